This is an optimization exercise on Yosys and OpenROAD, whose aim is small area, a short achievable clock period and few clock cycles, not a production implementation.
In this exercise RTL edits were held to simulation tests only and were not proved equivalent to the original.
Runs are listed by start time; runs that overlapped did not see each other's results, and the first one shown may already differ from the original design.
Some runs may be left out. An edit can pass the tests and still lose a function that they never use.

### flow/run.sh
#!/bin/bash
# synth_recipe.tcl (not shown) runs the flow's synth.tcl, then flattens the netlist and writes it again
# the make line also repeats each setting of config.mk as NAME=value (left out here)
make -C /OpenROAD-flow-scripts/flow DESIGN_CONFIG=/design/flow/config.mk WORK_HOME=/design/flow/orfs CLKGATE_MAP_FILE= SYNTH_SCRIPT=/design/flow/synth_recipe.tcl finish
### flow/config.mk
export PLATFORM = sky130hd
export DESIGN_NAME = top
export DESIGN_NICKNAME = top
export VERILOG_FILES = /design/flow/design.v
export SDC_FILE = /design/flow/constraint.sdc
export NUM_CORES = 4
export LEC_CHECK = 0
export CAP_MARGIN = 20
export CORE_MARGIN = 2
export CORE_UTILIZATION = 45
export PLACE_DENSITY = 0.6
export SLEW_MARGIN = 20
### flow/constraint.sdc
create_clock -name core_clock -period 35.0 [get_ports {clk}]
set_input_delay 7.0000 -clock core_clock [delete_from_list [all_inputs] [get_ports {clk}]]
set_output_delay 7.0000 -clock core_clock [all_outputs]
set_load 0.01 [all_outputs]
### flow/design.v
module multiplier #(parameter n=32, 
                    parameter intbits=12,
                    parameter fracbits=20)
                    (input [n-1:0] a,b,
                    output [n-1:0] result,
                    output reg ovf);
        reg [2*n-1:0] inter_result;
        reg [n-1:0] o_result;
        assign result=o_result;
        always @(a,b) begin
            inter_result=a[n-2:0]*b[n-2:0];
            o_result={a[n-1]^b[n-1],inter_result[n+fracbits-2:fracbits]};
            ovf=(inter_result[2*n-1:n+fracbits-1]>0);
        end
endmodule
`timescale 1ns/1ns
module adder_tree #(parameter m=8,
                    parameter n=32,
                    parameter intbits=12,
                    parameter fracbits=20 )
                    (
                    input [n*m-1:0] operand,
                    output reg [n-1:0] result
                    );
    reg [n-1:0] o_result;
    reg sign;
    integer i;
    always @(operand) begin
        for(i=0;i<=m;i=i+1) begin
            if(i==0)begin
                o_result=0;
            end
            else begin
                o_result=sum(o_result,operand[n*i-1 -: n]);
            end
        end
        if(o_result[n-1])
            o_result = 0;
        else
            o_result = o_result;
        result<=o_result[n-1:0];
    end
function [n-1:0] sum;
    input[n-1:0] a,b;
    reg [n-1:0] res;
begin
    if(a[n-1] == b[n-1]) begin				
		res[n-2:0] = a[n-2:0] + b[n-2:0];	 	
		res[n-1] = a[n-1];				
	end												
	else if(a[n-1] == 0 && b[n-1] == 1) begin		
		if( a[n-2:0] > b[n-2:0] ) begin					
			res[n-2:0] = a[n-2:0] - b[n-2:0];			
			res[n-1] = 0;										
			end
		else begin												
			res[n-2:0] = b[n-2:0] - a[n-2:0];			
			if (res[n-2:0] == 0)
				res[n-1] = 0;										
			else
				res[n-1] = 1;										
			end
		end
	else begin												
		if( a[n-2:0] > b[n-2:0] ) begin					
			res[n-2:0] = a[n-2:0] - b[n-2:0];			
			if (res[n-2:0] == 0)
				res[n-1] = 0;										
			else
				res[n-1] = 1;										
			end
		else begin												
			res[n-2:0] = b[n-2:0] - a[n-2:0];			
			res[n-1] = 0;										
			end
		end
sum=res;
end
endfunction
endmodule
module s1neuron #(parameter M=8,           
                  parameter n=32,           
                  parameter intbits=12,
                  parameter fracbits=20)(
    input [M*n-1:0] X,
    input [M*n-1:0] W,
    output [n-1:0] H
);
    wire [M*n-1:0] WX;
    wire [M-1:0] ovf;
    genvar i;
    generate
        for (i=1;i<=M;i=i+1) begin:gen
            multiplier #(n,intbits,fracbits)mul(.a(X[n*i-1 -:n]),
                           .b(W[n*i-1 -:n]),
                           .result(WX[n*i-1 -:n]),
                           .ovf(ovf[i-1])
                            );
        end
    endgenerate
    adder_tree #(M,n,intbits,fracbits) adder(WX,H);
endmodule
module rmac#(parameter S=8,
            parameter  n=32,
            parameter intbits=12,
            parameter fracbits=20)
            (input [n-1:0] W,X,
            input clk,
            input reset,
            output reg [n-1:0] sum);
    wire [n-1:0] WX;
    wire ovf;
    reg [n-1:0] psum;
    integer cnt;
    multiplier #(n,intbits,fracbits) mult(W,X,WX,ovf);
    always @(posedge clk) begin
        if(reset)begin
            cnt<=0;
        end
        else begin
            if(cnt==0||cnt==1)begin
                psum<=0;
                cnt<=cnt+1;
            end
            else if(cnt<S+2) begin
                psum <= sum_of(WX,psum);
                cnt <= cnt+1;
            end
            else begin
                if(psum[n-1])
                    sum <= 'b0;
                else
                sum <= psum;
            end
        end
    end
    function [n-1:0] sum_of;
    input[n-1:0] a,b;
    reg [n-1:0] res;
    begin
    if(a[n-1] == b[n-1]) begin				
		res[n-2:0] = a[n-2:0] + b[n-2:0];	 	
		res[n-1] = a[n-1];				
	end												
	else if(a[n-1] == 0 && b[n-1] == 1) begin		
		if( a[n-2:0] > b[n-2:0] ) begin					
			res[n-2:0] = a[n-2:0] - b[n-2:0];			
			res[n-1] = 0;										
			end
		else begin												
			res[n-2:0] = b[n-2:0] - a[n-2:0];			
			if (res[n-2:0] == 0)
				res[n-1] = 0;										
			else
				res[n-1] = 1;										
			end
		end
	else begin												
		if( a[n-2:0] > b[n-2:0] ) begin					
			res[n-2:0] = a[n-2:0] - b[n-2:0];			
			if (res[n-2:0] == 0)
				res[n-1] = 0;										
			else
				res[n-1] = 1;										
			end
		else begin												
			res[n-2:0] = b[n-2:0] - a[n-2:0];			
			res[n-1] = 0;										
			end
		end
    sum_of=res;
    end
endfunction
endmodule
module s2neuron #(parameter N=8,
                parameter S=8,
                parameter n=32,
                parameter intbits=12,
                parameter fracbits=32)
                (
                input [n-1 : 0] H,
                input [N*n-1 : 0] W,
                input clk,
                input reset,
                output [N*n-1 : 0] Y
                );
    genvar i;
    generate
        for(i=1;i<=N;i=i+1) begin:gen
            rmac #(S,n,intbits,fracbits) mac (.W(W[n*i-1 -:n]),
                                              .X(H),
                                              .clk(clk),
                                              .reset(reset),
                                              .sum(Y[n*i-1 -:n]));
        end
    endgenerate
endmodule
module ctrl #(parameter S=8,
                parameter addrwidth=3)(
    input clk,
    input reset,
    output reg finished,
    output reg [addrwidth:0] addr_r,addr_c
);
    integer state;
    always @(posedge clk) begin
        if(reset) begin
            state<=0;
            finished <= 0;
        end
        else
            if(state <= S+2)begin
                state <= state + 1;
                if(state==S+2)
                    finished <= 1;
            end
    end
    always @(state) begin
        if(state==0)begin
            addr_r<=8;
            addr_c<=8;
        end
        else if(state==1)begin
            addr_r<=state-1;
            addr_c<=8;
        end
        else if(state<=S)begin
            addr_r<=state-1;
            addr_c<=state-2;
        end
        else if(state==S+1) begin
            addr_r <=8;
            addr_c <=state-2;
        end
        else begin
            addr_r<=8;
            addr_c<=8;
        end
    end
endmodule
module top(input clk,reset,
            input start,
            input [127 : 0] IN,
            output [3:0] addr_r,addr_c,
            input [127 : 0] Wr,
            input [127 : 0] Wc,
            output done,
            output [127: 0] Y);
    wire finished;
    wire restart;
    wire [15 : 0] H;
    reg [15 : 0] H1;
    always@(posedge clk)begin
        H1<=H;
    end
    assign restart = reset | start;
    assign done = finished;
    ctrl #(8,3) ctrl_path(clk,restart,finished,addr_r,addr_c);
    s1neuron #(8,16,6,10) s1n(IN,Wr,H);
    s2neuron #(8,8,16,6,10) s2n(H1,Wc,clk,restart,Y);
endmodule
==> run_results.csv, run 1 <==
group,metric,value,unit
floorplan,initial_utilization,45.1,%
global_route,grt_usage,25.1,%
yosys,synth_area,0.157,mm^2
placed_design,place.gp.congestion,0.959,
clocking,cts.sinks,552,
setup_path,critical_path_buf_inv_count,19,
timing,worst_pin_slew,1.17,ns
routing,drt_iter0_drc,7742,
clocking,root_buffer,"clkbuf_16",
routing,num_vias,123353,
timing,min_period,33.16,ns
routing,drt_wl_total,440000,um
yosys,ys_async_sr_fraction,0,%
placed_design,io_buffers,515,
clocking,cts_tree,"yes",
floorplan,rows,217,
setup_path,cp-start-kind,"input port",
clocking,clk_pin_slew,0.06,ns
yosys,syn_inst,18518,
setup_path,end_kind,"flop",
timing,hold_viol,0,
floorplan,die_height,595,um
setup_path,path_class,"input port to flop",
placed_design,place_area,0.167,mm^2
yosys,avgSynthCellArea,8.50,um^2
global_route,grt_pass1_vias,127298,
finish,drive_gt1_share,2.73,%
routing,ant_nets,0,
clocking,htree_levels,3,
clocking,clockBufferDepth,3,
clocking,clk_latency,0.71,ns
timing,relSlewSlack,21.1,%
finish,multi_input_area,0.129,mm^2
outcome,status,"finished clean",
finish,layout_commonest_cell,"inv_1",
finish,fin_nets,23113,
finish,fill_cells,33947,
finish,syn2layout_area_growth,7.53,%
finish,design_area,0.169,mm^2
setup_path,worst-path-max-fanout,25,
timing,setup_viol,0,
run,maxCapViolations,0,
finish,seq_area,0.0136,mm^2
global_route,grt_first_pass_wirelength,715000,um
clocking,cts_buffers,72,
floorplan,ios,524,
yosys,synth_seq_area_share,8.60,%
yosys,ys.flop_type,"dfxtp_1",
clocking,postCtsHoldBufs,0,
setup_path,crit_family,"compound AO/OA/AOI/OAI gates",
finish,final_cell_mix,"inv_1, fa_1, nand2_1, ha_1, and2_1",
routing,drcViolationCount,0,
routing,wire_per_inst,19.0,um
setup_path,crit_path_max_incr_delay,0.62,ns
global_route,grt_max_degree,73,
timing,fin_skew,0.0326,ns
floorplan,core_area,0.349,mm^2
timing,drv_slew,0,
placed_design,hpwl,351000,um
yosys,yosysWarnings,5,
setup_path,cp.arrival,33.77,ns
yosys,synth_edf_count,248,
floorplan,dieArea,0.355,mm^2
routing,vias_per_cell,5.34,
global_route,grt.overflow.total,0,
floorplan,die_w,595,um
timing,fin_crit_sh,94.8,%
global_route,antenna_found_initial,87,
setup_path,critPathSlowestCell,"clkdlybuf4s50_1",
routing,first_pass_iters,6,
setup_path,cp.required,35.60,ns
min_path,hold_path.class,"flop to flop",
yosys,ys_seq_elements,552,
yosys,synth.distinct_cells,98,
setup_path,cp_common_cell,"a21oi_1",
timing,fmax,30.2,MHz
## worst reg2reg max path, delay by kind of cell, from the launching register on
kind | cells | cell delay (ns)
fa+ha+maj | 8 | 3.72
compound gates | 9 | 3.37
buf+inv | 7 | 2.15
simple gates | 4 | 0.91
flops | 1 | 0.54
xor+xnor | 1 | 0.39
## sequential cells by signal (all words and copies together) (netlist names)
register,flops
H1,15
ctrl_path.finished,1
ctrl_path.state,32
s2n.gen.mac.cnt,256
s2n.gen.mac.psum,128
s2n.gen.mac.sum,120
## layer usage
metal	part of all wire (%)	vias to the layer above	track usage, %
met4	2.5	30	6.25
met2	48	2917	42.2
met3	4.8	493	2.70
met5	0.039	-	0
li1	-	57886	-
met1	45	62027	34.5
## timing repair
| item | 4_1_cts | 5_1_grt |
|---|---|---|
| setup buffers | 0 | 1 |
| endpoints found under the hold margin | 0 | 0 |
| setup endpoints to repair | 0 | 15 |
| resized for setup | 0 | 41 |
## cells by family after synthesis
family,count (synthesis),synth area share (%)
adder cells (fa/ha/maj),4313,46.5
AND/OR/NAND/NOR,6205,19.1
XOR/XNOR,1097,6.10
flip-flops,552,8.60
other,1,0.00238
buffers and inverters,4032,9.65
multiplexers,152,0.997
AO/OA/AOI/OAI,2166,9.00
## layout make-up
class / count / share of cell area, %
multi-input combinational: 13941 / 76.2
sequential: 552 / 8.03
inverter: 3147 / 6.98
timing repair buffer: 699 / 3.89
tap: 4599 / 3.40
clock buffer: 90 / 1.20
clock inverter: 43 / 0.279
antenna: 40 / 0.0591
## per-stage QoR
stage	setup WS, ns	std cells	TNS, ns	utilization (%)	hold slack, ns
finish	1.84	23111	0	48.5	0.459
global placement	0.956	22936	0	47.7	0.451
global route	-0.0514	23102	-0.196	48.5	0.501
CTS	1.33	23070	0	48.4	0.461
detailed placement	0.664	22937	0	47.7	0.453
floorplan	2.28	18525	0	-	0.425
## path summary, 6_finish.rpt
check	depth (start not counted)	slack (ns)	startpoint	to
setup / recovery	111	1.84	IN[10]	H1[8]
hold / removal	2	0.46	s2n.gen[5].mac.cnt[31]	s2n.gen[5].mac.cnt[31]
setup reg to reg	29	23.75	H1[3]	s2n.gen[7].mac.psum[3]
hold reg to reg	2	0.46	s2n.gen[5].mac.cnt[31]	s2n.gen[5].mac.cnt[31]
## Yosys cell counts, types with 45 or more instances
library cell	n	area share (%)
nand2b_1	78	0.31
o21bai_1	186	0.89
o31ai_1	55	0.26
dfxtp_1	304	3.9
xor2_1	427	2.4
a21o_1	174	0.83
or3_1	89	0.35
inv_1	3128	7.5
mux2i_1	116	0.74
and2_1	1521	6.0
a31oi_1	71	0.28
nor2b_1	131	0.52
nand3_1	214	0.68
xnor2_1	670	3.7
or2_2	50	0.20
o21a_1	51	0.24
clkbuf_1	827	2.0
ha_1	1740	14
and3_1	115	0.46
nor3_1	229	0.73
nor4_1	124	0.49
a21oi_1	700	2.2
fa_1	2573	33
nand4_1	113	0.45
a211oi_1	86	0.41
nand2_1	2377	5.7
o211ai_1	45	0.21
edfxtp_1	248	4.7
o21ai_0	375	1.2
nor2_1	1015	2.4
Testbench counts, summed over its fixed seeds: cycles 6,144.
Power of run 1 is left out: the tool's default activity adds up to more than one toggle a clock period on the data nets, which glitch-free logic cannot reach.
==> inputs of run 2 (changes only) <==
==> flow/design.v (replaced) <==
module multiplier (
    input  [15:0] a,
    input  [15:0] b,
    output [15:0] p
);
    wire [24:0] full = a[14:0] * b[14:0];
    assign p = {a[15] ^ b[15], full[24:10]};
endmodule
module smacc (
    input  [15:0] acc,
    input  [15:0] p,
    output [15:0] res
);
    wire        az = ~(|acc[14:0]);
    wire        as = acc[15] & ~az;           
    wire        s  = p[15];
    wire [16:0] t  = {as, as, acc[14:0]} + {s, s, p[14:0] ^ {15{s}}} + {16'd0, s};
    assign res = {t[16], t[14:0]};
endmodule
module s1neuron #(parameter G = 2, parameter CW = 5) (
    input              clk,
    input  [CW-1:0]    cnt,
    input              busy,
    input  [127:0]     IN,
    input  [127:0]     Wr,
    output [3:0]       addr_r,
    output reg [15:0]  h
);
    localparam Q = 8 / G;
    localparam LG = (G <= 2) ? 1 : (G <= 4) ? 2 : 3;
    wire [CW-1:0] u = cnt;
    wire [LG-1:0] g = (G == 1) ? 0 : u[LG-1:0];
    assign addr_r = (u < 8*G) ? {1'b0, u[LG+2:LG]} : 4'd0;
    reg  [16*Q-1:0] opx, opw;
    reg  [16*Q-1:0] prod;
    wire [16*Q-1:0] pw;
    reg  [15:0] acc;
    genvar i;
    generate
        for (i = 0; i < Q; i = i + 1) begin : lane
            always @(posedge clk) begin
                opx[16*i +: 16] <= IN[16*(g*Q+i) +: 16];
                opw[16*i +: 16] <= Wr[16*(g*Q+i) +: 16];
            end
            multiplier mul (.a(opx[16*i +: 16]), .b(opw[16*i +: 16]), .p(pw[16*i +: 16]));
        end
    endgenerate
    always @(posedge clk) prod <= pw;
    wire [CW-1:0] u2 = cnt - 2;
    wire          act = (cnt >= 2) && (cnt < 8*G+2);
    wire          first = (G == 1) ? 1'b1 : (u2[LG-1:0] == 0);
    wire          last  = (G == 1) ? 1'b1 : (u2[LG-1:0] == G-1);
    wire [16*(Q+1)-1:0] chain;
    assign chain[15:0] = first ? 16'd0 : acc;
    generate
        for (i = 0; i < Q; i = i + 1) begin : fold
            smacc add (.acc(chain[16*i +: 16]), .p(prod[16*i +: 16]), .res(chain[16*(i+1) +: 16]));
        end
    endgenerate
    wire [15:0] s = chain[16*Q +: 16];
    always @(posedge clk) begin
        if (act) acc <= s;
        if (act && last) h <= s[15] ? 16'd0 : s;
    end
endmodule
module rmac #(parameter G = 2) (
    input              clk,
    input              act,
    input  [G-1:0]     sel,
    input              first,
    input  [15:0]      w,
    input  [15:0]      h,
    output reg [16*G-1:0] y
);
    wire [15:0] p, s;
    reg  [15:0] cur;
    integer k;
    always @* begin
        cur = 16'd0;
        for (k = 0; k < G; k = k + 1)
            if (sel[k]) cur = y[16*k +: 16];
    end
    multiplier mul (.a(w), .b(h), .p(p));
    smacc add (.acc(first ? 16'd0 : cur), .p(p), .res(s));
    always @(posedge clk)
        for (k = 0; k < G; k = k + 1)
            if (act && sel[k]) y[16*k +: 16] <= s;
endmodule
module s2neuron #(parameter G = 2, parameter CW = 5) (
    input              clk,
    input  [CW-1:0]    cnt,
    input  [127:0]     Wc,
    input  [15:0]      h,
    output [3:0]       addr_c,
    output [127:0]     Y
);
    localparam Q = 8 / G;
    localparam LG = (G <= 2) ? 1 : (G <= 4) ? 2 : 3;
    wire [CW-1:0] v = cnt - (G + 1);
    wire [LG-1:0] g = (G == 1) ? 0 : v[LG-1:0];
    assign addr_c = {1'b0, v[LG+2:LG]};
    wire [CW-1:0] v2 = cnt - (G + 2);
    wire          act = (cnt >= G+2) && (cnt < 9*G+2);
    wire [LG-1:0] g2 = (G == 1) ? 0 : v2[LG-1:0];
    wire          first = (v2 < G);
    wire [G-1:0]  sel = 1 << g2;
    reg  [16*Q-1:0] opw;
    wire [16*8-1:0] y;
    genvar i, k;
    generate
        for (i = 0; i < Q; i = i + 1) begin : lane
            wire [16*G-1:0] ly;
            always @(posedge clk) opw[16*i +: 16] <= Wc[16*(g*Q+i) +: 16];
            rmac #(G) mac (.clk(clk), .act(act), .sel(sel), .first(first),
                           .w(opw[16*i +: 16]), .h(h), .y(ly));
            for (k = 0; k < G; k = k + 1) begin : out
                assign y[16*(k*Q+i) +: 16] = ly[16*k +: 16];
            end
        end
        for (i = 0; i < 8; i = i + 1) begin : relu
            assign Y[16*i +: 16] = y[16*i+15] ? 16'd0 : y[16*i +: 16];
        end
    endgenerate
endmodule
module ctrl #(parameter G = 2, parameter CW = 5) (
    input               clk,
    input               reset,
    input               start,
    output reg          done,
    output reg [CW-1:0] cnt,
    output reg          busy
);
    localparam LAST = 9*G+1;
    always @(posedge clk) begin
        if (reset) begin
            busy <= 1'b0;
            cnt  <= 0;
            done <= 1'b0;
        end else if (start) begin
            busy <= 1'b1;
            cnt  <= busy ? 0 : 1;
            done <= 1'b0;
        end else if (busy) begin
            if (cnt == LAST) begin
                busy <= 1'b0;
                cnt  <= 0;
                done <= 1'b1;
            end else
                cnt <= cnt + 1'b1;
        end
    end
endmodule
module top (
    input          clk,
    input          reset,
    input          start,
    input  [127:0] IN,
    output [3:0]   addr_r,
    output [3:0]   addr_c,
    input  [127:0] Wr,
    input  [127:0] Wc,
    output         done,
    output [127:0] Y
);
    localparam G  = 2;
    localparam CW = 5;
    wire [CW-1:0] cnt;
    wire          busy;
    wire [15:0]   h;
    ctrl #(G, CW) ctrl_path (.clk(clk), .reset(reset), .start(start),
                             .done(done), .cnt(cnt), .busy(busy));
    s1neuron #(G, CW) s1n (.clk(clk), .cnt(cnt), .busy(busy), .IN(IN), .Wr(Wr),
                           .addr_r(addr_r), .h(h));
    s2neuron #(G, CW) s2n (.clk(clk), .cnt(cnt), .Wc(Wc), .h(h),
                           .addr_c(addr_c), .Y(Y));
endmodule
==> run 2 against run 1 <==
Net effect:
- non-clock buffer count shrank 146
- final area shrank 53%
- clock-buffer cell count shrank 18
- hold slack gained 0.018 ns
- global-route usage shrank 1.9 points
- final cell count shrank 57%
- maximum frequency grew to 3.3 times the previous value
- sequential share of layout area grew 4.5 points
- die area shrank 54%
- utilization grew 2.2 points
- flip-flop and latch count shrank 130
- highest routed layer unchanged
==> run_results.csv, run 2 <==
group,metric,value,unit
setup_path,cp.arrival,3.11,ns
finish,layout_commonest_cell,"inv_1",
clocking,clk_pin_slew,0.06,ns
placed_design,io_buffers,513,
global_route,grt_usage,23.2,%
global_route,use_met1,31.1,%
global_route,gr-max-usage-layer,"met2",
floorplan,initial_utilization,45.2,%
yosys,synth_area,0.0713,mm^2
global_route,grt_first_pass_wirelength,300000,um
timing,grt_setup_unrepaired,"false",
timing,relSlewSlack,29.3,%
yosys,yosysMostFrequentCell,"inv_1",
min_path,hold_path.class,"flop to flop",
yosys,synth_common_cells,"inv_1, fa_1, nand2_1",
placed_design,dp_cells,9819,
outcome,status,"finished clean",
setup_path,reg2regPathDepth,29,
yosys,synth_edf_count,159,
global_route,grt_max_degree,104,
setup_path,path_class,"flop to output port",
timing,drv_slew,0,
clocking,root_buffer,"clkbuf_16",
timing,setup_tns,0,ns
floorplan,die_height,402,um
clocking,clk_latency,0.72,ns
yosys,synth.distinct_cells,79,
timing,worst_pin_slew,1.06,ns
clocking,cts_setup_buffers,0,
routing,vias_per_cell,5.11,
routing,num_vias,50686,
clocking,cts.sinks,422,
floorplan,rows,146,
clocking,htree_levels,2,
yosys,synth_seq_area_share,14.1,%
floorplan,core_area,0.158,mm^2
yosys,ys_async_sr_fraction,0,%
global_route,grt.overflow.total,0,
timing,hold_viol,0,
yosys,ys_seq_elements,422,
routing,wire_per_inst,18.3,um
clocking,cts_tree,"yes",
finish,fin_nets,10109,
setup_path,worst-path-max-fanout,62,
setup_path,cp-start-kind,"flop",
finish,regMostFlops,"s2n.lane.mac.y",
yosys,yosysWarnings,4,
timing,fin_crit_sh,28.9,%
yosys,avgSynthCellArea,9.46,um^2
timing,fin_skew,0.0413,ns
finish,syn2layout_area_growth,12.2,%
clocking,ctsResizeCount,0,
timing,min_period,10.11,ns
global_route,antenna_found_initial,4,
finish,final_cell_mix,"inv_1, fa_1, nand2_1, and2_1, ha_1",
finish,drive_gt1_share,4.56,%
finish,layout.cells.non_filler,9925,
placed_design,hpwl,141000,um
timing,setup_viol,0,
run,maxCapViolations,0,
routing,ant_nets,0,
routing,drt_wl_total,182000,um
clocking,postCtsHoldBufs,0,
setup_path,cp.required,28.00,ns
placed_design,place.gp.congestion,0.847,
global_route,met3_usage,2.94,%
min_path,whs_path_depth,1,
timing,fmax,98.9,MHz
global_route,grt_pass1_vias,55846,
finish,largest_register_ffs,128,
timing,holdWs,0.477,ns
yosys,synth_top_cell_by_area,"fa_1",
yosys,yosys.area.top_type_share,35.7,%
routing,drcViolationCount,0,
yosys,ys.flop_type,"dfxtp_1",
yosys,synth_area_leaders,"fa_1, ha_1, dfxtp_1",
setup_path,end_kind,"output port",
clocking,cts_buffers,56,
routing,drt_iter0_drc,2491,
clocking,clockBufferDepth,3,
yosys,syn_inst,7536,
floorplan,dieArea,0.162,mm^2
routing,first_pass_iters,5,
global_route,use_met2,39.9,%
floorplan,die_w,402,um
floorplan,ios,524,
run 2: cell types whose count changed after synthesis, sizes merged, moves of 279 or more:
cell	previous run	this run
inv	3129	1375
nand2	2377	1000
fa	2573	1272
ha	1740	645
nor2	1015	187
and2	1521	768
a21oi	711	141
clkbuf	827	318
xnor2	670	265
o21ai	384	63
xor2	427	148
run 2: path summary, 6_finish.rpt:
kind / end / slack, ns / start
worst max register to register: s2n.lane[2].mac.y[14] / 25.94 / s1n.h[5]
worst min-delay path: s1n.prod[15] / 0.48 / s1n.opx[15]
worst max-delay path: addr_c[2] / 24.89 / ctrl_path.cnt[0]
worst min register to register: s1n.prod[15] / 0.48 / s1n.opx[15]
run 2: area by class of cell:
class                           count  area, um^2
Tap cell                         2072        2590
Fill cell                       14678       77800
Inverter                         1375        5160
Clock inverter                     33         424
Multi-Input combinational cell   5397       54800
Antenna cell                        1        2.50
Timing Repair Buffer              553        5450
Clock buffer                       72        1540
Sequential cell                   422       10000
run 2: critical path: stages, from the launching register on:
cell and delay, ns:
dfxtp_4 0.94, a21oi_1 0.17, xnor2_1 0.57, clkdlybuf4s50_1 0.72
run 2: per-layer routing:
metal	vias to the layer above	wire (um)
li1	23480	-
met1	25815	79300
met2	1183	88600
met3	204	9540
met4	4	4150
met5	-	29
run 2: cell families (layout without fill, tap and decap cells):
| logic type | Yosys count | in the layout | synth area share [%] |
|---|---|---|---|
| mux | 262 | 262 | 4.02 |
| other cells | 1 | 11 | 0.00526 |
| simple gates | 2350 | 2350 | 16.4 |
| buf+inv | 1726 | 2033 | 9.14 |
| fa+ha+maj | 1917 | 1917 | 47.0 |
| xor+xnor | 416 | 416 | 5.17 |
| flops | 422 | 422 | 14.1 |
| compound gates | 442 | 442 | 4.16 |
run 2: per-stage QoR:
step / setup WS (ns) / cell area, um^2 / util [%]
2_1_floorplan: 25.25 / 71400 / -
5_1_grt: 24.66 / 80000 / 50.7
3_5_place_dp: 25.57 / 78100 / 49.5
4_1_cts: 24.76 / 80000 / 50.7
3_3_place_gp: 25.57 / 78100 / 49.5
6_report: 24.89 / 80000 / 50.7
Testbench counts for the RTL of run 2, summed over its fixed seeds: cycles 10,240.
Power of run 2 is left out for the same reason.
==> inputs of run 3 (changes only) <==
--- a/flow/design.v
+++ b/flow/design.v
@@ -23,14 +23,12 @@
     input              busy,
     input  [127:0]     IN,
     input  [127:0]     Wr,
-    output [3:0]       addr_r,
     output reg [15:0]  h
 );
     localparam Q = 8 / G;
     localparam LG = (G <= 2) ? 1 : (G <= 4) ? 2 : 3;
     wire [CW-1:0] u = cnt;
     wire [LG-1:0] g = (G == 1) ? 0 : u[LG-1:0];
-    assign addr_r = (u < 8*G) ? {1'b0, u[LG+2:LG]} : 4'd0;
     reg  [16*Q-1:0] opx, opw;
     reg  [16*Q-1:0] prod;
     wire [16*Q-1:0] pw;
@@ -91,14 +89,12 @@
     input  [CW-1:0]    cnt,
     input  [127:0]     Wc,
     input  [15:0]      h,
-    output [3:0]       addr_c,
     output [127:0]     Y
 );
     localparam Q = 8 / G;
     localparam LG = (G <= 2) ? 1 : (G <= 4) ? 2 : 3;
     wire [CW-1:0] v = cnt - (G + 1);
     wire [LG-1:0] g = (G == 1) ? 0 : v[LG-1:0];
-    assign addr_c = {1'b0, v[LG+2:LG]};
     wire [CW-1:0] v2 = cnt - (G + 2);
     wire          act = (cnt >= G+2) && (cnt < 9*G+2);
     wire [LG-1:0] g2 = (G == 1) ? 0 : v2[LG-1:0];
@@ -128,25 +124,37 @@
     input               start,
     output reg          done,
     output reg [CW-1:0] cnt,
-    output reg          busy
+    output reg          busy,
+    output reg [3:0]    addr_r,
+    output reg [3:0]    addr_c
 );
     localparam LAST = 9*G+1;
+    localparam LG = (G <= 2) ? 1 : (G <= 4) ? 2 : 3;
+    reg [CW-1:0] nxt;
+    reg [CW-1:0] vn;
+    always @* begin
+        nxt = cnt;
+        if (reset)
+            nxt = 0;
+        else if (start)
+            nxt = busy ? 0 : 1;
+        else if (busy)
+            nxt = (cnt == LAST) ? 0 : cnt + 1'b1;
+        vn = nxt - (G + 1);
+    end
     always @(posedge clk) begin
+        cnt    <= nxt;
+        addr_r <= (nxt < 8*G) ? {1'b0, nxt[LG+2:LG]} : 4'd0;
+        addr_c <= {1'b0, vn[LG+2:LG]};
         if (reset) begin
             busy <= 1'b0;
-            cnt  <= 0;
             done <= 1'b0;
         end else if (start) begin
             busy <= 1'b1;
-            cnt  <= busy ? 0 : 1;
             done <= 1'b0;
-        end else if (busy) begin
-            if (cnt == LAST) begin
-                busy <= 1'b0;
-                cnt  <= 0;
-                done <= 1'b1;
-            end else
-                cnt <= cnt + 1'b1;
+        end else if (busy && cnt == LAST) begin
+            busy <= 1'b0;
+            done <= 1'b1;
         end
     end
 endmodule
@@ -168,9 +176,10 @@
     wire          busy;
     wire [15:0]   h;
     ctrl #(G, CW) ctrl_path (.clk(clk), .reset(reset), .start(start),
-                             .done(done), .cnt(cnt), .busy(busy));
+                             .done(done), .cnt(cnt), .busy(busy),
+                             .addr_r(addr_r), .addr_c(addr_c));
     s1neuron #(G, CW) s1n (.clk(clk), .cnt(cnt), .busy(busy), .IN(IN), .Wr(Wr),
-                           .addr_r(addr_r), .h(h));
+                           .h(h));
     s2neuron #(G, CW) s2n (.clk(clk), .cnt(cnt), .Wc(Wc), .h(h),
-                           .addr_c(addr_c), .Y(Y));
+                           .Y(Y));
 endmodule
==> run 3 against run 2 <==
Net effect:
- still clean on timing, DRC and antenna
- wire length is 1.7% higher
- critical path depth decreased by 1
- die area up 0.74%
- synthesized cell count rose by 1.0%
- hold slack better by 0.011 ns
- flip-flop and latch count grew 6
- register-to-register slack gained 0.26 ns
- area after synthesis increased by 0.75%
- sequential share of layout area increased by 0.091 points
- global-route usage is 0.16 points higher
- setup slack improved by 0.80 ns
- highest routed layer is now met4
==> run_results.csv, run 3 <==
group,metric,value,unit
floorplan,die_w,404,um
timing,relSlewSlack,23.8,%
yosys,synth_area_leaders,"fa_1, ha_1, dfxtp_1",
finish,largest_register_ffs,128,
timing,setup_tns,0,ns
yosys,synth_top_cell_by_area,"fa_1",
yosys,ys_async_sr_fraction,0,%
floorplan,ios,524,
run,maxCapViolations,0,
clocking,cts_setup_buffers,0,
global_route,grt_pass1_vias,56104,
setup_path,cp.arrival,2.31,ns
timing,drv_slew,0,
finish,fin_nets,10185,
yosys,synth.distinct_cells,82,
clocking,ctsResizeCount,0,
yosys,synth_common_cells,"inv_1, fa_1, nand2_1",
yosys,synth_area,0.0719,mm^2
global_route,antenna_found_initial,3,
finish,drive_gt1_share,4.60,%
yosys,synth_seq_area_share,14.1,%
floorplan,rows,146,
global_route,grt_usage,23.4,%
yosys,avgSynthCellArea,9.44,um^2
yosys,syn_inst,7615,
routing,num_vias,51354,
routing,drt_wl_total,185000,um
placed_design,io_buffers,513,
setup_path,cp-start-kind,"flop",
clocking,root_buffer,"clkbuf_16",
finish,layout_commonest_cell,"inv_1",
min_path,hold_path.class,"flop to flop",
clocking,cts.sinks,428,
routing,drt_iter0_drc,2705,
clocking,clk_latency,0.68,ns
placed_design,place.gp.congestion,0.865,
yosys,yosysWarnings,4,
yosys,ys.flop_type,"dfxtp_1",
timing,fmax,107,MHz
global_route,grt_max_degree,61,
timing,grt_setup_unrepaired,"false",
finish,syn2layout_area_growth,11.9,%
clocking,postCtsHoldBufs,0,
finish,fill_cells,14797,
timing,fin_crit_sh,26.6,%
timing,hold_viol,0,
clocking,clk_pin_slew,0.06,ns
floorplan,die_height,404,um
setup_path,worst-path-max-fanout,16,
timing,setup_viol,0,
setup_path,cp.required,28.00,ns
routing,drcViolationCount,0,
floorplan,initial_utilization,45.3,%
clocking,cts_tree,"yes",
setup_path,end_kind,"output port",
yosys,ys_seq_elements,428,
timing,worst_pin_slew,1.14,ns
clocking,htree_levels,2,
floorplan,dieArea,0.163,mm^2
finish,regMostFlops,"s2n.lane.mac.y",
timing,min_period,9.31,ns
global_route,grt_first_pass_wirelength,303000,um
placed_design,hpwl,147000,um
routing,ant_nets,0,
global_route,grt.overflow.total,0,
outcome,status,"finished clean",
clocking,cts_buffers,55,
finish,final_cell_mix,"inv_1, fa_1, nand2_1, and2_1, ha_1",
yosys,yosysMostFrequentCell,"inv_1",
floorplan,core_area,0.159,mm^2
yosys,synth_edf_count,159,
routing,vias_per_cell,5.13,
clocking,clockBufferDepth,3,
timing,fin_skew,0.0381,ns
setup_path,path_class,"flop to output port",
yosys,yosys.area.top_type_share,35.4,%
routing,wire_per_inst,18.5,um
routing,first_pass_iters,5,
run 3: routing by layer:
layer  GRT usage, %  vias to the layer above  wire, um
met4           6.26                        0      5040
met5              0                        -         0
met1           30.9                    26110     79600
met3           2.66                      219      9310
met2           40.7                     1300     90900
li1               -                    23725         -
run 3: logic make-up after synthesis:
logic type                 after synthesis  share of synthesized area [%]
and+or+nand+nor                       2357                           16.5
buffers and inverters                 1775                           9.34
AOI/OAI and AO/OA                      465                           4.28
xor gates and xnor gates               410                           5.08
other                                    1                        0.00522
muxes                                  262                           3.99
adders and majority gates             1917                           46.7
DFF                                    428                           14.1
run 3: through the flow:
stage                     cell area [um^2]  cells  utilization (%)  hold slack (ns)  setup WS (ns)
final                                80400  10002             50.7            0.488          25.69
after global placement               78600   9896             49.5            0.470          26.35
after detailed placement             78600   9896             49.5            0.492          26.21
after CTS                            80400  10000             50.7            0.504          25.58
after floorplan                      71900   7624                -            0.406          27.10
after global routing                 80400  10000             50.7            0.504          25.58
run 3: final cells by class:
| cell class | count | area, um^2 | share of cell area (%) |
|---|---|---|---|
| inverter | 1424 | 5350 | 6.65 |
| clock buffer | 75 | 1570 | 1.96 |
| timing repair buffer | 551 | 5420 | 6.74 |
| sequential | 428 | 10200 | 12.6 |
| multi-input combinational | 5421 | 55000 | 68.5 |
| antenna | 2 | 5.00 | 0.00622 |
| clock inverter | 29 | 267 | 0.331 |
| tap | 2072 | 2590 | 3.22 |
run 3: worst max-delay path, cell delays in order, from the launching register on:
cell and delay, ns:
edfxtp_1 0.97, nor2b_1 0.13, clkdlybuf4s50_1 0.53
run 3: final timing paths:
kind	end	slack [ns]	cells after the start	startpoint
worst max register to register	s2n.lane[0].mac.y[30]	26.20	29	s1n.h[3]
worst min-delay path	ctrl_path.done	0.49	1	ctrl_path.done
worst min register to register	ctrl_path.done	0.49	1	ctrl_path.done
worst max-delay path	Y[99]	25.69	2	s2n.lane[2].mac.y[31]
Testbench counts for the RTL of run 3, summed over its fixed seeds: cycles 10,240.
Power of run 3 is left out for the same reason.
==> inputs of run 4 (changes only) <==
==> flow/flow/run.sh (new file) <==
#!/bin/bash
set -euo pipefail
bash standard.sh SETUP_SLACK_MARGIN=26.5 finish > standard_flow.log 2>&1
==> flow/standard.sh (new file) <==
#!/bin/bash
# synth_recipe.tcl (not shown) runs the flow's synth.tcl, then flattens the netlist and writes it again
# the make line also repeats each setting of config.mk as NAME=value (left out here)
make -C /OpenROAD-flow-scripts/flow DESIGN_CONFIG=/design/flow/config.mk WORK_HOME=/design/flow/orfs CLKGATE_MAP_FILE= SYNTH_SCRIPT=/design/flow/synth_recipe.tcl "${@:-finish}"
removed: flow/run.sh
==> run 4 against run 3 <==
Net effect:
- clock-buffer cell count unchanged
- wire length increased by 0.41%
- final area rose by 0.33%
- maximum frequency rose by 7.6%
- critical path depth increased by 2
- via count up 0.23%
- critical endpoint is now Y[107]
- critical path type unchanged
- non-clock buffer count is 24 higher
==> run_results.csv, run 4 <==
group,metric,value,unit
outcome,status,"finished clean",
yosys,yosys.area_share.adder,46.7,%
timing,drv_slew,0,
min_path,hold_path.class,"flop to flop",
yosys,synth_edf_count,159,
floorplan,die_height,404,um
yosys,synth_top_cell_by_area,"fa_1",
setup_path,reg2regPathDepth,30,
global_route,grt_first_pass_wirelength,304000,um
clocking,clk_pin_slew,0.06,ns
routing,wire_per_inst,18.5,um
global_route,grt_pass1_vias,56199,
placed_design,place.gp.congestion,0.865,
routing,vias_per_cell,5.13,
timing,hold_viol,0,
placed_design,place_ws,26.21,ns
yosys,ys_async_sr_fraction,0,%
routing,drt_wl_total,186000,um
floorplan,die_w,404,um
yosys,synth.distinct_cells,82,
yosys,avgSynthCellArea,9.44,um^2
finish,regMostFlops,"s2n.lane.mac.y",
finish,drive_gt1_share,6.99,%
yosys,synthSimpleGateAreaFrac,16.5,%
timing,setup_tns,0,ns
timing,worst_pin_slew,1.16,ns
timing,setup_viol,0,
floorplan,rows,146,
clocking,htree_levels,2,
clocking,clockBufferDepth,3,
timing,setup_ws,26.35,ns
yosys,synth_compound_area_share,4.28,%
global_route,antenna_found_initial,3,
clocking,postCtsHoldBufs,0,
placed_design,io_buffers,513,
yosys,synth_top_family_by_area,"adder cells",
routing,first_pass_iters,5,
setup_path,crit_family,"buffers and inverters",
setup_path,worst-path-max-fanout,6,
yosys,yosys.area.top_type_share,35.4,%
yosys,ys.flop_type,"dfxtp_1",
run,maxCapViolations,0,
floorplan,initial_utilization,45.3,%
yosys,ys_seq_elements,428,
global_route,grt.overflow.total,0,
timing,relSlewSlack,22.7,%
timing,grt_setup_unrepaired,"true",
timing,fmax,116,MHz
placed_design,hpwl,147000,um
clocking,cts_tree,"yes",
yosys,yosysMostFrequentCell,"inv_1",
finish,syn2layout_area_growth,12.3,%
yosys,synthXorXnorAreaFrac,5.08,%
setup_path,cp-start-kind,"flop",
routing,drt_iter0_drc,2719,
floorplan,dieArea,0.163,mm^2
setup_path,crit_path_max_incr_delay,0.38,ns
setup_path,path_cells,"buf_6 > buf_12 > nor2b_1 > buf_2",
clocking,clk_latency,0.68,ns
routing,drcViolationCount,0,
yosys,syn_inst,7615,
setup_path,cp.arrival,1.65,ns
timing,min_period,8.65,ns
setup_path,critPathSlowestCell,"edfxtp_1",
clocking,cts_buffers,55,
floorplan,core_area,0.159,mm^2
routing,ant_nets,0,
yosys,yosysWarnings,4,
floorplan,ios,524,
finish,design_area,0.0807,mm^2
finish,layout_commonest_cell,"inv_1",
setup_path,critPathCapture,"Y[107]",
setup_path,cp.depth,4,
clocking,root_buffer,"clkbuf_16",
setup_path,end_kind,"output port",
setup_path,r2r_slack,26.79,ns
setup_path,critical_path_buf_inv_count,3,
timing,fin_skew,0.0393,ns
finish,largest_register_ffs,128,
setup_path,r2r-end,"s2n.lane[2].mac.y[14]",
yosys,synth_seq_area_share,14.1,%
timing,fin_crit_sh,24.7,%
yosys,synth_common_cells,"inv_1, fa_1, nand2_1",
yosys,muxShareOfSynthArea,3.99,%
setup_path,r2r-start,"s1n.h[2]",
setup_path,path_class,"flop to output port",
setup_path,cp.required,28.00,ns
yosys,synth_area_leaders,"fa_1, ha_1, dfxtp_1",
global_route,grt_max_degree,61,
global_route,grt_usage,23.5,%
setup_path,startpoint,"s2n.lane[2].mac.y[31]",
routing,num_vias,51473,
yosys,synth_area,0.0719,mm^2
clocking,cts.sinks,428,
placed_design,place_area,0.0786,mm^2
finish,final_cell_mix,"inv_1, fa_1, nand2_1, and2_1, ha_1",
finish,fin_nets,10209,
## run 4: cell counts after synthesis
Identical to the previous run, type by type.
## run 4: worst reg2reg max path: cells and delay by family, from the launching register on
family                     cells  cell delay, ns
AOI/OAI and AO/OA             11            2.17
buffers and inverters          6            0.58
DFF                            1            0.37
and+or+nand+nor                4            0.79
adders and majority gates      8            3.67
muxes                          1            0.37
## run 4: repair_timing
item / 4_1_cts / 5_1_grt
cloned: 3 / 2
setup endpoints to repair: 135 / 145
pin swaps: 0 / 1
gates resized for setup: 484 / 103
buffers inserted: 17 / 2
## run 4: per-layer routing
metal  vias to the layer above  part of all wire, %  global-route usage, %
met5                         -                    0                      0
met3                       223                  5.3                   2.76
li1                      23769                    -                      -
met2                      1322                   49                   40.7
met1                     26159                   43                   31.0
met4                         0                  2.8                   6.38
## run 4: kinds of logic after synthesis
| logic type | count (synthesis) |
|---|---|
| flops | 428 |
| buf+inv | 1775 |
| simple gates | 2357 |
| fa+ha+maj | 1917 |
| other cells | 1 |
| xor+xnor | 410 |
| mux | 262 |
| compound gates | 465 |
## run 4: how the worst min path moves through the flow
stage,to,depth (start not counted),start,slack (ns)
6_report,ctrl_path.done,1,ctrl_path.done,0.49
5_1_grt,ctrl_path.done,1,ctrl_path.done,0.50
4_1_cts,ctrl_path.done,1,ctrl_path.done,0.50
3_5_place_dp,ctrl_path.done,1,ctrl_path.done,0.49
3_3_place_gp,ctrl_path.done,1,ctrl_path.done,0.47
2_1_floorplan,s1n.prod[15],1,s1n.opx[15],0.41
## run 4: cell type report
cell class | count | area [um^2]
fill | 14794 | 77900
antenna | 1 | 2.50
clock inverter | 29 | 267
tap | 2072 | 2590
timing repair buffer | 575 | 5440
multi-input combinational | 5421 | 55300
sequential | 428 | 10200
inverter | 1424 | 5350
clock buffer | 75 | 1570
## run 4: per-stage QoR
stage / util (%) / std cells / hold slack [ns]
after detailed placement: 49.5 / 9896 / 0.492
after CTS: 50.7 / 10020 / 0.502
after floorplan: - / 7624 / 0.406
after global placement: 49.5 / 9896 / 0.470
final: 50.9 / 10025 / 0.487
after global routing: 50.9 / 10024 / 0.503
Power of run 4 is left out for the same reason.
==> inputs of run 5 (changes only) <==
--- a/flow/design.v
+++ b/flow/design.v
@@ -66,9 +66,11 @@
     input              act,
     input  [G-1:0]     sel,
     input              first,
+    input              last,
     input  [15:0]      w,
     input  [15:0]      h,
-    output reg [16*G-1:0] y
+    output reg [16*G-1:0] y,
+    output reg [G-1:0] neg
 );
     wire [15:0] p, s;
     reg  [15:0] cur;
@@ -82,7 +84,10 @@
     smacc add (.acc(first ? 16'd0 : cur), .p(p), .res(s));
     always @(posedge clk)
         for (k = 0; k < G; k = k + 1)
-            if (act && sel[k]) y[16*k +: 16] <= s;
+            if (act && sel[k]) begin
+                y[16*k +: 16] <= s;
+                neg[k] <= last & s[15];
+            end
 endmodule
 module s2neuron #(parameter G = 2, parameter CW = 5) (
     input              clk,
@@ -99,22 +104,26 @@
     wire          act = (cnt >= G+2) && (cnt < 9*G+2);
     wire [LG-1:0] g2 = (G == 1) ? 0 : v2[LG-1:0];
     wire          first = (v2 < G);
+    wire          last  = (v2 >= 7*G);
     wire [G-1:0]  sel = 1 << g2;
     reg  [16*Q-1:0] opw;
     wire [16*8-1:0] y;
+    wire [7:0]      neg;
     genvar i, k;
     generate
         for (i = 0; i < Q; i = i + 1) begin : lane
             wire [16*G-1:0] ly;
+            wire [G-1:0]    lneg;
             always @(posedge clk) opw[16*i +: 16] <= Wc[16*(g*Q+i) +: 16];
-            rmac #(G) mac (.clk(clk), .act(act), .sel(sel), .first(first),
-                           .w(opw[16*i +: 16]), .h(h), .y(ly));
+            rmac #(G) mac (.clk(clk), .act(act), .sel(sel), .first(first), .last(last),
+                           .w(opw[16*i +: 16]), .h(h), .y(ly), .neg(lneg));
             for (k = 0; k < G; k = k + 1) begin : out
                 assign y[16*(k*Q+i) +: 16] = ly[16*k +: 16];
+                assign neg[k*Q+i] = lneg[k];
             end
         end
         for (i = 0; i < 8; i = i + 1) begin : relu
-            assign Y[16*i +: 16] = y[16*i+15] ? 16'd0 : y[16*i +: 16];
+            assign Y[16*i +: 16] = neg[i] ? 16'd0 : y[16*i +: 16];
         end
     endgenerate
 endmodule
==> flow/flow/run.sh (replaced) <==
#!/bin/bash
set -euo pipefail
bash standard.sh SETUP_SLACK_MARGIN=26.8 finish > standard_flow.log 2>&1
==> run 5 against run 4 <==
Net effect:
- via count is 0.33% higher
- sequential share of layout area is 0.10 points higher
- wire length is 3.9% higher
- area after synthesis is 0.26% lower
- critical path depth stayed put
- clock skew is 0.0042 ns lower
- global-route usage is 0.34 points higher
- first-iteration DRC count is 4.0% higher
- critical path type unchanged
- final area is 1.7% higher
==> run_results.csv, run 5 <==
group,metric,value,unit
outcome,status,"finished clean",
setup_path,r2r_slack,26.86,ns
placed_design,io_buffers,521,
yosys,synth_edf_count,167,
clocking,clockBufferDepth,3,
floorplan,dieArea,0.162,mm^2
global_route,met3_usage,4.16,%
global_route,grt_first_pass_wirelength,306000,um
setup_path,critPathSlowestCell,"edfxtp_1",
finish,multi_input_area,0.0556,mm^2
timing,setup_viol,0,
placed_design,place_area,0.0786,mm^2
setup_path,end_kind,"output port",
setup_path,worst-path-max-fanout,9,
routing,wire_per_inst,19.3,um
finish,num_antenna_cells,0,
yosys,synth_seq_area_share,14.5,%
routing,vias_per_cell,5.16,
timing,grt_setup_unrepaired,"true",
timing,worst_pin_slew,1.14,ns
finish,final_cell_mix,"inv_1, fa_1, nand2_1, and2_1, ha_1",
clocking,htree_levels,2,
yosys,avgSynthCellArea,9.55,um^2
global_route,gr-max-usage-layer,"met2",
global_route,use_met1,32.2,%
finish,syn2layout_area_growth,14.4,%
yosys,yosysMostFrequentCell,"inv_1",
timing,setup_tns,0,ns
floorplan,core_area,0.158,mm^2
yosys,syn_inst,7507,
routing,ant_nets,0,
yosys,synth_top_cell_by_area,"fa_1",
yosys,ys_async_sr_fraction,0,%
yosys,yosysWarnings,4,
clocking,clk_pin_slew,0.06,ns
routing,drt_iter0_drc,2827,
run,maxCapViolations,0,
global_route,antenna_found_initial,4,
finish,drive_gt1_share,9.21,%
floorplan,die_height,403,um
placed_design,place_ws,26.12,ns
placed_design,hpwl,147000,um
clocking,clk_latency,0.69,ns
timing,relSlewSlack,24.3,%
finish,seq_area,0.0104,mm^2
routing,num_vias,51643,
finish,layout_commonest_cell,"inv_1",
timing,drv_slew,0,
finish,regMostFlops,"s2n.lane.mac.y",
min_path,hold_path.class,"flop to flop",
yosys,synth_common_cells,"inv_1, fa_1, nand2_1",
yosys,synth.distinct_cells,81,
floorplan,die_w,403,um
finish,largest_register_ffs,128,
global_route,grt_max_degree,87,
global_route,grt.overflow.total,0,
setup_path,cp.required,28.00,ns
routing,drcViolationCount,0,
setup_path,cp.arrival,1.68,ns
yosys,yosys.area.top_type_share,35.5,%
setup_path,crit_path_max_incr_delay,0.43,ns
timing,hold_viol,0,
placed_design,place.gp.congestion,0.870,
setup_path,cp-start-kind,"flop",
finish,fill_cells,14551,
floorplan,ios,524,
floorplan,rows,146,
yosys,ys_seq_elements,436,
global_route,grt_usage,23.8,%
timing,fmax,115,MHz
yosys,ys.flop_type,"dfxtp_1",
finish,fin_nets,10188,
timing,fin_crit_sh,24.8,%
timing,min_period,8.68,ns
clocking,cts.sinks,436,
global_route,grt_pass1_vias,56104,
yosys,synth_area,0.0717,mm^2
routing,drt_wl_total,193000,um
global_route,use_met2,40.1,%
floorplan,initial_utilization,45.3,%
yosys,synth_area_leaders,"fa_1, ha_1, dfxtp_1",
clocking,root_buffer,"clkbuf_16",
routing,first_pass_iters,7,
finish,design_area,0.0820,mm^2
clocking,cts_tree,"yes",
setup_path,path_class,"flop to output port",
timing,setup_ws,26.32,ns
timing,fin_skew,0.0351,ns
setup_path,path_cells,"buf_6 > buf_12 > nor2b_1 > buf_2",
clocking,cts_buffers,55,
## run 5: cell types whose count changed after synthesis, sizes merged, moves of 10 or more
cell	before	now
xnor2	254	271
o21ai	83	60
nand2	982	967
inv	1424	1347
clkbuf	317	306
or3	17	7
or4	9	19
a21o	47	63
## run 5: final timing paths
path	start	to	cells past startpoint
max	s2n.lane[0].mac.neg[0]	Y[14]	4
min	s1n.opx[31]	s1n.prod[31]	1
max reg2reg	s1n.h[1]	s2n.lane[1].mac.y[30]	33
min reg2reg	s1n.opx[31]	s1n.prod[31]	1
## run 5: area by class of cell
type | instances | area share, %
Multi-Input combinational cell | 5384 | 67.8
Sequential cell | 436 | 12.7
Tap cell | 2072 | 3.16
Timing Repair Buffer | 660 | 7.88
Clock inverter | 30 | 0.314
Clock buffer | 73 | 1.93
Inverter | 1347 | 6.17
## run 5: kinds of logic after synthesis
| group | Yosys count | share of synthesized area (%) |
|---|---|---|
| xor gates and xnor gates | 422 | 5.22 |
| buffers and inverters | 1688 | 8.89 |
| DFF | 436 | 14.5 |
| AOI/OAI and AO/OA | 449 | 4.25 |
| adders and majority gates | 1917 | 46.8 |
| muxes | 263 | 4.02 |
| and+or+nand+nor | 2331 | 16.3 |
| other | 1 | 0.00523 |
## run 5: what timing repair did
item	4_1_cts	5_1_grt
gates cloned	1	12
endpoints found under the setup margin	177	190
resized for setup	541	234
hold endpoints to repair	0	0
buffers inserted	28	51
hold buffers	0	0
pin swaps	3	52
## run 5: metrics by stage
stage / utilization, % / hold slack (ns) / std cells
after floorplan: - / 0.406 / 7508
after global placement: 49.7 / 0.471 / 9807
after detailed placement: 49.7 / 0.472 / 9807
after CTS: 51.0 / 0.481 / 9939
after global routing: 51.8 / 0.488 / 10002
final: 51.8 / 0.488 / 10002
## run 5: critical path, delay by kind of cell, from the launching register on
kind          cells  cell delay, ns
flops             1            0.43
simple gates      1            0.12
buf+inv           3            0.45
## run 5: routing by layer
layer,up-vias,share of wire [%]
li1,23636,-
met1,26349,44
met2,1448,48
met3,210,6.3
met4,0,2.2
met5,-,0
Testbench counts for the RTL of run 5, summed over its fixed seeds: cycles 10,240.
Power of run 5 is left out for the same reason.
==> inputs of run 6 (changes only) <==
--- a/flow/design.v
+++ b/flow/design.v
@@ -3,8 +3,399 @@
     input  [15:0] b,
     output [15:0] p
 );
-    wire [24:0] full = a[14:0] * b[14:0];
-    assign p = {a[15] ^ b[15], full[24:10]};
+    wire [14:0] m;
+    umul15 mag (.a(a[14:0]), .b(b[14:0]), .p(m));
+    assign p = {a[15] ^ b[15], m};
+endmodule
+module umul15 (
+    input  [14:0] a,
+    input  [14:0] b,
+    output [14:0] p
+);
+    wire [224:0] pp;
+    genvar i, j;
+    generate
+        for (i = 0; i < 15; i = i + 1) begin : row
+            for (j = 0; j < 15; j = j + 1) begin : col
+                assign pp[i*15+j] = ~(a[i] & b[j]);
+            end
+        end
+    endgenerate
+    wire n1, n2;
+    fadd h0 (.a(pp[13]), .b(pp[27]), .c(1'b1), .s(n1), .co(n2));
+    wire n3, n4;
+    fadd f1 (.a(pp[14]), .b(pp[28]), .c(pp[42]), .s(n3), .co(n4));
+    wire n5, n6;
+    fadd h2 (.a(pp[56]), .b(pp[70]), .c(1'b1), .s(n5), .co(n6));
+    wire n7, n8;
+    fadd f3 (.a(pp[29]), .b(pp[43]), .c(pp[57]), .s(n7), .co(n8));
+    wire n9, n10;
+    fadd h4 (.a(pp[71]), .b(pp[85]), .c(1'b1), .s(n9), .co(n10));
+    wire n11, n12;
+    fadd f5 (.a(pp[44]), .b(pp[58]), .c(pp[72]), .s(n11), .co(n12));
+    wire n13, n14;
+    fadd h6 (.a(pp[9]), .b(pp[23]), .c(1'b1), .s(n13), .co(n14));
+    wire n15, n16;
+    fadd f7 (.a(pp[10]), .b(pp[24]), .c(pp[38]), .s(n15), .co(n16));
+    wire n17, n18;
+    fadd h8 (.a(pp[52]), .b(pp[66]), .c(1'b1), .s(n17), .co(n18));
+    wire n19, n20;
+    fadd f9 (.a(pp[11]), .b(pp[25]), .c(pp[39]), .s(n19), .co(n20));
+    wire n21, n22;
+    fadd f10 (.a(pp[53]), .b(pp[67]), .c(pp[81]), .s(n21), .co(n22));
+    wire n23, n24;
+    fadd h11 (.a(pp[95]), .b(pp[109]), .c(1'b1), .s(n23), .co(n24));
+    wire n25, n26;
+    fadd f12 (.a(pp[12]), .b(pp[26]), .c(pp[40]), .s(n25), .co(n26));
+    wire n27, n28;
+    fadd f13 (.a(pp[54]), .b(pp[68]), .c(pp[82]), .s(n27), .co(n28));
+    wire n29, n30;
+    fadd f14 (.a(pp[96]), .b(pp[110]), .c(pp[124]), .s(n29), .co(n30));
+    wire n31, n32;
+    fadd h15 (.a(pp[138]), .b(pp[152]), .c(1'b1), .s(n31), .co(n32));
+    wire n33, n34;
+    fadd f16 (.a(n1), .b(pp[41]), .c(pp[55]), .s(n33), .co(n34));
+    wire n35, n36;
+    fadd f17 (.a(pp[69]), .b(pp[83]), .c(pp[97]), .s(n35), .co(n36));
+    wire n37, n38;
+    fadd f18 (.a(pp[111]), .b(pp[125]), .c(pp[139]), .s(n37), .co(n38));
+    wire n39, n40;
+    fadd f19 (.a(pp[153]), .b(pp[167]), .c(pp[181]), .s(n39), .co(n40));
+    wire n41, n42;
+    fadd f20 (.a(n3), .b(n5), .c(pp[84]), .s(n41), .co(n42));
+    wire n43, n44;
+    fadd f21 (.a(pp[98]), .b(pp[112]), .c(pp[126]), .s(n43), .co(n44));
+    wire n45, n46;
+    fadd f22 (.a(pp[140]), .b(pp[154]), .c(pp[168]), .s(n45), .co(n46));
+    wire n47, n48;
+    fadd f23 (.a(pp[182]), .b(pp[196]), .c(pp[210]), .s(n47), .co(n48));
+    wire n49, n50;
+    fadd f24 (.a(n7), .b(n9), .c(pp[99]), .s(n49), .co(n50));
+    wire n51, n52;
+    fadd f25 (.a(pp[113]), .b(pp[127]), .c(pp[141]), .s(n51), .co(n52));
+    wire n53, n54;
+    fadd f26 (.a(pp[155]), .b(pp[169]), .c(pp[183]), .s(n53), .co(n54));
+    wire n55, n56;
+    fadd f27 (.a(pp[197]), .b(pp[211]), .c(n4), .s(n55), .co(n56));
+    wire n57, n58;
+    fadd f28 (.a(n11), .b(pp[86]), .c(pp[100]), .s(n57), .co(n58));
+    wire n59, n60;
+    fadd f29 (.a(pp[114]), .b(pp[128]), .c(pp[142]), .s(n59), .co(n60));
+    wire n61, n62;
+    fadd f30 (.a(pp[156]), .b(pp[170]), .c(pp[184]), .s(n61), .co(n62));
+    wire n63, n64;
+    fadd f31 (.a(pp[198]), .b(pp[212]), .c(n8), .s(n63), .co(n64));
+    wire n65, n66;
+    fadd f32 (.a(pp[59]), .b(pp[73]), .c(pp[87]), .s(n65), .co(n66));
+    wire n67, n68;
+    fadd f33 (.a(pp[101]), .b(pp[115]), .c(pp[129]), .s(n67), .co(n68));
+    wire n69, n70;
+    fadd f34 (.a(pp[143]), .b(pp[157]), .c(pp[171]), .s(n69), .co(n70));
+    wire n71, n72;
+    fadd f35 (.a(pp[185]), .b(pp[199]), .c(pp[213]), .s(n71), .co(n72));
+    wire n73, n74;
+    fadd f36 (.a(pp[74]), .b(pp[88]), .c(pp[102]), .s(n73), .co(n74));
+    wire n75, n76;
+    fadd f37 (.a(pp[116]), .b(pp[130]), .c(pp[144]), .s(n75), .co(n76));
+    wire n77, n78;
+    fadd f38 (.a(pp[158]), .b(pp[172]), .c(pp[186]), .s(n77), .co(n78));
+    wire n79, n80;
+    fadd f39 (.a(pp[89]), .b(pp[103]), .c(pp[117]), .s(n79), .co(n80));
+    wire n81, n82;
+    fadd f40 (.a(pp[131]), .b(pp[145]), .c(pp[159]), .s(n81), .co(n82));
+    wire n83, n84;
+    fadd f41 (.a(pp[104]), .b(pp[118]), .c(pp[132]), .s(n83), .co(n84));
+    wire n85, n86;
+    fadd h42 (.a(pp[6]), .b(pp[20]), .c(1'b1), .s(n85), .co(n86));
+    wire n87, n88;
+    fadd f43 (.a(pp[7]), .b(pp[21]), .c(pp[35]), .s(n87), .co(n88));
+    wire n89, n90;
+    fadd h44 (.a(pp[49]), .b(pp[63]), .c(1'b1), .s(n89), .co(n90));
+    wire n91, n92;
+    fadd f45 (.a(pp[8]), .b(pp[22]), .c(pp[36]), .s(n91), .co(n92));
+    wire n93, n94;
+    fadd f46 (.a(pp[50]), .b(pp[64]), .c(pp[78]), .s(n93), .co(n94));
+    wire n95, n96;
+    fadd h47 (.a(pp[92]), .b(pp[106]), .c(1'b1), .s(n95), .co(n96));
+    wire n97, n98;
+    fadd f48 (.a(n13), .b(pp[37]), .c(pp[51]), .s(n97), .co(n98));
+    wire n99, n100;
+    fadd f49 (.a(pp[65]), .b(pp[79]), .c(pp[93]), .s(n99), .co(n100));
+    wire n101, n102;
+    fadd f50 (.a(pp[107]), .b(pp[121]), .c(pp[135]), .s(n101), .co(n102));
+    wire n103, n104;
+    fadd f51 (.a(n15), .b(n17), .c(pp[80]), .s(n103), .co(n104));
+    wire n105, n106;
+    fadd f52 (.a(pp[94]), .b(pp[108]), .c(pp[122]), .s(n105), .co(n106));
+    wire n107, n108;
+    fadd f53 (.a(pp[136]), .b(pp[150]), .c(n14), .s(n107), .co(n108));
+    wire n109, n110;
+    fadd f54 (.a(n19), .b(n21), .c(n23), .s(n109), .co(n110));
+    wire n111, n112;
+    fadd f55 (.a(pp[123]), .b(pp[137]), .c(pp[151]), .s(n111), .co(n112));
+    wire n113, n114;
+    fadd f56 (.a(pp[165]), .b(n16), .c(n18), .s(n113), .co(n114));
+    wire n115, n116;
+    fadd f57 (.a(n25), .b(n27), .c(n29), .s(n115), .co(n116));
+    wire n117, n118;
+    fadd f58 (.a(n31), .b(pp[166]), .c(pp[180]), .s(n117), .co(n118));
+    wire n119, n120;
+    fadd f59 (.a(n20), .b(n22), .c(n24), .s(n119), .co(n120));
+    wire n121, n122;
+    fadd f60 (.a(n33), .b(n35), .c(n37), .s(n121), .co(n122));
+    wire n123, n124;
+    fadd f61 (.a(n39), .b(pp[195]), .c(n26), .s(n123), .co(n124));
+    wire n125, n126;
+    fadd f62 (.a(n28), .b(n30), .c(n32), .s(n125), .co(n126));
+    wire n127, n128;
+    fadd f63 (.a(n41), .b(n43), .c(n45), .s(n127), .co(n128));
+    wire n129, n130;
+    fadd f64 (.a(n47), .b(n2), .c(n34), .s(n129), .co(n130));
+    wire n131, n132;
+    fadd f65 (.a(n36), .b(n38), .c(n40), .s(n131), .co(n132));
+    wire n133, n134;
+    fadd f66 (.a(n49), .b(n51), .c(n53), .s(n133), .co(n134));
+    wire n135, n136;
+    fadd f67 (.a(n55), .b(n6), .c(n42), .s(n135), .co(n136));
+    wire n137, n138;
+    fadd f68 (.a(n44), .b(n46), .c(n48), .s(n137), .co(n138));
+    wire n139, n140;
+    fadd f69 (.a(n57), .b(n59), .c(n61), .s(n139), .co(n140));
+    wire n141, n142;
+    fadd f70 (.a(n63), .b(n10), .c(n50), .s(n141), .co(n142));
+    wire n143, n144;
+    fadd f71 (.a(n52), .b(n54), .c(n56), .s(n143), .co(n144));
+    wire n145, n146;
+    fadd f72 (.a(n65), .b(n67), .c(n69), .s(n145), .co(n146));
+    wire n147, n148;
+    fadd f73 (.a(n71), .b(n12), .c(n58), .s(n147), .co(n148));
+    wire n149, n150;
+    fadd f74 (.a(n60), .b(n62), .c(n64), .s(n149), .co(n150));
+    wire n151, n152;
+    fadd f75 (.a(n73), .b(n75), .c(n77), .s(n151), .co(n152));
+    wire n153, n154;
+    fadd f76 (.a(pp[200]), .b(pp[214]), .c(n66), .s(n153), .co(n154));
+    wire n155, n156;
+    fadd f77 (.a(n68), .b(n70), .c(n72), .s(n155), .co(n156));
+    wire n157, n158;
+    fadd f78 (.a(n79), .b(n81), .c(pp[173]), .s(n157), .co(n158));
+    wire n159, n160;
+    fadd f79 (.a(pp[187]), .b(pp[201]), .c(pp[215]), .s(n159), .co(n160));
+    wire n161, n162;
+    fadd f80 (.a(n74), .b(n76), .c(n78), .s(n161), .co(n162));
+    wire n163, n164;
+    fadd f81 (.a(n83), .b(pp[146]), .c(pp[160]), .s(n163), .co(n164));
+    wire n165, n166;
+    fadd f82 (.a(pp[174]), .b(pp[188]), .c(pp[202]), .s(n165), .co(n166));
+    wire n167, n168;
+    fadd f83 (.a(pp[216]), .b(n80), .c(n82), .s(n167), .co(n168));
+    wire n169, n170;
+    fadd f84 (.a(pp[119]), .b(pp[133]), .c(pp[147]), .s(n169), .co(n170));
+    wire n171, n172;
+    fadd f85 (.a(pp[161]), .b(pp[175]), .c(pp[189]), .s(n171), .co(n172));
+    wire n173, n174;
+    fadd f86 (.a(pp[203]), .b(pp[217]), .c(n84), .s(n173), .co(n174));
+    wire n175, n176;
+    fadd f87 (.a(pp[134]), .b(pp[148]), .c(pp[162]), .s(n175), .co(n176));
+    wire n177, n178;
+    fadd f88 (.a(pp[176]), .b(pp[190]), .c(pp[204]), .s(n177), .co(n178));
+    wire n179, n180;
+    fadd f89 (.a(pp[149]), .b(pp[163]), .c(pp[177]), .s(n179), .co(n180));
+    wire n181, n182;
+    fadd h90 (.a(pp[4]), .b(pp[18]), .c(1'b1), .s(n181), .co(n182));
+    wire n183, n184;
+    fadd f91 (.a(pp[5]), .b(pp[19]), .c(pp[33]), .s(n183), .co(n184));
+    wire n185, n186;
+    fadd h92 (.a(pp[47]), .b(pp[61]), .c(1'b1), .s(n185), .co(n186));
+    wire n187, n188;
+    fadd f93 (.a(n85), .b(pp[34]), .c(pp[48]), .s(n187), .co(n188));
+    wire n189, n190;
+    fadd f94 (.a(pp[62]), .b(pp[76]), .c(pp[90]), .s(n189), .co(n190));
+    wire n191, n192;
+    fadd f95 (.a(n87), .b(n89), .c(pp[77]), .s(n191), .co(n192));
+    wire n193, n194;
+    fadd f96 (.a(pp[91]), .b(pp[105]), .c(n86), .s(n193), .co(n194));
+    wire n195, n196;
+    fadd f97 (.a(n91), .b(n93), .c(n95), .s(n195), .co(n196));
+    wire n197, n198;
+    fadd f98 (.a(pp[120]), .b(n88), .c(n90), .s(n197), .co(n198));
+    wire n199, n200;
+    fadd f99 (.a(n97), .b(n99), .c(n101), .s(n199), .co(n200));
+    wire n201, n202;
+    fadd f100 (.a(n92), .b(n94), .c(n96), .s(n201), .co(n202));
+    wire n203, n204;
+    fadd f101 (.a(n103), .b(n105), .c(n107), .s(n203), .co(n204));
+    wire n205, n206;
+    fadd f102 (.a(n98), .b(n100), .c(n102), .s(n205), .co(n206));
+    wire n207, n208;
+    fadd f103 (.a(n109), .b(n111), .c(n113), .s(n207), .co(n208));
+    wire n209, n210;
+    fadd f104 (.a(n104), .b(n106), .c(n108), .s(n209), .co(n210));
+    wire n211, n212;
+    fadd f105 (.a(n115), .b(n117), .c(n119), .s(n211), .co(n212));
+    wire n213, n214;
+    fadd f106 (.a(n110), .b(n112), .c(n114), .s(n213), .co(n214));
+    wire n215, n216;
+    fadd f107 (.a(n121), .b(n123), .c(n125), .s(n215), .co(n216));
+    wire n217, n218;
+    fadd f108 (.a(n116), .b(n118), .c(n120), .s(n217), .co(n218));
+    wire n219, n220;
+    fadd f109 (.a(n127), .b(n129), .c(n131), .s(n219), .co(n220));
+    wire n221, n222;
+    fadd f110 (.a(n122), .b(n124), .c(n126), .s(n221), .co(n222));
+    wire n223, n224;
+    fadd f111 (.a(n133), .b(n135), .c(n137), .s(n223), .co(n224));
+    wire n225, n226;
+    fadd f112 (.a(n128), .b(n130), .c(n132), .s(n225), .co(n226));
+    wire n227, n228;
+    fadd f113 (.a(n139), .b(n141), .c(n143), .s(n227), .co(n228));
+    wire n229, n230;
+    fadd f114 (.a(n134), .b(n136), .c(n138), .s(n229), .co(n230));
+    wire n231, n232;
+    fadd f115 (.a(n145), .b(n147), .c(n149), .s(n231), .co(n232));
+    wire n233, n234;
+    fadd f116 (.a(n140), .b(n142), .c(n144), .s(n233), .co(n234));
+    wire n235, n236;
+    fadd f117 (.a(n151), .b(n153), .c(n155), .s(n235), .co(n236));
+    wire n237, n238;
+    fadd f118 (.a(n146), .b(n148), .c(n150), .s(n237), .co(n238));
+    wire n239, n240;
+    fadd f119 (.a(n157), .b(n159), .c(n161), .s(n239), .co(n240));
+    wire n241, n242;
+    fadd f120 (.a(n152), .b(n154), .c(n156), .s(n241), .co(n242));
+    wire n243, n244;
+    fadd f121 (.a(n163), .b(n165), .c(n167), .s(n243), .co(n244));
+    wire n245, n246;
+    fadd f122 (.a(n158), .b(n160), .c(n162), .s(n245), .co(n246));
+    wire n247, n248;
+    fadd f123 (.a(n169), .b(n171), .c(n173), .s(n247), .co(n248));
+    wire n249, n250;
+    fadd f124 (.a(n164), .b(n166), .c(n168), .s(n249), .co(n250));
+    wire n251, n252;
+    fadd f125 (.a(n175), .b(n177), .c(pp[218]), .s(n251), .co(n252));
+    wire n253, n254;
+    fadd f126 (.a(n170), .b(n172), .c(n174), .s(n253), .co(n254));
+    wire n255, n256;
+    fadd f127 (.a(n179), .b(pp[191]), .c(pp[205]), .s(n255), .co(n256));
+    wire n257, n258;
+    fadd f128 (.a(pp[219]), .b(n176), .c(n178), .s(n257), .co(n258));
+    wire n259, n260;
+    fadd f129 (.a(pp[164]), .b(pp[178]), .c(pp[192]), .s(n259), .co(n260));
+    wire n261, n262;
+    fadd f130 (.a(pp[206]), .b(pp[220]), .c(n180), .s(n261), .co(n262));
+    wire n263, n264;
+    fadd h131 (.a(pp[3]), .b(pp[17]), .c(1'b1), .s(n263), .co(n264));
+    wire n265, n266;
+    fadd f132 (.a(n181), .b(pp[32]), .c(pp[46]), .s(n265), .co(n266));
+    wire n267, n268;
+    fadd f133 (.a(n183), .b(n185), .c(pp[75]), .s(n267), .co(n268));
+    wire n269, n270;
+    fadd f134 (.a(n187), .b(n189), .c(n184), .s(n269), .co(n270));
+    wire n271, n272;
+    fadd f135 (.a(n191), .b(n193), .c(n188), .s(n271), .co(n272));
+    wire n273, n274;
+    fadd f136 (.a(n195), .b(n197), .c(n192), .s(n273), .co(n274));
+    wire n275, n276;
+    fadd f137 (.a(n199), .b(n201), .c(n196), .s(n275), .co(n276));
+    wire n277, n278;
+    fadd f138 (.a(n203), .b(n205), .c(n200), .s(n277), .co(n278));
+    wire n279, n280;
+    fadd f139 (.a(n207), .b(n209), .c(n204), .s(n279), .co(n280));
+    wire n281, n282;
+    fadd f140 (.a(n211), .b(n213), .c(n208), .s(n281), .co(n282));
+    wire n283, n284;
+    fadd f141 (.a(n215), .b(n217), .c(n212), .s(n283), .co(n284));
+    wire n285, n286;
+    fadd f142 (.a(n219), .b(n221), .c(n216), .s(n285), .co(n286));
+    wire n287, n288;
+    fadd f143 (.a(n223), .b(n225), .c(n220), .s(n287), .co(n288));
+    wire n289, n290;
+    fadd f144 (.a(n227), .b(n229), .c(n224), .s(n289), .co(n290));
+    wire n291, n292;
+    fadd f145 (.a(n231), .b(n233), .c(n228), .s(n291), .co(n292));
+    wire n293, n294;
+    fadd f146 (.a(n235), .b(n237), .c(n232), .s(n293), .co(n294));
+    wire n295, n296;
+    fadd f147 (.a(n239), .b(n241), .c(n236), .s(n295), .co(n296));
+    wire n297, n298;
+    fadd f148 (.a(n243), .b(n245), .c(n240), .s(n297), .co(n298));
+    wire n299, n300;
+    fadd f149 (.a(n247), .b(n249), .c(n244), .s(n299), .co(n300));
+    wire n301, n302;
+    fadd f150 (.a(n251), .b(n253), .c(n248), .s(n301), .co(n302));
+    wire n303, n304;
+    fadd f151 (.a(n255), .b(n257), .c(n252), .s(n303), .co(n304));
+    wire n305, n306;
+    fadd f152 (.a(n259), .b(n261), .c(n256), .s(n305), .co(n306));
+    wire n307, n308;
+    fadd h153 (.a(pp[2]), .b(pp[16]), .c(1'b1), .s(n307), .co(n308));
+    wire n309, n310;
+    fadd f154 (.a(n263), .b(pp[31]), .c(pp[45]), .s(n309), .co(n310));
+    wire n311, n312;
+    fadd f155 (.a(n265), .b(pp[60]), .c(n264), .s(n311), .co(n312));
+    wire n313, n314;
+    fadd f156 (.a(n267), .b(n182), .c(n266), .s(n313), .co(n314));
+    wire n315, n316;
+    fadd f157 (.a(n269), .b(n186), .c(n268), .s(n315), .co(n316));
+    wire n317, n318;
+    fadd f158 (.a(n271), .b(n190), .c(n270), .s(n317), .co(n318));
+    wire n319, n320;
+    fadd f159 (.a(n273), .b(n194), .c(n272), .s(n319), .co(n320));
+    wire n321, n322;
+    fadd f160 (.a(n275), .b(n198), .c(n274), .s(n321), .co(n322));
+    wire n323, n324;
+    fadd f161 (.a(n277), .b(n202), .c(n276), .s(n323), .co(n324));
+    wire n325, n326;
+    fadd f162 (.a(n279), .b(n206), .c(n278), .s(n325), .co(n326));
+    wire n327, n328;
+    fadd f163 (.a(n281), .b(n210), .c(n280), .s(n327), .co(n328));
+    wire n329, n330;
+    fadd f164 (.a(n283), .b(n214), .c(n282), .s(n329), .co(n330));
+    wire n331, n332;
+    fadd f165 (.a(n285), .b(n218), .c(n284), .s(n331), .co(n332));
+    wire n333, n334;
+    fadd f166 (.a(n287), .b(n222), .c(n286), .s(n333), .co(n334));
+    wire n335, n336;
+    fadd f167 (.a(n289), .b(n226), .c(n288), .s(n335), .co(n336));
+    wire n337, n338;
+    fadd f168 (.a(n291), .b(n230), .c(n290), .s(n337), .co(n338));
+    wire n339, n340;
+    fadd f169 (.a(n293), .b(n234), .c(n292), .s(n339), .co(n340));
+    wire n341, n342;
+    fadd f170 (.a(n295), .b(n238), .c(n294), .s(n341), .co(n342));
+    wire n343, n344;
+    fadd f171 (.a(n297), .b(n242), .c(n296), .s(n343), .co(n344));
+    wire n345, n346;
+    fadd f172 (.a(n299), .b(n246), .c(n298), .s(n345), .co(n346));
+    wire n347, n348;
+    fadd f173 (.a(n301), .b(n250), .c(n300), .s(n347), .co(n348));
+    wire n349, n350;
+    fadd f174 (.a(n303), .b(n254), .c(n302), .s(n349), .co(n350));
+    wire n351, n352;
+    fadd f175 (.a(n305), .b(n258), .c(n304), .s(n351), .co(n352));
+    wire [24:0] x = ~{n351, n349, n347, n345, n343, n341, n339, n337, n335, n333, n331, n329, n327, n325, n323, n321, n319, n317, n315, n313, n311, n309, n307, pp[1], pp[0]};
+    wire [24:0] y = ~{n350, n348, n346, n344, n342, n340, n338, n336, n334, n332, n330, n328, n326, n324, n322, n320, n318, n316, n314, n312, n310, n308, pp[30], pp[15], 1'b1};
+    wire [10:0] lo = x[9:0] + y[9:0];
+    assign p = x[24:10] + y[24:10] + lo[10];
+endmodule
+module fadd (
+    input  a,
+    input  b,
+    input  c,
+    output s,
+    output co
+);
+    assign s  = a ^ b ^ c;
+    assign co = (a & b) | (a & c) | (b & c);
+endmodule
+module hadd_n (
+    input  a,
+    input  b,
+    output s,
+    output co
+);
+    assign s  = ~(a ^ b);
+    assign co = a | b;
 endmodule
 module smacc (
     input  [15:0] acc,
--- a/flow/config.mk
+++ b/flow/config.mk
@@ -10,3 +10,5 @@
 export CORE_UTILIZATION = 45
 export PLACE_DENSITY = 0.6
 export SLEW_MARGIN = 20
+export SYNTH_HIERARCHICAL = 1
+export SYNTH_MINIMUM_KEEP_SIZE = 0
==> run 6 against run 5 <==
Net effect:
- global-route usage is 1.8 points higher
- sequential share of layout area is 0.90 points higher
- setup slack better by 0.059 ns
- critical endpoint is now Y[11]
- utilization is 0.074 points higher
- register-to-register slack better by 0.27 ns
- wire length is 0.18% lower
- clock skew is 0.012 ns higher
- via count is 1.5% lower
- final cell count is 9.0% lower
- still clean on timing, DRC and antenna
- final area is 6.6% lower
==> run_results.csv, run 6 <==
group,metric,value,unit
clocking,cts_tree,"yes",
yosys,avgSynthCellArea,10.1,um^2
finish,fill_cells,13413,
finish,regMostFlops,"s2n.lane.mac.y",
routing,ant_nets,0,
yosys,ys_seq_elements,436,
routing,met2WireLength,91900,um
yosys,synth_common_cells,"nand2_1, fa_1, inv_1",
yosys,synth_top_cell_by_area,"fa_1",
timing,relSlewSlack,27.4,%
min_path,hold_path.class,"flop to flop",
routing,wire_per_inst,21.1,um
yosys,syn_inst,6630,
global_route,antenna_found_initial,1,
timing,fmax,116,MHz
floorplan,ios,524,
run,maxCapViolations,0,
timing,setup_viol,0,
outcome,status,"finished clean",
yosys,synth_edf_count,167,
finish,layout.cells.non_filler,9099,
clocking,clockBufferDepth,3,
clocking,postCtsHoldBufs,0,
routing,first_pass_iters,6,
setup_path,worst-path-max-fanout,6,
yosys,synth.distinct_cells,65,
finish,layout_commonest_cell,"nand2_1",
finish,syn2layout_area_growth,14.8,%
setup_path,path_class,"flop to output port",
placed_design,place.gp.congestion,0.912,
yosys,yosysMostFrequentCell,"nand2_1",
yosys,ys_async_sr_fraction,0,%
clocking,cts_buffers,57,
routing,vias_per_cell,5.59,
placed_design,dp_cells,8965,
routing,drcViolationCount,0,
floorplan,core_area,0.147,mm^2
timing,drv_slew,0,
global_route,grt_max_degree,58,
clocking,root_buffer,"clkbuf_16",
routing,met3_length,15000,um
setup_path,end_kind,"output port",
timing,worst_pin_slew,1.09,ns
routing,top_layer,"met5",
global_route,grt_usage,25.6,%
yosys,ys.flop_type,"dfxtp_1",
timing,setup_tns,0,ns
timing,fin_crit_sh,24.6,%
clocking,cts.sinks,436,
clocking,htree_levels,2,
placed_design,hpwl,143000,um
finish,fin_nets,9232,
floorplan,rows,141,
finish,final_cell_mix,"nand2_1, fa_1, inv_1, clkdlybuf4s50_1, ha_1",
setup_path,cp.required,28.00,ns
clocking,clk_pin_slew,0.06,ns
routing,drt_iter0_drc,3488,
global_route,grt_pass1_vias,55142,
finish,num_antenna_cells,0,
placed_design,io_buffers,521,
floorplan,initial_utilization,45.2,%
floorplan,die_w,389,um
finish,drive_gt1_share,10.4,%
yosys,synth_area_leaders,"fa_1, nand2_1, dfxtp_1",
timing,grt_setup_unrepaired,"true",
setup_path,cp.arrival,1.62,ns
floorplan,die_height,389,um
routing,wl_met1,78800,um
timing,min_period,8.62,ns
timing,hold_viol,0,
finish,largest_register_ffs,128,
clocking,clk_latency,0.70,ns
yosys,synth_seq_area_share,15.6,%
timing,fin_skew,0.0470,ns
yosys,yosysWarnings,10,
floorplan,dieArea,0.151,mm^2
yosys,synth_area,0.0667,mm^2
yosys,yosys.area.top_type_share,43.0,%
global_route,grt.overflow.total,0,
routing,drt_wl_total,192000,um
global_route,grt_first_pass_wirelength,305000,um
setup_path,cp-start-kind,"flop",
routing,num_vias,50866,
[run 6: timing repair]
| action | in CTS | in global routing |
|---|---|---|
| setup endpoints to repair | 149 | 185 |
| gates resized for setup | 490 | 186 |
| buffers inserted | 16 | 4 |
| cloned | 2 | 5 |
| pin swaps | 0 | 1 |
[run 6: logic make-up after synthesis]
family	Yosys count	share of synthesized area [%]
AOI/OAI and AO/OA	644	7.15
muxes	218	3.65
other	10	0.0563
xor gates and xnor gates	294	3.86
DFF	436	15.6
adders and majority gates	1724	48.5
and+or+nand+nor	2575	16.7
buffers and inverters	729	4.51
[run 6: worst max-delay path: stages, from the launching register on]
cell and delay [ns]:
edfxtp_1 0.47, buf_6 0.20, nor2b_1 0.12, buf_2 0.14
[run 6: layer usage]
layer  vias up  GRT usage, %
met5         -             0
met1     25969          34.0
li1      22391             -
met2      2164          42.7
met4         2          8.66
met3       340          4.06
[run 6: layout make-up]
cell class                      instances  area (um^2)  area share [%]
Sequential cell                       436        10400            13.6
Clock buffer                           66         1550            2.02
Tap cell                             1930         2410            3.15
Timing Repair Buffer                  641         6190            8.09
Inverter                              415         1560            2.03
Clock inverter                         41          423           0.552
Multi-Input combinational cell       5570        54000            70.5
[run 6: worst paths after layout]
| kind | slack [ns] | startpoint | end | cells after the start |
|---|---|---|---|---|
| max | 26.38 | s2n.lane[0].mac.neg[0] | Y[11] | 3 |
| max reg2reg | 27.13 | s1n.h[6] | s2n.lane[3].mac.y[14] | 28 |
| min | 0.49 | ctrl_path.done | ctrl_path.done | 2 |
| min reg2reg | 0.49 | ctrl_path.done | ctrl_path.done | 2 |
[run 6: Yosys stat by module, one instance, submodules excluded, excerpt]
module / flip-flops and latches / times used
smacc: 0 / 8
fadd: 0 / 1408
multiplier: 0 / 8
umul15: 0 / 8
[run 6: through the flow]
stage          utilization, %  setup WS (ns)  cell area (um^2)  hold WS (ns)
2_1_floorplan               -          27.07             67100         0.406
3_3_place_gp             50.2          26.55             74000         0.477
3_5_place_dp             50.2          26.48             74000         0.478
4_1_cts                  51.6          26.33             76100         0.487
5_1_grt                  51.9          26.31             76600         0.518
6_report                 51.9          26.38             76600         0.486
Testbench counts for the RTL of run 6, summed over its fixed seeds: cycles 10,240.
Power of run 6 is left out for the same reason.
==> inputs of run 7 (changes only) <==
--- a/flow/design.v
+++ b/flow/design.v
@@ -460,8 +460,7 @@
     input              last,
     input  [15:0]      w,
     input  [15:0]      h,
-    output reg [16*G-1:0] y,
-    output reg [G-1:0] neg
+    output reg [16*G-1:0] y
 );
     wire [15:0] p, s;
     reg  [15:0] cur;
@@ -476,8 +475,7 @@
     always @(posedge clk)
         for (k = 0; k < G; k = k + 1)
             if (act && sel[k]) begin
-                y[16*k +: 16] <= s;
-                neg[k] <= last & s[15];
+                y[16*k +: 16] <= (last && s[15]) ? 16'd0 : s;
             end
 endmodule
 module s2neuron #(parameter G = 2, parameter CW = 5) (
@@ -498,24 +496,17 @@
     wire          last  = (v2 >= 7*G);
     wire [G-1:0]  sel = 1 << g2;
     reg  [16*Q-1:0] opw;
-    wire [16*8-1:0] y;
-    wire [7:0]      neg;
     genvar i, k;
     generate
         for (i = 0; i < Q; i = i + 1) begin : lane
             wire [16*G-1:0] ly;
-            wire [G-1:0]    lneg;
             always @(posedge clk) opw[16*i +: 16] <= Wc[16*(g*Q+i) +: 16];
             rmac #(G) mac (.clk(clk), .act(act), .sel(sel), .first(first), .last(last),
-                           .w(opw[16*i +: 16]), .h(h), .y(ly), .neg(lneg));
+                           .w(opw[16*i +: 16]), .h(h), .y(ly));
             for (k = 0; k < G; k = k + 1) begin : out
-                assign y[16*(k*Q+i) +: 16] = ly[16*k +: 16];
-                assign neg[k*Q+i] = lneg[k];
+                assign Y[16*(k*Q+i) +: 16] = ly[16*k +: 16];
             end
         end
-        for (i = 0; i < 8; i = i + 1) begin : relu
-            assign Y[16*i +: 16] = neg[i] ? 16'd0 : y[16*i +: 16];
-        end
     endgenerate
 endmodule
 module ctrl #(parameter G = 2, parameter CW = 5) (
@@ -530,31 +521,26 @@
 );
     localparam LAST = 9*G+1;
     localparam LG = (G <= 2) ? 1 : (G <= 4) ? 2 : 3;
-    reg [CW-1:0] nxt;
-    reg [CW-1:0] vn;
-    always @* begin
-        nxt = cnt;
-        if (reset)
-            nxt = 0;
-        else if (start)
-            nxt = busy ? 0 : 1;
-        else if (busy)
-            nxt = (cnt == LAST) ? 0 : cnt + 1'b1;
-        vn = nxt - (G + 1);
-    end
+    wire [CW-1:0] inc = cnt + 1'b1;
+    wire [CW-1:0] vn  = inc - (G + 1);
     always @(posedge clk) begin
-        cnt    <= nxt;
-        addr_r <= (nxt < 8*G) ? {1'b0, nxt[LG+2:LG]} : 4'd0;
+        addr_r <= (reset || !busy || inc >= 8*G) ? 4'd0 : {1'b0, inc[LG+2:LG]};
         addr_c <= {1'b0, vn[LG+2:LG]};
         if (reset) begin
             busy <= 1'b0;
+            cnt  <= 0;
             done <= 1'b0;
         end else if (start) begin
             busy <= 1'b1;
+            cnt  <= busy ? {CW{1'b1}} : 1;
             done <= 1'b0;
-        end else if (busy && cnt == LAST) begin
-            busy <= 1'b0;
-            done <= 1'b1;
+        end else if (busy) begin
+            if (cnt == LAST) begin
+                busy <= 1'b0;
+                cnt  <= 0;
+                done <= 1'b1;
+            end else
+                cnt <= inc;
         end
     end
 endmodule
==> run 7 against run 6 <==
Net effect:
- sequential share of layout area shrank 0.15 points
- area after synthesis shrank 0.93%
- clock skew shrank 0.0075 ns
- flip-flop and latch count shrank 8
- synthesized cell count shrank 1.0%
- utilization shrank 0.053 points
- via count shrank 0.65%
- final area shrank 1.3%
- global-route usage shrank 0.11 points
- critical path depth shrank 2
==> run_results.csv, run 7 <==
group,metric,value,unit
setup_path,crit_path_max_incr_delay,0.46,ns
clocking,cts_buffers,54,
clocking,cts_tree,"yes",
setup_path,end_kind,"output port",
global_route,grt.overflow.total,0,
global_route,antenna_found_initial,3,
timing,min_period,8.35,ns
yosys,synth_top_cell_by_area,"fa_1",
setup_path,path_cells,"buf_2",
finish,num_antenna_cells,0,
finish,drive_gt1_share,9.56,%
setup_path,cp.arrival,1.35,ns
clocking,clockBufferDepth,3,
timing,setup_viol,0,
finish,layout_commonest_cell,"nand2_1",
finish,multi_input_area,0.0534,mm^2
placed_design,hpwl,142000,um
finish,fin_nets,9208,
routing,drt_iter0_drc,3422,
floorplan,core_area,0.146,mm^2
routing,ant_nets,0,
timing,fmax,120,MHz
timing,relSlewSlack,34.8,%
outcome,status,"finished clean",
clocking,htree_levels,2,
finish,seq_area,0.0102,mm^2
yosys,ys_async_sr_fraction,0,%
routing,vias_per_cell,5.58,
setup_path,critPathSlowestCell,"edfxtp_1",
routing,wire_per_inst,21.0,um
routing,num_vias,50534,
setup_path,cp.required,28.00,ns
yosys,ys_seq_elements,428,
yosys,ys.flop_type,"dfxtp_1",
routing,first_pass_iters,6,
clocking,clk_latency,0.71,ns
clocking,clk_pin_slew,0.06,ns
finish,syn2layout_area_growth,14.4,%
timing,worst_pin_slew,0.977,ns
clocking,root_buffer,"clkbuf_16",
floorplan,die_w,387,um
yosys,synth_seq_area_share,15.4,%
finish,regMostFlops,"s2n.lane.mac.y",
setup_path,crit_family,"flip-flops",
placed_design,place.gp.congestion,0.889,
placed_design,io_buffers,521,
yosys,synth_common_cells,"nand2_1, fa_1, inv_1",
run,maxCapViolations,0,
yosys,synth.distinct_cells,73,
timing,hold_viol,0,
timing,drv_slew,0,
routing,drt_wl_total,190000,um
timing,fin_skew,0.0394,ns
setup_path,cp-start-kind,"flop",
floorplan,ios,524,
floorplan,initial_utilization,45.3,%
yosys,synth_area_leaders,"fa_1, nand2_1, dfxtp_1",
yosys,yosysMostFrequentCell,"nand2_1",
finish,final_cell_mix,"nand2_1, fa_1, inv_1, clkdlybuf4s50_1, ha_1",
floorplan,die_height,387,um
floorplan,rows,140,
floorplan,dieArea,0.150,mm^2
finish,fill_cells,13301,
yosys,avgSynthCellArea,10.1,um^2
setup_path,critical_path_buf_inv_count,1,
yosys,synth_edf_count,159,
timing,grt_setup_unrepaired,"true",
yosys,synth_area,0.0661,mm^2
routing,drcViolationCount,0,
yosys,yosysWarnings,10,
global_route,grt_max_degree,68,
clocking,postCtsHoldBufs,0,
setup_path,worst-path-max-fanout,2,
timing,fin_crit_sh,23.9,%
yosys,syn_inst,6564,
min_path,hold_path.class,"flop to flop",
global_route,grt_usage,25.5,%
global_route,grt_first_pass_wirelength,302000,um
clocking,cts.sinks,428,
finish,largest_register_ffs,128,
setup_path,path_class,"flop to output port",
yosys,yosys.area.top_type_share,43.4,%
timing,setup_tns,0,ns
global_route,grt_pass1_vias,54770,
setup_path,r2r_slack,27.10,ns
run 7: changes by cell type after synthesis, sizes merged, moves of 4 or more:
cell / before / now
and2: 52 / 108
and2b: 8 / 13
buf: 48 / 52
edfxtp: 167 / 159
nor2b: 180 / 48
run 7: repair_timing:
action                                  4_1_cts  5_1_grt
cloned                                        0        3
resized for setup                           574       80
endpoints found under the setup margin      259      256
pin swaps                                     0        1
buffers inserted                             52       42
run 7: final timing paths:
path | start | end | cells past startpoint
worst min-delay path | s1n.opw[63] | s1n.prod[63] | 1
worst min register to register | s1n.opw[63] | s1n.prod[63] | 1
worst max-delay path | s2n.lane[3].mac.y[29] | Y[125] | 1
worst max register to register | s1n.h[10] | s2n.lane[3].mac.y[13] | 24
run 7: logic make-up (layout without fill, tap and decap cells):
| group | Yosys count | after routing | share of synthesized area, % |
|---|---|---|---|
| other cells | 10 | 115 | 0.0568 |
| xor+xnor | 294 | 294 | 3.92 |
| buf+inv | 733 | 1207 | 4.66 |
| mux | 217 | 217 | 3.67 |
| simple gates | 2509 | 2509 | 16.2 |
| compound gates | 649 | 649 | 7.18 |
| flops | 428 | 428 | 15.4 |
| fa+ha+maj | 1724 | 1724 | 48.9 |
run 7: per-stage QoR:
| stage | hold slack (ns) | instance area [um^2] | setup slack (ns) | util (%) | instances |
|---|---|---|---|---|---|
| 6_report | 0.457 | 75600 | 26.65 | 51.9 | 9060 |
| 5_1_grt | 0.488 | 75600 | 26.63 | 51.9 | 9060 |
| 4_1_cts | 0.465 | 74800 | 26.61 | 51.4 | 9015 |
| 3_5_place_dp | 0.466 | 73100 | 26.24 | 50.2 | 8861 |
| 3_3_place_gp | 0.469 | 73100 | 26.24 | 50.2 | 8861 |
| 2_1_floorplan | 0.406 | 66500 | 27.37 | - | 6669 |
run 7: area by class of cell:
cell class	count	area share [%]
well taps	1917	3.17
repair buffers	687	8.18
multi-input cells	5508	70.6
clock inverters	40	0.576
inverters	418	2.08
clock buffers	62	1.91
flip-flops and latches	428	13.5
run 7: per-layer routing:
layer	GRT usage, %	routed length, um
met1	33.2	77400
met3	4.17	13800
met4	7.94	6210
met2	43.5	92900
met5	0	11
run 7: modules after synthesis, one instance, submodules excluded, a selection:
module	copies in the design	flip-flops and latches	cell area, um^2	cells
umul15	8	0	1950	402
smacc	8	0	937	125
fadd	1408	0	20.0	1
multiplier	8	0	8.76	1
Testbench counts for the RTL of run 7, summed over its fixed seeds: cycles 10,240.
Power of run 7 is left out for the same reason.
==> inputs of run 8 (changes only) <==
--- a/flow/design.v
+++ b/flow/design.v
@@ -388,26 +388,6 @@
     assign s  = a ^ b ^ c;
     assign co = (a & b) | (a & c) | (b & c);
 endmodule
-module hadd_n (
-    input  a,
-    input  b,
-    output s,
-    output co
-);
-    assign s  = ~(a ^ b);
-    assign co = a | b;
-endmodule
-module smacc (
-    input  [15:0] acc,
-    input  [15:0] p,
-    output [15:0] res
-);
-    wire        az = ~(|acc[14:0]);
-    wire        as = acc[15] & ~az;           
-    wire        s  = p[15];
-    wire [16:0] t  = {as, as, acc[14:0]} + {s, s, p[14:0] ^ {15{s}}} + {16'd0, s};
-    assign res = {t[16], t[14:0]};
-endmodule
 module s1neuron #(parameter G = 2, parameter CW = 5) (
     input              clk,
     input  [CW-1:0]    cnt,
@@ -424,6 +404,17 @@
     reg  [16*Q-1:0] prod;
     wire [16*Q-1:0] pw;
     reg  [15:0] acc;
+    function [15:0] smacc;
+        input [15:0] acc;
+        input [15:0] p;
+        reg         as;
+        reg  [16:0] t;
+        begin
+            as = acc[15] & (|acc[14:0]);       
+            t  = {as, as, acc[14:0]} + {p[15], p[15], p[14:0] ^ {15{p[15]}}} + {16'd0, p[15]};
+            smacc = {t[16], t[14:0]};
+        end
+    endfunction
     genvar i;
     generate
         for (i = 0; i < Q; i = i + 1) begin : lane
@@ -443,7 +434,7 @@
     assign chain[15:0] = first ? 16'd0 : acc;
     generate
         for (i = 0; i < Q; i = i + 1) begin : fold
-            smacc add (.acc(chain[16*i +: 16]), .p(prod[16*i +: 16]), .res(chain[16*(i+1) +: 16]));
+            assign chain[16*(i+1) +: 16] = smacc(chain[16*i +: 16], prod[16*i +: 16]);
         end
     endgenerate
     wire [15:0] s = chain[16*Q +: 16];
@@ -465,13 +456,24 @@
     wire [15:0] p, s;
     reg  [15:0] cur;
     integer k;
+    function [15:0] smacc;
+        input [15:0] acc;
+        input [15:0] p;
+        reg         as;
+        reg  [16:0] t;
+        begin
+            as = acc[15] & (|acc[14:0]);       
+            t  = {as, as, acc[14:0]} + {p[15], p[15], p[14:0] ^ {15{p[15]}}} + {16'd0, p[15]};
+            smacc = {t[16], t[14:0]};
+        end
+    endfunction
     always @* begin
         cur = 16'd0;
         for (k = 0; k < G; k = k + 1)
             if (sel[k]) cur = y[16*k +: 16];
     end
     multiplier mul (.a(w), .b(h), .p(p));
-    smacc add (.acc(first ? 16'd0 : cur), .p(p), .res(s));
+    assign s = smacc(first ? 16'd0 : cur, p);
     always @(posedge clk)
         for (k = 0; k < G; k = k + 1)
             if (act && sel[k]) begin
==> run 8 against run 7 <==
Net effect:
- still clean
- flip-flop and latch count stayed put
- global-route usage down 0.36 points
- critical path depth unchanged
- clock skew decreased by 0.00077 ns
- final area shrank 0.25%
- final cell count fell by 0.19%
- synthesized cell count is essentially flat
- critical path type unchanged
==> run_results.csv, run 8 <==
group,metric,value,unit
setup_path,cp.depth,1,
setup_path,critical_path_buf_inv_count,1,
global_route,grt.overflow.total,0,
timing,hold_viol,0,
floorplan,ios,524,
routing,vias_per_cell,5.49,
clocking,cts.sinks,428,
floorplan,initial_utilization,45.5,%
finish,largest_register_ffs,128,
yosys,synth_top_cell_by_area,"fa_1",
placed_design,place_ws,26.55,ns
setup_path,r2r-end,"s2n.lane[1].mac.y[14]",
setup_path,path_class,"flop to output port",
setup_path,worst-path-max-fanout,2,
timing,relSlewSlack,25.5,%
min_path,whs_path_depth,1,
routing,first_pass_iters,5,
setup_path,cp-start-kind,"flop",
timing,setup_ws,26.68,ns
clocking,clk_pin_slew,0.07,ns
floorplan,core_area,0.144,mm^2
yosys,muxShareOfSynthArea,3.56,%
setup_path,crit_family,"flip-flops",
finish,drive_gt1_share,9.50,%
global_route,grt_first_pass_wirelength,294000,um
finish,layout_commonest_cell,"nand2_1",
timing,worst_pin_slew,1.12,ns
min_path,hp-start,"s1n.opx[63]",
setup_path,cp.required,28.00,ns
floorplan,dieArea,0.149,mm^2
timing,drv_slew,0,
setup_path,critPathSlowestCell,"edfxtp_1",
setup_path,cp.arrival,1.32,ns
floorplan,die_w,385,um
yosys,ys.flop_type,"dfxtp_1",
finish,syn2layout_area_growth,15.1,%
timing,fin_crit_sh,23.8,%
yosys,synthXorXnorAreaFrac,4.17,%
global_route,grt_max_degree,66,
clocking,cts_tree,"yes",
yosys,yosysMostFrequentCell,"nand2_1",
clocking,clockBufferDepth,3,
clocking,htree_levels,2,
run,maxCapViolations,0,
yosys,synth_edf_count,159,
yosys,syn_inst,6562,
min_path,hold_path.class,"flop to flop",
min_path,hold_end,"s1n.prod[63]",
finish,regMostFlops,"s2n.lane.mac.y",
yosys,yosys.area.top_type_share,43.8,%
placed_design,dp_cells,8857,
finish,num_antenna_cells,0,
finish,layout.cells.non_filler,9043,
floorplan,rows,139,
placed_design,io_buffers,521,
clocking,root_buffer,"clkbuf_16",
setup_path,end_kind,"output port",
setup_path,r2r-start,"s1n.h[10]",
clocking,cts_buffers,54,
yosys,synth_common_cells,"nand2_1, fa_1, inv_1",
timing,grt_setup_unrepaired,"true",
global_route,antenna_found_initial,0,
floorplan,die_height,385,um
global_route,grt_pass1_vias,54226,
yosys,synthSimpleGateAreaFrac,16.1,%
routing,drcViolationCount,0,
yosys,synth_compound_area_share,6.83,%
yosys,avgSynthCellArea,9.98,um^2
yosys,ys_async_sr_fraction,0,%
routing,num_vias,49688,
placed_design,place.gp.congestion,0.880,
timing,min_period,8.32,ns
yosys,synth_seq_area_share,15.5,%
yosys,synth_top_family_by_area,"adder cells",
timing,fmax,120,MHz
setup_path,reg2regPathDepth,23,
yosys,synth.distinct_cells,89,
routing,ant_nets,0,
clocking,clk_latency,0.68,ns
routing,drt_wl_total,186000,um
routing,drt_iter0_drc,3167,
yosys,ys_seq_elements,428,
finish,final_cell_mix,"nand2_1, fa_1, inv_1, clkdlybuf4s50_1, ha_1",
yosys,synth_area,0.0655,mm^2
yosys,synth_area_leaders,"fa_1, nand2_1, dfxtp_1",
setup_path,path_cells,"buf_6",
timing,fin_skew,0.0387,ns
setup_path,r2r_slack,27.10,ns
outcome,status,"finished clean",
placed_design,hpwl,137000,um
setup_path,crit_path_max_incr_delay,0.47,ns
finish,fin_nets,9205,
global_route,grt_usage,25.1,%
timing,setup_viol,0,
yosys,yosys.area_share.adder,49.4,%
routing,wire_per_inst,20.6,um
yosys,yosysWarnings,10,
timing,setup_tns,0,ns
## run 8: cell types whose count changed after synthesis, moves of 17 or more
cell,before,now
a22oi_1,0,56
buf_6,28,6
nor3_1,76,47
nand3_1,99,82
nor2_1,144,234
and2_1,96,32
a31oi_1,60,39
nor4_1,56,22
a32o_1,60,0
nand2b_1,1,36
## run 8: worst max path at each step
stage | startpoint | end | slack (ns)
after floorplan | start | ctrl_path.cnt[4] | 27.37
after global placement | s1n.h[6] | s2n.lane[2].mac.y[10] | 26.63
after detailed placement | s1n.h[6] | s2n.lane[2].mac.y[10] | 26.55
after CTS | s2n.lane[2].mac.y[11] | Y[43] | 26.63
after global routing | s2n.lane[2].mac.y[11] | Y[43] | 26.63
final | s2n.lane[2].mac.y[11] | Y[43] | 26.68
## run 8: what timing repair did
action,4_1_cts,5_1_grt
hold endpoints to repair,0,0
pin swaps,0,2
endpoints found under the setup margin,255,270
gates cloned,0,7
hold buffers,0,0
gates resized for setup,575,86
setup buffers,49,28
## run 8: final cells by class
class                      count  area, um^2
clock buffer                  69        1550
clock inverter                33         464
fill                       13192       68600
inverter                     420        1580
multi-input combinational   5503       53000
sequential                   428       10200
tap                         1903        2380
timing repair buffer         687        6240
## run 8: layer usage
metal	GRT usage, %	share of wire (%)	vias up
met1	32.9	41	25491
met4	6.72	2.8	0
met5	0	0	-
met3	3.24	6.8	302
met2	43.8	50	1889
li1	-	-	22006
## run 8: Yosys stat by module (local to each module, per instance), a selection
module	flops+latches	cells	area, um^2	copies in the design
umul15	0	402	1950	8
fadd	0	1	20.0	1408
multiplier	0	1	8.76	8
## run 8: cell families (layout without fill, tap and decap cells)
family,after synthesis,in the layout
xor gates and xnor gates,305,305
adders and majority gates,1724,1724
muxes,209,209
buffers and inverters,736,1209
and+or+nand+nor,2516,2516
AOI/OAI and AO/OA,634,634
other,10,115
DFF,428,428
## run 8: stage by stage
step | utilization [%] | hold slack (ns) | area, um^2
3_3_place_gp | 50.6 | 0.500 | 72800
5_1_grt | 52.4 | 0.509 | 75400
2_1_floorplan | - | 0.406 | 65900
6_report | 52.4 | 0.491 | 75400
4_1_cts | 51.9 | 0.505 | 74700
3_5_place_dp | 50.6 | 0.508 | 72800
Testbench counts for the RTL of run 8, summed over its fixed seeds: cycles 10,240.
Power of run 8 is left out for the same reason.
==> inputs of run 9 (changes only) <==
==> flow/flow/run.sh (replaced) <==
#!/bin/bash
set -euo pipefail
bash standard.sh "BUFFER_PORTS_ARGS=-buffer_cell sky130_fd_sc_hd__buf_1" \
    SETUP_SLACK_MARGIN=26.8 finish > standard_flow.log 2>&1
==> run 9 against run 8 <==
Net effect:
- critical path type unchanged
- non-clock buffer count is 39 lower
- maximum frequency is 0.81% lower
- flip-flop and latch count stayed put
- global-route usage is 0.62 points lower
- setup slack worse by 0.068 ns
- via count decreased by 0.71%
- final cell count down 0.43%
- still clean on timing, DRC and antenna
- synthesized cell count is the same
==> run_results.csv, run 9 <==
group,metric,value,unit
global_route,grt_max_degree,78,
routing,ant_nets,0,
timing,min_period,8.39,ns
run,maxCapViolations,0,
finish,final_cell_mix,"nand2_1, fa_1, inv_1, buf_1, ha_1",
clocking,cts.sinks,428,
floorplan,ios,524,
finish,fin_nets,9167,
finish,syn2layout_area_growth,10.7,%
placed_design,hpwl,135000,um
routing,wire_per_inst,20.1,um
finish,largest_register_ffs,128,
setup_path,path_class,"flop to output port",
setup_path,end_kind,"output port",
yosys,synth_area_leaders,"fa_1, nand2_1, dfxtp_1",
outcome,status,"finished clean",
yosys,synth.distinct_cells,89,
floorplan,die_height,385,um
routing,drcViolationCount,0,
clocking,htree_levels,2,
yosys,avgSynthCellArea,9.98,um^2
global_route,grt_pass1_vias,52700,
timing,fin_crit_sh,24.0,%
yosys,ys_async_sr_fraction,0,%
clocking,postCtsHoldBufs,0,
timing,fin_skew,0.0320,ns
timing,setup_tns,0,ns
routing,first_pass_iters,5,
timing,setup_viol,0,
global_route,grt_usage,24.5,%
min_path,hold_path.class,"flop to flop",
global_route,use_met2,42.1,%
setup_path,crit_path_max_incr_delay,0.52,ns
setup_path,worst-path-max-fanout,2,
global_route,grt.overflow.total,0,
timing,hold_viol,0,
routing,vias_per_cell,5.48,
global_route,antenna_found_initial,2,
floorplan,dieArea,0.149,mm^2
setup_path,critical_path_buf_inv_count,1,
yosys,synth_top_cell_by_area,"fa_1",
clocking,clockBufferDepth,3,
setup_path,crit_family,"flip-flops",
finish,regMostFlops,"s2n.lane.mac.y",
setup_path,critPathSlowestCell,"edfxtp_1",
yosys,ys_seq_elements,428,
finish,layout_commonest_cell,"nand2_1",
timing,drv_slew,0,
timing,grt_setup_unrepaired,"true",
placed_design,io_buffers,521,
yosys,syn_inst,6562,
yosys,synth_common_cells,"nand2_1, fa_1, inv_1",
setup_path,path_cells,"buf_6",
yosys,yosysWarnings,10,
global_route,use_met1,32.2,%
clocking,root_buffer,"clkbuf_16",
global_route,gr-max-usage-layer,"met2",
finish,num_antenna_cells,0,
clocking,cts_buffers,55,
setup_path,cp.required,28.00,ns
clocking,clk_latency,0.69,ns
finish,layout.cells.non_filler,9004,
finish,drive_gt1_share,8.93,%
floorplan,rows,139,
floorplan,core_area,0.144,mm^2
setup_path,cp.arrival,1.39,ns
clocking,clk_pin_slew,0.07,ns
placed_design,dp_cells,8843,
timing,fmax,119,MHz
routing,num_vias,49337,
floorplan,initial_utilization,45.5,%
yosys,ys.flop_type,"dfxtp_1",
timing,relSlewSlack,26.9,%
placed_design,place.gp.congestion,0.892,
yosys,yosysMostFrequentCell,"nand2_1",
setup_path,cp-start-kind,"flop",
global_route,grt_first_pass_wirelength,286000,um
floorplan,die_w,385,um
yosys,synth_area,0.0655,mm^2
yosys,synth_edf_count,159,
timing,worst_pin_slew,1.09,ns
clocking,cts_tree,"yes",
yosys,yosys.area.top_type_share,43.8,%
routing,drt_wl_total,181000,um
global_route,met3_usage,3.41,%
yosys,synth_seq_area_share,15.5,%
finish,fill_cells,13371,
routing,drt_iter0_drc,3268,
==> run 9: cell count changes in the layout (fill, tap and decap cells not counted), sizes merged <==
| cell | previous run | this run |
|---|---|---|
| clkdlybuf4s50 | 386 | 0 |
| bufinv | 9 | 4 |
| clkbuf | 76 | 166 |
| buf | 294 | 543 |
| inv | 431 | 435 |
| clkinv | 11 | 20 |
==> run 9: cell type report <==
cell class	count	area (um^2)	area share, %
multi-input combinational	5503	53000	73.1
sequential	428	10200	14.1
timing repair buffer	648	3520	4.86
tap	1903	2380	3.29
inverter	420	1580	2.18
clock buffer	61	1450	2.00
clock inverter	41	384	0.530
==> run 9: what timing repair did <==
item / in CTS / in global routing
gates cloned: 0 / 8
resized for setup: 57 / 181
setup endpoints to repair: 251 / 270
buffers inserted: 24 / 27
pin swaps: 0 / 3
==> run 9: final timing paths <==
| kind | from | to | slack (ns) | depth (start not counted) |
|---|---|---|---|---|
| setup / recovery | s2n.lane[2].mac.y[29] | Y[109] | 26.61 | 1 |
| hold / removal | s1n.opx[47] | s1n.prod[47] | 0.50 | 1 |
| setup reg to reg | s1n.h[4] | s2n.lane[0].mac.y[13] | 27.12 | 28 |
| hold reg to reg | s1n.opx[47] | s1n.prod[47] | 0.50 | 1 |
==> run 9: cell families after synthesis <==
logic type,count (synthesis),share of synthesized area [%]
AO/OA/AOI/OAI,634,6.83
multiplexers,209,3.56
adder cells (fa/ha/maj),1724,49.4
XOR/XNOR,305,4.17
buffers and inverters,736,4.39
AND/OR/NAND/NOR,2516,16.1
other,10,0.0573
flip-flops,428,15.5
==> run 9: per-module statistics from Yosys (local to each module, per instance), a selection <==
module      flops+latches  cells inside  area (um^2)  times used
fadd                    0             1         20.0        1408
multiplier              0             1         8.76           8
umul15                  0           402         1950           8
==> run 9: layer usage <==
layer | vias to the layer above | part of all wire (%)
met5 | - | 0.011
met3 | 269 | 7.2
met1 | 25167 | 40
li1 | 21951 | -
met4 | 2 | 3.0
met2 | 1948 | 49
==> run 9: per-stage QoR <==
step | worst slack [ns] | hold WS [ns] | instance area [um^2] | utilization, %
floorplan | 27.37 | 0.406 | 65900 | -
finish | 26.61 | 0.504 | 72500 | 50.3
detailed placement | 26.58 | 0.494 | 69500 | 48.2
global placement | 26.74 | 0.499 | 69500 | 48.2
CTS | 26.56 | 0.509 | 71600 | 49.7
global route | 26.59 | 0.511 | 72500 | 50.3
Power of run 9 is left out for the same reason.
==> inputs of run 10 (changes only) <==
--- a/flow/design.v
+++ b/flow/design.v
@@ -376,7 +376,55 @@
     wire [24:0] x = ~{n351, n349, n347, n345, n343, n341, n339, n337, n335, n333, n331, n329, n327, n325, n323, n321, n319, n317, n315, n313, n311, n309, n307, pp[1], pp[0]};
     wire [24:0] y = ~{n350, n348, n346, n344, n342, n340, n338, n336, n334, n332, n330, n328, n326, n324, n322, n320, n318, n316, n314, n312, n310, n308, pp[30], pp[15], 1'b1};
     wire [10:0] lo = x[9:0] + y[9:0];
-    assign p = x[24:10] + y[24:10] + lo[10];
+    wire [14:0] hg = x[24:10] & y[24:10];
+    wire [14:0] hp = x[24:10] ^ y[24:10];
+    wire bg0 = hg[0] | (hp[0] & lo[10]);
+    wire bg1 = hg[1] | (hp[1] & bg0);
+    wire bp1 = hp[1] & hp[0];
+    wire bg2 = hg[3] | (hp[3] & hg[2]);
+    wire bp2 = hp[3] & hp[2];
+    wire bg3 = hg[5] | (hp[5] & hg[4]);
+    wire bp3 = hp[5] & hp[4];
+    wire bg4 = hg[7] | (hp[7] & hg[6]);
+    wire bp4 = hp[7] & hp[6];
+    wire bg5 = hg[9] | (hp[9] & hg[8]);
+    wire bp5 = hp[9] & hp[8];
+    wire bg6 = hg[11] | (hp[11] & hg[10]);
+    wire bp6 = hp[11] & hp[10];
+    wire bg7 = hg[13] | (hp[13] & hg[12]);
+    wire bp7 = hp[13] & hp[12];
+    wire bg8 = bg2 | (bp2 & bg1);
+    wire bp8 = bp2 & bp1;
+    wire bg9 = bg4 | (bp4 & bg3);
+    wire bp9 = bp4 & bp3;
+    wire bg10 = bg6 | (bp6 & bg5);
+    wire bp10 = bp6 & bp5;
+    wire bg11 = bg9 | (bp9 & bg8);
+    wire bp11 = bp9 & bp8;
+    wire bg12 = bg10 | (bp10 & bg11);
+    wire bp12 = bp10 & bp11;
+    wire bg13 = bg3 | (bp3 & bg8);
+    wire bp13 = bp3 & bp8;
+    wire bg14 = bg5 | (bp5 & bg11);
+    wire bp14 = bp5 & bp11;
+    wire bg15 = bg7 | (bp7 & bg12);
+    wire bp15 = bp7 & bp12;
+    wire bg16 = hg[2] | (hp[2] & bg1);
+    wire bp16 = hp[2] & bp1;
+    wire bg17 = hg[4] | (hp[4] & bg8);
+    wire bp17 = hp[4] & bp8;
+    wire bg18 = hg[6] | (hp[6] & bg13);
+    wire bp18 = hp[6] & bp13;
+    wire bg19 = hg[8] | (hp[8] & bg11);
+    wire bp19 = hp[8] & bp11;
+    wire bg20 = hg[10] | (hp[10] & bg14);
+    wire bp20 = hp[10] & bp14;
+    wire bg21 = hg[12] | (hp[12] & bg12);
+    wire bp21 = hp[12] & bp12;
+    wire bg22 = hg[14] | (hp[14] & bg15);
+    wire bp22 = hp[14] & bp15;
+    wire [14:0] cy = {bg22, bg15, bg21, bg12, bg20, bg14, bg19, bg11, bg18, bg13, bg17, bg8, bg16, bg1, bg0};
+    assign p = hp ^ {cy[13:0], lo[10]};
 endmodule
 module fadd (
     input  a,
==> run 10 against run 9 <==
Net effect:
- critical endpoint is now Y[125]
- still clean
- maximum frequency grew 0.23%
- register-to-register slack lost 0.05 ns
- sequential share of layout area grew 0.17 points
- global-route usage grew 0.45 points
- hold slack lost 0.041 ns
- clock skew shrank 0.0025 ns
- first-iteration DRC count shrank 2.1%
- utilization grew 0.17 points
==> run_results.csv, run 10 <==
group,metric,value,unit
outcome,status,"finished clean",
yosys,synth_seq_area_share,15.8,%
setup_path,startpoint,"s2n.lane[3].mac.y[29]",
placed_design,hpwl,133000,um
timing,drv_slew,0,
clocking,root_buffer,"clkbuf_16",
floorplan,die_w,382,um
yosys,yosysWarnings,10,
floorplan,die_height,382,um
clocking,clk_latency,0.67,ns
setup_path,crit_family,"flip-flops",
yosys,synth_top_family_by_area,"adder cells",
clocking,htree_levels,2,
floorplan,ios,524,
clocking,clk_pin_slew,0.06,ns
timing,min_period,8.37,ns
setup_path,path_class,"flop to output port",
setup_path,critical_path_buf_inv_count,1,
timing,relSlewSlack,28.3,%
yosys,ys_async_sr_fraction,0,%
timing,fin_skew,0.0294,ns
routing,vias_per_cell,5.45,
setup_path,critPathSlowestCell,"edfxtp_1",
setup_path,r2r-start,"s1n.h[14]",
placed_design,place.gp.congestion,0.895,
finish,syn2layout_area_growth,11.3,%
min_path,hold_path.class,"flop to flop",
setup_path,r2r_slack,27.07,ns
finish,drive_gt1_share,9.66,%
timing,grt_setup_unrepaired,"true",
floorplan,core_area,0.142,mm^2
setup_path,cp-start-kind,"flop",
routing,wire_per_inst,20.6,um
routing,ant_nets,0,
routing,num_vias,47531,
clocking,cts.sinks,428,
global_route,use_met1,32.5,%
yosys,synth_top_cell_by_area,"fa_1",
finish,largest_register_ffs,128,
run,maxCapViolations,0,
setup_path,cp.arrival,1.37,ns
routing,first_pass_iters,6,
setup_path,reg2regPathDepth,25,
routing,drcViolationCount,0,
yosys,synth_compound_area_share,6.10,%
setup_path,cp.required,28.00,ns
timing,worst_pin_slew,1.07,ns
yosys,synth_common_cells,"nand2_1, fa_1, inv_1",
timing,fin_crit_sh,23.9,%
timing,setup_tns,0,ns
timing,hold_viol,0,
clocking,postCtsHoldBufs,0,
finish,regMostFlops,"s2n.lane.mac.y",
yosys,synth.distinct_cells,86,
yosys,yosysMostFrequentCell,"nand2_1",
routing,drt_wl_total,180000,um
finish,layout_commonest_cell,"nand2_1",
floorplan,initial_utilization,45.4,%
global_route,grt_max_degree,63,
min_path,hp-start,"s1n.opx[31]",
routing,drt_iter0_drc,3201,
yosys,yosys.area_share.adder,51.6,%
yosys,synthXorXnorAreaFrac,3.97,%
floorplan,rows,138,
clocking,cts_tree,"yes",
setup_path,path_cells,"buf_6",
finish,fin_nets,8939,
setup_path,end_kind,"output port",
min_path,whs_path_depth,1,
setup_path,worst-path-max-fanout,2,
yosys,synthSimpleGateAreaFrac,14.7,%
yosys,ys.flop_type,"dfxtp_1",
setup_path,crit_path_max_incr_delay,0.52,ns
yosys,syn_inst,6290,
clocking,clockBufferDepth,3,
global_route,use_met2,42.5,%
yosys,ys_seq_elements,428,
yosys,yosys.area.top_type_share,46.1,%
placed_design,io_buffers,521,
yosys,synth_edf_count,159,
yosys,muxShareOfSynthArea,3.38,%
global_route,gr-max-usage-layer,"met2",
clocking,cts_buffers,54,
global_route,grt.overflow.total,0,
global_route,met3_usage,4.38,%
yosys,synth_area_leaders,"fa_1, nand2_1, dfxtp_1",
yosys,synth_area,0.0643,mm^2
global_route,grt_usage,24.9,%
global_route,antenna_found_initial,2,
global_route,grt_pass1_vias,52543,
timing,fmax,120,MHz
global_route,grt_first_pass_wirelength,287000,um
timing,setup_viol,0,
setup_path,critPathCapture,"Y[125]",
finish,final_cell_mix,"nand2_1, fa_1, buf_1, inv_1, ha_1",
yosys,avgSynthCellArea,10.2,um^2
setup_path,cp.depth,1,
floorplan,dieArea,0.146,mm^2
setup_path,r2r-end,"s2n.lane[2].mac.y[30]",
run 10: kinds of logic (layout without fill, tap and decap cells):
group	after synthesis	in the layout
xor+xnor	285	285
buf+inv	736	1172
other cells	10	116
flops	428	428
compound gates	558	558
fa+ha+maj	1764	1764
simple gates	2316	2317
mux	193	193
run 10: worst min-delay path by stage:
stage,end
after CTS,s1n.prod[47]
after floorplan,s1n.prod[15]
final,s1n.prod[31]
after global routing,s1n.prod[47]
after global placement,s1n.prod[47]
after detailed placement,s1n.prod[47]
run 10: metal layers:
metal / part of all wire, % / wire length (um)
met1: 41 / 72900
met2: 49 / 88000
met4: 2.9 / 5290
met5: 0 / 0
met3: 7.5 / 13500
run 10: what timing repair did:
item | CTS | global route
cloned | 0 | 6
resized for setup | 95 | 198
endpoints found under the setup margin | 256 | 272
endpoints found under the hold margin | 0 | 0
buffers inserted | 24 | 48
pin swaps | 0 | 48
run 10: area by class of cell:
type	count	area (um^2)
Fill cell	12984	70200
Multi-Input combinational cell	5232	52100
Sequential cell	428	10200
Timing Repair Buffer	668	3730
Tap cell	1890	2360
Inverter	404	1520
Clock buffer	74	1500
Clock inverter	26	219
Antenna cell	1	2.50
run 10: stage by stage:
step | std cells | hold slack [ns] | util (%) | instance area, um^2 | setup WS [ns]
6_report | 8723 | 0.463 | 50.5 | 71600 | 26.63
3_5_place_dp | 8544 | 0.456 | 48.2 | 68300 | 26.17
4_1_cts | 8668 | 0.465 | 49.7 | 70500 | 26.59
2_1_floorplan | 6395 | 0.406 | - | 64700 | 27.37
5_1_grt | 8722 | 0.481 | 50.5 | 71600 | 26.60
3_3_place_gp | 8544 | 0.459 | 48.1 | 68300 | 26.22
run 10: Yosys stat by module (local to each module, per instance), a selection:
| module | area (um^2) | cells inside | flip-flops and latches |
|---|---|---|---|
| multiplier | 8.76 | 1 | 0 |
| umul15 | 1800 | 363 | 0 |
| fadd | 20.0 | 1 | 0 |
Testbench counts for the RTL of run 10, summed over its fixed seeds: cycles 10,240.
Power of run 10 is left out for the same reason.
==> inputs of run 11 (changes only) <==
--- a/flow/design.v
+++ b/flow/design.v
@@ -426,6 +426,445 @@
     wire [14:0] cy = {bg22, bg15, bg21, bg12, bg20, bg14, bg19, bg11, bg18, bg13, bg17, bg8, bg16, bg1, bg0};
     assign p = hp ^ {cy[13:0], lo[10]};
 endmodule
+module multiplier_s (
+    input  [15:0] a,
+    input  [15:0] b,
+    output [15:0] p
+);
+    wire [14:0] m;
+    umul15_s mag (.a(a[14:0]), .b(b[14:0]), .p(m));
+    assign p = {a[15] ^ b[15], m};
+endmodule
+module umul15_s (
+    input  [14:0] a,
+    input  [14:0] b,
+    output [14:0] p
+);
+    wire [224:0] pp;
+    genvar i, j;
+    generate
+        for (i = 0; i < 15; i = i + 1) begin : row
+            for (j = 0; j < 15; j = j + 1) begin : col
+                assign pp[i*15+j] = ~(a[i] & b[j]);
+            end
+        end
+    endgenerate
+    wire n1, n2;
+    fadd h0 (.a(pp[13]), .b(pp[27]), .c(1'b1), .s(n1), .co(n2));
+    wire n3, n4;
+    fadd f1 (.a(pp[14]), .b(pp[28]), .c(pp[42]), .s(n3), .co(n4));
+    wire n5, n6;
+    fadd h2 (.a(pp[56]), .b(pp[70]), .c(1'b1), .s(n5), .co(n6));
+    wire n7, n8;
+    fadd f3 (.a(pp[29]), .b(pp[43]), .c(pp[57]), .s(n7), .co(n8));
+    wire n9, n10;
+    fadd h4 (.a(pp[71]), .b(pp[85]), .c(1'b1), .s(n9), .co(n10));
+    wire n11, n12;
+    fadd f5 (.a(pp[44]), .b(pp[58]), .c(pp[72]), .s(n11), .co(n12));
+    wire n13, n14;
+    fadd h6 (.a(pp[9]), .b(pp[23]), .c(1'b1), .s(n13), .co(n14));
+    wire n15, n16;
+    fadd f7 (.a(pp[10]), .b(pp[24]), .c(pp[38]), .s(n15), .co(n16));
+    wire n17, n18;
+    fadd h8 (.a(pp[52]), .b(pp[66]), .c(1'b1), .s(n17), .co(n18));
+    wire n19, n20;
+    fadd f9 (.a(pp[11]), .b(pp[25]), .c(pp[39]), .s(n19), .co(n20));
+    wire n21, n22;
+    fadd f10 (.a(pp[53]), .b(pp[67]), .c(pp[81]), .s(n21), .co(n22));
+    wire n23, n24;
+    fadd h11 (.a(pp[95]), .b(pp[109]), .c(1'b1), .s(n23), .co(n24));
+    wire n25, n26;
+    fadd f12 (.a(pp[12]), .b(pp[26]), .c(pp[40]), .s(n25), .co(n26));
+    wire n27, n28;
+    fadd f13 (.a(pp[54]), .b(pp[68]), .c(pp[82]), .s(n27), .co(n28));
+    wire n29, n30;
+    fadd f14 (.a(pp[96]), .b(pp[110]), .c(pp[124]), .s(n29), .co(n30));
+    wire n31, n32;
+    fadd h15 (.a(pp[138]), .b(pp[152]), .c(1'b1), .s(n31), .co(n32));
+    wire n33, n34;
+    fadd f16 (.a(n1), .b(pp[41]), .c(pp[55]), .s(n33), .co(n34));
+    wire n35, n36;
+    fadd f17 (.a(pp[69]), .b(pp[83]), .c(pp[97]), .s(n35), .co(n36));
+    wire n37, n38;
+    fadd f18 (.a(pp[111]), .b(pp[125]), .c(pp[139]), .s(n37), .co(n38));
+    wire n39, n40;
+    fadd f19 (.a(pp[153]), .b(pp[167]), .c(pp[181]), .s(n39), .co(n40));
+    wire n41, n42;
+    fadd f20 (.a(n3), .b(n5), .c(pp[84]), .s(n41), .co(n42));
+    wire n43, n44;
+    fadd f21 (.a(pp[98]), .b(pp[112]), .c(pp[126]), .s(n43), .co(n44));
+    wire n45, n46;
+    fadd f22 (.a(pp[140]), .b(pp[154]), .c(pp[168]), .s(n45), .co(n46));
+    wire n47, n48;
+    fadd f23 (.a(pp[182]), .b(pp[196]), .c(pp[210]), .s(n47), .co(n48));
+    wire n49, n50;
+    fadd f24 (.a(n7), .b(n9), .c(pp[99]), .s(n49), .co(n50));
+    wire n51, n52;
+    fadd f25 (.a(pp[113]), .b(pp[127]), .c(pp[141]), .s(n51), .co(n52));
+    wire n53, n54;
+    fadd f26 (.a(pp[155]), .b(pp[169]), .c(pp[183]), .s(n53), .co(n54));
+    wire n55, n56;
+    fadd f27 (.a(pp[197]), .b(pp[211]), .c(n4), .s(n55), .co(n56));
+    wire n57, n58;
+    fadd f28 (.a(n11), .b(pp[86]), .c(pp[100]), .s(n57), .co(n58));
+    wire n59, n60;
+    fadd f29 (.a(pp[114]), .b(pp[128]), .c(pp[142]), .s(n59), .co(n60));
+    wire n61, n62;
+    fadd f30 (.a(pp[156]), .b(pp[170]), .c(pp[184]), .s(n61), .co(n62));
+    wire n63, n64;
+    fadd f31 (.a(pp[198]), .b(pp[212]), .c(n8), .s(n63), .co(n64));
+    wire n65, n66;
+    fadd f32 (.a(pp[59]), .b(pp[73]), .c(pp[87]), .s(n65), .co(n66));
+    wire n67, n68;
+    fadd f33 (.a(pp[101]), .b(pp[115]), .c(pp[129]), .s(n67), .co(n68));
+    wire n69, n70;
+    fadd f34 (.a(pp[143]), .b(pp[157]), .c(pp[171]), .s(n69), .co(n70));
+    wire n71, n72;
+    fadd f35 (.a(pp[185]), .b(pp[199]), .c(pp[213]), .s(n71), .co(n72));
+    wire n73, n74;
+    fadd f36 (.a(pp[74]), .b(pp[88]), .c(pp[102]), .s(n73), .co(n74));
+    wire n75, n76;
+    fadd f37 (.a(pp[116]), .b(pp[130]), .c(pp[144]), .s(n75), .co(n76));
+    wire n77, n78;
+    fadd f38 (.a(pp[158]), .b(pp[172]), .c(pp[186]), .s(n77), .co(n78));
+    wire n79, n80;
+    fadd f39 (.a(pp[89]), .b(pp[103]), .c(pp[117]), .s(n79), .co(n80));
+    wire n81, n82;
+    fadd f40 (.a(pp[131]), .b(pp[145]), .c(pp[159]), .s(n81), .co(n82));
+    wire n83, n84;
+    fadd f41 (.a(pp[104]), .b(pp[118]), .c(pp[132]), .s(n83), .co(n84));
+    wire n85, n86;
+    fadd h42 (.a(pp[6]), .b(pp[20]), .c(1'b1), .s(n85), .co(n86));
+    wire n87, n88;
+    fadd f43 (.a(pp[7]), .b(pp[21]), .c(pp[35]), .s(n87), .co(n88));
+    wire n89, n90;
+    fadd h44 (.a(pp[49]), .b(pp[63]), .c(1'b1), .s(n89), .co(n90));
+    wire n91, n92;
+    fadd f45 (.a(pp[8]), .b(pp[22]), .c(pp[36]), .s(n91), .co(n92));
+    wire n93, n94;
+    fadd f46 (.a(pp[50]), .b(pp[64]), .c(pp[78]), .s(n93), .co(n94));
+    wire n95, n96;
+    fadd h47 (.a(pp[92]), .b(pp[106]), .c(1'b1), .s(n95), .co(n96));
+    wire n97, n98;
+    fadd f48 (.a(n13), .b(pp[37]), .c(pp[51]), .s(n97), .co(n98));
+    wire n99, n100;
+    fadd f49 (.a(pp[65]), .b(pp[79]), .c(pp[93]), .s(n99), .co(n100));
+    wire n101, n102;
+    fadd f50 (.a(pp[107]), .b(pp[121]), .c(pp[135]), .s(n101), .co(n102));
+    wire n103, n104;
+    fadd f51 (.a(n15), .b(n17), .c(pp[80]), .s(n103), .co(n104));
+    wire n105, n106;
+    fadd f52 (.a(pp[94]), .b(pp[108]), .c(pp[122]), .s(n105), .co(n106));
+    wire n107, n108;
+    fadd f53 (.a(pp[136]), .b(pp[150]), .c(n14), .s(n107), .co(n108));
+    wire n109, n110;
+    fadd f54 (.a(n19), .b(n21), .c(n23), .s(n109), .co(n110));
+    wire n111, n112;
+    fadd f55 (.a(pp[123]), .b(pp[137]), .c(pp[151]), .s(n111), .co(n112));
+    wire n113, n114;
+    fadd f56 (.a(pp[165]), .b(n16), .c(n18), .s(n113), .co(n114));
+    wire n115, n116;
+    fadd f57 (.a(n25), .b(n27), .c(n29), .s(n115), .co(n116));
+    wire n117, n118;
+    fadd f58 (.a(n31), .b(pp[166]), .c(pp[180]), .s(n117), .co(n118));
+    wire n119, n120;
+    fadd f59 (.a(n20), .b(n22), .c(n24), .s(n119), .co(n120));
+    wire n121, n122;
+    fadd f60 (.a(n33), .b(n35), .c(n37), .s(n121), .co(n122));
+    wire n123, n124;
+    fadd f61 (.a(n39), .b(pp[195]), .c(n26), .s(n123), .co(n124));
+    wire n125, n126;
+    fadd f62 (.a(n28), .b(n30), .c(n32), .s(n125), .co(n126));
+    wire n127, n128;
+    fadd f63 (.a(n41), .b(n43), .c(n45), .s(n127), .co(n128));
+    wire n129, n130;
+    fadd f64 (.a(n47), .b(n2), .c(n34), .s(n129), .co(n130));
+    wire n131, n132;
+    fadd f65 (.a(n36), .b(n38), .c(n40), .s(n131), .co(n132));
+    wire n133, n134;
+    fadd f66 (.a(n49), .b(n51), .c(n53), .s(n133), .co(n134));
+    wire n135, n136;
+    fadd f67 (.a(n55), .b(n6), .c(n42), .s(n135), .co(n136));
+    wire n137, n138;
+    fadd f68 (.a(n44), .b(n46), .c(n48), .s(n137), .co(n138));
+    wire n139, n140;
+    fadd f69 (.a(n57), .b(n59), .c(n61), .s(n139), .co(n140));
+    wire n141, n142;
+    fadd f70 (.a(n63), .b(n10), .c(n50), .s(n141), .co(n142));
+    wire n143, n144;
+    fadd f71 (.a(n52), .b(n54), .c(n56), .s(n143), .co(n144));
+    wire n145, n146;
+    fadd f72 (.a(n65), .b(n67), .c(n69), .s(n145), .co(n146));
+    wire n147, n148;
+    fadd f73 (.a(n71), .b(n12), .c(n58), .s(n147), .co(n148));
+    wire n149, n150;
+    fadd f74 (.a(n60), .b(n62), .c(n64), .s(n149), .co(n150));
+    wire n151, n152;
+    fadd f75 (.a(n73), .b(n75), .c(n77), .s(n151), .co(n152));
+    wire n153, n154;
+    fadd f76 (.a(pp[200]), .b(pp[214]), .c(n66), .s(n153), .co(n154));
+    wire n155, n156;
+    fadd f77 (.a(n68), .b(n70), .c(n72), .s(n155), .co(n156));
+    wire n157, n158;
+    fadd f78 (.a(n79), .b(n81), .c(pp[173]), .s(n157), .co(n158));
+    wire n159, n160;
+    fadd f79 (.a(pp[187]), .b(pp[201]), .c(pp[215]), .s(n159), .co(n160));
+    wire n161, n162;
+    fadd f80 (.a(n74), .b(n76), .c(n78), .s(n161), .co(n162));
+    wire n163, n164;
+    fadd f81 (.a(n83), .b(pp[146]), .c(pp[160]), .s(n163), .co(n164));
+    wire n165, n166;
+    fadd f82 (.a(pp[174]), .b(pp[188]), .c(pp[202]), .s(n165), .co(n166));
+    wire n167, n168;
+    fadd f83 (.a(pp[216]), .b(n80), .c(n82), .s(n167), .co(n168));
+    wire n169, n170;
+    fadd f84 (.a(pp[119]), .b(pp[133]), .c(pp[147]), .s(n169), .co(n170));
+    wire n171, n172;
+    fadd f85 (.a(pp[161]), .b(pp[175]), .c(pp[189]), .s(n171), .co(n172));
+    wire n173, n174;
+    fadd f86 (.a(pp[203]), .b(pp[217]), .c(n84), .s(n173), .co(n174));
+    wire n175, n176;
+    fadd f87 (.a(pp[134]), .b(pp[148]), .c(pp[162]), .s(n175), .co(n176));
+    wire n177, n178;
+    fadd f88 (.a(pp[176]), .b(pp[190]), .c(pp[204]), .s(n177), .co(n178));
+    wire n179, n180;
+    fadd f89 (.a(pp[149]), .b(pp[163]), .c(pp[177]), .s(n179), .co(n180));
+    wire n181, n182;
+    fadd h90 (.a(pp[4]), .b(pp[18]), .c(1'b1), .s(n181), .co(n182));
+    wire n183, n184;
+    fadd f91 (.a(pp[5]), .b(pp[19]), .c(pp[33]), .s(n183), .co(n184));
+    wire n185, n186;
+    fadd h92 (.a(pp[47]), .b(pp[61]), .c(1'b1), .s(n185), .co(n186));
+    wire n187, n188;
+    fadd f93 (.a(n85), .b(pp[34]), .c(pp[48]), .s(n187), .co(n188));
+    wire n189, n190;
+    fadd f94 (.a(pp[62]), .b(pp[76]), .c(pp[90]), .s(n189), .co(n190));
+    wire n191, n192;
+    fadd f95 (.a(n87), .b(n89), .c(pp[77]), .s(n191), .co(n192));
+    wire n193, n194;
+    fadd f96 (.a(pp[91]), .b(pp[105]), .c(n86), .s(n193), .co(n194));
+    wire n195, n196;
+    fadd f97 (.a(n91), .b(n93), .c(n95), .s(n195), .co(n196));
+    wire n197, n198;
+    fadd f98 (.a(pp[120]), .b(n88), .c(n90), .s(n197), .co(n198));
+    wire n199, n200;
+    fadd f99 (.a(n97), .b(n99), .c(n101), .s(n199), .co(n200));
+    wire n201, n202;
+    fadd f100 (.a(n92), .b(n94), .c(n96), .s(n201), .co(n202));
+    wire n203, n204;
+    fadd f101 (.a(n103), .b(n105), .c(n107), .s(n203), .co(n204));
+    wire n205, n206;
+    fadd f102 (.a(n98), .b(n100), .c(n102), .s(n205), .co(n206));
+    wire n207, n208;
+    fadd f103 (.a(n109), .b(n111), .c(n113), .s(n207), .co(n208));
+    wire n209, n210;
+    fadd f104 (.a(n104), .b(n106), .c(n108), .s(n209), .co(n210));
+    wire n211, n212;
+    fadd f105 (.a(n115), .b(n117), .c(n119), .s(n211), .co(n212));
+    wire n213, n214;
+    fadd f106 (.a(n110), .b(n112), .c(n114), .s(n213), .co(n214));
+    wire n215, n216;
+    fadd f107 (.a(n121), .b(n123), .c(n125), .s(n215), .co(n216));
+    wire n217, n218;
+    fadd f108 (.a(n116), .b(n118), .c(n120), .s(n217), .co(n218));
+    wire n219, n220;
+    fadd f109 (.a(n127), .b(n129), .c(n131), .s(n219), .co(n220));
+    wire n221, n222;
+    fadd f110 (.a(n122), .b(n124), .c(n126), .s(n221), .co(n222));
+    wire n223, n224;
+    fadd f111 (.a(n133), .b(n135), .c(n137), .s(n223), .co(n224));
+    wire n225, n226;
+    fadd f112 (.a(n128), .b(n130), .c(n132), .s(n225), .co(n226));
+    wire n227, n228;
+    fadd f113 (.a(n139), .b(n141), .c(n143), .s(n227), .co(n228));
+    wire n229, n230;
+    fadd f114 (.a(n134), .b(n136), .c(n138), .s(n229), .co(n230));
+    wire n231, n232;
+    fadd f115 (.a(n145), .b(n147), .c(n149), .s(n231), .co(n232));
+    wire n233, n234;
+    fadd f116 (.a(n140), .b(n142), .c(n144), .s(n233), .co(n234));
+    wire n235, n236;
+    fadd f117 (.a(n151), .b(n153), .c(n155), .s(n235), .co(n236));
+    wire n237, n238;
+    fadd f118 (.a(n146), .b(n148), .c(n150), .s(n237), .co(n238));
+    wire n239, n240;
+    fadd f119 (.a(n157), .b(n159), .c(n161), .s(n239), .co(n240));
+    wire n241, n242;
+    fadd f120 (.a(n152), .b(n154), .c(n156), .s(n241), .co(n242));
+    wire n243, n244;
+    fadd f121 (.a(n163), .b(n165), .c(n167), .s(n243), .co(n244));
+    wire n245, n246;
+    fadd f122 (.a(n158), .b(n160), .c(n162), .s(n245), .co(n246));
+    wire n247, n248;
+    fadd f123 (.a(n169), .b(n171), .c(n173), .s(n247), .co(n248));
+    wire n249, n250;
+    fadd f124 (.a(n164), .b(n166), .c(n168), .s(n249), .co(n250));
+    wire n251, n252;
+    fadd f125 (.a(n175), .b(n177), .c(pp[218]), .s(n251), .co(n252));
+    wire n253, n254;
+    fadd f126 (.a(n170), .b(n172), .c(n174), .s(n253), .co(n254));
+    wire n255, n256;
+    fadd f127 (.a(n179), .b(pp[191]), .c(pp[205]), .s(n255), .co(n256));
+    wire n257, n258;
+    fadd f128 (.a(pp[219]), .b(n176), .c(n178), .s(n257), .co(n258));
+    wire n259, n260;
+    fadd f129 (.a(pp[164]), .b(pp[178]), .c(pp[192]), .s(n259), .co(n260));
+    wire n261, n262;
+    fadd f130 (.a(pp[206]), .b(pp[220]), .c(n180), .s(n261), .co(n262));
+    wire n263, n264;
+    fadd h131 (.a(pp[3]), .b(pp[17]), .c(1'b1), .s(n263), .co(n264));
+    wire n265, n266;
+    fadd f132 (.a(n181), .b(pp[32]), .c(pp[46]), .s(n265), .co(n266));
+    wire n267, n268;
+    fadd f133 (.a(n183), .b(n185), .c(pp[75]), .s(n267), .co(n268));
+    wire n269, n270;
+    fadd f134 (.a(n187), .b(n189), .c(n184), .s(n269), .co(n270));
+    wire n271, n272;
+    fadd f135 (.a(n191), .b(n193), .c(n188), .s(n271), .co(n272));
+    wire n273, n274;
+    fadd f136 (.a(n195), .b(n197), .c(n192), .s(n273), .co(n274));
+    wire n275, n276;
+    fadd f137 (.a(n199), .b(n201), .c(n196), .s(n275), .co(n276));
+    wire n277, n278;
+    fadd f138 (.a(n203), .b(n205), .c(n200), .s(n277), .co(n278));
+    wire n279, n280;
+    fadd f139 (.a(n207), .b(n209), .c(n204), .s(n279), .co(n280));
+    wire n281, n282;
+    fadd f140 (.a(n211), .b(n213), .c(n208), .s(n281), .co(n282));
+    wire n283, n284;
+    fadd f141 (.a(n215), .b(n217), .c(n212), .s(n283), .co(n284));
+    wire n285, n286;
+    fadd f142 (.a(n219), .b(n221), .c(n216), .s(n285), .co(n286));
+    wire n287, n288;
+    fadd f143 (.a(n223), .b(n225), .c(n220), .s(n287), .co(n288));
+    wire n289, n290;
+    fadd f144 (.a(n227), .b(n229), .c(n224), .s(n289), .co(n290));
+    wire n291, n292;
+    fadd f145 (.a(n231), .b(n233), .c(n228), .s(n291), .co(n292));
+    wire n293, n294;
+    fadd f146 (.a(n235), .b(n237), .c(n232), .s(n293), .co(n294));
+    wire n295, n296;
+    fadd f147 (.a(n239), .b(n241), .c(n236), .s(n295), .co(n296));
+    wire n297, n298;
+    fadd f148 (.a(n243), .b(n245), .c(n240), .s(n297), .co(n298));
+    wire n299, n300;
+    fadd f149 (.a(n247), .b(n249), .c(n244), .s(n299), .co(n300));
+    wire n301, n302;
+    fadd f150 (.a(n251), .b(n253), .c(n248), .s(n301), .co(n302));
+    wire n303, n304;
+    fadd f151 (.a(n255), .b(n257), .c(n252), .s(n303), .co(n304));
+    wire n305, n306;
+    fadd f152 (.a(n259), .b(n261), .c(n256), .s(n305), .co(n306));
+    wire n307, n308;
+    fadd h153 (.a(pp[2]), .b(pp[16]), .c(1'b1), .s(n307), .co(n308));
+    wire n309, n310;
+    fadd f154 (.a(n263), .b(pp[31]), .c(pp[45]), .s(n309), .co(n310));
+    wire n311, n312;
+    fadd f155 (.a(n265), .b(pp[60]), .c(n264), .s(n311), .co(n312));
+    wire n313, n314;
+    fadd f156 (.a(n267), .b(n182), .c(n266), .s(n313), .co(n314));
+    wire n315, n316;
+    fadd f157 (.a(n269), .b(n186), .c(n268), .s(n315), .co(n316));
+    wire n317, n318;
+    fadd f158 (.a(n271), .b(n190), .c(n270), .s(n317), .co(n318));
+    wire n319, n320;
+    fadd f159 (.a(n273), .b(n194), .c(n272), .s(n319), .co(n320));
+    wire n321, n322;
+    fadd f160 (.a(n275), .b(n198), .c(n274), .s(n321), .co(n322));
+    wire n323, n324;
+    fadd f161 (.a(n277), .b(n202), .c(n276), .s(n323), .co(n324));
+    wire n325, n326;
+    fadd f162 (.a(n279), .b(n206), .c(n278), .s(n325), .co(n326));
+    wire n327, n328;
+    fadd f163 (.a(n281), .b(n210), .c(n280), .s(n327), .co(n328));
+    wire n329, n330;
+    fadd f164 (.a(n283), .b(n214), .c(n282), .s(n329), .co(n330));
+    wire n331, n332;
+    fadd f165 (.a(n285), .b(n218), .c(n284), .s(n331), .co(n332));
+    wire n333, n334;
+    fadd f166 (.a(n287), .b(n222), .c(n286), .s(n333), .co(n334));
+    wire n335, n336;
+    fadd f167 (.a(n289), .b(n226), .c(n288), .s(n335), .co(n336));
+    wire n337, n338;
+    fadd f168 (.a(n291), .b(n230), .c(n290), .s(n337), .co(n338));
+    wire n339, n340;
+    fadd f169 (.a(n293), .b(n234), .c(n292), .s(n339), .co(n340));
+    wire n341, n342;
+    fadd f170 (.a(n295), .b(n238), .c(n294), .s(n341), .co(n342));
+    wire n343, n344;
+    fadd f171 (.a(n297), .b(n242), .c(n296), .s(n343), .co(n344));
+    wire n345, n346;
+    fadd f172 (.a(n299), .b(n246), .c(n298), .s(n345), .co(n346));
+    wire n347, n348;
+    fadd f173 (.a(n301), .b(n250), .c(n300), .s(n347), .co(n348));
+    wire n349, n350;
+    fadd f174 (.a(n303), .b(n254), .c(n302), .s(n349), .co(n350));
+    wire n351, n352;
+    fadd f175 (.a(n305), .b(n258), .c(n304), .s(n351), .co(n352));
+    wire [24:0] x = ~{n351, n349, n347, n345, n343, n341, n339, n337, n335, n333, n331, n329, n327, n325, n323, n321, n319, n317, n315, n313, n311, n309, n307, pp[1], pp[0]};
+    wire [24:0] y = ~{n350, n348, n346, n344, n342, n340, n338, n336, n334, n332, n330, n328, n326, n324, n322, n320, n318, n316, n314, n312, n310, n308, pp[30], pp[15], 1'b1};
+    wire [10:0] lo;
+    assign lo[0] = 1'b0;
+    assign lo[1] = (x[0] & y[0]) | ((x[0] | y[0]) & lo[0]);
+    assign lo[2] = (x[1] & y[1]) | ((x[1] | y[1]) & lo[1]);
+    assign lo[3] = (x[2] & y[2]) | ((x[2] | y[2]) & lo[2]);
+    assign lo[4] = (x[3] & y[3]) | ((x[3] | y[3]) & lo[3]);
+    assign lo[5] = (x[4] & y[4]) | ((x[4] | y[4]) & lo[4]);
+    assign lo[6] = (x[5] & y[5]) | ((x[5] | y[5]) & lo[5]);
+    assign lo[7] = (x[6] & y[6]) | ((x[6] | y[6]) & lo[6]);
+    assign lo[8] = (x[7] & y[7]) | ((x[7] | y[7]) & lo[7]);
+    assign lo[9] = (x[8] & y[8]) | ((x[8] | y[8]) & lo[8]);
+    assign lo[10] = (x[9] & y[9]) | ((x[9] | y[9]) & lo[9]);
+    wire [14:0] hg = x[24:10] & y[24:10];
+    wire [14:0] hp = x[24:10] ^ y[24:10];
+    wire bg0 = hg[0] | (hp[0] & lo[10]);
+    wire bg1 = hg[1] | (hp[1] & bg0);
+    wire bp1 = hp[1] & hp[0];
+    wire bg2 = hg[3] | (hp[3] & hg[2]);
+    wire bp2 = hp[3] & hp[2];
+    wire bg3 = hg[5] | (hp[5] & hg[4]);
+    wire bp3 = hp[5] & hp[4];
+    wire bg4 = hg[7] | (hp[7] & hg[6]);
+    wire bp4 = hp[7] & hp[6];
+    wire bg5 = hg[9] | (hp[9] & hg[8]);
+    wire bp5 = hp[9] & hp[8];
+    wire bg6 = hg[11] | (hp[11] & hg[10]);
+    wire bp6 = hp[11] & hp[10];
+    wire bg7 = hg[13] | (hp[13] & hg[12]);
+    wire bp7 = hp[13] & hp[12];
+    wire bg8 = bg2 | (bp2 & bg1);
+    wire bp8 = bp2 & bp1;
+    wire bg9 = bg4 | (bp4 & bg3);
+    wire bp9 = bp4 & bp3;
+    wire bg10 = bg6 | (bp6 & bg5);
+    wire bp10 = bp6 & bp5;
+    wire bg11 = bg9 | (bp9 & bg8);
+    wire bp11 = bp9 & bp8;
+    wire bg12 = bg10 | (bp10 & bg11);
+    wire bp12 = bp10 & bp11;
+    wire bg13 = bg3 | (bp3 & bg8);
+    wire bp13 = bp3 & bp8;
+    wire bg14 = bg5 | (bp5 & bg11);
+    wire bp14 = bp5 & bp11;
+    wire bg15 = bg7 | (bp7 & bg12);
+    wire bp15 = bp7 & bp12;
+    wire bg16 = hg[2] | (hp[2] & bg1);
+    wire bp16 = hp[2] & bp1;
+    wire bg17 = hg[4] | (hp[4] & bg8);
+    wire bp17 = hp[4] & bp8;
+    wire bg18 = hg[6] | (hp[6] & bg13);
+    wire bp18 = hp[6] & bp13;
+    wire bg19 = hg[8] | (hp[8] & bg11);
+    wire bp19 = hp[8] & bp11;
+    wire bg20 = hg[10] | (hp[10] & bg14);
+    wire bp20 = hp[10] & bp14;
+    wire bg21 = hg[12] | (hp[12] & bg12);
+    wire bp21 = hp[12] & bp12;
+    wire bg22 = hg[14] | (hp[14] & bg15);
+    wire bp22 = hp[14] & bp15;
+    wire [14:0] cy = {bg22, bg15, bg21, bg12, bg20, bg14, bg19, bg11, bg18, bg13, bg17, bg8, bg16, bg1, bg0};
+    assign p = hp ^ {cy[13:0], lo[10]};
+endmodule
 module fadd (
     input  a,
     input  b,
@@ -470,7 +909,7 @@
                 opx[16*i +: 16] <= IN[16*(g*Q+i) +: 16];
                 opw[16*i +: 16] <= Wr[16*(g*Q+i) +: 16];
             end
-            multiplier mul (.a(opx[16*i +: 16]), .b(opw[16*i +: 16]), .p(pw[16*i +: 16]));
+            multiplier_s mul (.a(opx[16*i +: 16]), .b(opw[16*i +: 16]), .p(pw[16*i +: 16]));
         end
     endgenerate
     always @(posedge clk) prod <= pw;
==> run 11 against run 10 <==
Net effect:
- synthesized cell count down 1.6%
- non-clock buffer count rose by 3
- area after synthesis down 0.69%
- utilization shrank 0.23 points
- setup slack improved by 0.088 ns
- sequential share of layout area rose by 0.12 points
- hold slack lost 0.0016 ns
- first-iteration DRC count fell by 7.2%
- flip-flop and latch count unchanged
- die area decreased by 0.68%
- global-route usage decreased by 0.61 points
- wire length fell by 1.9%
- highest routed layer unchanged
==> run_results.csv, run 11 <==
group,metric,value,unit
outcome,status,"finished clean",
clocking,cts_buffers,53,
timing,grt_setup_unrepaired,"true",
clocking,cts.sinks,428,
global_route,grt.overflow.total,0,
floorplan,die_height,381,um
finish,layout_commonest_cell,"nand2_1",
yosys,yosys.area.top_type_share,46.4,%
yosys,synth_edf_count,159,
floorplan,ios,524,
setup_path,crit_family,"flip-flops",
routing,vias_per_cell,5.45,
setup_path,cp.arrival,1.28,ns
routing,first_pass_iters,6,
floorplan,rows,138,
finish,regMostFlops,"s2n.lane.mac.y",
setup_path,critPathSlowestCell,"edfxtp_1",
yosys,syn_inst,6190,
routing,drt_iter0_drc,2971,
timing,min_period,8.28,ns
clocking,root_buffer,"clkbuf_16",
yosys,ys_seq_elements,428,
finish,final_cell_mix,"nand2_1, fa_1, buf_1, inv_1, dfxtp_1",
yosys,synth_top_cell_by_area,"fa_1",
yosys,ys_async_sr_fraction,0,%
run,maxCapViolations,0,
timing,setup_tns,0,ns
clocking,clockBufferDepth,3,
finish,largest_register_ffs,128,
floorplan,die_w,381,um
yosys,yosysWarnings,10,
routing,wire_per_inst,20.4,um
yosys,synth_area_leaders,"fa_1, nand2_1, dfxtp_1",
timing,drv_slew,0,
placed_design,io_buffers,521,
yosys,yosysMostFrequentCell,"nand2_1",
timing,fin_crit_sh,23.7,%
setup_path,path_cells,"clkbuf_2",
global_route,antenna_found_initial,4,
yosys,synth_seq_area_share,15.9,%
yosys,avgSynthCellArea,10.3,um^2
floorplan,core_area,0.141,mm^2
floorplan,dieArea,0.145,mm^2
setup_path,worst-path-max-fanout,2,
global_route,grt_max_degree,77,
setup_path,critical_path_buf_inv_count,1,
global_route,grt_pass1_vias,51422,
timing,hold_viol,0,
finish,drive_gt1_share,9.86,%
timing,worst_pin_slew,1.05,ns
global_route,grt_first_pass_wirelength,279000,um
floorplan,initial_utilization,45.2,%
setup_path,cp-start-kind,"flop",
global_route,grt_usage,24.3,%
clocking,clk_pin_slew,0.06,ns
finish,syn2layout_area_growth,11.1,%
yosys,synth.distinct_cells,96,
setup_path,end_kind,"output port",
finish,fill_cells,13000,
clocking,postCtsHoldBufs,0,
timing,relSlewSlack,30.2,%
setup_path,path_class,"flop to output port",
yosys,synth_area,0.0639,mm^2
clocking,htree_levels,2,
routing,drt_wl_total,176000,um
min_path,hold_path.class,"flop to flop",
routing,drcViolationCount,0,
timing,fmax,121,MHz
setup_path,cp.required,28.00,ns
yosys,synth_common_cells,"nand2_1, fa_1, inv_1",
timing,fin_skew,0.0540,ns
clocking,cts_tree,"yes",
timing,setup_viol,0,
setup_path,crit_path_max_incr_delay,0.45,ns
routing,num_vias,47118,
routing,ant_nets,0,
yosys,ys.flop_type,"dfxtp_1",
finish,num_antenna_cells,0,
finish,fin_nets,8826,
placed_design,place.gp.congestion,0.868,
placed_design,hpwl,128000,um
clocking,clk_latency,0.69,ns
[run 11: changes by cell type in the layout (fill, tap and decap cells not counted), sizes merged, moves of 16 or more]
cell / before / now
xnor2: 58 / 78
ha: 284 / 252
xor2: 223 / 207
inv: 412 / 358
nand2b: 24 / 40
nor2: 211 / 190
[run 11: Yosys stat by module (local to each module, per instance), a selection]
| module | area, um^2 | times used | cells |
|---|---|---|---|
| multiplier_s | 8.76 | 4 | 1 |
| multiplier | 8.76 | 4 | 1 |
| umul15_s | 1700 | 4 | 348 |
| umul15 | 1800 | 4 | 363 |
| fadd | 20.0 | 1408 | 1 |
[run 11: per-stage QoR]
step           std cells  hold slack, ns  setup WS (ns)  utilization (%)  instance area, um^2
3_5_place_dp        8463           0.462          26.17             48.1                67900
4_1_cts             8600           0.471          26.66             49.7                70200
6_report            8642           0.461          26.72             50.3                71000
2_1_floorplan       6295           0.406          27.37                -                64300
3_3_place_gp        8463           0.457          26.30             48.1                67900
5_1_grt             8642           0.488          26.68             50.3                71000
[run 11: routing by layer]
metal / global-route usage, % / wire length, um / vias to the layer above / share of wire, %
met5: 0 / 0 / - / 0
met4: 7.13 / 5710 / 0 / 3.2
met3: 3.38 / 13200 / 320 / 7.5
met2: 42.1 / 86800 / 2033 / 49
met1: 31.8 / 70600 / 24148 / 40
li1: - / - / 20617 / -
[run 11: cell families after synthesis]
| family | synth area share (%) |
|---|---|
| and+or+nand+nor | 14.7 |
| adders and majority gates | 51.4 |
| buffers and inverters | 4.06 |
| AOI/OAI and AO/OA | 6.24 |
| DFF | 15.9 |
| xor gates and xnor gates | 4.05 |
| muxes | 3.59 |
| other | 0.0588 |
[run 11: worst paths after layout]
check                                           start                     to  slack, ns  depth (start not counted)
worst min register to register            s1n.opx[31]           s1n.prod[31]       0.46                          1
worst min-delay path                      s1n.opx[31]           s1n.prod[31]       0.46                          1
worst max register to register               s1n.h[9]  s2n.lane[0].mac.y[12]      27.03                         26
worst max-delay path            s2n.lane[2].mac.y[24]                 Y[104]      26.72                          1
[run 11: cell type report]
class / count / area, um^2 / area share (%)
tap: 1890 / 2360 / 3.33
timing repair buffer: 671 / 3570 / 5.03
multi-input combinational: 5209 / 51700 / 72.9
inverter: 344 / 1290 / 1.82
clock inverter: 34 / 375 / 0.529
clock buffer: 66 / 1460 / 2.06
sequential: 428 / 10200 / 14.3
[run 11: timing repair]
action / in CTS / in global routing
pin swaps: 1 / 22
setup buffers: 36 / 34
gates resized for setup: 63 / 149
cloned: 1 / 8
setup endpoints to repair: 249 / 269
Testbench counts for the RTL of run 11, summed over its fixed seeds: cycles 10,240.
Power of run 11 is left out for the same reason.
==> inputs of run 12 (changes only) <==
--- a/flow/design.v
+++ b/flow/design.v
@@ -895,10 +895,42 @@
         input [15:0] acc;
         input [15:0] p;
         reg         as;
-        reg  [16:0] t;
+        reg  [16:0] a, b, g, q, c, t;
         begin
             as = acc[15] & (|acc[14:0]);       
-            t  = {as, as, acc[14:0]} + {p[15], p[15], p[14:0] ^ {15{p[15]}}} + {16'd0, p[15]};
+            a  = {as, as, acc[14:0]};
+            b  = {p[15], p[15], p[14:0] ^ {15{p[15]}}};
+            g  = a & b;
+            q  = a ^ b;
+            g[0] = g[0] | (q[0] & p[15]);
+            g[1] = g[1] | (q[1] & g[0]);  q[1] = q[1] & q[0];
+            g[3] = g[3] | (q[3] & g[2]);  q[3] = q[3] & q[2];
+            g[5] = g[5] | (q[5] & g[4]);  q[5] = q[5] & q[4];
+            g[7] = g[7] | (q[7] & g[6]);  q[7] = q[7] & q[6];
+            g[9] = g[9] | (q[9] & g[8]);  q[9] = q[9] & q[8];
+            g[11] = g[11] | (q[11] & g[10]);  q[11] = q[11] & q[10];
+            g[13] = g[13] | (q[13] & g[12]);  q[13] = q[13] & q[12];
+            g[15] = g[15] | (q[15] & g[14]);  q[15] = q[15] & q[14];
+            g[3] = g[3] | (q[3] & g[1]);  q[3] = q[3] & q[1];
+            g[7] = g[7] | (q[7] & g[5]);  q[7] = q[7] & q[5];
+            g[11] = g[11] | (q[11] & g[9]);  q[11] = q[11] & q[9];
+            g[15] = g[15] | (q[15] & g[13]);  q[15] = q[15] & q[13];
+            g[7] = g[7] | (q[7] & g[3]);  q[7] = q[7] & q[3];
+            g[15] = g[15] | (q[15] & g[11]);  q[15] = q[15] & q[11];
+            g[15] = g[15] | (q[15] & g[7]);  q[15] = q[15] & q[7];
+            g[11] = g[11] | (q[11] & g[7]);  q[11] = q[11] & q[7];
+            g[5] = g[5] | (q[5] & g[3]);  q[5] = q[5] & q[3];
+            g[9] = g[9] | (q[9] & g[7]);  q[9] = q[9] & q[7];
+            g[13] = g[13] | (q[13] & g[11]);  q[13] = q[13] & q[11];
+            g[2] = g[2] | (q[2] & g[1]);  q[2] = q[2] & q[1];
+            g[4] = g[4] | (q[4] & g[3]);  q[4] = q[4] & q[3];
+            g[6] = g[6] | (q[6] & g[5]);  q[6] = q[6] & q[5];
+            g[8] = g[8] | (q[8] & g[7]);  q[8] = q[8] & q[7];
+            g[10] = g[10] | (q[10] & g[9]);  q[10] = q[10] & q[9];
+            g[12] = g[12] | (q[12] & g[11]);  q[12] = q[12] & q[11];
+            g[14] = g[14] | (q[14] & g[13]);  q[14] = q[14] & q[13];
+            g[16] = g[16] | (q[16] & g[15]);  q[16] = q[16] & q[15];
+            t  = (a ^ b) ^ {g[15:0], p[15]};
             smacc = {t[16], t[14:0]};
         end
     endfunction
==> run 12 against run 11 <==
Net effect:
- flip-flop and latch count stayed put
- first-iteration DRC count is 0.20% higher
- final area is 0.39% higher
- final cell count is essentially flat
- wire length grew 1.0%
- utilization grew 0.26 points
- register-to-register slack better by 0.10 ns
- critical path type unchanged
- critical endpoint is now Y[59]
==> run_results.csv, run 12 <==
group,metric,value,unit
timing,setup_tns,0,ns
run,maxCapViolations,0,
yosys,synth_common_cells,"nand2_1, fa_1, inv_1",
finish,multi_input_area,0.0516,mm^2
placed_design,hpwl,131000,um
yosys,synth_area_leaders,"fa_1, nand2_1, dfxtp_1",
setup_path,end_kind,"output port",
finish,seq_area,0.0102,mm^2
timing,fin_skew,0.0426,ns
setup_path,cp-start-kind,"flop",
placed_design,place_area,0.0678,mm^2
finish,fin_nets,8843,
yosys,yosys.area.top_type_share,47.2,%
clocking,postCtsHoldBufs,0,
setup_path,path_class,"flop to output port",
yosys,synth_top_cell_by_area,"fa_1",
timing,drv_slew,0,
routing,drt_wl_total,178000,um
clocking,cts_tree,"yes",
routing,drt_iter0_drc,2977,
routing,ant_nets,0,
min_path,hold_path.class,"flop to flop",
yosys,synth_edf_count,159,
clocking,cts_buffers,55,
global_route,antenna_found_initial,6,
setup_path,critical_path_buf_inv_count,1,
timing,min_period,8.38,ns
timing,grt_setup_unrepaired,"true",
setup_path,worst-path-max-fanout,2,
floorplan,ios,524,
global_route,grt_first_pass_wirelength,280000,um
clocking,cts.sinks,428,
finish,layout_commonest_cell,"nand2_1",
floorplan,die_w,381,um
clocking,clk_latency,0.69,ns
setup_path,cp.required,28.00,ns
timing,setup_viol,0,
placed_design,dp_cells,8443,
yosys,synth.distinct_cells,87,
finish,largest_register_ffs,128,
global_route,grt_usage,24.7,%
placed_design,place.gp.congestion,0.882,
yosys,ys_seq_elements,428,
yosys,syn_inst,6168,
routing,wire_per_inst,20.6,um
routing,vias_per_cell,5.44,
timing,worst_pin_slew,1.01,ns
finish,final_cell_mix,"nand2_1, fa_1, buf_1, inv_1, dfxtp_1",
finish,design_area,0.0713,mm^2
floorplan,die_height,381,um
finish,regMostFlops,"s2n.lane.mac.y",
placed_design,place_ws,26.23,ns
floorplan,dieArea,0.145,mm^2
global_route,grt.overflow.total,0,
routing,first_pass_iters,6,
setup_path,crit_family,"flip-flops",
clocking,root_buffer,"clkbuf_16",
finish,fill_cells,12935,
floorplan,initial_utilization,45.2,%
yosys,avgSynthCellArea,10.3,um^2
timing,relSlewSlack,32.3,%
setup_path,path_cells,"buf_6",
yosys,synth_area,0.0638,mm^2
clocking,htree_levels,2,
setup_path,cp.arrival,1.38,ns
global_route,grt_pass1_vias,51019,
floorplan,rows,138,
floorplan,core_area,0.141,mm^2
timing,setup_ws,26.62,ns
clocking,clockBufferDepth,3,
routing,drcViolationCount,0,
timing,fin_crit_sh,23.9,%
finish,drive_gt1_share,10.2,%
finish,syn2layout_area_growth,11.7,%
setup_path,crit_path_max_incr_delay,0.52,ns
placed_design,io_buffers,521,
setup_path,critPathSlowestCell,"edfxtp_1",
yosys,yosysWarnings,10,
yosys,ys_async_sr_fraction,0,%
timing,hold_viol,0,
yosys,synth_seq_area_share,15.9,%
yosys,yosysMostFrequentCell,"nand2_1",
finish,layout.cells.non_filler,8643,
yosys,ys.flop_type,"dfxtp_1",
routing,num_vias,47040,
global_route,grt_max_degree,76,
outcome,status,"finished clean",
timing,fmax,119,MHz
clocking,clk_pin_slew,0.06,ns
==> run 12: changes by cell type after synthesis, moves of 5 or more <==
cell | previous run | this run
a31oi_1 | 19 | 14
and2_1 | 28 | 23
fa_1 | 1480 | 1503
inv_1 | 340 | 376
nand2_1 | 1792 | 1800
nor2b_1 | 32 | 21
nor3_1 | 59 | 52
nor4_1 | 14 | 20
o21ai_0 | 80 | 92
or3_1 | 10 | 5
or4_1 | 10 | 4
xnor2_1 | 78 | 66
xor2_1 | 207 | 194
==> run 12: per-module statistics from Yosys (local to each module, per instance), a selection <==
| module | copies in the design | flip-flops and latches | cells | area, um^2 |
|---|---|---|---|---|
| fadd | 1408 | 0 | 1 | 20.0 |
| umul15 | 4 | 0 | 363 | 1800 |
| umul15_s | 4 | 0 | 348 | 1700 |
| multiplier_s | 4 | 0 | 1 | 8.76 |
| multiplier | 4 | 0 | 1 | 8.76 |
==> run 12: final timing paths <==
path / start / end / slack [ns] / cells after the start
hold / removal: s1n.opx[63] / s1n.prod[63] / 0.47 / 1
setup / recovery: s2n.lane[3].mac.y[11] / Y[59] / 26.62 / 1
setup reg to reg: s1n.h[11] / s2n.lane[0].mac.y[7] / 27.13 / 21
hold reg to reg: s1n.opx[63] / s1n.prod[63] / 0.47 / 1
==> run 12: timing repair <==
item	CTS	global route
resized for setup	76	160
gates cloned	1	7
pin swaps	3	25
buffers inserted	37	50
setup endpoints to repair	271	272
==> run 12: cells by family (layout without fill, tap and decap cells) <==
kind of cell,after synthesis,after routing,share of synthesized area (%)
compound gates,549,549,5.97
xor+xnor,263,263,3.67
fa+ha+maj,1755,1755,52.1
buf+inv,695,1170,4.30
flops,428,428,15.9
mux,206,206,3.61
other cells,10,118,0.0588
simple gates,2262,2264,14.4
==> run 12: cell type report <==
| type | count | area share (%) |
|---|---|---|
| diodes | 3 | 0.0105 |
| clock buffers | 66 | 2.08 |
| clock inverters | 36 | 0.623 |
| inverters | 380 | 2.00 |
| multi-input cells | 5152 | 72.4 |
| flip-flops and latches | 428 | 14.3 |
| well taps | 1890 | 3.32 |
| repair buffers | 688 | 5.28 |
==> run 12: through the flow <==
step	hold slack [ns]	utilization (%)
floorplan	0.406	-
global placement	0.472	48.1
detailed placement	0.468	48.1
CTS	0.475	49.8
global route	0.488	50.5
finish	0.466	50.5
==> run 12: layer usage <==
metal	vias to the layer above	GRT usage, %	wire, um
met2	1933	42.7	89200
met5	-	0	13
met3	329	4.80	13600
met4	2	8.84	6430
li1	20505	-	-
met1	24271	30.7	68900
Testbench counts for the RTL of run 12, summed over its fixed seeds: cycles 10,240.
Power of run 12 is left out for the same reason.
==> inputs of run 13 (changes only) <==
--- a/flow/design.v
+++ b/flow/design.v
@@ -895,42 +895,10 @@
         input [15:0] acc;
         input [15:0] p;
         reg         as;
-        reg  [16:0] a, b, g, q, c, t;
+        reg  [16:0] t;
         begin
             as = acc[15] & (|acc[14:0]);       
-            a  = {as, as, acc[14:0]};
-            b  = {p[15], p[15], p[14:0] ^ {15{p[15]}}};
-            g  = a & b;
-            q  = a ^ b;
-            g[0] = g[0] | (q[0] & p[15]);
-            g[1] = g[1] | (q[1] & g[0]);  q[1] = q[1] & q[0];
-            g[3] = g[3] | (q[3] & g[2]);  q[3] = q[3] & q[2];
-            g[5] = g[5] | (q[5] & g[4]);  q[5] = q[5] & q[4];
-            g[7] = g[7] | (q[7] & g[6]);  q[7] = q[7] & q[6];
-            g[9] = g[9] | (q[9] & g[8]);  q[9] = q[9] & q[8];
-            g[11] = g[11] | (q[11] & g[10]);  q[11] = q[11] & q[10];
-            g[13] = g[13] | (q[13] & g[12]);  q[13] = q[13] & q[12];
-            g[15] = g[15] | (q[15] & g[14]);  q[15] = q[15] & q[14];
-            g[3] = g[3] | (q[3] & g[1]);  q[3] = q[3] & q[1];
-            g[7] = g[7] | (q[7] & g[5]);  q[7] = q[7] & q[5];
-            g[11] = g[11] | (q[11] & g[9]);  q[11] = q[11] & q[9];
-            g[15] = g[15] | (q[15] & g[13]);  q[15] = q[15] & q[13];
-            g[7] = g[7] | (q[7] & g[3]);  q[7] = q[7] & q[3];
-            g[15] = g[15] | (q[15] & g[11]);  q[15] = q[15] & q[11];
-            g[15] = g[15] | (q[15] & g[7]);  q[15] = q[15] & q[7];
-            g[11] = g[11] | (q[11] & g[7]);  q[11] = q[11] & q[7];
-            g[5] = g[5] | (q[5] & g[3]);  q[5] = q[5] & q[3];
-            g[9] = g[9] | (q[9] & g[7]);  q[9] = q[9] & q[7];
-            g[13] = g[13] | (q[13] & g[11]);  q[13] = q[13] & q[11];
-            g[2] = g[2] | (q[2] & g[1]);  q[2] = q[2] & q[1];
-            g[4] = g[4] | (q[4] & g[3]);  q[4] = q[4] & q[3];
-            g[6] = g[6] | (q[6] & g[5]);  q[6] = q[6] & q[5];
-            g[8] = g[8] | (q[8] & g[7]);  q[8] = q[8] & q[7];
-            g[10] = g[10] | (q[10] & g[9]);  q[10] = q[10] & q[9];
-            g[12] = g[12] | (q[12] & g[11]);  q[12] = q[12] & q[11];
-            g[14] = g[14] | (q[14] & g[13]);  q[14] = q[14] & q[13];
-            g[16] = g[16] | (q[16] & g[15]);  q[16] = q[16] & q[15];
-            t  = (a ^ b) ^ {g[15:0], p[15]};
+            t  = {as, as, acc[14:0]} + {p[15], p[15], p[14:0] ^ {15{p[15]}}} + {16'd0, p[15]};
             smacc = {t[16], t[14:0]};
         end
     endfunction
==> flow/flow/run.sh (replaced) <==
#!/bin/bash
set -euo pipefail
bash standard.sh "BUFFER_PORTS_ARGS=-buffer_cell sky130_fd_sc_hd__buf_1" \
    SETUP_SLACK_MARGIN=26.65 finish > standard_flow.log 2>&1
==> run 13 against run 12 <==
Net effect:
- global-route usage is 0.44 points lower
- critical path depth stayed put
- sequential share of layout area is 0.24 points higher
- final cell count is 0.83% lower
- via count is 0.66% lower
- utilization is 0.92 points lower
- die area is 0.12% higher
- largest cell class unchanged
- still clean
- setup slack better by 0.087 ns
==> run_results.csv, run 13 <==
group,metric,value,unit
placed_design,dp_cells,8463,
finish,largest_register_ffs,128,
yosys,synth_common_cells,"nand2_1, fa_1, inv_1",
finish,fin_nets,8755,
timing,setup_viol,0,
yosys,ys_seq_elements,428,
timing,min_period,8.29,ns
setup_path,path_cells,"buf_1",
finish,fill_cells,13075,
setup_path,worst-path-max-fanout,2,
global_route,grt_first_pass_wirelength,278000,um
setup_path,cp.required,28.00,ns
clocking,clockBufferDepth,3,
routing,ant_nets,0,
yosys,synth_area,0.0639,mm^2
yosys,synth_edf_count,159,
clocking,cts.sinks,428,
timing,worst_pin_slew,1.05,ns
yosys,yosysWarnings,10,
timing,setup_tns,0,ns
setup_path,cp.arrival,1.29,ns
setup_path,crit_family,"flip-flops",
clocking,cts_buffers,53,
routing,drt_wl_total,174000,um
finish,syn2layout_area_growth,9.67,%
clocking,root_buffer,"clkbuf_16",
clocking,cts_tree,"yes",
timing,fin_skew,0.0528,ns
floorplan,dieArea,0.145,mm^2
finish,regMostFlops,"s2n.lane.mac.y",
setup_path,critical_path_buf_inv_count,1,
global_route,grt_pass1_vias,51258,
global_route,grt_max_degree,77,
yosys,synth.distinct_cells,96,
finish,layout_commonest_cell,"nand2_1",
run,maxCapViolations,0,
clocking,clk_pin_slew,0.06,ns
yosys,ys.flop_type,"dfxtp_1",
placed_design,place.gp.congestion,0.868,
clocking,postCtsHoldBufs,0,
placed_design,io_buffers,521,
global_route,grt.overflow.total,0,
yosys,yosys.area.top_type_share,46.4,%
timing,hold_viol,0,
routing,vias_per_cell,5.45,
placed_design,hpwl,128000,um
setup_path,cp-start-kind,"flop",
floorplan,rows,138,
routing,num_vias,46730,
routing,first_pass_iters,6,
yosys,yosysMostFrequentCell,"nand2_1",
timing,fmax,121,MHz
finish,drive_gt1_share,7.14,%
yosys,ys_async_sr_fraction,0,%
yosys,syn_inst,6190,
yosys,synth_area_leaders,"fa_1, nand2_1, dfxtp_1",
finish,fin_util,49.6,%
timing,relSlewSlack,30.2,%
setup_path,critPathSlowestCell,"edfxtp_1",
yosys,avgSynthCellArea,10.3,um^2
timing,fin_crit_sh,23.7,%
routing,drcViolationCount,0,
clocking,clk_latency,0.68,ns
finish,num_antenna_cells,0,
floorplan,die_w,381,um
routing,wire_per_inst,20.3,um
global_route,grt_usage,24.2,%
floorplan,die_height,381,um
floorplan,ios,524,
finish,final_cell_mix,"nand2_1, fa_1, buf_1, inv_1, dfxtp_1",
outcome,status,"finished clean",
routing,drt_iter0_drc,2962,
setup_path,path_class,"flop to output port",
clocking,htree_levels,2,
min_path,hold_path.class,"flop to flop",
timing,grt_setup_unrepaired,"true",
finish,layout.cells.non_filler,8571,
global_route,antenna_found_initial,5,
yosys,synth_seq_area_share,15.9,%
setup_path,end_kind,"output port",
timing,drv_slew,0,
yosys,synth_top_cell_by_area,"fa_1",
setup_path,crit_path_max_incr_delay,0.35,ns
floorplan,core_area,0.141,mm^2
floorplan,initial_utilization,45.2,%
-- run 13: changes by cell type in the layout (fill, tap and decap cells not counted), sizes merged, moves of 5 or more --
cell / delta
o21ai: -9
xnor2: +11
nor3: +8
inv: -30
or4: +6
clkbuf: -84
nand2: -9
fa: -23
xor2: +13
nor4: -6
a31oi: +6
nor2b: +11
a21boi: +5
and2: +5
-- run 13: kinds of logic (layout without fill, tap and decap cells) --
| kind of cell | count (synthesis) | after routing | synth area share, % |
|---|---|---|---|
| AO/OA/AOI/OAI | 570 | 570 | 6.24 |
| XOR/XNOR | 289 | 289 | 4.05 |
| adder cells (fa/ha/maj) | 1736 | 1736 | 51.4 |
| buffers and inverters | 660 | 1045 | 4.06 |
| flip-flops | 428 | 428 | 15.9 |
| multiplexers | 205 | 205 | 3.59 |
| other | 10 | 115 | 0.0588 |
| AND/OR/NAND/NOR | 2292 | 2293 | 14.7 |
-- run 13: routing by layer --
| metal | track usage, % | part of all wire, % | vias to the layer above |
|---|---|---|---|
| met5 | 0 | 0 | - |
| met4 | 6.95 | 2.8 | 0 |
| met3 | 3.37 | 6.9 | 281 |
| met2 | 42.0 | 50 | 1884 |
| met1 | 31.7 | 41 | 24094 |
| li1 | - | - | 20471 |
-- run 13: worst paths after layout --
| path | startpoint | endpoint | slack (ns) | depth (start not counted) |
|---|---|---|---|---|
| setup / recovery | s2n.lane[3].mac.y[4] | Y[52] | 26.71 | 1 |
| hold / removal | s1n.opx[31] | s1n.prod[31] | 0.46 | 1 |
| setup reg to reg | s1n.h[9] | s2n.lane[3].mac.y[26] | 26.95 | 24 |
| hold reg to reg | s1n.opx[31] | s1n.prod[31] | 0.46 | 1 |
-- run 13: area by class of cell --
type	instances	area [um^2]	share of cell area [%]
multi-input cells	5208	51700	73.8
flip-flops and latches	428	10200	14.5
repair buffers	601	2670	3.82
well taps	1890	2360	3.38
clock buffers	66	1460	2.08
inverters	344	1290	1.84
clock inverters	34	375	0.536
-- run 13: timing repair --
action | in CTS | in global routing
endpoints found under the setup margin | 122 | 128
buffers inserted | 2 | 4
gates cloned | 0 | 2
pin swaps | 0 | 9
gates resized for setup | 11 | 52
endpoints found under the hold margin | 0 | 0
-- run 13: through the flow --
step           worst slack [ns]  hold slack [ns]  instance area (um^2)
6_report                  26.71            0.461                 70000
5_1_grt                   26.63            0.488                 70000
4_1_cts                   26.66            0.471                 69800
3_5_place_dp              26.17            0.462                 67900
3_3_place_gp              26.30            0.457                 67900
2_1_floorplan             27.37            0.406                 64300
-- run 13: Yosys stat by module (local to each module, per instance), a selection --
module	area (um^2)	flops+latches	cells
multiplier	8.76	0	1
umul15_s	1700	0	348
multiplier_s	8.76	0	1
umul15	1800	0	363
fadd	20.0	0	1
Testbench counts for the RTL of run 13, summed over its fixed seeds: cycles 10,240.
Power of run 13 is left out for the same reason.
==> inputs of run 14 (changes only) <==
==> flow/flow/run.sh (replaced) <==
#!/bin/bash
set -euo pipefail
bash standard.sh "BUFFER_PORTS_ARGS=-buffer_cell sky130_fd_sc_hd__buf_1" \
    SETUP_SLACK_MARGIN=27.0 finish > standard_flow.log 2>&1
==> run 14 against run 13 <==
Net effect:
- non-clock buffer count is 87 higher
- final area is 1.8% higher
- hold slack hardly changed
- critical path depth stayed put
- final cell count is 1.1% higher
- maximum frequency is 0.12% higher
==> run_results.csv, run 14 <==
group,metric,value,unit
finish,largest_register_ffs,128,
setup_path,cp.required,28.00,ns
timing,setup_tns,0,ns
timing,hold_viol,0,
min_path,whs_path_depth,1,
min_path,hold_path.class,"flop to flop",
clocking,clockBufferDepth,3,
clocking,postCtsHoldBufs,0,
clocking,htree_levels,2,
outcome,status,"finished clean",
timing,relSlewSlack,30.2,%
floorplan,initial_utilization,45.2,%
routing,drt_iter0_drc,3132,
routing,vias_per_cell,5.44,
min_path,hold_end,"s1n.prod[31]",
finish,fin_nets,8845,
setup_path,worst-path-max-fanout,2,
yosys,yosysMostFrequentCell,"nand2_1",
clocking,root_buffer,"clkbuf_16",
global_route,grt.overflow.total,0,
clocking,clk_latency,0.68,ns
yosys,ys.flop_type,"dfxtp_1",
routing,wire_per_inst,20.5,um
placed_design,hpwl,128000,um
timing,grt_setup_unrepaired,"true",
timing,min_period,8.28,ns
run,maxCapViolations,0,
yosys,syn_inst,6190,
finish,num_antenna_cells,0,
clocking,cts_tree,"yes",
finish,layout_commonest_cell,"nand2_1",
yosys,ys_seq_elements,428,
yosys,synth_area,0.0639,mm^2
setup_path,cp-start-kind,"flop",
setup_path,path_cells,"clkbuf_2",
global_route,grt_usage,24.4,%
timing,worst_pin_slew,1.05,ns
routing,num_vias,47127,
timing,drv_slew,0,
setup_path,end_kind,"output port",
timing,fin_skew,0.0513,ns
floorplan,core_area,0.141,mm^2
min_path,hp-start,"s1n.opx[31]",
yosys,avgSynthCellArea,10.3,um^2
setup_path,cp.arrival,1.28,ns
routing,drcViolationCount,0,
yosys,synth_seq_area_share,15.9,%
floorplan,rows,138,
floorplan,die_w,381,um
yosys,ys_async_sr_fraction,0,%
timing,setup_viol,0,
placed_design,place.gp.congestion,0.868,
clocking,clk_pin_slew,0.06,ns
clocking,cts.sinks,428,
yosys,yosys.area.top_type_share,46.4,%
yosys,synth.distinct_cells,96,
yosys,synth_common_cells,"nand2_1, fa_1, inv_1",
routing,ant_nets,0,
setup_path,crit_path_max_incr_delay,0.45,ns
finish,regMostFlops,"s2n.lane.mac.y",
setup_path,critical_path_buf_inv_count,1,
yosys,synth_area_leaders,"fa_1, nand2_1, dfxtp_1",
clocking,cts_buffers,53,
global_route,grt_pass1_vias,51619,
finish,final_cell_mix,"nand2_1, fa_1, buf_1, inv_1, dfxtp_1",
setup_path,critPathSlowestCell,"edfxtp_1",
floorplan,dieArea,0.145,mm^2
yosys,synth_top_cell_by_area,"fa_1",
setup_path,reg2regPathDepth,23,
routing,drt_wl_total,178000,um
timing,fmax,121,MHz
global_route,grt_max_degree,77,
routing,first_pass_iters,5,
setup_path,r2r_slack,27.17,ns
finish,syn2layout_area_growth,11.7,%
setup_path,path_class,"flop to output port",
finish,fill_cells,12957,
placed_design,io_buffers,521,
yosys,synth_edf_count,159,
setup_path,crit_family,"flip-flops",
setup_path,r2r-start,"s2n.opw[19]",
yosys,yosysWarnings,10,
global_route,antenna_found_initial,4,
global_route,grt_first_pass_wirelength,280000,um
setup_path,r2r-end,"s2n.lane[1].mac.y[30]",
floorplan,ios,524,
finish,drive_gt1_share,10.6,%
timing,fin_crit_sh,23.7,%
floorplan,die_height,381,um
[run 14: cell types whose count changed in the layout (fill, tap and decap cells not counted), moves of 6 or more]
cell      change
buf_6        +13
buf_12        +7
buf_4        +71
fa_1          -6
buf_2        +23
buf_1       -119
fa_2          +6
clkbuf_2     +84
dfxtp_1       -7
[run 14: per-module statistics from Yosys (local to each module, per instance), a selection]
module        times used  cell area [um^2]  flops+latches  cells inside
fadd                1408              20.0              0             1
umul15                 4              1800              0           363
multiplier_s           4              8.76              0             1
umul15_s               4              1700              0           348
multiplier             4              8.76              0             1
[run 14: per-layer routing]
metal | wire (um) | vias up | track usage (%)
met5 | 0 | - | 0
met4 | 5680 | 0 | 7.44
met3 | 13000 | 317 | 3.30
met2 | 87800 | 1979 | 42.2
met1 | 71100 | 24166 | 32.0
li1 | - | 20665 | -
[run 14: timing repair]
| item | in CTS | in global routing |
|---|---|---|
| setup endpoints to repair | 263 | 279 |
| buffers inserted | 40 | 46 |
| pin swaps | 8 | 50 |
| resized for setup | 105 | 170 |
| gates cloned | 5 | 7 |
[run 14: cells by family (layout without fill, tap and decap cells)]
kind of cell               count (synthesis)  count (layout)  synth area share, %
muxes                                    205             205                 3.59
xor gates and xnor gates                 289             289                 4.05
buffers and inverters                    660            1132                 4.06
other                                     10             115               0.0588
DFF                                      428             428                 15.9
AOI/OAI and AO/OA                        570             570                 6.24
adders and majority gates               1736            1736                 51.4
and+or+nand+nor                         2292            2296                 14.7
[run 14: metrics by stage]
| step | cell area (um^2) | util (%) | hold WS (ns) | instances | worst slack (ns) |
|---|---|---|---|---|---|
| 2_1_floorplan | 64300 | - | 0.406 | 6295 | 27.37 |
| 3_3_place_gp | 67900 | 48.1 | 0.457 | 8463 | 26.30 |
| 3_5_place_dp | 67900 | 48.1 | 0.462 | 8463 | 26.17 |
| 4_1_cts | 70400 | 49.9 | 0.471 | 8608 | 26.66 |
| 5_1_grt | 71300 | 50.5 | 0.488 | 8661 | 26.68 |
| 6_report | 71300 | 50.5 | 0.461 | 8661 | 26.72 |
[run 14: how the worst max path moves through the flow]
| stage | startpoint | endpoint | slack [ns] | cells past startpoint |
|---|---|---|---|---|
| floorplan | start | ctrl_path.cnt[4] | 27.37 | 4 |
| global placement | s1n.h[9] | s2n.lane[3].mac.y[10] | 26.30 | 24 |
| detailed placement | s1n.h[9] | s2n.lane[0].mac.y[10] | 26.17 | 24 |
| CTS | s2n.lane[2].mac.y[24] | Y[104] | 26.66 | 1 |
| global route | s2n.lane[2].mac.y[24] | Y[104] | 26.68 | 1 |
| finish | s2n.lane[2].mac.y[24] | Y[104] | 26.72 | 1 |
[run 14: layout make-up]
type / count / area [um^2] / share of cell area [%]
timing repair buffer: 688 / 3790 / 5.31
tap: 1890 / 2360 / 3.31
clock buffer: 66 / 1460 / 2.05
clock inverter: 34 / 375 / 0.526
multi-input combinational: 5211 / 51900 / 72.7
inverter: 344 / 1290 / 1.81
sequential: 428 / 10200 / 14.3
Power of run 14 is left out for the same reason.
==> inputs of run 15 (changes only) <==
==> flow/flow/run.sh (replaced) <==
#!/bin/bash
set -euo pipefail
bash standard.sh "BUFFER_PORTS_ARGS=-buffer_cell sky130_fd_sc_hd__buf_1" \
    SETUP_SLACK_MARGIN=26.5 finish > standard_flow.log 2>&1
==> run 15 against run 14 <==
Net effect:
- flip-flop and latch count stayed put
- non-clock buffer count decreased by 89
- utilization fell by 0.98 points
- largest cell class unchanged
- maximum frequency hardly changed
- wire length shrank 2.3%
- final cell count fell by 1.1%
- clock-buffer cell count unchanged
==> run_results.csv, run 15 <==
group,metric,value,unit
routing,drt_wl_total,173000,um
global_route,grt_first_pass_wirelength,278000,um
yosys,ys.flop_type,"dfxtp_1",
clocking,clockBufferDepth,3,
yosys,synth_top_family_by_area,"adder cells",
setup_path,r2r_slack,26.82,ns
yosys,synth_compound_area_share,6.24,%
global_route,antenna_found_initial,5,
yosys,ys_seq_elements,428,
outcome,status,"finished clean",
timing,setup_viol,0,
timing,fmax,121,MHz
timing,hold_viol,0,
setup_path,path_cells,"buf_1",
yosys,avgSynthCellArea,10.3,um^2
placed_design,hpwl,128000,um
finish,layout_commonest_cell,"nand2_1",
yosys,yosysMostFrequentCell,"nand2_1",
finish,largest_register_ffs,128,
setup_path,critical_path_buf_inv_count,1,
timing,drv_slew,0,
yosys,ys_async_sr_fraction,0,%
timing,fin_crit_sh,23.7,%
timing,fin_skew,0.0537,ns
clocking,cts_buffers,53,
yosys,syn_inst,6190,
finish,num_antenna_cells,0,
clocking,htree_levels,2,
yosys,synth_common_cells,"nand2_1, fa_1, inv_1",
finish,drive_gt1_share,6.95,%
global_route,grt_max_degree,77,
setup_path,cp.arrival,1.28,ns
timing,worst_pin_slew,1.05,ns
timing,grt_setup_unrepaired,"false",
finish,seq_area,0.0102,mm^2
yosys,synth_top_cell_by_area,"fa_1",
routing,vias_per_cell,5.45,
yosys,yosys.area_share.adder,51.4,%
setup_path,crit_path_max_incr_delay,0.35,ns
yosys,synth_edf_count,159,
clocking,clk_latency,0.68,ns
floorplan,initial_utilization,45.2,%
floorplan,die_w,381,um
global_route,grt_usage,24.2,%
timing,min_period,8.28,ns
setup_path,cp-start-kind,"flop",
routing,drt_iter0_drc,3053,
routing,ant_nets,0,
clocking,clk_pin_slew,0.06,ns
finish,layout.cells.non_filler,8569,
setup_path,critPathSlowestCell,"edfxtp_1",
setup_path,crit_family,"flip-flops",
clocking,cts_tree,"yes",
setup_path,reg2regPathDepth,24,
setup_path,end_kind,"output port",
yosys,synthSimpleGateAreaFrac,14.7,%
setup_path,cp.depth,1,
setup_path,worst-path-max-fanout,2,
finish,regMostFlops,"s2n.lane.mac.y",
floorplan,ios,524,
yosys,muxShareOfSynthArea,3.59,%
yosys,synth_area_leaders,"fa_1, nand2_1, dfxtp_1",
finish,multi_input_area,0.0516,mm^2
run,maxCapViolations,0,
yosys,yosys.area.top_type_share,46.4,%
yosys,synth_seq_area_share,15.9,%
timing,relSlewSlack,29.9,%
min_path,hold_path.class,"flop to flop",
global_route,grt.overflow.total,0,
setup_path,cp.required,28.00,ns
timing,holdWs,0.461,ns
clocking,postCtsHoldBufs,0,
routing,num_vias,46721,
global_route,grt_pass1_vias,51263,
finish,syn2layout_area_growth,9.53,%
floorplan,die_height,381,um
placed_design,io_buffers,521,
floorplan,rows,138,
finish,fin_nets,8753,
routing,first_pass_iters,6,
placed_design,dp_cells,8463,
min_path,whs_path_depth,1,
clocking,root_buffer,"clkbuf_16",
setup_path,path_class,"flop to output port",
clocking,cts.sinks,428,
routing,wire_per_inst,20.2,um
finish,fin_util,49.5,%
placed_design,place.gp.congestion,0.868,
yosys,synth.distinct_cells,96,
finish,fill_cells,13091,
routing,drcViolationCount,0,
yosys,synth_area,0.0639,mm^2
finish,final_cell_mix,"nand2_1, fa_1, buf_1, inv_1, dfxtp_1",
yosys,synthXorXnorAreaFrac,4.05,%
yosys,yosysWarnings,10,
floorplan,core_area,0.141,mm^2
floorplan,dieArea,0.145,mm^2
timing,setup_tns,0,ns
==> run 15: final timing paths <==
check,from,endpoint
max,s2n.lane[3].mac.y[4],Y[52]
min reg2reg,s1n.opx[31],s1n.prod[31]
max reg2reg,s1n.h[9],s2n.lane[3].mac.y[6]
min,s1n.opx[31],s1n.prod[31]
==> run 15: through the flow <==
step,cell area (um^2),setup WS (ns)
2_1_floorplan,64300,27.37
3_3_place_gp,67900,26.30
3_5_place_dp,67900,26.17
4_1_cts,69800,26.51
5_1_grt,70000,26.51
6_report,70000,26.72
==> run 15: modules after synthesis, one instance, submodules excluded, excerpt <==
module	copies in the design	area, um^2
multiplier	4	8.76
fadd	1408	20.0
umul15	4	1800
multiplier_s	4	8.76
umul15_s	4	1700
==> run 15: cell type report <==
type                    instances  share of cell area (%)
multi-input cells            5208                    73.8
flip-flops and latches        428                    14.5
repair buffers                599                    3.80
well taps                    1890                    3.38
clock buffers                  66                    2.09
inverters                     344                    1.85
clock inverters                34                   0.537
==> run 15: cell families (layout without fill, tap and decap cells) <==
kind of cell             count (synthesis)  count (layout)
AND/OR/NAND/NOR                       2292            2293
adder cells (fa/ha/maj)               1736            1736
flip-flops                             428             428
XOR/XNOR                               289             289
buffers and inverters                  660            1043
AO/OA/AOI/OAI                          570             570
other                                   10             115
multiplexers                           205             205
==> run 15: worst reg2reg max path: stages (launching register included) <==
cell and delay (ns):
edfxtp_1 0.44, buf_12 0.29, nand2_1 0.17, fa_1 0.52
fa_1 0.52, fa_1 0.52, fa_1 0.52, fa_1 0.54
inv_1 0.04, ha_1 0.18, nor3_1 0.19, a32oi_1 0.16
fa_1 0.48, fa_1 0.46, a211oi_2 0.28, o21ai_0 0.18
fa_1 0.41, xor2_1 0.18, xor2_1 0.15, ha_1 0.38
a21o_1 0.21, o311a_1 0.41, a211o_1 0.41, nand2_4 0.19
nor2_1 0.10
==> run 15: layer usage <==
layer | global-route usage (%) | up-vias | wire [um]
li1 | - | 20483 | -
met1 | 31.7 | 24064 | 70700
met2 | 42.0 | 1901 | 86100
met3 | 3.35 | 273 | 12100
met4 | 6.89 | 0 | 4610
met5 | 0 | - | 0
==> run 15: timing repair <==
| action | in CTS | in global routing |
|---|---|---|
| cloned | 0 | 2 |
| endpoints found under the setup margin | 92 | 122 |
| pin swaps | 0 | 2 |
| resized for setup | 6 | 40 |
| buffers inserted | 2 | 2 |
Power of run 15 is left out for the same reason.
==> inputs of run 16 (changes only) <==
==> flow/flow/run.sh (replaced) <==
#!/bin/bash
set -euo pipefail
bash standard.sh "BUFFER_PORTS_ARGS=-buffer_cell sky130_fd_sc_hd__buf_1" \
    SETUP_SLACK_MARGIN=26.3 finish > standard_flow.log 2>&1
==> run 16 against run 15 <==
Net effect:
- area after synthesis stayed put
- via count is essentially flat
- clock skew is essentially flat
- non-clock buffer count unchanged
- die area unchanged
- wire length decreased by 0.17%
- hold slack about the same
- utilization is 0.065 points lower
- critical path depth is 24 higher
- sequential share of layout area is essentially flat
- register-to-register slack got worse by 0.18 ns
- critical path type is now flop to flop
==> run_results.csv, run 16 <==
group,metric,value,unit
global_route,grt_pass1_vias,51256,
floorplan,initial_utilization,45.2,%
clocking,cts.sinks,428,
floorplan,die_height,381,um
finish,seq_area,0.0102,mm^2
floorplan,core_area,0.141,mm^2
setup_path,r2r-end,"s2n.lane[3].mac.y[6]",
floorplan,rows,138,
timing,setup_ws,26.64,ns
finish,fill_cells,13105,
placed_design,io_buffers,521,
timing,min_period,8.36,ns
global_route,grt_first_pass_wirelength,278000,um
clocking,clockBufferDepth,3,
routing,ant_nets,0,
setup_path,cp-start-kind,"flop",
finish,drive_gt1_share,6.71,%
routing,vias_per_cell,5.45,
clocking,cts_tree,"yes",
finish,regMostFlops,"s2n.lane.mac.y",
min_path,hold_end,"s1n.prod[31]",
timing,worst_pin_slew,1.05,ns
global_route,antenna_found_initial,5,
min_path,whs_path_depth,1,
yosys,synth_area,0.0639,mm^2
run,maxCapViolations,0,
routing,num_vias,46698,
setup_path,critPathSlowestCell,"fa_1",
finish,multi_input_area,0.0516,mm^2
routing,first_pass_iters,6,
clocking,cts_buffers,53,
yosys,yosysWarnings,10,
global_route,grt_max_degree,77,
timing,fin_crit_sh,23.9,%
yosys,avgSynthCellArea,10.3,um^2
placed_design,place_ws,26.17,ns
routing,drt_iter0_drc,3039,
timing,fmax,120,MHz
setup_path,cp.arrival,8.77,ns
global_route,grt.overflow.total,0,
yosys,synth_area_leaders,"fa_1, nand2_1, dfxtp_1",
finish,design_area,0.0699,mm^2
routing,drcViolationCount,0,
floorplan,die_w,381,um
setup_path,cp.required,35.40,ns
setup_path,cp_common_cell,"fa_1",
clocking,htree_levels,2,
setup_path,reg2regPathDepth,25,
finish,final_cell_mix,"nand2_1, fa_1, buf_1, inv_1, dfxtp_1",
yosys,synth_edf_count,159,
yosys,synth_seq_area_share,15.9,%
timing,relSlewSlack,29.6,%
setup_path,r2r_slack,26.64,ns
setup_path,end_kind,"flop",
routing,drt_wl_total,173000,um
clocking,root_buffer,"clkbuf_16",
min_path,hp-start,"s1n.opx[31]",
yosys,yosysMostFrequentCell,"nand2_1",
clocking,clk_latency,0.69,ns
global_route,grt_usage,24.2,%
yosys,synth_common_cells,"nand2_1, fa_1, inv_1",
finish,syn2layout_area_growth,9.39,%
yosys,ys_async_sr_fraction,0,%
finish,largest_register_ffs,128,
floorplan,ios,524,
timing,hold_viol,0,
placed_design,place.gp.congestion,0.868,
timing,grt_setup_unrepaired,"false",
finish,fin_nets,8752,
timing,setup_viol,0,
routing,wire_per_inst,20.2,um
placed_design,place_area,0.0679,mm^2
yosys,ys_seq_elements,428,
clocking,clk_pin_slew,0.08,ns
placed_design,hpwl,128000,um
timing,drv_slew,0,
min_path,hold_path.class,"flop to flop",
outcome,status,"finished clean",
floorplan,dieArea,0.145,mm^2
setup_path,path_class,"flop to flop",
yosys,synth_top_cell_by_area,"fa_1",
setup_path,crit_path_max_incr_delay,0.55,ns
setup_path,worst-path-max-fanout,48,
yosys,ys.flop_type,"dfxtp_1",
yosys,yosys.area.top_type_share,46.4,%
yosys,syn_inst,6190,
finish,layout_commonest_cell,"nand2_1",
timing,setup_tns,0,ns
setup_path,r2r-start,"s1n.h[9]",
yosys,synth.distinct_cells,96,
timing,fin_skew,0.0542,ns
## run 16: cell count changes in the layout (fill, tap and decap cells not counted), sizes merged
cell   before   now
diode       0     1
nand2    1797  1796
## run 16: through the flow
stage / std cells / util, % / hold WS [ns]
6_report: 8569 / 49.5 / 0.461
3_3_place_gp: 8463 / 48.1 / 0.457
5_1_grt: 8568 / 49.5 / 0.488
4_1_cts: 8563 / 49.4 / 0.471
2_1_floorplan: 6295 / - / 0.406
3_5_place_dp: 8463 / 48.1 / 0.462
## run 16: Yosys stat by module, one instance, submodules excluded, a selection
module	flip-flops and latches	cell area, um^2	times used	cells
umul15	0	1800	4	363
fadd	0	20.0	1408	1
multiplier	0	8.76	4	1
umul15_s	0	1700	4	348
multiplier_s	0	8.76	4	1
## run 16: metal layers
metal  part of all wire (%)  track usage (%)  up-vias
met5                      0                0        -
met1                     40             31.7    23961
li1                       -                -    20482
met3                    7.2             3.35      286
met2                     50             42.0     1969
met4                    2.8             6.87        0
## run 16: cells by family (layout without fill, tap and decap cells)
group / after synthesis / count (layout) / synth area share (%)
xor gates and xnor gates: 289 / 289 / 4.05
DFF: 428 / 428 / 15.9
muxes: 205 / 205 / 3.59
buffers and inverters: 660 / 1043 / 4.06
and+or+nand+nor: 2292 / 2292 / 14.7
other: 10 / 116 / 0.0588
adders and majority gates: 1736 / 1736 / 51.4
AOI/OAI and AO/OA: 570 / 570 / 6.24
## run 16: final cells by class
class / count / area share (%)
antenna: 1 / 0.00358
timing repair buffer: 599 / 3.76
clock buffer: 66 / 2.09
inverter: 344 / 1.85
tap: 1890 / 3.38
sequential: 428 / 14.5
clock inverter: 34 / 0.537
multi-input combinational: 5207 / 73.8
## run 16: timing repair
| action | CTS | global route |
|---|---|---|
| hold buffers | 0 | 0 |
| gates resized for setup | 2 | 19 |
| buffers inserted | 0 | 4 |
| cloned | 0 | 1 |
| endpoints found under the setup margin | 78 | 122 |
| pin swaps | 0 | 0 |
## run 16: worst max-delay path by stage
stage / startpoint / to / slack, ns
floorplan: start / ctrl_path.cnt[4] / 27.37
global placement: s1n.h[9] / s2n.lane[3].mac.y[10] / 26.30
detailed placement: s1n.h[9] / s2n.lane[0].mac.y[10] / 26.17
CTS: s1n.h[9] / s2n.lane[0].mac.y[10] / 26.30
global route: s2n.opw[0] / s2n.lane[0].mac.y[26] / 26.30
finish: s1n.h[9] / s2n.lane[3].mac.y[6] / 26.64
## run 16: critical path, delay by kind of cell, from the launching register on
family / cells / cell delay [ns]
and+or+nand+nor: 4 / 0.71
AOI/OAI and AO/OA: 6 / 1.63
buffers and inverters: 3 / 0.45
xor gates and xnor gates: 2 / 0.33
DFF: 1 / 0.39
adders and majority gates: 10 / 4.56
Power of run 16 is left out for the same reason.
==> inputs of run 17 (changes only) <==
--- a/flow/design.v
+++ b/flow/design.v
@@ -895,10 +895,42 @@
         input [15:0] acc;
         input [15:0] p;
         reg         as;
-        reg  [16:0] t;
+        reg  [16:0] a, b, g, q, c, t;
         begin
             as = acc[15] & (|acc[14:0]);       
-            t  = {as, as, acc[14:0]} + {p[15], p[15], p[14:0] ^ {15{p[15]}}} + {16'd0, p[15]};
+            a  = {as, as, acc[14:0]};
+            b  = {p[15], p[15], p[14:0] ^ {15{p[15]}}};
+            g  = a & b;
+            q  = a ^ b;
+            g[0] = g[0] | (q[0] & p[15]);
+            g[1] = g[1] | (q[1] & g[0]);  q[1] = q[1] & q[0];
+            g[3] = g[3] | (q[3] & g[2]);  q[3] = q[3] & q[2];
+            g[5] = g[5] | (q[5] & g[4]);  q[5] = q[5] & q[4];
+            g[7] = g[7] | (q[7] & g[6]);  q[7] = q[7] & q[6];
+            g[9] = g[9] | (q[9] & g[8]);  q[9] = q[9] & q[8];
+            g[11] = g[11] | (q[11] & g[10]);  q[11] = q[11] & q[10];
+            g[13] = g[13] | (q[13] & g[12]);  q[13] = q[13] & q[12];
+            g[15] = g[15] | (q[15] & g[14]);  q[15] = q[15] & q[14];
+            g[3] = g[3] | (q[3] & g[1]);  q[3] = q[3] & q[1];
+            g[7] = g[7] | (q[7] & g[5]);  q[7] = q[7] & q[5];
+            g[11] = g[11] | (q[11] & g[9]);  q[11] = q[11] & q[9];
+            g[15] = g[15] | (q[15] & g[13]);  q[15] = q[15] & q[13];
+            g[7] = g[7] | (q[7] & g[3]);  q[7] = q[7] & q[3];
+            g[15] = g[15] | (q[15] & g[11]);  q[15] = q[15] & q[11];
+            g[15] = g[15] | (q[15] & g[7]);  q[15] = q[15] & q[7];
+            g[11] = g[11] | (q[11] & g[7]);  q[11] = q[11] & q[7];
+            g[5] = g[5] | (q[5] & g[3]);  q[5] = q[5] & q[3];
+            g[9] = g[9] | (q[9] & g[7]);  q[9] = q[9] & q[7];
+            g[13] = g[13] | (q[13] & g[11]);  q[13] = q[13] & q[11];
+            g[2] = g[2] | (q[2] & g[1]);  q[2] = q[2] & q[1];
+            g[4] = g[4] | (q[4] & g[3]);  q[4] = q[4] & q[3];
+            g[6] = g[6] | (q[6] & g[5]);  q[6] = q[6] & q[5];
+            g[8] = g[8] | (q[8] & g[7]);  q[8] = q[8] & q[7];
+            g[10] = g[10] | (q[10] & g[9]);  q[10] = q[10] & q[9];
+            g[12] = g[12] | (q[12] & g[11]);  q[12] = q[12] & q[11];
+            g[14] = g[14] | (q[14] & g[13]);  q[14] = q[14] & q[13];
+            g[16] = g[16] | (q[16] & g[15]);  q[16] = q[16] & q[15];
+            t  = (a ^ b) ^ {g[15:0], p[15]};
             smacc = {t[16], t[14:0]};
         end
     endfunction
@@ -947,10 +979,42 @@
         input [15:0] acc;
         input [15:0] p;
         reg         as;
-        reg  [16:0] t;
+        reg  [16:0] a, b, g, q, c, t;
         begin
             as = acc[15] & (|acc[14:0]);       
-            t  = {as, as, acc[14:0]} + {p[15], p[15], p[14:0] ^ {15{p[15]}}} + {16'd0, p[15]};
+            a  = {as, as, acc[14:0]};
+            b  = {p[15], p[15], p[14:0] ^ {15{p[15]}}};
+            g  = a & b;
+            q  = a ^ b;
+            g[0] = g[0] | (q[0] & p[15]);
+            g[1] = g[1] | (q[1] & g[0]);  q[1] = q[1] & q[0];
+            g[3] = g[3] | (q[3] & g[2]);  q[3] = q[3] & q[2];
+            g[5] = g[5] | (q[5] & g[4]);  q[5] = q[5] & q[4];
+            g[7] = g[7] | (q[7] & g[6]);  q[7] = q[7] & q[6];
+            g[9] = g[9] | (q[9] & g[8]);  q[9] = q[9] & q[8];
+            g[11] = g[11] | (q[11] & g[10]);  q[11] = q[11] & q[10];
+            g[13] = g[13] | (q[13] & g[12]);  q[13] = q[13] & q[12];
+            g[15] = g[15] | (q[15] & g[14]);  q[15] = q[15] & q[14];
+            g[3] = g[3] | (q[3] & g[1]);  q[3] = q[3] & q[1];
+            g[7] = g[7] | (q[7] & g[5]);  q[7] = q[7] & q[5];
+            g[11] = g[11] | (q[11] & g[9]);  q[11] = q[11] & q[9];
+            g[15] = g[15] | (q[15] & g[13]);  q[15] = q[15] & q[13];
+            g[7] = g[7] | (q[7] & g[3]);  q[7] = q[7] & q[3];
+            g[15] = g[15] | (q[15] & g[11]);  q[15] = q[15] & q[11];
+            g[15] = g[15] | (q[15] & g[7]);  q[15] = q[15] & q[7];
+            g[11] = g[11] | (q[11] & g[7]);  q[11] = q[11] & q[7];
+            g[5] = g[5] | (q[5] & g[3]);  q[5] = q[5] & q[3];
+            g[9] = g[9] | (q[9] & g[7]);  q[9] = q[9] & q[7];
+            g[13] = g[13] | (q[13] & g[11]);  q[13] = q[13] & q[11];
+            g[2] = g[2] | (q[2] & g[1]);  q[2] = q[2] & q[1];
+            g[4] = g[4] | (q[4] & g[3]);  q[4] = q[4] & q[3];
+            g[6] = g[6] | (q[6] & g[5]);  q[6] = q[6] & q[5];
+            g[8] = g[8] | (q[8] & g[7]);  q[8] = q[8] & q[7];
+            g[10] = g[10] | (q[10] & g[9]);  q[10] = q[10] & q[9];
+            g[12] = g[12] | (q[12] & g[11]);  q[12] = q[12] & q[11];
+            g[14] = g[14] | (q[14] & g[13]);  q[14] = q[14] & q[13];
+            g[16] = g[16] | (q[16] & g[15]);  q[16] = q[16] & q[15];
+            t  = (a ^ b) ^ {g[15:0], p[15]};
             smacc = {t[16], t[14:0]};
         end
     endfunction
==> flow/flow/run.sh (replaced) <==
#!/bin/bash
set -euo pipefail
bash standard.sh "BUFFER_PORTS_ARGS=-buffer_cell sky130_fd_sc_hd__buf_1" \
    SETUP_SLACK_MARGIN=26.65 finish > standard_flow.log 2>&1
==> run 17 against run 16 <==
Net effect:
- hold slack got worse by 0.0054 ns
- die area decreased by 0.57%
- register-to-register slack improved by 0.38 ns
- critical path depth decreased by 24
- still clean on timing, DRC and antenna
- wire length increased by 0.78%
- final cell count decreased by 1.4%
- utilization increased by 0.65 points
- first-iteration DRC count decreased by 1.5%
- sequential share of layout area about the same
- highest routed layer is now met5
- clock-buffer cell count increased by 2
==> run_results.csv, run 17 <==
group,metric,value,unit
setup_path,cp.arrival,1.34,ns
timing,setup_viol,0,
routing,num_vias,45692,
routing,ant_nets,0,
finish,drive_gt1_share,7.92,%
yosys,synth_area_leaders,"fa_1, nand2_1, dfxtp_1",
global_route,grt.overflow.total,0,
yosys,yosysMostFrequentCell,"nand2_1",
setup_path,reg2regPathDepth,27,
floorplan,dieArea,0.144,mm^2
yosys,synth_top_cell_by_area,"fa_1",
floorplan,core_area,0.140,mm^2
setup_path,r2r-end,"s2n.lane[1].mac.y[29]",
placed_design,place.gp.congestion,0.871,
global_route,grt_pass1_vias,51148,
routing,vias_per_cell,5.41,
finish,fin_nets,8690,
yosys,syn_inst,6060,
setup_path,cp.required,28.00,ns
floorplan,ios,524,
setup_path,path_cells,"buf_1",
timing,drv_slew,0,
global_route,grt_usage,24.6,%
clocking,cts_tree,"yes",
placed_design,place_ws,26.09,ns
timing,setup_ws,26.66,ns
timing,grt_setup_unrepaired,"true",
min_path,hold_end,"s1n.prod[47]",
clocking,cts_buffers,52,
setup_path,critPathSlowestCell,"edfxtp_1",
timing,setup_tns,0,ns
finish,largest_register_ffs,128,
setup_path,path_class,"flop to output port",
timing,worst_pin_slew,0.957,ns
finish,layout_commonest_cell,"nand2_1",
yosys,ys.flop_type,"dfxtp_1",
routing,drt_wl_total,175000,um
global_route,antenna_found_initial,7,
yosys,synth_common_cells,"nand2_1, fa_1, inv_1",
run,maxCapViolations,0,
timing,fin_crit_sh,23.8,%
floorplan,die_height,380,um
yosys,synth.distinct_cells,84,
clocking,clockBufferDepth,3,
timing,relSlewSlack,36.1,%
clocking,root_buffer,"clkbuf_16",
timing,fmax,120,MHz
clocking,clk_pin_slew,0.06,ns
setup_path,critical_path_buf_inv_count,1,
yosys,synth_area,0.0635,mm^2
yosys,avgSynthCellArea,10.5,um^2
timing,min_period,8.34,ns
yosys,ys_seq_elements,428,
setup_path,crit_path_max_incr_delay,0.51,ns
timing,holdWs,0.456,ns
floorplan,die_w,380,um
clocking,clk_latency,0.67,ns
yosys,yosys.area.top_type_share,48.1,%
min_path,hold_path.class,"flop to flop",
yosys,synth_seq_area_share,16.0,%
setup_path,r2r_slack,27.02,ns
setup_path,r2r-start,"s1n.h[5]",
finish,final_cell_mix,"nand2_1, fa_1, buf_1, inv_1, dfxtp_1",
floorplan,initial_utilization,45.5,%
setup_path,end_kind,"output port",
yosys,ys_async_sr_fraction,0,%
routing,first_pass_iters,6,
finish,syn2layout_area_growth,10.2,%
routing,drcViolationCount,0,
placed_design,hpwl,128000,um
routing,drt_iter0_drc,2992,
setup_path,worst-path-max-fanout,2,
clocking,htree_levels,2,
timing,hold_viol,0,
routing,wire_per_inst,20.7,um
setup_path,cp-start-kind,"flop",
min_path,hp-start,"s1n.opw[47]",
global_route,grt_max_degree,112,
floorplan,rows,137,
min_path,whs_path_depth,1,
yosys,yosysWarnings,10,
timing,fin_skew,0.0299,ns
global_route,grt_first_pass_wirelength,281000,um
setup_path,crit_family,"flip-flops",
yosys,synth_edf_count,159,
finish,regMostFlops,"s2n.lane.mac.y",
outcome,status,"finished clean",
clocking,cts.sinks,428,
placed_design,io_buffers,521,
==> run 17: cell count changes after synthesis, moves of 16 or more <==
cell	before	now
fa_1	1480	1527
nor2_1	190	159
a21oi_1	139	118
a22oi_1	60	36
o21ai_0	80	64
xor2_1	207	182
inv_1	340	404
==> run 17: per-layer routing <==
metal | vias up | global-route usage (%) | part of all wire, %
met4 | 4 | 6.64 | 2.6
met2 | 1911 | 42.9 | 50
met5 | - | 0 | 0.013
met1 | 23665 | 32.4 | 40
li1 | 19837 | - | -
met3 | 275 | 3.30 | 7.2
==> run 17: Yosys stat by module (local to each module, per instance), excerpt <==
module,area [um^2],cells inside,copies in the design
umul15,1800,363,4
multiplier_s,8.76,1,4
multiplier,8.76,1,4
fadd,20.0,1,1408
umul15_s,1700,348,4
==> run 17: area by class of cell <==
cell class	instances	area (um^2)
Inverter	408	1530
Sequential cell	428	10200
Tap cell	1876	2350
Timing Repair Buffer	628	3090
Clock buffer	68	1500
Antenna cell	1	2.50
Clock inverter	29	319
Fill cell	12732	69700
Multi-Input combinational cell	5014	51000
==> run 17: worst max path at each step <==
stage	endpoint	startpoint	depth (start not counted)
after floorplan	s1n.h[11]	ctrl_path.cnt[0]	35
after global placement	s2n.lane[1].mac.y[13]	s1n.h[9]	27
after detailed placement	s2n.lane[1].mac.y[13]	s1n.h[9]	27
after CTS	Y[15]	s2n.lane[0].mac.y[15]	1
after global routing	s2n.lane[2].mac.y[13]	s1n.h[8]	28
final	Y[15]	s2n.lane[0].mac.y[15]	1
==> run 17: cell families (layout without fill, tap and decap cells) <==
logic type | after synthesis | after routing | synth area share [%]
buf+inv | 723 | 1133 | 4.64
flops | 428 | 428 | 16.0
other cells | 10 | 116 | 0.0591
fa+ha+maj | 1775 | 1775 | 53.0
simple gates | 2202 | 2202 | 14.0
compound gates | 465 | 465 | 5.14
mux | 206 | 206 | 3.63
xor+xnor | 251 | 251 | 3.52
==> run 17: what timing repair did <==
action,CTS,global route
setup buffers,5,26
setup endpoints to repair,149,143
hold buffers,0,0
hold endpoints to repair,0,0
resized for setup,41,72
pin swaps,0,20
cloned,0,4
==> run 17: metrics by stage <==
step	util [%]	std cells	instance area, um^2
floorplan	-	6165	63900
global placement	48.2	8319	67400
detailed placement	48.2	8319	67400
CTS	49.7	8421	69400
global route	50.1	8451	70000
finish	50.1	8452	70000
Testbench counts for the RTL of run 17, summed over its fixed seeds: cycles 10,240.
Power of run 17 is left out for the same reason.

## static timing again, ports no longer ideal
How much do the figures lean on ideal ports? The routed layouts below were timed once more, with nothing changed but the port constraints. Step 1 sets driving cells, clkbuf_16 on the clock port and buf_2 on the other inputs (assumed; they add their load-dependent delay and slew). Step 2 moves the port delays by t, midway between the first and last clock arrival at a register: inputs arrive t later, outputs are due t later. That takes back most of the time a late clock gives input paths. Slacks: ideal ports / drivers / drivers and shift; pairs: ideal ports / drivers.
run | t (ns) | setup WS [ns] | worst setup path after step 2
run 1 | 0.788 | 1.837 / 1.841 / 1.053 | input to register
run 2 | 0.786 | 24.891 / 24.801 / 25.586 | register to output
run 3 | 0.744 | 25.689 / 25.607 / 26.195 | register to register
run 4 | 0.745 | 26.348 / 26.267 / 26.573 | input to register
run 5 | 0.748 | 26.319 / 26.239 / 26.396 | input to register
run 6 | 0.750 | 26.378 / 26.305 / 26.592 | input to register
run 7 | 0.767 | 26.650 / 26.576 / 26.836 | input to register
run 8 | 0.737 | 26.682 / 26.602 / 26.798 | input to register
run 9 | 0.745 | 26.615 / 26.538 / 27.124 | register to register
run 10 | 0.724 | 26.634 / 26.561 / 27.067 | register to register
run 11 | 0.746 | 26.722 / 26.640 / 27.028 | register to register
run 12 | 0.750 | 26.624 / 26.545 / 27.128 | register to register
run 13 | 0.745 | 26.711 / 26.630 / 26.946 | register to register
run 14 | 0.746 | 26.721 / 26.639 / 27.174 | register to register
run 15 | 0.744 | 26.718 / 26.637 / 26.820 | register to register
run 16 | 0.746 | 26.639 / 26.632 / 26.639 | register to register
run 17 | 0.733 | 26.663 / 26.585 / 26.730 | input to register
After both steps setup and hold are still met in every run listed. For run 1, which loses most, drivers alone change the setup slack by +0.004 ns; drivers and shift together by -0.784 ns.
